What follows belongs to an exercise in optimizing a design on an open flow for small area; a production flow would make more cautious choices.
RTL that was checked went through simulation tests only; none was proved equivalent to the original.
Order is by start time. A run may have started before the one above it ended, and the first run may already hold edits.
Some runs may be left out. An edit can pass the tests and still lose a function that they never use.
For runs 11 and 12, only the layout was checked, not whether the RTL still works.
The clock cells of runs 10 and 12 to 16 come from the design's own scripts or RTL, not from TritonCTS.
No driver is modelled on the clock port, so clock power and skew are understated where the tree is cut down; a real chip needs a root buffer or a tree.
Power is estimated from default activity; no workload was simulated.

**run.sh**
```bash
#!/bin/bash
# synth_recipe.tcl (not shown) runs the flow's synth.tcl, then flattens the netlist and writes it again
# the make line also repeats each setting of config.mk as NAME=value (left out here)
make -C /OpenROAD-flow-scripts/flow DESIGN_CONFIG=/design/flow/config.mk WORK_HOME=/design/flow/orfs CLKGATE_MAP_FILE= SYNTH_SCRIPT=/design/flow/synth_recipe.tcl finish
```
**config.mk**
```make
export PLATFORM = sky130hd
export DESIGN_NAME = lcd_driver
export DESIGN_NICKNAME = lcd_driver
export VERILOG_FILES = /design/flow/design.v
export SDC_FILE = /design/flow/constraint.sdc
export NUM_CORES = 4
export LEC_CHECK = 0
export CAP_MARGIN = 20
export CORE_MARGIN = 2
export CORE_UTILIZATION = 40
export SLEW_MARGIN = 20
```
**constraint.sdc**
```tcl
create_clock -name core_clock -period 10.0 [get_ports {clk}]
set_input_delay 2.0000 -clock core_clock [delete_from_list [all_inputs] [get_ports {clk}]]
set_output_delay 2.0000 -clock core_clock [all_outputs]
set_load 0.01 [all_outputs]
```
**design.v**
```verilog
`timescale 1ns / 1ps
module lcd_driver(line1, line2, clk, rst, lcd_rs, lcd_w, lcd_e, data);
		input [127:0]line1;
		input [127:0]line2;
		input clk;
		input rst;
		output lcd_rs, lcd_w, lcd_e;
		output [3:0]data;
		reg lcd_rs, lcd_w, lcd_e;
		reg [3:0]data;
		reg [7:0] db;
		reg [19:0]counter;
		reg [5:0] state;
		reg [2:0] s1;
		reg [6:0] idx;
		always @(posedge clk) begin
			if(rst) begin
				counter <= 20'b0;
				state <= 6'b0;
				s1 <= 3'b0;
				idx <= 7'b1111111;
				lcd_rs <= 0;
				lcd_w <= 0;
				lcd_e <= 0;
				data <= 4'b0;
			end
			else if(counter == 500) begin
				case(state)
					6'b000000: begin
									lcd_e <= 0;
									state <= state + 1;
								end
					6'b000001: begin
									lcd_rs <= 0;
									lcd_w <= 0;
									data <= 4'b0011;
									state <= state + 1;
								end
					6'b000010: begin
									lcd_e <= 1;
									state <= state + 1;
								end
					6'b000011: begin
									lcd_e <= 0;
									state <= state + 1;
								end
					6'b000100: begin
									lcd_rs <= 0;
									lcd_w <= 0;
									data <= 4'b0011;
									state <= state + 1;
								end
					6'b000101: begin
									lcd_e <= 1;
									state <= state + 1;
								end
					6'b000110: begin
									lcd_e <= 0;
									state <= state + 1;
								end
					6'b000111: begin
									lcd_rs <= 0;
									lcd_w <= 0;
									data <= 4'b0011;
									state <= state + 1;
								end
					6'b001000: begin
									lcd_e <= 1;
									state <= state + 1;
								end
					6'b001001: begin
									lcd_e <= 0;
									state <= state + 1;
								end
					6'b001010: begin
									lcd_rs <= 0;
									lcd_w <= 0;
									data <= 4'b0010;
									state <= state + 1;
								end
					6'b001011: begin
									lcd_e <= 1;
									state <= state + 1;
								end
					6'b001100: begin
									lcd_e <= 0;
									state <= state + 1;
								end
					6'b001101: begin
									lcd_rs <= 0;
									lcd_w <= 0;
									data <= 4'b0010;
									state <= state + 1;
								end
					6'b001110: begin
									lcd_e <= 1;
									state <= state + 1;
								end
					6'b001111: begin
									lcd_e <= 0;
									state <= state + 1;
								end
					6'b010000: begin
									lcd_rs <= 0;
									lcd_w <= 0;
									data <= 4'b1000;
									state <= state + 1;
								end
					6'b010001: begin
									lcd_e <= 1;
									state <= state + 1;
								end
					6'b010010: begin
									lcd_e <= 0;
									state <= state + 1;
								end
					6'b010011: begin
									lcd_rs <= 0;
									lcd_w <= 0;
									data <= 4'b0000;
									state <= state + 1;
								end
					6'b010100: begin
									lcd_e <= 1;
									state <= state + 1;
								end
					6'b010101: begin
									lcd_e <= 0;
									state <= state + 1;
								end
					6'b010110: begin
									lcd_rs <= 0;
									lcd_w <= 0;
									data <= 4'b0110;
									state <= state + 1;
								end
					6'b010111: begin
									lcd_e <= 1;
									state <= state + 1;
								end
					6'b011000: begin
									lcd_e <= 0;
									state <= state + 1;
								end
					6'b011001: begin
									lcd_rs <= 0;
									lcd_w <= 0;
									data <= 4'b0000;
									state <= state + 1;
								end
					6'b011010: begin
									lcd_e <= 1;
									state <= state + 1;
								end
					6'b011011: begin
									lcd_e <= 0;
									state <= state + 1;
								end
					6'b011100: begin
									lcd_rs <= 0;
									lcd_w <= 0;
									data <= 4'b1100;
									state <= state + 1;
								end
					6'b011101: begin
									lcd_e <= 1;
									state <= state + 1;
								end
					6'b011110: begin
									lcd_e <= 0;
									state <= state + 1;
								end
					6'b011111: begin
									lcd_rs <= 0;
									lcd_w <= 0;
									data <= 4'b0000;
									state <= state + 1;
								end
					6'b100000: begin
									lcd_e <= 1;
									state <= state + 1;
								end
					6'b100001: begin
									lcd_e <= 0;
									state <= state + 1;
								end
					6'b100010: begin
									lcd_rs <= 0;
									lcd_w <= 0;
									data <= 4'b0001;
									state <= state + 1;
								end
					6'b100011: begin
									lcd_e <= 1;
									state <= state + 1;
								end
					6'b100100: begin
									lcd_e <= 0;
									state <= state + 1;
								end
					6'b100101: begin
									lcd_rs <= 0;
									lcd_w <= 0;
									data <= 4'b1000;
									state <= state + 1;
								end
					6'b100110: begin
									lcd_e <= 1;
									state <= state + 1;
								end
					6'b100111: begin
									lcd_e <= 0;
									state <= state + 1;
								end
					6'b101000: begin
									lcd_rs <= 0;
									lcd_w <= 0;
									data <= 4'b0000;
									state <= state + 1;
								end
					6'b101001: begin
									lcd_e <= 1;
									state <= state + 1;
								end
					6'b101010:begin
									case(s1)
										3'b000: begin
													db= {line1[idx],line1[idx-1],line1[idx-2],line1[idx-3],line1[idx-4],line1[idx-5],line1[idx-6],line1[idx-7]};
													lcd_e <= 0;
													s1 <= s1 + 1;
												end
										3'b001: begin
													lcd_rs <= 1;
													lcd_w <= 0;
													data <= db[7:4];
													s1 <= s1 + 1;
												end
										3'b010: begin
													lcd_e <= 1;
													s1 <= s1 + 1;
												end
										3'b011: begin
													lcd_e <= 0;
													s1 <= s1 + 1;
												end
										3'b100: begin
													lcd_rs <= 1;
													lcd_w <= 0;
													data <= db[3:0];
													s1 <= s1 + 1;
												end
										3'b101: begin
													lcd_e <= 1;
													if(idx > 7'b0000111) begin
														idx <= idx - 8;
													end
													else begin
														state <= state + 1;
														idx <= 7'b1111111;
													end
													s1 <= 3'b000;
												end
									endcase
								end
					6'b101011: begin
									lcd_e <= 0;
									state <= state + 1;
								end
					6'b101100: begin
									lcd_rs <= 0;
									lcd_w <= 0;
									data <= 4'b1100;
									state <= state + 1;
								end
					6'b101101: begin
									lcd_e <= 1;
									state <= state + 1;
								end
					6'b101110: begin
									lcd_e <= 0;
									state <= state + 1;
								end
					6'b101111: begin
									lcd_rs <= 0;
									lcd_w <= 0;
									data <= 4'b0000;
									state <= state + 1;
								end
					6'b110000: begin
									lcd_e <= 1;
									state <= state + 1;
								end
					6'b110001:begin
									case(s1)
										3'b000: begin
													db= {line2[idx],line2[idx-1],line2[idx-2],line2[idx-3],line2[idx-4],line2[idx-5],line2[idx-6],line2[idx-7]};
													lcd_e <= 0;
													s1 <= s1 + 1;
												end
										3'b001: begin
													lcd_rs <= 1;
													lcd_w <= 0;
													data <= db[7:4];
													s1 <= s1 + 1;
												end
										3'b010: begin
													lcd_e <= 1;
													s1 <= s1 + 1;
												end
										3'b011: begin
													lcd_e <= 0;
													s1 <= s1 + 1;
												end
										3'b100: begin
													lcd_rs <= 1;
													lcd_w <= 0;
													data <= db[3:0];
													s1 <= s1 + 1;
												end
										3'b101: begin
													lcd_e <= 1;
													if(idx > 7'b0000111) begin
														idx <= idx - 8;
													end
													else begin
														state <= state + 1;
														idx <= 7'b1111111;
													end
													s1 <= 3'b000;
												end
									endcase
								end
					6'b110010: begin
									lcd_e <= 0;
								end
				endcase
				counter <= 20'b0;
			end
			else begin
				counter <= counter + 1;
			end
		end
endmodule
```
==> flow_metrics.env, run 1 <==
export IMPL_via_count=6865
export IMPL_number_of_nets_produced_by_synthesis=969
export IMPL_register_area_um2=1040
export IMPL_netSwitchingPower_uw=127
export IMPL_seq_power_share_pct=36.1
export IMPL_clock_fmax_mhz=230
export IMPL_viasPerCell=6.17
export IMPL_clock_tree_from_tritoncts="done"
export IMPL_ctsRootBufferMaster="sky130_fd_sc_hd__clkbuf_16"
export IMPL_yosys_mux_area_fraction_pct=32.2
export IMPL_hold_start="counter[0]"
export IMPL_vias_in_the_first_global_route=6736
export IMPL_timing_final_hold_violations=0
export IMPL_synth_xor_xnor_area_share_pct=4.54
export IMPL_power_frac_comb_pct=29.8
export IMPL_fin_crit_sh_pct=43.4
export IMPL_worst_ir_drop_vdd_mv=0.0797
export IMPL_timing_reg2reg_worst_path_depth=8
export IMPL_critical_path_startpoint="state[3]"
export IMPL_dpl_cell_count=1104
export IMPL_core_rowCount=45
export IMPL_post_dp_hpwl_mm=20.1
export IMPL_detailed_place_area_um2=8810
export IMPL_grt_antenna_before_repair=2
export IMPL_multi_input_comb_area_um2=4770
export IMPL_filler_cell_count=1358
export IMPL_global_route_congestion_overflow_total=0
export IMPL_die_w_um=128
export IMPL_synth_ff_type="sky130_fd_sc_hd__dfxtp_1"
export IMPL_postRouteAntennaNets=0
export IMPL_synth_top_family_by_area="multiplexers"
export IMPL_clockBufferDepth=2
export IMPL_critPathRequiredTime_ps=10030
export IMPL_crit_path_start_kind="register"
export IMPL_end_kind="register"
export IMPL_tritoncts_num_buffers=5
export IMPL_final_cell_area_um2=8990
export IMPL_drtPass1Iterations=8
export IMPL_p_leak_nw=3.04
export IMPL_end_of_flow_core_utilization_pct=59.3
export IMPL_drc=0
export IMPL_routed_wire_length_per_instance_um=22.1
export IMPL_tns_ps=0
export IMPL_die_area_um2=16500
export IMPL_clk_transition_reported_paths_ps=70
export IMPL_powerDensity_nw_per_um2=61.2
export IMPL_pwr_share_clk_pct=34.2
export IMPL_synth_simple_gate_area_share_pct=17.3
export IMPL_synth_seq_area_share_pct=16.8
export IMPL_synth_async_sr_flop_share_pct=0
export IMPL_post_cts_repair_setup_buffers=0
export IMPL_synthesis_area_um2=6180
export IMPL_ioPinCount=265
export IMPL_synth_seq_cells=48
export IMPL_syn_instance_count=698
export IMPL_timing_hold_worst_class="reg -> reg"
export IMPL_timing_max_cap_violations=0
export IMPL_postCtsHoldBufs=0
export IMPL_mostFrequentLayoutCells="sky130_fd_sc_hd__clkdlybuf4s50_1 (263), sky130_fd_sc_hd__mux2i_1 (83), sky130_fd_sc_hd__nor2_1 (70), sky130_fd_sc_hd__mux4_2 (49)"
export IMPL_final_cell_count_without_fillers=1113
export IMPL_signal_arrival_time_at_the_worst_endpoint_ps=4370
export IMPL_grt_setup_unrepaired="false"
export IMPL_synth_yosys_warnings=1
export IMPL_max_slew_margin_pct=34.9
export IMPL_post_route_cells_drive_above_1_share_pct=9.42
export IMPL_drt_first_iter_violations=763
export IMPL_grt_max_degree=59
export IMPL_synth_fa_ha_area_share_pct=2.63
export IMPL_netSwitchingFraction_pct=23.1
export IMPL_worstPathMaxFanout=58
export IMPL_synth_enable_flop_cells=8
export IMPL_clock_skew_final_ps=6.55
export IMPL_timing_setup_critical_path_class="reg -> reg"
export IMPL_initial_core_util_pct=40.8
export IMPL_hold_path_depth=1
export IMPL_first_pass_grt_wire_length_mm=36.9
export IMPL_design_final_nets=1194
export IMPL_htree_levels=2
export IMPL_core_area_um2=15100
export IMPL_final_critical_delay_including_setup_and_external_delays_ps=4340
export IMPL_placement_io_buffers=263
export IMPL_postSynthAreaPerCell_um2=8.85
export IMPL_yosys_cell_types_count=70
export IMPL_place_congestion=0.977
export IMPL_result_of_the_run="finished clean"
export IMPL_synth_compound_area_share_pct=20.3
export IMPL_clk_latency_ps=290
export IMPL_gr_usage_all_layers_pct=28.7
export IMPL_internal_power_uw=423
export IMPL_cts_resized_gates=0
export IMPL_die_height_um=128
export IMPL_setup_violations=0
export IMPL_syn_to_final_growth_pct=45.4
export IMPL_worstReg2RegStart="state[3]"
export IMPL_layout_commonest_cell="sky130_fd_sc_hd__clkdlybuf4s50_1"
export IMPL_worst_slew_pin_slew_ps=976
export IMPL_clkSinkCount=48
export IMPL_postRouteWirelength_mm=24.6
export IMPL_drv_slew=0
## power groups by stage
stage | logic (mW) | registers, mW | clock network, mW
after global routing | 0.172 | 0.198 | 0.198
after detailed placement | 0.162 | 0.203 | 0
after floorplan | 0.0426 | 0.202 | 0
after CTS | 0.163 | 0.198 | 0.191
final | 0.164 | 0.198 | 0.188
after global placement | 0.161 | 0.203 | 0
## metrics by stage
| stage | setup slack (ps) | total power, mW | hold slack [ps] |
|---|---|---|---|
| 2_1_floorplan | 6450 | 0.245 | 441 |
| 3_3_place_gp | 5810 | 0.363 | 457 |
| 3_5_place_dp | 5720 | 0.365 | 470 |
| 4_1_cts | 5690 | 0.552 | 486 |
| 5_1_grt | 5420 | 0.569 | 504 |
| 6_report | 5660 | 0.550 | 480 |
## worst max-delay path: stages (launching register included)
cell and delay [ps]:
sky130_fd_sc_hd__dfxtp_1 590, sky130_fd_sc_hd__or3b_1 600, sky130_fd_sc_hd__nor2_8 780, sky130_fd_sc_hd__buf_4 790, sky130_fd_sc_hd__mux4_2 420, sky130_fd_sc_hd__a22oi_1 280
sky130_fd_sc_hd__nor2_1 80, sky130_fd_sc_hd__o41ai_1 350, sky130_fd_sc_hd__nor3_1 120
## cell usage after synthesis, types with 10 or more instances
| cell | instances | area, µm² |
|---|---|---|
| sky130_fd_sc_hd__clkbuf_1 | 31 | 116 |
| sky130_fd_sc_hd__nand3_1 | 28 | 140 |
| sky130_fd_sc_hd__nor2_1 | 70 | 263 |
| sky130_fd_sc_hd__inv_1 | 15 | 56.3 |
| sky130_fd_sc_hd__nor3_1 | 10 | 50.1 |
| sky130_fd_sc_hd__xor2_1 | 16 | 140 |
| sky130_fd_sc_hd__ha_1 | 13 | 163 |
| sky130_fd_sc_hd__mux4_2 | 49 | 1100 |
| sky130_fd_sc_hd__nor2b_1 | 11 | 68.8 |
| sky130_fd_sc_hd__a221oi_1 | 10 | 87.6 |
| sky130_fd_sc_hd__mux2i_1 | 83 | 831 |
| sky130_fd_sc_hd__xnor2_1 | 16 | 140 |
| sky130_fd_sc_hd__a21oi_1 | 40 | 200 |
| sky130_fd_sc_hd__o22ai_1 | 17 | 106 |
| sky130_fd_sc_hd__dfxtp_1 | 40 | 801 |
| sky130_fd_sc_hd__nand2_1 | 38 | 143 |
| sky130_fd_sc_hd__o221ai_1 | 20 | 175 |
| sky130_fd_sc_hd__o21ai_0 | 33 | 165 |
## flip-flops by register name, summed over array words and instances (netlist names)
name,count
counter,20
db,8
state,6
idx,5
data,4
s1,3
lcd_e,1
lcd_rs,1
## kinds of logic (layout without fill, tap and decap cells)
kind of cell / Yosys count / in the layout
mux: 137 / 137
other cells: 1 / 2
fa+ha+maj: 13 / 13
buf+inv: 72 / 298
flops: 48 / 48
simple gates: 213 / 213
compound gates: 182 / 182
xor+xnor: 32 / 32
## per-layer routing
layer / wire length (µm) / vias to the layer above / part of all wire, % / track usage, %
met2: 12500 / 349 / 51 / 50.5
met5: 0 / - / 0 / 0
li1: - / 3167 / - / -
met1: 9930 / 3312 / 40 / 37.6
met4: 388 / 0 / 1.6 / 6.08
met3: 1770 / 37 / 7.2 / 3.71
## final timing paths
path	to	slack (ps)
min reg2reg	counter[0]	480
min	counter[0]	480
max	db[2]	5660
max reg2reg	db[2]	5660
## cell type report
type | count | share of cell area [%]
flip-flops and latches | 48 | 11.6
clock inverters | 2 | 0.167
diodes | 1 | 0.0278
clock buffers | 6 | 1.67
repair buffers | 273 | 30.1
well taps | 188 | 2.62
inverters | 17 | 0.710
multi-input cells | 578 | 53.1
==> run 2, diff against run 1 <==
==> design.v (replaced) <==
module lcd_driver(line1, line2, clk, rst, lcd_rs, lcd_w, lcd_e, data);
  input  [127:0] line1;
  input  [127:0] line2;
  input  clk;
  input  rst;
  output lcd_rs, lcd_w, lcd_e;
  output [3:0] data;
  reg [8:0] div;      
  reg [1:0] ph;       
  reg [1:0] sec;      
  reg [3:0] c;        
  reg       h;        
  reg [3:0] dreg;
  wire tick = (div == 9'd500);
  wire done = (sec == 2'd3) & (&c) & h;
  wire       h_n   = ~h;
  wire       cc    = h & ((&c) | (sec == 2'd2));
  wire [3:0] c_n   = (sec == 2'd2) ? 4'd0 : c + {3'b0, h};
  wire [1:0] sec_n = sec + {1'b0, cc};
  wire [127:0] ln  = sec_n[1] ? line2 : line1;
  wire [4:0]   k   = {c_n, h_n};
  wire [3:0]   lnib = ln[(5'd31 - k)*4 +: 4];
  reg  [3:0]   cnib;
  always @* begin
    case ({sec_n[1], c_n, h_n})
      6'b0_1001_0: cnib = 4'h3;
      6'b0_1001_1: cnib = 4'h3;
      6'b0_1010_0: cnib = 4'h3;
      6'b0_1010_1: cnib = 4'h2;
      6'b0_1011_0: cnib = 4'h2;
      6'b0_1011_1: cnib = 4'h8;
      6'b0_1100_0: cnib = 4'h0;
      6'b0_1100_1: cnib = 4'h6;
      6'b0_1101_0: cnib = 4'h0;
      6'b0_1101_1: cnib = 4'hC;
      6'b0_1110_0: cnib = 4'h0;
      6'b0_1110_1: cnib = 4'h1;
      6'b0_1111_0: cnib = 4'h8;
      6'b0_1111_1: cnib = 4'h0;
      6'b1_0000_0: cnib = 4'hC;
      6'b1_0000_1: cnib = 4'h0;
      default:     cnib = 4'hx;
    endcase
  end
  wire [3:0] nib = sec_n[0] ? lnib : cnib;
  always @(posedge clk) begin
    if (rst) begin
      div  <= 9'd0;
      ph   <= 2'd3;
      sec  <= 2'd0;
      c    <= 4'd8;
      h    <= 1'b1;
      dreg <= 4'd0;
    end else begin
      div <= tick ? 9'd0 : div + 9'd1;
      if (tick) begin
        case (ph)
          2'd3: ph <= 2'd2;
          2'd0: ph <= 2'd1;
          2'd1: ph <= 2'd2;
          2'd2: if (!done) begin
                  ph   <= 2'd0;
                  sec  <= sec_n;
                  c    <= c_n;
                  h    <= h_n;
                  dreg <= nib;
                end
        endcase
      end
    end
  end
  assign lcd_rs = sec[0];
  assign lcd_w  = 1'b0;
  assign lcd_e  = (ph == 2'd1);
  assign data   = dreg;
endmodule
==> flow_metrics.env, run 2 <==
export IMPL_place_congestion=0.973
export IMPL_critical_path_slowest_cell="sky130_fd_sc_hd__buf_4"
export IMPL_clockBufferDepth=2
export IMPL_synth_seq_cells=22
export IMPL_drc=0
export IMPL_ctsRootBufferMaster="sky130_fd_sc_hd__clkbuf_8"
export IMPL_drt_first_iter_violations=312
export IMPL_power_frac_comb_pct=43.7
export IMPL_worstSetupPathDepth=12
export IMPL_number_of_nets_produced_by_synthesis=761
export IMPL_post_route_cells_drive_above_1_share_pct=4.25
export IMPL_max_stage_delay_ps=840
export IMPL_mostFrequentLayoutCells="sky130_fd_sc_hd__clkdlybuf4s50_1 (263), sky130_fd_sc_hd__nand2_1 (108), sky130_fd_sc_hd__a21oi_1 (58), sky130_fd_sc_hd__mux2i_1 (53), sky130_fd_sc_hd__nor2_1 (25)"
export IMPL_grt_antenna_before_repair=1
export IMPL_clk_transition_reported_paths_ps=90
export IMPL_design_final_nets=994
export IMPL_seq_power_share_pct=28.9
export IMPL_final_cell_count_without_fillers=836
export IMPL_timing_hold_worst_class="reg -> reg"
export IMPL_worstReg2RegStart="sec[1]"
export IMPL_gr_usage_all_layers_pct=35.3
export IMPL_signal_arrival_time_at_the_worst_endpoint_ps=5040
export IMPL_post_dp_hpwl_mm=13.9
export IMPL_filler_cell_count=677
export IMPL_grt_setup_unrepaired="false"
export IMPL_synth_enable_flop_cells=0
export IMPL_post_layout_total_power_uw=310
export IMPL_clock_skew_final_ps=6.83
export IMPL_finalWorstSetupSlack_ps=5120
export IMPL_viasPerCell=5.94
export IMPL_result_of_the_run="finished clean"
export IMPL_ioPinCount=265
export IMPL_worst_slew_pin_slew_ps=978
export IMPL_yosys_cell_types_count=48
export IMPL_synth_seq_area_share_pct=12.7
export IMPL_tritoncts_num_buffers=3
export IMPL_first_pass_grt_wire_length_mm=26.8
export IMPL_die_height_um=97.1
export IMPL_hold_path_depth=1
export IMPL_post_cts_repair_setup_buffers=0
export IMPL_clock_tree_from_tritoncts="done"
export IMPL_postSynthAreaPerCell_um2=6.95
export IMPL_synth_ff_type="sky130_fd_sc_hd__dfxtp_1"
export IMPL_initial_core_util_pct=41.7
export IMPL_synth_commonest_cells="sky130_fd_sc_hd__nand2_1 (108), sky130_fd_sc_hd__a21oi_1 (58), sky130_fd_sc_hd__mux2i_1 (53), sky130_fd_sc_hd__nor2_1 (25), sky130_fd_sc_hd__o22ai_1 (24)"
export IMPL_routed_wire_length_per_instance_um=21.0
export IMPL_netSwitchingFraction_pct=21.1
export IMPL_timing_reg2reg_worst_path_depth=12
export IMPL_synth_area_leader_cell="sky130_fd_sc_hd__mux2i_1"
export IMPL_final_critical_delay_including_setup_and_external_delays_ps=4880
export IMPL_grt_max_degree=72
export IMPL_critical_path_startpoint="sec[1]"
export IMPL_clk_latency_ps=270
export IMPL_vias_in_the_first_global_route=4850
export IMPL_critPathRequiredTime_ps=10160
export IMPL_drv_slew=0
export IMPL_die_w_um=97.1
export IMPL_synthTopCellsByArea="sky130_fd_sc_hd__mux2i_1 (15%), sky130_fd_sc_hd__dfxtp_1 (13%), sky130_fd_sc_hd__nand2_1 (12%)"
export IMPL_netSwitchingPower_uw=65.3
export IMPL_most_frequent_cell_on_the_critical_path="sky130_fd_sc_hd__buf_4"
export IMPL_cts_resized_gates=0
export IMPL_timing_critical_path_max_delay_family="buffers and inverters"
export IMPL_crit_buf_inv=2
export IMPL_synthesis_area_um2=3460
export IMPL_timing_final_hold_violations=0
export IMPL_post_synth_top_area_fraction_pct=15.3
export IMPL_core_area_um2=8300
export IMPL_clock_fmax_mhz=205
export IMPL_postRouteWirelength_mm=17.6
export IMPL_syn_to_final_growth_pct=77.8
export IMPL_worst_hold_slack_ps=471
export IMPL_crit_path_start_kind="register"
export IMPL_die_area_um2=9420
export IMPL_core_rowCount=33
export IMPL_powerDensity_nw_per_um2=50.4
export IMPL_cp_cell_sequence="nand2b_1 > a21oi_1 > ha_1 > xnor2_4 > buf_4 > buf_4 > mux2i_1 > o22ai_1 > nor4_1 > a211oi_1 > a221oi_1 > nor3_1"
export IMPL_global_route_congestion_overflow_total=0
export IMPL_largest_register="div"
export IMPL_setup_violations=0
export IMPL_p_leak_nw=2.64
export IMPL_drtPass1Iterations=5
export IMPL_end_kind="register"
export IMPL_largest_register_ffs=9
export IMPL_hold_start="div[0]"
export IMPL_timing_max_cap_violations=0
export IMPL_layout_commonest_cell="sky130_fd_sc_hd__clkdlybuf4s50_1"
export IMPL_dpl_worst_slack_ps=5200
export IMPL_clkSinkCount=22
export IMPL_synth_async_sr_flop_share_pct=0
export IMPL_tns_ps=0
export IMPL_max_slew_margin_pct=34.8
export IMPL_pwr_share_clk_pct=27.5
export IMPL_htree_levels=1
export IMPL_worst_ir_drop_vdd_mv=0.0826
export IMPL_fin_crit_sh_pct=48.8
export IMPL_postRouteAntennaNets=0
export IMPL_internal_power_uw=245
export IMPL_placement_io_buffers=263
export IMPL_worstPathMaxFanout=71
export IMPL_synth_yosys_warnings=1
export IMPL_yosysMostFrequentCell="sky130_fd_sc_hd__nand2_1"
export IMPL_timing_setup_critical_path_class="reg -> reg"
export IMPL_postCtsHoldBufs=0
export IMPL_syn_instance_count=498
export IMPL_dpl_cell_count=831
export IMPL_via_count=4968
## run 2: cell count changes after synthesis, sizes merged, moves of 13 or more
cell    change
dfxtp      -18
mux4       -39
nand2      +70
nor2       -45
mux2i      -30
nand3      -14
o21ai      -13
a21oi      +18
o221ai     -15
## run 2: final cells by class
class,instances,area (µm²),share of cell area [%]
multi-input combinational,428,2810,45.6
antenna,1,2.50,0.0406
inverter,7,26.3,0.427
tap,105,131,2.13
sequential,22,440,7.15
clock inverter,1,30.0,0.488
timing repair buffer,269,2680,43.5
clock buffer,3,41.3,0.670
## run 2: metrics by stage
step	instance area [µm²]	util, %
2_1_floorplan	3460	-
3_3_place_gp	6080	73.3
3_5_place_dp	6080	73.3
4_1_cts	6160	74.2
5_1_grt	6160	74.2
6_report	6160	74.2
## run 2: worst reg2reg max path, delay by kind of cell, from the launching register on
| family | cells | cell delay, ps |
|---|---|---|
| and+or+nand+nor | 3 | 810 |
| buffers and inverters | 2 | 1290 |
| muxes | 1 | 330 |
| DFF | 1 | 800 |
| adders and majority gates | 1 | 620 |
| xor gates and xnor gates | 1 | 170 |
| AOI/OAI and AO/OA | 4 | 770 |
## run 2: cells by family (layout without fill, tap and decap cells)
kind of cell	after synthesis	in the layout	synth area share, %
compound gates	154	154	27.4
flops	22	22	12.7
fa+ha+maj	5	5	1.81
mux	69	69	23.8
other cells	1	2	0.108
xor+xnor	12	12	3.79
simple gates	187	187	23.9
buf+inv	48	280	6.50
## run 2: routing by layer
metal	track usage [%]	share of wire, %
met1	44.5	38
met2	62.1	49
met5	0	0
met3	7.77	10
met4	6.83	2.4
## run 2: power by group through the flow
| stage | clock, mW | sequential, mW | combinational (mW) |
|---|---|---|---|
| after global placement | 0 | 0.0915 | 0.133 |
| after floorplan | 0 | 0.0914 | 0.0251 |
| after global routing | 0.0893 | 0.0898 | 0.143 |
| after detailed placement | 0 | 0.0917 | 0.133 |
| final | 0.0852 | 0.0896 | 0.135 |
| after CTS | 0.0860 | 0.0896 | 0.135 |
## run 2: final timing paths
| kind | endpoint | slack [ps] |
|---|---|---|
| hold / removal | div[0] | 470 |
| setup reg to reg | dreg[0] | 5120 |
| setup / recovery | dreg[0] | 5120 |
| hold reg to reg | div[0] | 470 |
==> run 3, diff against run 2 <==
==> flow/run.sh (new file) <==
#!/bin/bash
# Standard ORFS layout, with the port buffers made from the smallest buffer cell.
set -euo pipefail
export BUFFER_PORTS_ARGS="-buffer_cell sky130_fd_sc_hd__buf_1"
bash standard.sh finish > orfs_make.log 2>&1
==> standard.sh (new file) <==
#!/bin/bash
# synth_recipe.tcl (not shown) runs the flow's synth.tcl, then flattens the netlist and writes it again
# the make line also repeats each setting of config.mk as NAME=value (left out here)
make -C /OpenROAD-flow-scripts/flow DESIGN_CONFIG=/design/flow/config.mk WORK_HOME=/design/flow/orfs CLKGATE_MAP_FILE= SYNTH_SCRIPT=/design/flow/synth_recipe.tcl "${@:-finish}"
removed: run.sh
==> flow_metrics.env, run 3 <==
export IMPL_synth_enable_flop_cells=0
export IMPL_postSynthAreaPerCell_um2=6.95
export IMPL_core_rowCount=33
export IMPL_netSwitchingPower_uw=67.3
export IMPL_layout_commonest_cell="sky130_fd_sc_hd__buf_1"
export IMPL_synth_simple_gate_area_share_pct=23.9
export IMPL_post_cts_repair_setup_buffers=0
export IMPL_filler_cell_count=916
export IMPL_synth_area_leader_cell="sky130_fd_sc_hd__mux2i_1"
export IMPL_placement_io_buffers=263
export IMPL_cp_cell_sequence="nand2b_1 > a21oi_1 > ha_1 > xnor2_4 > buf_4 > buf_4 > mux4_2 > nand2_1 > o221ai_1 > a221o_1 > a211oi_1 > nor3_1"
export IMPL_worst_hold_slack_ps=467
export IMPL_timing_hold_worst_class="reg -> reg"
export IMPL_timing_max_cap_violations=0
export IMPL_pwr_share_clk_pct=35.1
export IMPL_grt_antenna_before_repair=0
export IMPL_ioPinCount=265
export IMPL_syn_instance_count=498
export IMPL_post_route_cells_drive_above_1_share_pct=4.25
export IMPL_synthesis_area_um2=3460
export IMPL_post_synth_top_area_fraction_pct=15.3
export IMPL_clkSinkCount=22
export IMPL_ctsRootBufferMaster="sky130_fd_sc_hd__clkbuf_8"
export IMPL_die_height_um=97.1
export IMPL_grt_setup_unrepaired="false"
export IMPL_core_area_um2=8300
export IMPL_htree_levels=1
export IMPL_tritoncts_num_buffers=3
export IMPL_synth_xor_xnor_area_share_pct=3.79
export IMPL_cts_resized_gates=0
export IMPL_clock_tree_from_tritoncts="done"
export IMPL_max_slew_margin_pct=36.5
export IMPL_synth_commonest_cells="sky130_fd_sc_hd__nand2_1 (108), sky130_fd_sc_hd__a21oi_1 (58), sky130_fd_sc_hd__mux2i_1 (53), sky130_fd_sc_hd__nor2_1 (25), sky130_fd_sc_hd__o22ai_1 (24)"
export IMPL_clock_fmax_mhz=198
export IMPL_crit_path_start_kind="register"
export IMPL_routed_wire_length_per_instance_um=19.3
export IMPL_worstPathMaxFanout=60
export IMPL_yosys_mux_area_fraction_pct=23.8
export IMPL_viasPerCell=5.84
export IMPL_end_kind="register"
export IMPL_grt_max_degree=61
export IMPL_tns_ps=0
export IMPL_gr_usage_all_layers_pct=31.7
export IMPL_synth_compound_area_share_pct=27.4
export IMPL_worst_slew_pin_slew_ps=952
export IMPL_drtPass1Iterations=7
export IMPL_number_of_nets_produced_by_synthesis=761
export IMPL_clock_skew_final_ps=7.78
export IMPL_post_dp_hpwl_mm=12.7
export IMPL_largest_register_ffs=9
export IMPL_die_w_um=97.1
export IMPL_largest_register="div"
export IMPL_final_critical_delay_including_setup_and_external_delays_ps=5050
export IMPL_postRouteWirelength_mm=16.1
export IMPL_first_pass_grt_wire_length_mm=24.1
export IMPL_signal_arrival_time_at_the_worst_endpoint_ps=5220
export IMPL_insertedDiodeCount=0
export IMPL_fin_crit_sh_pct=50.5
export IMPL_timing_setup_critical_path_class="reg -> reg"
export IMPL_place_congestion=0.948
export IMPL_vias_in_the_first_global_route=4643
export IMPL_seq_power_share_pct=36.1
export IMPL_synth_seq_cells=22
export IMPL_most_frequent_cell_on_the_critical_path="sky130_fd_sc_hd__buf_4"
export IMPL_yosysMostFrequentCell="sky130_fd_sc_hd__nand2_1"
export IMPL_synth_fa_ha_area_share_pct=1.81
export IMPL_synth_seq_area_share_pct=12.7
export IMPL_setup_violations=0
export IMPL_syn_to_final_growth_pct=30.8
export IMPL_clk_latency_ps=280
export IMPL_synthTopCellsByArea="sky130_fd_sc_hd__mux2i_1 (15%), sky130_fd_sc_hd__dfxtp_1 (13%), sky130_fd_sc_hd__nand2_1 (12%)"
export IMPL_worst_ir_drop_vdd_mv=0.0564
export IMPL_result_of_the_run="finished clean"
export IMPL_timing_final_hold_violations=0
export IMPL_synth_top_family_by_area="compound AO/OA/AOI/OAI gates"
export IMPL_clockBufferDepth=2
export IMPL_global_route_congestion_overflow_total=0
export IMPL_critPathRequiredTime_ps=10170
export IMPL_netSwitchingFraction_pct=27.2
export IMPL_postRouteAntennaNets=0
export IMPL_internal_power_uw=180
export IMPL_power_frac_comb_pct=28.8
export IMPL_design_final_nets=994
export IMPL_drv_slew=0
export IMPL_p_leak_nw=1.93
export IMPL_mostFrequentLayoutCells="sky130_fd_sc_hd__buf_1 (263), sky130_fd_sc_hd__nand2_1 (108), sky130_fd_sc_hd__a21oi_1 (58), sky130_fd_sc_hd__mux2i_1 (53), sky130_fd_sc_hd__nor2_1 (25)"
export IMPL_initial_core_util_pct=41.7
export IMPL_synth_async_sr_flop_share_pct=0
export IMPL_critical_path_slowest_cell="sky130_fd_sc_hd__dfxtp_1"
export IMPL_powerDensity_nw_per_um2=54.7
export IMPL_max_stage_delay_ps=810
export IMPL_die_area_um2=9420
export IMPL_yosys_cell_types_count=48
export IMPL_synth_ff_type="sky130_fd_sc_hd__dfxtp_1"
export IMPL_via_count=4878
export IMPL_postCtsHoldBufs=0
export IMPL_synth_yosys_warnings=1
export IMPL_drc=0
export IMPL_clk_transition_reported_paths_ps=90
export IMPL_drt_first_iter_violations=351
-- run 3: cell count changes in the layout (fill, tap and decap cells not counted) --
cell,previous run,this run
sky130_fd_sc_hd__buf_16,0,1
sky130_fd_sc_hd__buf_4,6,5
sky130_fd_sc_hd__diode_2,1,0
sky130_fd_sc_hd__buf_1,0,263
sky130_fd_sc_hd__clkdlybuf4s50_1,263,0
-- run 3: power groups by stage --
stage                     clock (mW)  combinational [mW]  sequential, mW
after global routing          0.0913              0.0782          0.0897
after CTS                     0.0879              0.0706          0.0895
final                         0.0869              0.0712          0.0895
after global placement             0              0.0705          0.0915
after detailed placement           0              0.0700          0.0916
after floorplan                    0              0.0251          0.0914
-- run 3: layout make-up --
class	instances	area, µm²	share of cell area [%]
flip-flops and latches	22	440	9.72
clock inverters	1	30.0	0.663
multi-input cells	428	2810	62.0
clock buffers	3	41.3	0.911
well taps	105	131	2.90
repair buffers	269	1050	23.2
inverters	7	26.3	0.580
-- run 3: final timing paths --
| kind | cells after the start | from | slack, ps | end |
|---|---|---|---|---|
| max | 12 | sec[1] | 4950 | dreg[3] |
| min | 1 | div[0] | 470 | div[0] |
| max reg2reg | 12 | sec[1] | 4950 | dreg[3] |
| min reg2reg | 1 | div[0] | 470 | div[0] |
-- run 3: logic make-up after synthesis --
family	Yosys count
and+or+nand+nor	187
buffers and inverters	48
AOI/OAI and AO/OA	154
xor gates and xnor gates	12
adders and majority gates	5
muxes	69
DFF	22
other	1
-- run 3: worst max-delay path, delay by kind of cell, from the launching register on --
family	cells	cell delay [ps]
xor gates and xnor gates	1	170
DFF	1	810
AOI/OAI and AO/OA	4	950
buffers and inverters	2	1310
adders and majority gates	1	620
and+or+nand+nor	3	440
muxes	1	590
-- run 3: through the flow --
stage / area (µm²) / setup WS [ps] / utilization [%] / power (mW) / cells
final: 4530 / 4950 / 54.6 / 0.248 / 835
after global routing: 4530 / 4600 / 54.6 / 0.259 / 835
after CTS: 4500 / 5000 / 54.3 / 0.248 / 834
after detailed placement: 4430 / 5020 / 53.4 / 0.162 / 830
after global placement: 4430 / 5130 / 53.4 / 0.162 / 830
after floorplan: 3460 / 6640 / - / 0.116 / 498
-- run 3: per-layer routing --
metal  vias to the layer above  routed length [µm]  global-route usage, %  share of wire, %
met2                       245                7710                   53.6                48
met1                      2268                6640                   41.5                41
met4                         0                 430                   9.64               2.7
met5                         -                   0                      0                 0
met3                        30                1290                   5.11               8.0
li1                       2335                   -                      -                 -
==> run 4, diff against run 3 <==
==> design.v (replaced) <==
module lcd_driver(line1, line2, clk, rst, lcd_rs, lcd_w, lcd_e, data);
  input  [127:0] line1;
  input  [127:0] line2;
  input  clk;
  input  rst;
  output lcd_rs, lcd_w, lcd_e;
  output [3:0] data;
  reg [8:0] lfsr;
  reg [1:0] ph;       
  reg [1:0] sec;
  reg [3:0] c;
  reg       h;
  reg [3:0] dreg;
  wire tick = (lfsr == 9'h043);           
  wire done = (&sec) & (&c) & h;
  wire adv  = tick & (ph == 2'd2) & ~done;
  wire       c15   = &c;
  wire       inc_c = adv & h & ~(c15 & (sec == 2'd1));
  wire       inc_s = adv & h & c15;
  wire       h_d   = rst ? 1'b1    : h ^ adv;
  wire [3:0] c_d   = rst ? 4'd8    : c + {3'b0, inc_c};
  wire [1:0] sec_d = rst ? 2'd0    : sec + {1'b0, inc_s};
  wire [4:0] k   = {c_d, h_d};
  wire [7:0] row = 8'd1 << k[2:0];
  wire [7:0] col = sec_d[0] ? (8'd1 << {sec_d[1], k[4:3]}) : 8'd0;
  reg  [3:0] lnib;
  reg  [7:0] y;
  integer j, cl, r, kk;
  always @* begin
    for (j = 0; j < 4; j = j + 1) begin
      for (cl = 0; cl < 8; cl = cl + 1) begin
        y[cl] = 1'b0;
        for (r = 0; r < 8; r = r + 1) begin
          kk = (cl & 3) * 8 + r;
          y[cl] = y[cl] | (row[r] & (cl >= 4 ? line2[(31-kk)*4 + j] : line1[(31-kk)*4 + j]));
        end
      end
      lnib[j] = |(y & col);
    end
  end
  reg [3:0] cnib;
  always @* begin
    case ({sec_d[1], c_d, h_d})
      6'b0_1000_1: cnib = 4'h0;
      6'b0_1001_0: cnib = 4'h3;
      6'b0_1001_1: cnib = 4'h3;
      6'b0_1010_0: cnib = 4'h3;
      6'b0_1010_1: cnib = 4'h2;
      6'b0_1011_0: cnib = 4'h2;
      6'b0_1011_1: cnib = 4'h8;
      6'b0_1100_0: cnib = 4'h0;
      6'b0_1100_1: cnib = 4'h6;
      6'b0_1101_0: cnib = 4'h0;
      6'b0_1101_1: cnib = 4'hC;
      6'b0_1110_0: cnib = 4'h0;
      6'b0_1110_1: cnib = 4'h1;
      6'b0_1111_0: cnib = 4'h8;
      6'b0_1111_1: cnib = 4'h0;
      6'b1_1111_0: cnib = 4'hC;
      6'b1_1111_1: cnib = 4'h0;
      default:     cnib = 4'hx;
    endcase
  end
  wire [3:0] nib = lnib | (sec_d[0] ? 4'd0 : cnib);
  always @(posedge clk) begin
    if (rst | tick) lfsr <= 9'd0;
    else            lfsr <= {lfsr[7:0], ~(lfsr[8] ^ lfsr[4])};
    if (rst) ph <= 2'd3;
    else if (tick) begin
      case (ph)
        2'd3: ph <= 2'd2;
        2'd0: ph <= 2'd1;
        2'd1: ph <= 2'd2;
        2'd2: if (!done) ph <= 2'd0;
      endcase
    end
    h    <= h_d;
    c    <= c_d;
    sec  <= sec_d;
    dreg <= nib;
  end
  assign lcd_rs = sec[0];
  assign lcd_w  = 1'b0;
  assign lcd_e  = (ph == 2'd1);
  assign data   = dreg;
endmodule
==> flow/run.sh (replaced) <==
#!/bin/bash
# Standard ORFS layout (standard.sh), except:
#  - synthesis maps with an area-oriented ABC script (flow/synth.tcl);
#  - the port buffers use the smallest buffer cell, sky130_fd_sc_hd__buf_1.
set -euo pipefail
here=$(pwd)
export AREA_ABC_SCRIPT=$here/flow/abc_area.script
export BUFFER_PORTS_ARGS="-buffer_cell sky130_fd_sc_hd__buf_1"
bash standard.sh SYNTH_SCRIPT=$here/flow/synth.tcl finish > orfs_make.log 2>&1
==> flow/abc_area.script (new file) <==
strash
&get -n
&fraig -x
&put
scorr
dc2
dretime
strash
&get -n
&dch -f
&nf -a
&put
==> flow/synth.tcl (new file) <==
# synth_recipe.tcl (the standard synthesis), with ABC mapping for area:
# the abc call of ORFS's synth.tcl uses flow/abc_area.script instead of its
# own script, and no delay target.
proc synth {args} { yosys synth -nofsm -noshare {*}$args }
proc abc {args} {
  set i [lsearch $args -script]
  set args [lreplace $args $i [expr {$i+1}] -script $::env(AREA_ABC_SCRIPT)]
  set j [lsearch $args -D]
  if {$j >= 0} { set args [lreplace $args $j [expr {$j+1}]] }
  yosys abc {*}$args
}
source $::env(SCRIPTS_DIR)/synth.tcl
# left out here: clear keep_hierarchy, flatten, clean up, hide names made inside functions, write 1_2_yosys.v
==> flow_metrics.env, run 4 <==
export IMPL_ioPinCount=265
export IMPL_synth_top_family_by_area="compound AO/OA/AOI/OAI gates"
export IMPL_end_of_flow_core_utilization_pct=65.0
export IMPL_synth_yosys_warnings=1
export IMPL_power_frac_comb_pct=23.2
export IMPL_gr_usage_all_layers_pct=37.7
export IMPL_critPathCapture="dreg[2]"
export IMPL_layout_commonest_cell="sky130_fd_sc_hd__buf_1"
export IMPL_critPathRequiredTime_ps=10110
export IMPL_post_layout_total_power_uw=225
export IMPL_timing_max_cap_violations=0
export IMPL_syn_instance_count=271
export IMPL_netSwitchingFraction_pct=24.6
export IMPL_vias_in_the_first_global_route=3726
export IMPL_mostFrequentLayoutCells="sky130_fd_sc_hd__buf_1 (263), sky130_fd_sc_hd__a222oi_1 (41), sky130_fd_sc_hd__nand2_1 (23), sky130_fd_sc_hd__dfxtp_1 (22), sky130_fd_sc_hd__a22o_1 (21)"
export IMPL_register_area_um2=440
export IMPL_synthTopCellsByArea="sky130_fd_sc_hd__dfxtp_1 (20%), sky130_fd_sc_hd__a222oi_1 (18%), sky130_fd_sc_hd__a22o_1 (8.1%)"
export IMPL_post_dp_hpwl_mm=10.4
export IMPL_synth_seq_area_share_pct=19.5
export IMPL_synth_compound_area_share_pct=53.8
export IMPL_drv_slew=0
export IMPL_timing_final_hold_violations=0
export IMPL_crit_path_start_kind="register"
export IMPL_number_of_nets_produced_by_synthesis=533
export IMPL_worstPathMaxFanout=17
export IMPL_die_area_um2=6260
export IMPL_grt_antenna_before_repair=1
export IMPL_dpl_cell_count=614
export IMPL_tns_ps=0
export IMPL_routed_wire_length_per_instance_um=20.7
export IMPL_worst_slew_pin_slew_ps=973
export IMPL_core_rowCount=27
export IMPL_post_cts_repair_setup_buffers=0
export IMPL_synth_xor_xnor_area_share_pct=0.776
export IMPL_detailed_place_area_um2=3460
export IMPL_yosys_cell_types_count=42
export IMPL_synth_fa_ha_area_share_pct=2.22
export IMPL_synth_simple_gate_area_share_pct=22.9
export IMPL_postSynthAreaPerCell_um2=8.33
export IMPL_design_final_nets=810
export IMPL_powerDensity_nw_per_um2=63.4
export IMPL_synth_commonest_cells="sky130_fd_sc_hd__a222oi_1 (41), sky130_fd_sc_hd__nand2_1 (23), sky130_fd_sc_hd__dfxtp_1 (22), sky130_fd_sc_hd__a22o_1 (21)"
export IMPL_clock_fmax_mhz=229
export IMPL_timing_setup_critical_path_class="reg -> reg"
export IMPL_signal_arrival_time_at_the_worst_endpoint_ps=4480
export IMPL_post_synth_top_area_fraction_pct=19.5
export IMPL_seq_power_share_pct=39.5
export IMPL_result_of_the_run="finished clean"
export IMPL_clock_skew_final_ps=2.55
export IMPL_placement_io_buffers=263
export IMPL_die_w_um=79.1
export IMPL_critical_path_startpoint="lfsr[3]"
export IMPL_die_height_um=79.1
export IMPL_timing_hold_worst_class="reg -> reg"
export IMPL_synthesis_area_um2=2260
export IMPL_clk_transition_reported_paths_ps=80
export IMPL_p_leak_nw=1.09
export IMPL_synth_seq_cells=22
export IMPL_viasPerCell=6.62
export IMPL_yosys_mux_area_fraction_pct=0
export IMPL_via_count=4114
export IMPL_postRouteWirelength_mm=12.9
export IMPL_grt_max_degree=27
export IMPL_synth_area_leader_cell="sky130_fd_sc_hd__dfxtp_1"
export IMPL_ctsRootBufferMaster="sky130_fd_sc_hd__clkbuf_8"
export IMPL_reg2reg_setup_slack_ps=5630
export IMPL_initial_core_util_pct=41.3
export IMPL_syn_to_final_growth_pct=57.5
export IMPL_global_route_congestion_overflow_total=0
export IMPL_synth_ff_type="sky130_fd_sc_hd__dfxtp_1"
export IMPL_clk_latency_ps=270
export IMPL_cts_resized_gates=0
export IMPL_drc=0
export IMPL_multi_input_comb_area_um2=1880
export IMPL_max_slew_margin_pct=35.1
export IMPL_pwr_share_clk_pct=37.4
export IMPL_end_kind="register"
export IMPL_post_route_cells_drive_above_1_share_pct=3.66
export IMPL_fin_crit_sh_pct=43.7
export IMPL_synth_async_sr_flop_share_pct=0
export IMPL_dpl_worst_slack_ps=5510
export IMPL_worst_ir_drop_vdd_mv=0.0659
export IMPL_final_cell_count_without_fillers=621
export IMPL_timing_reg2reg_worst_path_depth=14
export IMPL_setup_violations=0
export IMPL_clkSinkCount=22
export IMPL_worstReg2RegStart="lfsr[3]"
export IMPL_clockBufferDepth=2
export IMPL_drt_first_iter_violations=705
export IMPL_synth_enable_flop_cells=0
export IMPL_first_pass_grt_wire_length_mm=18.6
export IMPL_grt_setup_unrepaired="false"
export IMPL_postRouteAntennaNets=0
export IMPL_htree_levels=1
export IMPL_r2r_end="dreg[2]"
export IMPL_largest_register="lfsr"
export IMPL_clock_tree_from_tritoncts="done"
export IMPL_worst_hold_slack_ps=464
export IMPL_filler_cell_count=530
export IMPL_tritoncts_num_buffers=3
export IMPL_final_critical_delay_including_setup_and_external_delays_ps=4370
export IMPL_netSwitchingPower_uw=55.3
export IMPL_finalWorstSetupSlack_ps=5630
export IMPL_drtPass1Iterations=8
export IMPL_largest_register_ffs=9
export IMPL_internal_power_uw=170
export IMPL_core_area_um2=5470
export IMPL_place_congestion=0.931
export IMPL_final_cell_area_um2=3560
export IMPL_postCtsHoldBufs=0
export IMPL_yosysMostFrequentCell="sky130_fd_sc_hd__a222oi_1"
run 4: cell types whose count changed after synthesis, sizes merged, moves of 19 or more:
cell,before,now
a221oi,1,20
o22ai,24,0
a222oi,0,41
nand2,108,23
a21oi,58,4
clkbuf,22,0
a22o,0,21
mux2i,53,0
run 4: worst min path at each step:
| stage | from | to | slack [ps] | cells past startpoint |
|---|---|---|---|---|
| floorplan | lfsr[6] | lfsr[7] | 420 | 1 |
| global placement | lfsr[6] | lfsr[7] | 430 | 1 |
| detailed placement | lfsr[3] | lfsr[4] | 450 | 1 |
| CTS | lfsr[3] | lfsr[4] | 470 | 1 |
| global route | lfsr[5] | lfsr[6] | 490 | 1 |
| finish | lfsr[3] | lfsr[4] | 460 | 1 |
run 4: kinds of logic after synthesis:
group / count (synthesis)
compound gates: 146
xor+xnor: 2
fa+ha+maj: 4
buf+inv: 3
flops: 22
other cells: 1
simple gates: 93
run 4: area by class of cell:
cell class / instances / share of cell area, %
diodes: 2 / 0.141
clock buffers: 3 / 1.16
clock inverters: 1 / 0.844
inverters: 2 / 0.211
multi-input cells: 246 / 52.7
flip-flops and latches: 22 / 12.4
well taps: 72 / 2.53
repair buffers: 273 / 30.0
run 4: per-layer routing:
layer  routed length (µm)  track usage, %  vias to the layer above  part of all wire (%)
li1                     -               -                     1823                     -
met1                 4850            51.2                     1873                    38
met5                    0               0                        -                     0
met2                 5920            60.0                      374                    46
met4                  380            10.2                        0                   3.0
met3                 1730            8.41                       44                    13
run 4: power groups by stage:
stage / combinational (mW) / clock (mW) / sequential [mW]
floorplan: 0.00801 / 0 / 0.0909
global placement: 0.0517 / 0 / 0.0910
detailed placement: 0.0505 / 0 / 0.0910
CTS: 0.0508 / 0.0831 / 0.0889
global route: 0.0561 / 0.0865 / 0.0891
finish: 0.0522 / 0.0842 / 0.0889
run 4: critical path: stages (launching register included):
cell,delay (ps)
sky130_fd_sc_hd__dfxtp_1,310
sky130_fd_sc_hd__nor4_1,320
sky130_fd_sc_hd__nand4_1,180
sky130_fd_sc_hd__nor4b_1,320
sky130_fd_sc_hd__ha_1,210
sky130_fd_sc_hd__clkinv_1,70
sky130_fd_sc_hd__nor2_1,130
sky130_fd_sc_hd__ha_1,220
sky130_fd_sc_hd__ha_1,440
sky130_fd_sc_hd__o21bai_1,160
sky130_fd_sc_hd__and2_1,410
sky130_fd_sc_hd__a222oi_1,430
sky130_fd_sc_hd__a31oi_1,160
sky130_fd_sc_hd__a2111oi_0,640
sky130_fd_sc_hd__nand4_1,190
==> run 5, diff against run 4 <==
--- a/design.v
+++ b/design.v
@@ -20,22 +20,35 @@
   wire       h_d   = rst ? 1'b1    : h ^ adv;
-  wire [3:0] c_d   = rst ? 4'd8    : c + {3'b0, inc_c};
-  wire [1:0] sec_d = rst ? 2'd0    : sec + {1'b0, inc_s};
-  wire [4:0] k   = {c_d, h_d};
-  wire [7:0] row = 8'd1 << k[2:0];
-  wire [7:0] col = sec_d[0] ? (8'd1 << {sec_d[1], k[4:3]}) : 8'd0;
-  reg  [3:0] lnib;
-  reg  [7:0] y;
-  integer j, cl, r, kk;
+  wire [3:0] c_inc = {c[3] ^ (inc_c & c[2] & c[1] & c[0]),
+                      c[2] ^ (inc_c & c[1] & c[0]),
+                      c[1] ^ (inc_c & c[0]),
+                      c[0] ^ inc_c};
+  wire [3:0] c_d   = rst ? 4'd8    : c_inc;
+  wire [1:0] sec_d = rst ? 2'd0    : {sec[1] ^ (inc_s & sec[0]), sec[0] ^ inc_s};
+  wire [4:0] k = {c_d, h_d};
+  reg  [7:0] rown, coln;
+  integer q;
   always @* begin
-    for (j = 0; j < 4; j = j + 1) begin
-      for (cl = 0; cl < 8; cl = cl + 1) begin
-        y[cl] = 1'b0;
-        for (r = 0; r < 8; r = r + 1) begin
-          kk = (cl & 3) * 8 + r;
-          y[cl] = y[cl] | (row[r] & (cl >= 4 ? line2[(31-kk)*4 + j] : line1[(31-kk)*4 + j]));
-        end
-      end
-      lnib[j] = |(y & col);
+    for (q = 0; q < 8; q = q + 1) begin
+      rown[q] = ~(k[2:0] == q);
+      coln[q] = ~(sec_d[0] & ({sec_d[1], k[4:3]} == q));
     end
   end
+  wire [3:0] lnib;
+  genvar gj, gc, gr;
+  generate
+    for (gj = 0; gj < 4; gj = gj + 1) begin : bit_g
+      wire [7:0] y;
+      for (gc = 0; gc < 8; gc = gc + 1) begin : col_g
+        wire [7:0] d;
+        for (gr = 0; gr < 8; gr = gr + 1) begin : row_g
+          if (gc >= 4)
+            assign d[gr] = line2[(31 - ((gc % 4) * 8 + gr)) * 4 + gj];
+          else
+            assign d[gr] = line1[(31 - ((gc % 4) * 8 + gr)) * 4 + gj];
+        end
+        lcd_and8 u_row (.sn(rown), .d(d), .y(y[gc]));
+      end
+      lcd_and8 u_col (.sn(coln), .d(y), .y(lnib[gj]));
+    end
+  endgenerate
   reg [3:0] cnib;
@@ -63,3 +76,3 @@
   end
-  wire [3:0] nib = lnib | (sec_d[0] ? 4'd0 : cnib);
+  wire [3:0] nib = lnib & (sec_d[0] ? 4'hf : cnib);
   always @(posedge clk) begin
@@ -86 +99,22 @@
 endmodule
+module lcd_and8(sn, d, y);
+  input  [7:0] sn;
+  input  [7:0] d;
+  output y;
+  wire [3:0] z;
+  lcd_oai22 u0 (.a0(d[0]), .s0(sn[0]), .a1(d[1]), .s1(sn[1]), .y(z[0]));
+  lcd_oai22 u1 (.a0(d[2]), .s0(sn[2]), .a1(d[3]), .s1(sn[3]), .y(z[1]));
+  lcd_oai22 u2 (.a0(d[4]), .s0(sn[4]), .a1(d[5]), .s1(sn[5]), .y(z[2]));
+  lcd_oai22 u3 (.a0(d[6]), .s0(sn[6]), .a1(d[7]), .s1(sn[7]), .y(z[3]));
+  lcd_nor4  u4 (.a(z), .y(y));
+endmodule
+module lcd_oai22(a0, s0, a1, s1, y);
+  input a0, s0, a1, s1;
+  output y;
+  assign y = ~((a0 | s0) & (a1 | s1));
+endmodule
+module lcd_nor4(a, y);
+  input [3:0] a;
+  output y;
+  assign y = ~|a;
+endmodule
==> flow/run.sh (replaced) <==
#!/bin/bash
# Standard ORFS layout (standard.sh), except:
#  - synthesis maps with an area-oriented ABC script (flow/synth.tcl);
#  - the port buffers use the smallest buffer cell, sky130_fd_sc_hd__buf_1;
#  - clock tree synthesis uses small clock buffers and no dummy loads.
set -euo pipefail
here=$(pwd)
export AREA_ABC_SCRIPT=$here/flow/abc_area.script
export BUFFER_PORTS_ARGS="-buffer_cell sky130_fd_sc_hd__buf_1"
export CTS_ARGS="-sink_clustering_enable -repair_clock_nets -dont_use_dummy_load -buf_list {sky130_fd_sc_hd__clkbuf_2 sky130_fd_sc_hd__clkbuf_4 sky130_fd_sc_hd__clkbuf_8}"
bash standard.sh SYNTH_SCRIPT=$here/flow/synth.tcl finish > orfs_make.log 2>&1
==> flow/abc_area.script (replaced) <==
strash
dc2
&get -n
&dch -f
&nf -a -p
&put
--- a/config.mk
+++ b/config.mk
@@ -11 +11,2 @@
 export SLEW_MARGIN = 20
+export SYNTH_HIERARCHICAL = 1
==> flow_metrics.env, run 5 <==
export IMPL_result_of_the_run="finished clean"
export IMPL_routed_wl_met3_mm=1.63
export IMPL_worst_ir_drop_vdd_mv=0.0434
export IMPL_synth_ff_type="sky130_fd_sc_hd__dfxtp_1"
export IMPL_clock_skew_final_ps=10.1
export IMPL_global_route_congestion_overflow_total=0
export IMPL_synth_seq_area_share_pct=21.0
export IMPL_synth_seq_cells=22
export IMPL_end_of_flow_core_utilization_pct=64.4
export IMPL_post_synth_top_area_fraction_pct=43.0
export IMPL_grt_antenna_before_repair=1
export IMPL_mostFrequentLayoutCells="sky130_fd_sc_hd__buf_1 (263), sky130_fd_sc_hd__o22ai_1 (144), sky130_fd_sc_hd__nor4_1 (37), sky130_fd_sc_hd__dfxtp_1 (22)"
export IMPL_post_cts_repair_setup_buffers=0
export IMPL_netSwitchingPower_uw=54.4
export IMPL_critPathRequiredTime_ps=10210
export IMPL_synth_async_sr_flop_share_pct=0
export IMPL_first_pass_grt_wire_length_mm=18.9
export IMPL_max_slew_margin_pct=49.5
export IMPL_post_layout_total_power_uw=200
export IMPL_seq_power_share_pct=44.5
export IMPL_core_rowCount=26
export IMPL_postSynthAreaPerCell_um2=7.18
export IMPL_postRouteWirelength_mm=12.6
export IMPL_ioPinCount=265
export IMPL_place_congestion=1.02
export IMPL_clk_latency_ps=270
export IMPL_drc=0
export IMPL_post_dp_hpwl_mm=10.2
export IMPL_tritoncts_num_buffers=3
export IMPL_timing_setup_critical_path_class="reg -> reg"
export IMPL_powerDensity_nw_per_um2=61.1
export IMPL_pwr_share_clk_pct=28.5
export IMPL_ctsRootBufferMaster="sky130_fd_sc_hd__clkbuf_8"
export IMPL_worst_hold_slack_ps=459
export IMPL_viasPerCell=6.24
export IMPL_tns_ps=0
export IMPL_wl_met1_mm=4.86
export IMPL_timing_hold_worst_class="reg -> reg"
export IMPL_syn_instance_count=292
export IMPL_clkSinkCount=22
export IMPL_final_cell_count_without_fillers=637
export IMPL_worstPathMaxFanout=17
export IMPL_die_height_um=76.4
export IMPL_cts_resized_gates=0
export IMPL_netSwitchingFraction_pct=27.3
export IMPL_clock_tree_from_tritoncts="done"
export IMPL_timing_max_cap_violations=0
export IMPL_core_area_um2=5070
export IMPL_crit_path_start_kind="register"
export IMPL_drtPass1Iterations=5
export IMPL_timing_final_hold_violations=0
export IMPL_number_of_nets_produced_by_synthesis=553
export IMPL_routed_wire_length_per_instance_um=19.7
export IMPL_post_route_cells_drive_above_1_share_pct=1.95
export IMPL_via_count=3977
export IMPL_fin_crit_sh_pct=51.7
export IMPL_postRouteAntennaNets=0
export IMPL_die_area_um2=5840
export IMPL_filler_cell_count=506
export IMPL_synthesis_area_um2=2100
export IMPL_design_final_nets=827
export IMPL_route_top_layer_used="met4"
export IMPL_end_kind="register"
export IMPL_initial_core_util_pct=41.3
export IMPL_gr_usage_all_layers_pct=40.6
export IMPL_layout_commonest_cell="sky130_fd_sc_hd__buf_1"
export IMPL_synthTopCellsByArea="sky130_fd_sc_hd__o22ai_1 (43%), sky130_fd_sc_hd__dfxtp_1 (21%), sky130_fd_sc_hd__nor4_1 (11%)"
export IMPL_power_frac_comb_pct=26.9
export IMPL_placement_io_buffers=263
export IMPL_clk_transition_reported_paths_ps=90
export IMPL_p_leak_nw=1.00
export IMPL_vias_in_the_first_global_route=3655
export IMPL_signal_arrival_time_at_the_worst_endpoint_ps=5380
export IMPL_setup_violations=0
export IMPL_synth_enable_flop_cells=0
export IMPL_syn_to_final_growth_pct=55.8
export IMPL_yosys_cell_types_count=29
export IMPL_final_critical_delay_including_setup_and_external_delays_ps=5170
export IMPL_worst_slew_pin_slew_ps=751
export IMPL_drt_first_iter_violations=398
export IMPL_synth_yosys_warnings=7
export IMPL_clockBufferDepth=2
export IMPL_synth_area_leader_cell="sky130_fd_sc_hd__o22ai_1"
export IMPL_dpl_cell_count=631
export IMPL_drv_slew=0
export IMPL_grt_setup_unrepaired="false"
export IMPL_postCtsHoldBufs=0
export IMPL_largest_register_ffs=9
export IMPL_die_w_um=76.4
export IMPL_largest_register="lfsr"
export IMPL_synth_commonest_cells="sky130_fd_sc_hd__o22ai_1 (144), sky130_fd_sc_hd__nor4_1 (37), sky130_fd_sc_hd__dfxtp_1 (22), sky130_fd_sc_hd__nand2_1 (11)"
export IMPL_internal_power_uw=145
export IMPL_grt_max_degree=34
export IMPL_wl_met2_mm=5.74
export IMPL_htree_levels=1
export IMPL_clock_fmax_mhz=193
export IMPL_yosysMostFrequentCell="sky130_fd_sc_hd__o22ai_1"
[run 5: logic make-up after synthesis]
family | after synthesis | share of synthesized area [%]
AOI/OAI and AO/OA | 161 | 48.0
xor gates and xnor gates | 5 | 2.09
adders and majority gates | 3 | 1.79
buffers and inverters | 4 | 0.895
DFF | 22 | 21.0
other | 1 | 0.179
and+or+nand+nor | 96 | 26.0
[run 5: path summary, 6_finish.rpt]
path,slack [ps],startpoint,depth (start not counted),to
hold reg to reg,460,lfsr[6],1,lfsr[7]
hold / removal,460,lfsr[6],1,lfsr[7]
setup reg to reg,4830,lfsr[4],16,dreg[1]
setup / recovery,4830,lfsr[4],16,dreg[1]
[run 5: modules after synthesis (local to each module, per instance), excerpt]
module	copies in the design	flip-flops and latches
lcd_nor4	36	0
lcd_oai22	144	0
lcd_driver	1	22
[run 5: metrics by stage]
step	cell area, µm²	setup WS (ps)
6_report	3270	4830
5_1_grt	3260	4540
4_1_cts	3260	4960
3_5_place_dp	3220	5030
3_3_place_gp	3220	5200
2_1_floorplan	2100	5600
[run 5: per-layer routing]
metal,track usage [%],up-vias
met5,0,-
met2,64.1,325
met4,13.6,0
met3,10.9,34
met1,53.4,1783
li1,-,1835
[run 5: power by group through the flow]
stage | sequential, mW | clock [mW] | combinational, mW
6_report | 0.0889 | 0.0569 | 0.0538
5_1_grt | 0.0890 | 0.0589 | 0.0582
4_1_cts | 0.0889 | 0.0550 | 0.0524
3_5_place_dp | 0.0909 | 0 | 0.0520
3_3_place_gp | 0.0909 | 0 | 0.0521
2_1_floorplan | 0.0908 | 0 | 0.0109
[run 5: cell type report]
type / instances / area (µm²) / area share, %
timing repair buffer: 270 / 1040 / 31.8
clock buffer: 3 / 41.3 / 1.26
tap: 70 / 87.6 / 2.68
multi-input combinational: 266 / 1640 / 50.2
inverter: 3 / 11.3 / 0.345
sequential: 22 / 440 / 13.5
antenna: 3 / 7.51 / 0.230
[run 5: worst max-delay path, cell delays in order, from the launching register on]
cell and delay [ps]:
sky130_fd_sc_hd__dfxtp_1 340, sky130_fd_sc_hd__or4b_1 510, sky130_fd_sc_hd__nor4_1 590, sky130_fd_sc_hd__o21ai_0 290
sky130_fd_sc_hd__nor3b_1 250, sky130_fd_sc_hd__ha_1 240, sky130_fd_sc_hd__o21a_1 140, sky130_fd_sc_hd__ha_1 200
sky130_fd_sc_hd__xnor2_1 180, sky130_fd_sc_hd__a21oi_1 240, sky130_fd_sc_hd__or2_1 550, sky130_fd_sc_hd__buf_4 360
sky130_fd_sc_hd__o22ai_1 120, sky130_fd_sc_hd__nor4_1 490, sky130_fd_sc_hd__o22ai_1 160, sky130_fd_sc_hd__nor4_1 300
sky130_fd_sc_hd__o21a_1 160
==> run 6, diff against run 5 <==
--- a/design.v
+++ b/design.v
@@ -7,4 +7,4 @@
   output [3:0] data;
-  reg [8:0] lfsr;
-  reg [1:0] ph;       
+  reg [8:0] tmr;
+  reg [1:0] ph;
   reg [1:0] sec;
@@ -13,9 +13,13 @@
   reg [3:0] dreg;
-  wire tick = (lfsr == 9'h043);           
+  wire tick = tmr[0] & ~tmr[1] & tmr[2] & ~tmr[3] & ~tmr[4] & ~tmr[5] &
+              ~tmr[6] & ~tmr[7] & tmr[8];
+  wire clr  = rst | tick;
   wire done = (&sec) & (&c) & h;
-  wire adv  = tick & (ph == 2'd2) & ~done;
+  wire adv  = tick & ~ph[1] & ~ph[0] & ~done;     
+  wire p1_n = ~ph[1] & ph[0];                      
+  wire p0_n = ~ph[1] & (ph[0] | ~done);            
   wire       c15   = &c;
-  wire       inc_c = adv & h & ~(c15 & (sec == 2'd1));
+  wire       inc_c = adv & h & ~(c15 & ~sec[1] & sec[0]);
   wire       inc_s = adv & h & c15;
-  wire       h_d   = rst ? 1'b1    : h ^ adv;
+  wire       h_d   = rst | (h ^ adv);
   wire [3:0] c_inc = {c[3] ^ (inc_c & c[2] & c[1] & c[0]),
@@ -24,4 +28,4 @@
                       c[0] ^ inc_c};
-  wire [3:0] c_d   = rst ? 4'd8    : c_inc;
-  wire [1:0] sec_d = rst ? 2'd0    : {sec[1] ^ (inc_s & sec[0]), sec[0] ^ inc_s};
+  wire [3:0] c_d   = rst ? 4'd8 : c_inc;
+  wire [1:0] sec_d = rst ? 2'd0 : {sec[1] ^ (inc_s & sec[0]), sec[0] ^ inc_s};
   wire [4:0] k = {c_d, h_d};
@@ -53,38 +57,18 @@
   endgenerate
-  reg [3:0] cnib;
-  always @* begin
-    case ({sec_d[1], c_d, h_d})
-      6'b0_1000_1: cnib = 4'h0;
-      6'b0_1001_0: cnib = 4'h3;
-      6'b0_1001_1: cnib = 4'h3;
-      6'b0_1010_0: cnib = 4'h3;
-      6'b0_1010_1: cnib = 4'h2;
-      6'b0_1011_0: cnib = 4'h2;
-      6'b0_1011_1: cnib = 4'h8;
-      6'b0_1100_0: cnib = 4'h0;
-      6'b0_1100_1: cnib = 4'h6;
-      6'b0_1101_0: cnib = 4'h0;
-      6'b0_1101_1: cnib = 4'hC;
-      6'b0_1110_0: cnib = 4'h0;
-      6'b0_1110_1: cnib = 4'h1;
-      6'b0_1111_0: cnib = 4'h8;
-      6'b0_1111_1: cnib = 4'h0;
-      6'b1_1111_0: cnib = 4'hC;
-      6'b1_1111_1: cnib = 4'h0;
-      default:     cnib = 4'hx;
-    endcase
-  end
-  wire [3:0] nib = lnib & (sec_d[0] ? 4'hf : cnib);
+  wire x = sec_d[1];
+  wire [2:0] cc = c_d[2:0];
+  wire hh = h_d;
+  wire [3:0] cnib;
+  assign cnib[0] = (~cc[2] & ~cc[0] & ~hh) | (~cc[2] & ~cc[1] & cc[0]) |
+                   (cc[2] & cc[1] & ~cc[0] & hh);
+  assign cnib[1] = (~cc[2] & ~hh) | (cc[2] & ~cc[1] & ~cc[0] & hh) |
+                   (~cc[2] & cc[1] & ~cc[0]) | (~cc[2] & ~cc[1] & cc[0]);
+  assign cnib[2] = (x & ~hh) | (cc[2] & ~cc[1] & hh);
+  assign cnib[3] = (cc[2] & ~cc[1] & cc[0] & hh) | (cc[2] & cc[1] & cc[0] & ~hh) |
+                   (~cc[2] & cc[1] & cc[0] & hh);
+  wire [3:0] nib = lnib & (cnib | {4{sec_d[0]}});
   always @(posedge clk) begin
-    if (rst | tick) lfsr <= 9'd0;
-    else            lfsr <= {lfsr[7:0], ~(lfsr[8] ^ lfsr[4])};
-    if (rst) ph <= 2'd3;
-    else if (tick) begin
-      case (ph)
-        2'd3: ph <= 2'd2;
-        2'd0: ph <= 2'd1;
-        2'd1: ph <= 2'd2;
-        2'd2: if (!done) ph <= 2'd0;
-      endcase
-    end
+    tmr  <= {~({8{clr}} | tmr[7:0]), ~clr & (tmr[3] ^ tmr[8])};
+    if (rst)       ph <= 2'b10;
+    else if (tick) ph <= {p1_n, p0_n};
     h    <= h_d;
@@ -96,3 +80,3 @@
   assign lcd_w  = 1'b0;
-  assign lcd_e  = (ph == 2'd1);
+  assign lcd_e  = ph[1] & ph[0];
   assign data   = dreg;
==> flow_metrics.env, run 6 <==
export IMPL_routed_wire_length_per_instance_um=18.9
export IMPL_worstPathMaxFanout=21
export IMPL_powerDensity_nw_per_um2=61.4
export IMPL_ioPinCount=265
export IMPL_ctsRootBufferMaster="sky130_fd_sc_hd__clkbuf_8"
export IMPL_worst_slew_pin_slew_ps=871
export IMPL_max_stage_delay_ps=670
export IMPL_seq_power_share_pct=45.9
export IMPL_final_critical_delay_including_setup_and_external_delays_ps=4830
export IMPL_timing_hold_worst_class="reg -> reg"
export IMPL_detailed_place_area_um2=3230
export IMPL_global_route_congestion_overflow_total=0
export IMPL_yosys_cell_types_count=30
export IMPL_drtPass1Iterations=7
export IMPL_gr_usage_all_layers_pct=39.2
export IMPL_die_area_um2=5760
export IMPL_post_dp_hpwl_mm=9.63
export IMPL_number_of_nets_produced_by_synthesis=555
export IMPL_first_pass_grt_wire_length_mm=18.2
export IMPL_synthesis_area_um2=2070
export IMPL_clkSinkCount=22
export IMPL_end_of_flow_core_utilization_pct=64.9
export IMPL_synth_commonest_cells="sky130_fd_sc_hd__o22ai_1 (144), sky130_fd_sc_hd__nor4_1 (36), sky130_fd_sc_hd__nor2_1 (24), sky130_fd_sc_hd__dfxtp_1 (22), sky130_fd_sc_hd__nand2_1 (11)"
export IMPL_placement_io_buffers=263
export IMPL_postRouteWirelength_mm=12.0
export IMPL_tns_ps=0
export IMPL_clock_tree_from_tritoncts="done"
export IMPL_filler_cell_count=510
export IMPL_post_synth_top_area_fraction_pct=43.6
export IMPL_initial_core_util_pct=41.0
export IMPL_fin_crit_sh_pct=48.3
export IMPL_postCtsHoldBufs=0
export IMPL_critPathRequiredTime_ps=10180
export IMPL_internal_power_uw=148
export IMPL_register_area_um2=440
export IMPL_clock_fmax_mhz=207
export IMPL_synth_ff_type="sky130_fd_sc_hd__dfxtp_1"
export IMPL_multi_input_comb_area_um2=1600
export IMPL_grt_setup_unrepaired="false"
export IMPL_yosysMostFrequentCell="sky130_fd_sc_hd__o22ai_1"
export IMPL_postSynthAreaPerCell_um2=7.03
export IMPL_worst_ir_drop_vdd_mv=0.0529
export IMPL_htree_levels=1
export IMPL_timing_setup_critical_path_class="reg -> reg"
export IMPL_crit_path_start_kind="register"
export IMPL_grt_antenna_before_repair=1
export IMPL_mostFrequentLayoutCells="sky130_fd_sc_hd__buf_1 (263), sky130_fd_sc_hd__o22ai_1 (144), sky130_fd_sc_hd__nor4_1 (36), sky130_fd_sc_hd__nor2_1 (24), sky130_fd_sc_hd__dfxtp_1 (22)"
export IMPL_layout_commonest_cell="sky130_fd_sc_hd__buf_1"
export IMPL_die_w_um=75.9
export IMPL_clockBufferDepth=2
export IMPL_synth_area_leader_cell="sky130_fd_sc_hd__o22ai_1"
export IMPL_netSwitchingFraction_pct=26.3
export IMPL_timing_final_hold_violations=0
export IMPL_timing_max_cap_violations=0
export IMPL_synthTopCellsByArea="sky130_fd_sc_hd__o22ai_1 (44%), sky130_fd_sc_hd__dfxtp_1 (21%), sky130_fd_sc_hd__nor4_1 (11%)"
export IMPL_via_count=3948
export IMPL_synth_async_sr_flop_share_pct=0
export IMPL_tritoncts_num_buffers=3
export IMPL_largest_register_ffs=9
export IMPL_syn_to_final_growth_pct=58.1
export IMPL_pwr_share_clk_pct=27.0
export IMPL_post_route_cells_drive_above_1_share_pct=2.12
export IMPL_die_height_um=75.9
export IMPL_power_frac_comb_pct=27.1
export IMPL_clock_skew_final_ps=14.1
export IMPL_synth_yosys_warnings=7
export IMPL_post_cts_repair_setup_buffers=0
export IMPL_clk_transition_reported_paths_ps=80
export IMPL_post_layout_total_power_uw=201
export IMPL_core_area_um2=5040
export IMPL_cts_resized_gates=0
export IMPL_synth_enable_flop_cells=0
export IMPL_postRouteAntennaNets=0
export IMPL_design_final_nets=830
export IMPL_result_of_the_run="finished clean"
export IMPL_core_rowCount=26
export IMPL_drt_first_iter_violations=358
export IMPL_end_kind="register"
export IMPL_cp_cell_sequence="nor4b_1 > nand4b_1 > nor2_1 > o21ai_0 > nor2_1 > ha_1 > clkinv_1 > nor2_1 > ha_1 > nor2b_1 > nor2_1 > nand2_1 > buf_4 > o22ai_1 > nor4_1 > o22ai_1 > nor4_1 > a21boi_0"
export IMPL_syn_instance_count=294
export IMPL_synth_seq_area_share_pct=21.3
export IMPL_p_leak_nw=1.01
export IMPL_critical_path_slowest_cell="sky130_fd_sc_hd__nand2_1"
export IMPL_final_cell_area_um2=3270
export IMPL_signal_arrival_time_at_the_worst_endpoint_ps=5010
export IMPL_place_congestion=0.916
export IMPL_viasPerCell=6.19
export IMPL_max_slew_margin_pct=41.8
export IMPL_drc=0
export IMPL_netSwitchingPower_uw=52.9
export IMPL_clk_latency_ps=260
export IMPL_vias_in_the_first_global_route=3689
export IMPL_setup_violations=0
export IMPL_worst_hold_slack_ps=409
export IMPL_synth_seq_cells=22
export IMPL_largest_register="tmr"
export IMPL_drv_slew=0
export IMPL_most_frequent_cell_on_the_critical_path="sky130_fd_sc_hd__nor2_1"
export IMPL_grt_max_degree=25
==> run 6: cell count changes after synthesis, sizes merged, moves of 2 or more <==
cell,before,now
xor2,3,1
nor2,8,24
nand3b,2,0
nor2b,10,3
clkinv,3,6
nand2b,5,1
and2,6,3
a31o,0,2
==> run 6: cells by family (layout without fill, tap and decap cells) <==
family	count (synthesis)	after routing	synth area share (%)
buffers and inverters	7	280	1.45
other	1	2	0.181
flip-flops	22	22	21.3
AND/OR/NAND/NOR	95	95	24.1
XOR/XNOR	4	4	1.69
adder cells (fa/ha/maj)	3	3	1.82
AO/OA/AOI/OAI	162	162	49.5
==> run 6: layout make-up <==
| type | instances | share of cell area (%) |
|---|---|---|
| multi-input cells | 265 | 49.0 |
| flip-flops and latches | 22 | 13.5 |
| diodes | 1 | 0.0765 |
| inverters | 6 | 0.689 |
| clock buffers | 3 | 1.26 |
| repair buffers | 271 | 32.9 |
| well taps | 70 | 2.68 |
==> run 6: worst max-delay path: cells and delay by family (launching register included) <==
family | cells | cell delay (ps)
buf+inv | 2 | 470
fa+ha+maj | 2 | 410
flops | 1 | 360
compound gates | 4 | 620
simple gates | 10 | 2870
==> run 6: through the flow <==
step	setup slack, ps	instances
floorplan	5160	294
global placement	5140	632
detailed placement	5200	634
CTS	5360	637
global route	4770	637
finish	5170	638
==> run 6: power groups by stage <==
stage	Combinational (mW)	Sequential (mW)	Clock, mW
global route	0.0596	0.0923	0.0576
global placement	0.0519	0.0939	0
finish	0.0543	0.0921	0.0543
detailed placement	0.0527	0.0940	0
floorplan	0.0127	0.0936	0
CTS	0.0531	0.0920	0.0536
==> run 6: layer usage <==
metal,part of all wire [%],GRT usage (%),vias to the layer above
met5,0,0,-
met2,46,62.2,299
met4,2.7,13.3,0
met3,11,7.14,30
li1,-,-,1851
met1,40,53.6,1768
==> run 6: worst paths after layout <==
check	from	end	slack (ps)	cells after the start
hold / removal	tmr[1]	tmr[2]	410	1
setup reg to reg	tmr[3]	dreg[2]	5170	18
setup / recovery	tmr[3]	dreg[2]	5170	18
hold reg to reg	tmr[1]	tmr[2]	410	1
==> run 6: Yosys stat by module, one instance, submodules excluded, excerpt <==
| module | cell area (µm²) | cells inside |
|---|---|---|
| lcd_driver | 942 | 114 |
| lcd_nor4 | 6.26 | 1 |
| lcd_oai22 | 6.26 | 1 |
==> run 7, diff against run 6 <==
--- a/design.v
+++ b/design.v
@@ -31,10 +31,12 @@
   wire [4:0] k = {c_d, h_d};
-  reg  [7:0] rown, coln;
+  wire [7:0] rown_a, rown_b, coln;
+  reg  [7:0] coln_r;
   integer q;
   always @* begin
-    for (q = 0; q < 8; q = q + 1) begin
-      rown[q] = ~(k[2:0] == q);
-      coln[q] = ~(sec_d[0] & ({sec_d[1], k[4:3]} == q));
-    end
+    for (q = 0; q < 8; q = q + 1)
+      coln_r[q] = ~(sec_d[0] & ({sec_d[1], k[4:3]} == q));
   end
+  assign coln = coln_r;
+  lcd_rowdec u_rowdec_a (.k(k[2:0]), .kn(~k[2:0]), .rown(rown_a));
+  lcd_rowdec u_rowdec_b (.k(k[2:0]), .kn(~k[2:0]), .rown(rown_b));
   wire [3:0] lnib;
@@ -52,3 +54,3 @@
         end
-        lcd_and8 u_row (.sn(rown), .d(d), .y(y[gc]));
+        lcd_and8 u_row (.sn(gj < 2 ? rown_a : rown_b), .d(d), .y(y[gc]));
       end
@@ -104 +106,12 @@
 endmodule
+module lcd_rowdec(k, kn, rown);
+  input  [2:0] k, kn;
+  output [7:0] rown;
+  genvar i;
+  generate
+    for (i = 0; i < 8; i = i + 1) begin : r_g
+      assign rown[i] = ~((i & 1 ? k[0] : kn[0]) & (i & 2 ? k[1] : kn[1]) &
+                         (i & 4 ? k[2] : kn[2]));
+    end
+  endgenerate
+endmodule
--- a/config.mk
+++ b/config.mk
@@ -10,2 +10,3 @@
 export CORE_UTILIZATION = 40
+export GPL_TIMING_DRIVEN = 0
 export SLEW_MARGIN = 20
==> flow_metrics.env, run 7 <==
export IMPL_final_cell_area_um2=3210
export IMPL_clock_skew_final_ps=10.2
export IMPL_detailed_place_area_um2=3170
export IMPL_critPathRequiredTime_ps=10180
export IMPL_synth_commonest_cells="sky130_fd_sc_hd__o22ai_1 (144), sky130_fd_sc_hd__nor4_1 (36), sky130_fd_sc_hd__dfxtp_1 (22), sky130_fd_sc_hd__nand3_1 (22), sky130_fd_sc_hd__nor2_1 (19)"
export IMPL_seq_power_share_pct=46.1
export IMPL_clk_latency_ps=260
export IMPL_netSwitchingPower_uw=51.5
export IMPL_placement_io_buffers=263
export IMPL_multi_input_comb_area_um2=1620
export IMPL_final_critical_delay_including_setup_and_external_delays_ps=5140
export IMPL_netSwitchingFraction_pct=25.8
export IMPL_postRouteAntennaNets=0
export IMPL_timing_setup_critical_path_class="in -> reg"
export IMPL_syn_to_final_growth_pct=53.4
export IMPL_postSynthAreaPerCell_um2=7.01
export IMPL_finalWorstSetupSlack_ps=4860
export IMPL_drc=0
export IMPL_power_frac_comb_pct=27.1
export IMPL_yosys_cell_types_count=28
export IMPL_end_kind="register"
export IMPL_worst_slew_pin_slew_ps=776
export IMPL_tns_ps=0
export IMPL_post_cts_repair_setup_buffers=0
export IMPL_post_dp_hpwl_mm=9.07
export IMPL_ctsRootBufferMaster="sky130_fd_sc_hd__clkbuf_8"
export IMPL_core_area_um2=5070
export IMPL_clockBufferDepth=2
export IMPL_worst_hold_slack_ps=408
export IMPL_routed_wire_length_per_instance_um=17.9
export IMPL_synth_async_sr_flop_share_pct=0
export IMPL_max_slew_margin_pct=48.1
export IMPL_grt_setup_unrepaired="false"
export IMPL_pwr_share_clk_pct=26.8
export IMPL_synth_ff_type="sky130_fd_sc_hd__dfxtp_1"
export IMPL_drt_first_iter_violations=420
export IMPL_result_of_the_run="finished clean"
export IMPL_synth_enable_flop_cells=0
export IMPL_post_synth_top_area_fraction_pct=43.0
export IMPL_die_area_um2=5830
export IMPL_syn_instance_count=299
export IMPL_timing_hold_worst_class="reg -> reg"
export IMPL_dpl_worst_slack_ps=4730
export IMPL_via_count=3968
export IMPL_htree_levels=1
export IMPL_grt_max_degree=17
export IMPL_largest_register="tmr"
export IMPL_reg2reg_setup_slack_ps=4950
export IMPL_drtPass1Iterations=5
export IMPL_drv_slew=0
export IMPL_synth_yosys_warnings=7
export IMPL_post_route_cells_drive_above_1_share_pct=0.708
export IMPL_hold_start="tmr[2]"
export IMPL_p_leak_nw=0.965
export IMPL_post_layout_total_power_uw=200
export IMPL_worst_ir_drop_vdd_mv=0.0402
export IMPL_yosysMostFrequentCell="sky130_fd_sc_hd__o22ai_1"
export IMPL_fin_crit_sh_pct=51.4
export IMPL_clock_fmax_mhz=195
export IMPL_mostFrequentLayoutCells="sky130_fd_sc_hd__buf_1 (263), sky130_fd_sc_hd__o22ai_1 (144), sky130_fd_sc_hd__nor4_1 (36), sky130_fd_sc_hd__nand3_1 (22), sky130_fd_sc_hd__dfxtp_1 (22)"
export IMPL_global_route_congestion_overflow_total=0
export IMPL_layout_commonest_cell="sky130_fd_sc_hd__buf_1"
export IMPL_viasPerCell=6.24
export IMPL_place_congestion=0.867
export IMPL_design_final_nets=828
export IMPL_timing_max_cap_violations=0
export IMPL_crit_path_start_kind="primary input"
export IMPL_gr_usage_all_layers_pct=35.6
export IMPL_r2r_end="dreg[0]"
export IMPL_postRouteWirelength_mm=11.4
export IMPL_postCtsHoldBufs=0
export IMPL_signal_arrival_time_at_the_worst_endpoint_ps=5320
export IMPL_register_area_um2=440
export IMPL_ioPinCount=265
export IMPL_synth_seq_cells=22
export IMPL_synth_area_leader_cell="sky130_fd_sc_hd__o22ai_1"
export IMPL_synthesis_area_um2=2090
export IMPL_hold_path_depth=1
export IMPL_worstReg2RegStart="tmr[3]"
export IMPL_tritoncts_num_buffers=3
export IMPL_die_height_um=76.4
export IMPL_clock_tree_from_tritoncts="done"
export IMPL_internal_power_uw=148
export IMPL_core_rowCount=26
export IMPL_die_w_um=76.4
export IMPL_powerDensity_nw_per_um2=62.1
export IMPL_worst_hold_path_endpoint="tmr[3]"
export IMPL_timing_final_hold_violations=0
export IMPL_clk_transition_reported_paths_ps=80
export IMPL_filler_cell_count=519
export IMPL_number_of_nets_produced_by_synthesis=560
export IMPL_synthTopCellsByArea="sky130_fd_sc_hd__o22ai_1 (43%), sky130_fd_sc_hd__dfxtp_1 (21%), sky130_fd_sc_hd__nor4_1 (11%)"
export IMPL_synth_seq_area_share_pct=21.0
export IMPL_largest_register_ffs=9
export IMPL_timing_reg2reg_worst_path_depth=19
export IMPL_setup_violations=0
export IMPL_first_pass_grt_wire_length_mm=17.0
export IMPL_grt_antenna_before_repair=0
export IMPL_worstPathMaxFanout=16
export IMPL_clkSinkCount=22
export IMPL_vias_in_the_first_global_route=3458
export IMPL_cts_resized_gates=0
export IMPL_initial_core_util_pct=41.3
[run 7: kinds of logic after synthesis]
logic type	count (synthesis)	share of synthesized area (%)
AO/OA/AOI/OAI	161	48.3
flip-flops	22	21.0
XOR/XNOR	3	1.25
adder cells (fa/ha/maj)	3	1.79
other	1	0.179
buffers and inverters	7	1.43
AND/OR/NAND/NOR	102	26.0
[run 7: cell type report]
class	count	area share [%]
multi-input cells	270	50.5
repair buffers	263	30.7
flip-flops and latches	22	13.7
well taps	70	2.73
clock buffers	3	1.29
inverters	6	0.701
plain buffers	1	0.234
diodes	1	0.0779
[run 7: stage by stage]
stage | utilization (%) | instances
after global placement | 62.5 | 632
after CTS | 63.3 | 635
after global routing | 63.3 | 635
after detailed placement | 62.5 | 632
final | 63.3 | 636
after floorplan | - | 299
[run 7: critical path, stage by stage]
cell	delay (ps)
sky130_fd_sc_hd__buf_1	220
sky130_fd_sc_hd__nor2_1	620
sky130_fd_sc_hd__clkinv_1	420
sky130_fd_sc_hd__nand3_1	660
sky130_fd_sc_hd__o22ai_1	200
sky130_fd_sc_hd__nor4_1	510
sky130_fd_sc_hd__o22ai_1	140
sky130_fd_sc_hd__nor4_1	290
sky130_fd_sc_hd__o21ai_0	120
sky130_fd_sc_hd__a21oi_1	140
[run 7: worst max path at each step]
stage	start	cells past startpoint	slack, ps	endpoint
6_report	rst	10	4860	dreg[0]
5_1_grt	tmr[3]	16	4540	dreg[0]
4_1_cts	rst	10	4980	dreg[0]
3_5_place_dp	rst	10	4730	dreg[0]
3_3_place_gp	rst	10	4730	dreg[0]
2_1_floorplan	rst	9	5820	dreg[0]
[run 7: modules after synthesis (local to each module, per instance), excerpt]
module | cells inside | area, µm²
lcd_nor4 | 1 | 6.26
lcd_driver | 103 | 888
lcd_oai22 | 1 | 6.26
lcd_rowdec | 8 | 40.0
[run 7: power groups by stage]
stage | registers (mW) | logic, mW | clock network, mW
6_report | 0.0920 | 0.0540 | 0.0535
5_1_grt | 0.0924 | 0.0589 | 0.0578
4_1_cts | 0.0920 | 0.0528 | 0.0540
3_5_place_dp | 0.0940 | 0.0525 | 0
3_3_place_gp | 0.0940 | 0.0514 | 0
2_1_floorplan | 0.0936 | 0.0124 | 0
[run 7: layer usage]
metal	part of all wire, %	up-vias	routed length [µm]	GRT usage, %
met5	0	-	0	0
met4	1.9	0	216	6.73
met3	11	34	1260	6.87
met2	45	315	5120	56.6
met1	42	1762	4790	50.4
li1	-	1857	-	-
==> run 8, diff against run 7 <==
--- a/config.mk
+++ b/config.mk
@@ -10,3 +10,2 @@
 export CORE_UTILIZATION = 40
-export GPL_TIMING_DRIVEN = 0
 export SLEW_MARGIN = 20
==> flow_metrics.env, run 8 <==
export IMPL_postRouteAntennaNets=0
export IMPL_max_slew_margin_pct=47.4
export IMPL_drt_first_iter_violations=437
export IMPL_clk_transition_reported_paths_ps=80
export IMPL_tns_ps=0
export IMPL_place_congestion=1.01
export IMPL_finalWorstSetupSlack_ps=4970
export IMPL_first_pass_grt_wire_length_mm=18.1
export IMPL_post_dp_hpwl_mm=9.45
export IMPL_drc=0
export IMPL_tritoncts_num_buffers=3
export IMPL_synth_ff_type="sky130_fd_sc_hd__dfxtp_1"
export IMPL_clock_skew_final_ps=4.42
export IMPL_synth_xor_xnor_area_share_pct=1.25
export IMPL_post_route_cells_drive_above_1_share_pct=0.532
export IMPL_design_final_nets=827
export IMPL_ctsRootBufferMaster="sky130_fd_sc_hd__clkbuf_8"
export IMPL_insertedDiodeCount=0
export IMPL_global_route_congestion_overflow_total=0
export IMPL_yosys_cell_types_count=28
export IMPL_cts_resized_gates=0
export IMPL_synth_seq_area_share_pct=21.0
export IMPL_grt_antenna_before_repair=0
export IMPL_synth_fa_ha_area_share_pct=1.79
export IMPL_synth_enable_flop_cells=0
export IMPL_gr_usage_all_layers_pct=38.1
export IMPL_syn_instance_count=299
export IMPL_grt_max_degree=17
export IMPL_end_kind="register"
export IMPL_viasPerCell=6.28
export IMPL_timing_hold_worst_class="reg -> reg"
export IMPL_worst_slew_pin_slew_ps=787
export IMPL_synthesis_area_um2=2090
export IMPL_syn_to_final_growth_pct=52.9
export IMPL_timing_final_hold_violations=0
export IMPL_die_w_um=76.4
export IMPL_core_rowCount=26
export IMPL_yosysMostFrequentCell="sky130_fd_sc_hd__o22ai_1"
export IMPL_postSynthAreaPerCell_um2=7.01
export IMPL_ioPinCount=265
export IMPL_clock_tree_from_tritoncts="done"
export IMPL_synth_seq_cells=22
export IMPL_grt_setup_unrepaired="false"
export IMPL_cp_cell_sequence="buf_1 > nor2_1 > clkinv_1 > nand3_1 > o22ai_1 > nor4_1 > o22ai_1 > nor4_1 > a21boi_0"
export IMPL_powerDensity_nw_per_um2=63.8
export IMPL_die_height_um=76.4
export IMPL_timing_setup_critical_path_class="in -> reg"
export IMPL_max_stage_delay_ps=660
export IMPL_die_area_um2=5830
export IMPL_vias_in_the_first_global_route=3679
export IMPL_post_cts_repair_setup_buffers=0
export IMPL_largest_register="tmr"
export IMPL_via_count=3980
export IMPL_dpl_worst_slack_ps=4830
export IMPL_layout_commonest_cell="sky130_fd_sc_hd__buf_1"
export IMPL_core_area_um2=5070
export IMPL_drv_slew=0
export IMPL_signal_arrival_time_at_the_worst_endpoint_ps=5210
export IMPL_final_cell_count_without_fillers=634
export IMPL_clock_fmax_mhz=199
export IMPL_fin_crit_sh_pct=50.3
export IMPL_dpl_cell_count=631
export IMPL_critPathRequiredTime_ps=10180
export IMPL_htree_levels=1
export IMPL_synth_yosys_warnings=7
export IMPL_synth_async_sr_flop_share_pct=0
export IMPL_clockBufferDepth=2
export IMPL_routed_wire_length_per_instance_um=18.7
export IMPL_filler_cell_count=508
export IMPL_largest_register_ffs=9
export IMPL_post_synth_top_area_fraction_pct=43.0
export IMPL_p_leak_nw=0.960
export IMPL_timing_max_cap_violations=0
export IMPL_synth_top_family_by_area="compound AO/OA/AOI/OAI gates"
export IMPL_hold_path_depth=1
export IMPL_result_of_the_run="finished clean"
export IMPL_postRouteWirelength_mm=11.9
export IMPL_post_layout_total_power_uw=204
export IMPL_number_of_nets_produced_by_synthesis=560
export IMPL_critical_path_slowest_cell="sky130_fd_sc_hd__nand3_1"
export IMPL_initial_core_util_pct=41.3
export IMPL_setup_violations=0
export IMPL_postCtsHoldBufs=0
export IMPL_synth_compound_area_share_pct=48.3
export IMPL_yosys_mux_area_fraction_pct=0
export IMPL_worst_ir_drop_vdd_mv=0.0483
export IMPL_clkSinkCount=22
export IMPL_synth_area_leader_cell="sky130_fd_sc_hd__o22ai_1"
export IMPL_drtPass1Iterations=8
export IMPL_crit_path_start_kind="primary input"
export IMPL_synth_simple_gate_area_share_pct=26.0
export IMPL_reg2reg_setup_slack_ps=5070
export IMPL_placement_io_buffers=263
export IMPL_mostFrequentLayoutCells="sky130_fd_sc_hd__buf_1 (263), sky130_fd_sc_hd__o22ai_1 (144), sky130_fd_sc_hd__nor4_1 (36), sky130_fd_sc_hd__nand3_1 (22), sky130_fd_sc_hd__dfxtp_1 (22)"
export IMPL_synthTopCellsByArea="sky130_fd_sc_hd__o22ai_1 (43%), sky130_fd_sc_hd__dfxtp_1 (21%), sky130_fd_sc_hd__nor4_1 (11%)"
export IMPL_timing_reg2reg_worst_path_depth=17
export IMPL_final_critical_delay_including_setup_and_external_delays_ps=5030
export IMPL_worstPathMaxFanout=16
export IMPL_synth_commonest_cells="sky130_fd_sc_hd__o22ai_1 (144), sky130_fd_sc_hd__nor4_1 (36), sky130_fd_sc_hd__dfxtp_1 (22), sky130_fd_sc_hd__nand3_1 (22), sky130_fd_sc_hd__nor2_1 (19)"
export IMPL_clk_latency_ps=270
[run 8: cell counts after synthesis]
No cell type changed its count.
[run 8: cells by family (layout without fill, tap and decap cells)]
group,after synthesis,count (layout)
buffers and inverters,7,272
adders and majority gates,3,3
other,1,1
DFF,22,22
and+or+nand+nor,102,102
AOI/OAI and AO/OA,161,161
xor gates and xnor gates,3,3
[run 8: worst paths after layout]
path,startpoint,endpoint
worst max-delay path,rst,dreg[3]
worst min-delay path,tmr[2],tmr[3]
worst max register to register,tmr[1],dreg[3]
worst min register to register,tmr[2],tmr[3]
[run 8: through the flow]
stage / area [µm²] / util (%) / hold WS (ps)
floorplan: 2090 / - / 383
global route: 3200 / 63.1 / 433
detailed placement: 3160 / 62.3 / 401
CTS: 3200 / 63.1 / 414
global placement: 3160 / 62.3 / 400
finish: 3200 / 63.1 / 415
[run 8: modules after synthesis, one instance, submodules excluded, a selection]
module	cells inside	cell area (µm²)	times used
lcd_nor4	1	6.26	36
lcd_rowdec	8	40.0	2
lcd_oai22	1	6.26	144
lcd_driver	103	888	1
[run 8: report_power, final]
group | leakage (nW) | internal, mW | switching (mW)
Combinational | 0.758 | 0.0305 | 0.0244
Sequential | 0.180 | 0.0904 | 0.00172
Clock | 0.0216 | 0.0270 | 0.0303
[run 8: cell type report]
type | instances | area [µm²] | share of cell area [%]
sequential | 22 | 440 | 13.7
inverter | 6 | 22.5 | 0.703
multi-input combinational | 270 | 1620 | 50.7
timing repair buffer | 263 | 987 | 30.8
tap | 70 | 87.6 | 2.73
clock buffer | 3 | 41.3 | 1.29
[run 8: worst max-delay path, delay by kind of cell]
family                 cells  cell delay, ps
and+or+nand+nor            4            1970
buffers and inverters      2             640
AOI/OAI and AO/OA          3             580
[run 8: per-layer routing]
metal | track usage [%] | wire [µm] | up-vias
li1 | - | - | 1844
met1 | 54.0 | 4890 | 1789
met2 | 59.7 | 5380 | 319
met3 | 7.11 | 1410 | 28
met4 | 9.27 | 166 | 0
met5 | 0 | 0 | -
==> run 9, diff against run 8 <==
--- a/design.v
+++ b/design.v
@@ -41,3 +41,3 @@
   lcd_rowdec u_rowdec_b (.k(k[2:0]), .kn(~k[2:0]), .rown(rown_b));
-  wire [3:0] lnib;
+  wire [3:0] nib, cmask;
   genvar gj, gc, gr;
@@ -56,3 +56,3 @@
       end
-      lcd_and8 u_col (.sn(coln), .d(y), .y(lnib[gj]));
+      lcd_and8g u_col (.sn(coln), .d(y), .g(cmask[gj]), .y(nib[gj]));
     end
@@ -70,3 +70,3 @@
                    (~cc[2] & cc[1] & cc[0] & hh);
-  wire [3:0] nib = lnib & (cnib | {4{sec_d[0]}});
+  assign cmask = cnib | {4{sec_d[0]}};
   always @(posedge clk) begin
@@ -96,2 +96,19 @@
 endmodule
+module lcd_and8g(sn, d, g, y);
+  input  [7:0] sn;
+  input  [7:0] d;
+  input  g;
+  output y;
+  wire [3:0] z;
+  lcd_oai22  u0 (.a0(d[0]), .s0(sn[0]), .a1(d[1]), .s1(sn[1]), .y(z[0]));
+  lcd_oai22  u1 (.a0(d[2]), .s0(sn[2]), .a1(d[3]), .s1(sn[3]), .y(z[1]));
+  lcd_oai22  u2 (.a0(d[4]), .s0(sn[4]), .a1(d[5]), .s1(sn[5]), .y(z[2]));
+  lcd_oai221 u3 (.a0(d[6]), .s0(sn[6]), .a1(d[7]), .s1(sn[7]), .g(g), .y(z[3]));
+  lcd_nor4   u4 (.a(z), .y(y));
+endmodule
+module lcd_oai221(a0, s0, a1, s1, g, y);
+  input a0, s0, a1, s1, g;
+  output y;
+  assign y = ~((a0 | s0) & (a1 | s1) & g);
+endmodule
 module lcd_oai22(a0, s0, a1, s1, y);
--- a/flow/run.sh
+++ b/flow/run.sh
@@ -2,8 +2,11 @@
 # Standard ORFS layout (standard.sh), except:
-#  - synthesis maps with an area-oriented ABC script (flow/synth.tcl);
+#  - synthesis maps with several area-oriented ABC scripts and keeps the
+#    smallest result (flow/synth.tcl, flow/abc_*.script);
 #  - the port buffers use the smallest buffer cell, sky130_fd_sc_hd__buf_1;
-#  - clock tree synthesis uses small clock buffers and no dummy loads.
+#  - clock tree synthesis inserts no dummy loads.
 set -euo pipefail
 here=$(pwd)
-export AREA_ABC_SCRIPT=$here/flow/abc_area.script
+AREA_ABC_SCRIPTS=""
+for s in $here/flow/abc_*.script; do AREA_ABC_SCRIPTS="$AREA_ABC_SCRIPTS $s"; done
+export AREA_ABC_SCRIPTS
 export BUFFER_PORTS_ARGS="-buffer_cell sky130_fd_sc_hd__buf_1"
==> flow/abc_P1.script (new file) <==
strash
&get -n
&dch -f
&nf -a -p
&put
==> flow/abc_P2.script (new file) <==
strash
dc2
&get -n
&dch -f
&nf -a -p -F 10 -A 10
&put
==> flow/abc_P3.script (new file) <==
strash
&get -n
&fraig -x
&put
dc2
strash
&get -n
&dch -f
&nf -a
&put
==> flow/abc_P4.script (new file) <==
strash
dch -f
map -a
topo
==> flow/abc_P5.script (new file) <==
strash
dc2
dch -f
amap
topo
==> flow/abc_P6.script (new file) <==
strash
balance
dc2
balance
dc2
&get -n
&dch -f
&nf -a -p
&put
==> flow/abc_P7.script (new file) <==
strash
&get -n
&st
&synch2
&dch -f
&nf -a -p
&put
==> flow/abc_P8.script (new file) <==
strash
rewrite -l
refactor -l
balance
dc2
&get -n
&dch -f
&nf -a -p
&put
==> flow/synth.tcl (replaced) <==
# synth_recipe.tcl (the standard synthesis), with area-oriented ABC mapping:
# the abc call of ORFS synth.tcl is replaced by the proc below.
proc synth {args} { yosys synth -nofsm -noshare {*}$args }
# Technology mapping: run ABC with each script in AREA_ABC_SCRIPTS and keep
# the mapping with the smallest total cell area.
proc abc {args} {
  set j [lsearch $args -D]
  if {$j >= 0} { set args [lreplace $args $j [expr {$j+1}]] }
  set i [lsearch $args -script]
  yosys design -save pre_abc
  set best -1
  set best_area 1e30
  set k 0
  foreach script $::env(AREA_ABC_SCRIPTS) {
    yosys design -load pre_abc
    yosys abc {*}[lreplace $args $i [expr {$i+1}] -script $script]
    set s [tee -q -s result.string stat {*}$::lib_args]
    set area 1e30
    regexp {Chip area for top module '[^']*': ([0-9.]+)} $s -> area
    if {$area == 1e30} { regexp {Chip area for module '[^']*': ([0-9.]+)} $s -> area }
    puts "ABC script $script: area $area"
    if {$area < $best_area} {
      set best_area $area
      set best $k
      yosys design -save best_abc
    }
    incr k
  }
  puts "ABC: kept script [lindex $::env(AREA_ABC_SCRIPTS) $best], area $best_area"
  yosys design -load best_abc
}
source $::env(SCRIPTS_DIR)/synth.tcl
# left out here: clear keep_hierarchy, flatten, clean up, hide names made inside functions, write 1_2_yosys.v
removed: flow/abc_area.script
==> flow_metrics.env, run 9 <==
export IMPL_result_of_the_run="finished clean"
export IMPL_worst_slew_pin_slew_ps=1050
export IMPL_synthesis_area_um2=2090
export IMPL_first_pass_grt_wire_length_mm=17.9
export IMPL_yosys_cell_types_count=26
export IMPL_initial_core_util_pct=41.2
export IMPL_clk_latency_ps=270
export IMPL_number_of_nets_produced_by_synthesis=560
export IMPL_final_cell_count_without_fillers=634
export IMPL_most_frequent_cell_on_the_critical_path="sky130_fd_sc_hd__nor4_1"
export IMPL_post_synth_top_area_fraction_pct=41.9
export IMPL_mostFrequentLayoutCells="sky130_fd_sc_hd__buf_1 (263), sky130_fd_sc_hd__o22ai_1 (140), sky130_fd_sc_hd__nor4_1 (38), sky130_fd_sc_hd__dfxtp_1 (22), sky130_fd_sc_hd__nor2_1 (19)"
export IMPL_vias_in_the_first_global_route=3624
export IMPL_cts_resized_gates=0
export IMPL_layout_commonest_cell="sky130_fd_sc_hd__buf_1"
export IMPL_crit_path_start_kind="register"
export IMPL_routed_wire_length_per_instance_um=18.9
export IMPL_clkSinkCount=22
export IMPL_postSynthAreaPerCell_um2=6.99
export IMPL_post_route_cells_drive_above_1_share_pct=0.532
export IMPL_synthTopCellsByArea="sky130_fd_sc_hd__o22ai_1 (42%), sky130_fd_sc_hd__dfxtp_1 (21%), sky130_fd_sc_hd__nor4_1 (11%)"
export IMPL_internal_power_uw=149
export IMPL_finalWorstSetupSlack_ps=4480
export IMPL_grt_antenna_before_repair=0
export IMPL_postCtsHoldBufs=0
export IMPL_final_critical_delay_including_setup_and_external_delays_ps=5520
export IMPL_post_cts_repair_setup_buffers=0
export IMPL_grt_setup_unrepaired="false"
export IMPL_global_route_congestion_overflow_total=0
export IMPL_synth_commonest_cells="sky130_fd_sc_hd__o22ai_1 (140), sky130_fd_sc_hd__nor4_1 (38), sky130_fd_sc_hd__dfxtp_1 (22), sky130_fd_sc_hd__nor2_1 (19), sky130_fd_sc_hd__nand3_1 (17)"
export IMPL_clockBufferDepth=2
export IMPL_synth_seq_area_share_pct=21.1
export IMPL_cp_cell_sequence="nor4_1 > nand4b_1 > nor3b_1 > nand2_1 > a41oi_1 > nor2b_1 > ha_1 > clkinv_1 > a31oi_1 > ha_1 > o21ai_0 > a21oi_1 > clkinv_1 > nand3_1 > o22ai_1 > nor4_1 > o221ai_1 > nor4_1"
export IMPL_netSwitchingPower_uw=54.5
export IMPL_detailed_place_area_um2=3160
export IMPL_design_final_nets=827
export IMPL_timing_critical_path_max_delay_family="simple AND/OR/NAND/NOR gates"
export IMPL_timing_max_cap_violations=0
export IMPL_worst_hold_slack_ps=403
export IMPL_synth_seq_cells=22
export IMPL_crit_buf_inv=2
export IMPL_final_cell_area_um2=3200
export IMPL_netSwitchingFraction_pct=26.8
export IMPL_timing_setup_critical_path_class="reg -> reg"
export IMPL_drt_first_iter_violations=391
export IMPL_tns_ps=0
export IMPL_critical_path_slowest_cell="sky130_fd_sc_hd__nand3_1"
export IMPL_die_w_um=76.3
export IMPL_worstPathMaxFanout=16
export IMPL_timing_hold_worst_class="reg -> reg"
export IMPL_setup_violations=0
export IMPL_dpl_worst_slack_ps=4640
export IMPL_synth_async_sr_flop_share_pct=0
export IMPL_end_of_flow_core_utilization_pct=63.0
export IMPL_yosysMostFrequentCell="sky130_fd_sc_hd__o22ai_1"
export IMPL_synth_ff_type="sky130_fd_sc_hd__dfxtp_1"
export IMPL_tritoncts_num_buffers=3
export IMPL_core_rowCount=26
export IMPL_grt_max_degree=17
export IMPL_viasPerCell=6.35
export IMPL_clock_skew_final_ps=7.90
export IMPL_max_stage_delay_ps=670
export IMPL_drv_slew=0
export IMPL_largest_register_ffs=9
export IMPL_post_dp_hpwl_mm=9.69
export IMPL_signal_arrival_time_at_the_worst_endpoint_ps=5690
export IMPL_clk_transition_reported_paths_ps=80
export IMPL_post_layout_total_power_uw=204
export IMPL_synth_enable_flop_cells=0
export IMPL_place_congestion=1.10
export IMPL_core_area_um2=5070
export IMPL_register_area_um2=440
export IMPL_end_kind="register"
export IMPL_critPathRequiredTime_ps=10180
export IMPL_p_leak_nw=0.949
export IMPL_drc=0
export IMPL_gr_usage_all_layers_pct=38.2
export IMPL_ioPinCount=265
export IMPL_syn_to_final_growth_pct=53.1
export IMPL_htree_levels=1
export IMPL_max_slew_margin_pct=29.5
export IMPL_die_height_um=76.3
export IMPL_powerDensity_nw_per_um2=63.7
export IMPL_postRouteAntennaNets=0
export IMPL_postRouteWirelength_mm=12.0
export IMPL_ctsRootBufferMaster="sky130_fd_sc_hd__clkbuf_8"
export IMPL_drtPass1Iterations=5
export IMPL_synth_area_leader_cell="sky130_fd_sc_hd__o22ai_1"
export IMPL_filler_cell_count=515
export IMPL_placement_io_buffers=263
export IMPL_seq_power_share_pct=45.2
export IMPL_synth_yosys_warnings=7
export IMPL_worst_ir_drop_vdd_mv=0.0759
export IMPL_via_count=4025
export IMPL_insertedDiodeCount=0
export IMPL_largest_register="tmr"
export IMPL_power_frac_comb_pct=27.7
export IMPL_clock_fmax_mhz=181
export IMPL_clock_tree_from_tritoncts="done"
export IMPL_pwr_share_clk_pct=27.1
export IMPL_fin_crit_sh_pct=55.2
export IMPL_timing_final_hold_violations=0
export IMPL_syn_instance_count=299
export IMPL_dpl_cell_count=631
export IMPL_die_area_um2=5820
export IMPL_multi_input_comb_area_um2=1590
==> run 9: cell types whose count changed in the layout (fill, tap and decap cells not counted), moves of 2 or more <==
cell	previous run	this run
sky130_fd_sc_hd__xnor2_1	3	0
sky130_fd_sc_hd__nand2b_1	5	0
sky130_fd_sc_hd__nor4_1	36	38
sky130_fd_sc_hd__o221ai_1	0	5
sky130_fd_sc_hd__o22ai_1	144	140
sky130_fd_sc_hd__clkinv_1	6	13
sky130_fd_sc_hd__and2_0	4	0
sky130_fd_sc_hd__a21boi_0	2	0
sky130_fd_sc_hd__a211oi_1	0	3
sky130_fd_sc_hd__nand3_1	22	17
sky130_fd_sc_hd__o21bai_1	0	2
sky130_fd_sc_hd__or3_1	2	8
==> run 9: final timing paths <==
check	from	to	slack, ps	cells after the start
hold / removal	tmr[6]	tmr[7]	400	1
hold reg to reg	tmr[6]	tmr[7]	400	1
setup / recovery	tmr[4]	dreg[1]	4480	18
setup reg to reg	tmr[4]	dreg[1]	4480	18
==> run 9: cells by family after synthesis <==
group	after synthesis	synth area share, %
compound gates	163	49.6
simple gates	96	24.7
flops	22	21.1
buf+inv	14	2.69
fa+ha+maj	3	1.80
other cells	1	0.179
==> run 9: power groups by stage <==
| stage | clock [mW] | combinational [mW] | sequential [mW] |
|---|---|---|---|
| floorplan | 0 | 0.0138 | 0.0935 |
| global placement | 0 | 0.0550 | 0.0939 |
| detailed placement | 0 | 0.0547 | 0.0940 |
| CTS | 0.0558 | 0.0551 | 0.0919 |
| global route | 0.0598 | 0.0609 | 0.0921 |
| finish | 0.0552 | 0.0564 | 0.0919 |
==> run 9: Yosys stat by module (local to each module, per instance), a selection <==
module | flops+latches | times used
lcd_oai22 | 0 | 140
lcd_rowdec | 0 | 2
lcd_oai221 | 0 | 4
lcd_driver | 22 | 1
lcd_nor4 | 0 | 36
==> run 9: cell type report <==
class / instances / area share [%]
Tap cell: 70 / 2.74
Sequential cell: 22 / 13.8
Clock buffer: 3 / 1.29
Multi-Input combinational cell: 263 / 49.8
Timing Repair Buffer: 263 / 30.9
Inverter: 13 / 1.53
==> run 9: per-layer routing <==
metal  wire length, µm  GRT usage (%)  vias up
met5                 0              0        -
li1                  -              -     1859
met3              1330           7.35       31
met1              4820           50.5     1809
met4               246           11.6        0
met2              5590           62.7      326
==> run 10, diff against run 9 <==
--- a/flow/run.sh
+++ b/flow/run.sh
@@ -5,3 +5,5 @@
 #  - the port buffers use the smallest buffer cell, sky130_fd_sc_hd__buf_1;
-#  - clock tree synthesis inserts no dummy loads.
+#  - the clock tree is one sky130_fd_sc_hd__buf_12 driving every register
+#    clock pin (flow/cts.tcl, run by ORFS's cts step in place of its
+#    clock_tree_synthesis).
 set -euo pipefail
@@ -12,3 +14,4 @@
 export BUFFER_PORTS_ARGS="-buffer_cell sky130_fd_sc_hd__buf_1"
-export CTS_ARGS="-sink_clustering_enable -repair_clock_nets -dont_use_dummy_load -buf_list {sky130_fd_sc_hd__clkbuf_2 sky130_fd_sc_hd__clkbuf_4 sky130_fd_sc_hd__clkbuf_8}"
+export PRE_CTS_TCL=$here/flow/cts.tcl
+export FLOW_CLOCK_PORT=clk FLOW_CLOCK_BUF=sky130_fd_sc_hd__buf_12 FLOW_CLOCK_NBUF=1
 bash standard.sh SYNTH_SCRIPT=$here/flow/synth.tcl finish > orfs_make.log 2>&1
==> flow/cts.tcl (new file) <==
# Clock tree for a small design: FLOW_CLOCK_NBUF clock buffers driven by the
# clock port, each driving the clock pins of one group of registers (grouped
# by x position) from the centre of its group.
proc clock_tree_synthesis {args} {
  set block [ord::get_db_block]
  set db [ord::get_db]
  set clk_net [[$block findBTerm $::env(FLOW_CLOCK_PORT)] getNet]
  set master [$db findMaster $::env(FLOW_CLOCK_BUF)]
  set nbuf $::env(FLOW_CLOCK_NBUF)
  set sinks {}
  foreach it [$clk_net getITerms] {
    set bb [[$it getInst] getBBox]
    lappend sinks [list [expr {([$bb xMin] + [$bb xMax]) / 2}] [expr {([$bb yMin] + [$bb yMax]) / 2}] $it]
  }
  set sinks [lsort -integer -index 0 $sinks]
  set n [llength $sinks]
  for {set b 0} {$b < $nbuf} {incr b} {
    set lo [expr {$b * $n / $nbuf}]
    set hi [expr {($b + 1) * $n / $nbuf - 1}]
    set inst [odb::dbInst_create $block $master clkbuf_${b}_clk]
    set net [odb::dbNet_create $block clknet_${b}_clk]
    $net setSigType CLOCK
    set sx 0; set sy 0; set m 0
    foreach s [lrange $sinks $lo $hi] {
      lassign $s x y it
      set sx [expr {$sx + $x}]; set sy [expr {$sy + $y}]; incr m
      $it disconnect
      $it connect $net
    }
    [$inst findITerm A] connect $clk_net
    [$inst findITerm X] connect $net
    $inst setLocation [expr {$sx / $m}] [expr {$sy / $m}]
    $inst setPlacementStatus PLACED
    puts "clock buffer [$master getName] drives $m clock pins"
  }
  global_connect
  set_propagated_clock [all_clocks]
}
==> flow_metrics.env, run 10 <==
export IMPL_result_of_the_run="finished clean"
export IMPL_ioPinCount=265
export IMPL_grt_setup_unrepaired="false"
export IMPL_worstReg2RegStart="tmr[4]"
export IMPL_synth_enable_flop_cells=0
export IMPL_largest_register_ffs=9
export IMPL_synth_seq_cells=22
export IMPL_insertedDiodeCount=0
export IMPL_timing_hold_worst_class="reg -> reg"
export IMPL_clk_latency_ps=130
export IMPL_synth_ff_type="sky130_fd_sc_hd__dfxtp_1"
export IMPL_place_congestion=1.10
export IMPL_post_route_cells_drive_above_1_share_pct=0.178
export IMPL_initial_core_util_pct=41.2
export IMPL_drt_first_iter_violations=429
export IMPL_mostFrequentLayoutCells="sky130_fd_sc_hd__buf_1 (263), sky130_fd_sc_hd__o22ai_1 (140), sky130_fd_sc_hd__nor4_1 (38), sky130_fd_sc_hd__dfxtp_1 (22), sky130_fd_sc_hd__nor2_1 (19)"
export IMPL_postRouteAntennaNets=0
export IMPL_core_rowCount=26
export IMPL_end_kind="register"
export IMPL_syn_to_final_growth_pct=52.0
export IMPL_cts_resized_gates=0
export IMPL_yosysMostFrequentCell="sky130_fd_sc_hd__o22ai_1"
export IMPL_most_frequent_cell_on_the_critical_path="sky130_fd_sc_hd__nor4_1"
export IMPL_postRouteWirelength_mm=11.9
export IMPL_powerDensity_nw_per_um2=59.6
export IMPL_p_leak_nw=0.937
export IMPL_post_synth_top_area_fraction_pct=41.9
export IMPL_drtPass1Iterations=8
export IMPL_timing_final_hold_violations=0
export IMPL_via_count=3974
export IMPL_post_layout_total_power_uw=189
export IMPL_synth_async_sr_flop_share_pct=0
export IMPL_die_height_um=76.3
export IMPL_routed_wire_length_per_instance_um=18.9
export IMPL_timing_setup_critical_path_class="reg -> reg"
export IMPL_max_stage_delay_ps=670
export IMPL_critPathRequiredTime_ps=10040
export IMPL_clock_fmax_mhz=179
export IMPL_grt_antenna_before_repair=0
export IMPL_drv_slew=0
export IMPL_clk_transition_reported_paths_ps=100
export IMPL_viasPerCell=6.29
export IMPL_vias_in_the_first_global_route=3599
export IMPL_number_of_nets_produced_by_synthesis=560
export IMPL_synth_area_leader_cell="sky130_fd_sc_hd__o22ai_1"
export IMPL_worst_ir_drop_vdd_mv=0.0896
export IMPL_postCtsHoldBufs=0
export IMPL_final_critical_delay_including_setup_and_external_delays_ps=5570
export IMPL_synth_seq_area_share_pct=21.1
export IMPL_drc=0
export IMPL_syn_instance_count=299
export IMPL_layout_commonest_cell="sky130_fd_sc_hd__buf_1"
export IMPL_hold_start="tmr[6]"
export IMPL_max_slew_margin_pct=28.4
export IMPL_worst_slew_pin_slew_ps=1070
export IMPL_synthesis_area_um2=2090
export IMPL_die_w_um=76.3
export IMPL_clock_skew_final_ps=7.16
export IMPL_crit_path_start_kind="register"
export IMPL_synth_commonest_cells="sky130_fd_sc_hd__o22ai_1 (140), sky130_fd_sc_hd__nor4_1 (38), sky130_fd_sc_hd__dfxtp_1 (22), sky130_fd_sc_hd__nor2_1 (19), sky130_fd_sc_hd__nand3_1 (17)"
export IMPL_critical_path_startpoint="tmr[4]"
export IMPL_grt_max_degree=23
export IMPL_synth_yosys_warnings=7
export IMPL_worstPathMaxFanout=16
export IMPL_gr_usage_all_layers_pct=37.1
export IMPL_yosys_cell_types_count=26
export IMPL_end_of_flow_core_utilization_pct=62.6
export IMPL_critical_path_slowest_cell="sky130_fd_sc_hd__a21oi_1"
export IMPL_post_dp_hpwl_mm=9.69
export IMPL_core_area_um2=5070
export IMPL_global_route_congestion_overflow_total=0
export IMPL_tns_ps=0
export IMPL_synthTopCellsByArea="sky130_fd_sc_hd__o22ai_1 (42%), sky130_fd_sc_hd__dfxtp_1 (21%), sky130_fd_sc_hd__nor4_1 (11%)"
export IMPL_post_cts_repair_setup_buffers=0
export IMPL_signal_arrival_time_at_the_worst_endpoint_ps=5620
export IMPL_fin_crit_sh_pct=55.7
export IMPL_design_final_nets=825
export IMPL_die_area_um2=5820
export IMPL_cp_cell_sequence="nor4_1 > nand4b_1 > nor3b_1 > nand2_1 > a41oi_1 > nor2b_1 > ha_1 > clkinv_1 > a31oi_1 > ha_1 > o21ai_0 > a21oi_1 > clkinv_1 > nand3_1 > o22ai_1 > nor4_1 > o221ai_1 > nor4_1"
export IMPL_largest_register="tmr"
export IMPL_placement_io_buffers=263
export IMPL_first_pass_grt_wire_length_mm=17.8
export IMPL_timing_max_cap_violations=0
export IMPL_setup_violations=0
export IMPL_postSynthAreaPerCell_um2=6.99
-- run 10: cell counts after synthesis --
Identical to the previous run, type by type.
-- run 10: modules after synthesis, one instance, submodules excluded, excerpt --
module	flip-flops and latches	copies in the design	cells inside	cell area, µm²
lcd_oai221	0	4	1	8.76
lcd_driver	22	1	103	873
lcd_nor4	0	36	1	6.26
lcd_rowdec	0	2	8	40.0
lcd_oai22	0	140	1	6.26
-- run 10: cells by family (layout without fill, tap and decap cells) --
logic type,after synthesis,count (layout),synth area share (%)
flip-flops,22,22,21.1
AND/OR/NAND/NOR,96,96,24.7
adder cells (fa/ha/maj),3,3,1.80
AO/OA/AOI/OAI,163,163,49.6
buffers and inverters,14,277,2.69
other,1,1,0.179
-- run 10: layer usage --
layer / track usage (%) / wire length [µm] / vias up
li1: - / - / 1847
met1: 49.7 / 4930 / 1809
met2: 62.8 / 5530 / 284
met3: 6.40 / 1210 / 34
met4: 7.27 / 246 / 0
met5: 0 / 0 / -
-- run 10: layout make-up --
class                           instances  area [µm²]
Multi-Input combinational cell        263        1590
Timing Repair Buffer                  263         987
Buffer                                  1        20.0
Inverter                               13        48.8
Sequential cell                        22         440
Tap cell                               70        87.6
Fill cell                             518        1900
-- run 10: per-stage QoR --
stage / worst slack [ps] / instance area, µm² / instances / hold WS [ps]
final: 4430 / 3180 / 632 / 413
after floorplan: 5690 / 2090 / 299 / 383
after global routing: 4040 / 3180 / 632 / 425
after global placement: 4830 / 3160 / 631 / 394
after CTS: 4580 / 3180 / 632 / 410
after detailed placement: 4640 / 3160 / 631 / 397
-- run 10: power by group --
group | switching [mW] | leakage [nW] | internal [mW]
combinational | 0.0249 | 0.747 | 0.0318
clock | 0.0245 | 0.00940 | 0.0163
sequential | 0.00160 | 0.180 | 0.0903
total | 0.0509 | 0.937 | 0.138
-- run 10: critical path, delay by kind of cell (launching register included) --
family,cells,cell delay (ps)
flip-flops,1,330
AO/OA/AOI/OAI,6,1620
AND/OR/NAND/NOR,8,2580
buffers and inverters,2,570
adder cells (fa/ha/maj),2,380
-- run 10: final timing paths --
kind	slack (ps)	endpoint	cells after the start
setup / recovery	4430	dreg[1]	18
hold / removal	410	tmr[7]	1
setup reg to reg	4430	dreg[1]	18
hold reg to reg	410	tmr[7]	1
==> run 11, diff against run 10 <==
--- a/design.v
+++ b/design.v
@@ -31,3 +31,3 @@
   wire [4:0] k = {c_d, h_d};
-  wire [7:0] rown_a, rown_b, coln;
+  wire [7:0] rown_a, coln;
   reg  [7:0] coln_r;
@@ -40,3 +40,2 @@
   lcd_rowdec u_rowdec_a (.k(k[2:0]), .kn(~k[2:0]), .rown(rown_a));
-  lcd_rowdec u_rowdec_b (.k(k[2:0]), .kn(~k[2:0]), .rown(rown_b));
   wire [3:0] nib, cmask;
@@ -54,3 +53,3 @@
         end
-        lcd_and8 u_row (.sn(gj < 2 ? rown_a : rown_b), .d(d), .y(y[gc]));
+        lcd_and8 u_row (.sn(rown_a), .d(d), .y(y[gc]));
       end
==> flow/abc_Q1.script (new file) <==
strash
dch -f
amap
topo
==> flow/abc_Q5.script (new file) <==
strash
&get -n
&dc2
&put
dch -f
amap
topo
==> flow/abc_Q7.script (new file) <==
strash
dc2
dch -f
amap -F 5 -A 5
topo
--- a/config.mk
+++ b/config.mk
@@ -7,6 +7,7 @@
 export LEC_CHECK = 0
-export CAP_MARGIN = 20
+export CAP_MARGIN = 0
 export CORE_MARGIN = 2
 export CORE_UTILIZATION = 40
-export SLEW_MARGIN = 20
+export GPL_TIMING_DRIVEN = 0
+export SLEW_MARGIN = 0
 export SYNTH_HIERARCHICAL = 1
==> flow_metrics.env, run 11 <==
export IMPL_die_height_um=75.4
export IMPL_synth_enable_flop_cells=0
export IMPL_stop_stage="I/O pin placement (3_2_place_iop)"
export IMPL_number_of_nets_produced_by_synthesis=553
export IMPL_postSynthAreaPerCell_um2=6.98
export IMPL_synth_area_leader_cell="sky130_fd_sc_hd__o22ai_1"
export IMPL_syn_instance_count=292
export IMPL_die_w_um=75.4
export IMPL_yosysMostFrequentCell="sky130_fd_sc_hd__o22ai_1"
export IMPL_core_rowCount=25
export IMPL_result_of_the_run="stopped before the end"
export IMPL_synth_seq_cells=22
export IMPL_initial_core_util_pct=42.3
export IMPL_synth_ff_type="sky130_fd_sc_hd__dfxtp_1"
export IMPL_post_synth_top_area_fraction_pct=43.0
export IMPL_synthesis_area_um2=2040
export IMPL_yosys_cell_types_count=23
export IMPL_synth_seq_area_share_pct=21.6
export IMPL_synth_async_sr_flop_share_pct=0
export IMPL_synth_yosys_warnings=7
export IMPL_first_error="[ERROR PPL-0024] Number of IO pins (265) exceeds maximum number of available positions (264). Increase the die perimeter from 301.52um to 360.40um."
export IMPL_synth_commonest_cells="sky130_fd_sc_hd__o22ai_1 (140), sky130_fd_sc_hd__nor4_1 (37), sky130_fd_sc_hd__dfxtp_1 (22), sky130_fd_sc_hd__nor2_1 (21), sky130_fd_sc_hd__clkinv_1 (15)"
export IMPL_synthTopCellsByArea="sky130_fd_sc_hd__o22ai_1 (43%), sky130_fd_sc_hd__dfxtp_1 (22%), sky130_fd_sc_hd__nor4_1 (11%)"
## run 11: cells by family after synthesis
| logic type | count (synthesis) | synth area share [%] |
|---|---|---|
| AO/OA/AOI/OAI | 163 | 50.6 |
| adder cells (fa/ha/maj) | 3 | 1.84 |
| buffers and inverters | 16 | 3.13 |
| flip-flops | 22 | 21.6 |
| other | 1 | 0.184 |
| AND/OR/NAND/NOR | 87 | 22.7 |
## run 11: Yosys stat by module (local to each module, per instance), a selection
module,flops+latches,cells,copies in the design
lcd_driver,22,104,1
lcd_rowdec,0,8,1
lcd_oai221,0,1,4
lcd_nor4,0,1,36
lcd_oai22,0,1,140
==> run 12, diff against run 11 <==
--- a/config.mk
+++ b/config.mk
@@ -9,3 +9,3 @@
 export CORE_MARGIN = 2
-export CORE_UTILIZATION = 40
+export CORE_UTILIZATION = 30
 export GPL_TIMING_DRIVEN = 0
==> flow_metrics.env, run 12 <==
export IMPL_yosys_cell_types_count=23
export IMPL_end_kind="register"
export IMPL_die_w_um=86.4
export IMPL_initial_core_util_pct=30.5
export IMPL_number_of_nets_produced_by_synthesis=553
export IMPL_die_area_um2=7470
export IMPL_dpl_worst_slack_ps=4510
export IMPL_timing_setup_critical_path_class="in -> reg"
export IMPL_postCtsHoldBufs=0
export IMPL_synth_async_sr_flop_share_pct=0
export IMPL_drtPass1Iterations=5
export IMPL_drt_first_iter_violations=332
export IMPL_postRouteAntennaNets=0
export IMPL_first_pass_grt_wire_length_mm=18.4
export IMPL_timing_final_hold_violations=0
export IMPL_grt_setup_unrepaired="false"
export IMPL_cts_resized_gates=0
export IMPL_fin_crit_sh_pct=52.8
export IMPL_crit_path_start_kind="primary input"
export IMPL_synth_commonest_cells="sky130_fd_sc_hd__o22ai_1 (140), sky130_fd_sc_hd__nor4_1 (37), sky130_fd_sc_hd__dfxtp_1 (22), sky130_fd_sc_hd__nor2_1 (21), sky130_fd_sc_hd__clkinv_1 (15)"
export IMPL_critPathRequiredTime_ps=10040
export IMPL_global_route_congestion_overflow_total=0
export IMPL_max_slew_margin_pct=42.8
export IMPL_synthesis_area_um2=2040
export IMPL_postRouteWirelength_mm=12.7
export IMPL_cp_cell_sequence="buf_1 > clkinv_1 > o21ai_0 > a21oi_1 > clkinv_1 > nand3_2 > o22ai_1 > nor4_1 > o221ai_1 > nor4_1"
export IMPL_layout_commonest_cell="sky130_fd_sc_hd__buf_1"
export IMPL_post_route_cells_drive_above_1_share_pct=1.80
export IMPL_clk_transition_reported_paths_ps=90
export IMPL_clock_skew_final_ps=4.06
export IMPL_yosysMostFrequentCell="sky130_fd_sc_hd__o22ai_1"
export IMPL_signal_arrival_time_at_the_worst_endpoint_ps=5320
export IMPL_mostFrequentLayoutCells="sky130_fd_sc_hd__buf_1 (263), sky130_fd_sc_hd__o22ai_1 (140), sky130_fd_sc_hd__nor4_1 (37), sky130_fd_sc_hd__dfxtp_1 (22), sky130_fd_sc_hd__nor2_1 (21)"
export IMPL_setup_violations=0
export IMPL_core_area_um2=6680
export IMPL_placement_io_buffers=263
export IMPL_clock_fmax_mhz=190
export IMPL_design_final_nets=819
export IMPL_drc=0
export IMPL_finalWorstSetupSlack_ps=4720
export IMPL_critical_path_slowest_cell="sky130_fd_sc_hd__nand3_2"
export IMPL_worstPathMaxFanout=32
export IMPL_powerDensity_nw_per_um2=59.1
export IMPL_tns_ps=0
export IMPL_filler_cell_count=737
export IMPL_synth_area_leader_cell="sky130_fd_sc_hd__o22ai_1"
export IMPL_gr_usage_all_layers_pct=30.9
export IMPL_synthTopCellsByArea="sky130_fd_sc_hd__o22ai_1 (43%), sky130_fd_sc_hd__dfxtp_1 (22%), sky130_fd_sc_hd__nor4_1 (11%)"
export IMPL_clk_latency_ps=130
export IMPL_via_count=3884
export IMPL_synth_yosys_warnings=7
export IMPL_die_height_um=86.4
export IMPL_syn_to_final_growth_pct=56.4
export IMPL_worst_ir_drop_vdd_mv=0.0547
export IMPL_core_rowCount=30
export IMPL_grt_max_degree=33
export IMPL_drv_slew=0
export IMPL_result_of_the_run="finished clean"
export IMPL_postSynthAreaPerCell_um2=6.98
export IMPL_viasPerCell=6.10
export IMPL_largest_register="tmr"
export IMPL_ioPinCount=265
export IMPL_synth_enable_flop_cells=0
export IMPL_place_congestion=0.856
export IMPL_post_dp_hpwl_mm=9.67
export IMPL_vias_in_the_first_global_route=3582
export IMPL_p_leak_nw=0.945
export IMPL_worst_slew_pin_slew_ps=853
export IMPL_syn_instance_count=292
export IMPL_timing_max_cap_violations=0
export IMPL_routed_wire_length_per_instance_um=19.9
export IMPL_post_synth_top_area_fraction_pct=43.0
export IMPL_max_stage_delay_ps=650
export IMPL_timing_hold_worst_class="reg -> reg"
export IMPL_post_cts_repair_setup_buffers=0
export IMPL_synth_seq_area_share_pct=21.6
export IMPL_final_critical_delay_including_setup_and_external_delays_ps=5280
export IMPL_synth_seq_cells=22
export IMPL_largest_register_ffs=9
export IMPL_grt_antenna_before_repair=1
export IMPL_synth_ff_type="sky130_fd_sc_hd__dfxtp_1"
[run 12: cell counts after synthesis]
Identical to the previous run, type by type.
[run 12: path summary, 6_finish.rpt]
| kind | start | endpoint | slack [ps] | cells past startpoint |
|---|---|---|---|---|
| hold reg to reg | tmr[7] | tmr[8] | 410 | 1 |
| setup reg to reg | tmr[4] | dreg[2] | 4970 | 18 |
| setup / recovery | rst | dreg[2] | 4720 | 10 |
| hold / removal | tmr[7] | tmr[8] | 410 | 1 |
[run 12: kinds of logic (layout without fill, tap and decap cells)]
kind of cell	Yosys count	after routing	share of synthesized area, %
AOI/OAI and AO/OA	163	163	50.6
and+or+nand+nor	87	87	22.7
DFF	22	22	21.6
buffers and inverters	16	280	3.13
adders and majority gates	3	3	1.84
other	1	2	0.184
[run 12: stage by stage]
| step | total power, mW | instances | util [%] | hold WS, ps | cell area, µm² |
|---|---|---|---|---|---|
| after detailed placement | 0.149 | 635 | 46.8 | 403 | 3130 |
| after floorplan | 0.107 | 292 | - | 383 | 2040 |
| final | 0.188 | 637 | 47.7 | 411 | 3190 |
| after global placement | 0.148 | 635 | 46.8 | 392 | 3130 |
| after CTS | 0.189 | 636 | 47.1 | 416 | 3150 |
| after global routing | 0.197 | 637 | 47.7 | 442 | 3190 |
[run 12: area by class of cell]
class                           instances  area [µm²]  share of cell area, %
Tap cell                               80         100                   3.14
Sequential cell                        22         440                   13.8
Antenna cell                            1        2.50                 0.0785
Multi-Input combinational cell        254        1570                   49.4
Timing Repair Buffer                  263         987                   31.0
Inverter                               15        56.3                   1.77
Buffer                                  2        27.5                  0.863
[run 12: report_power, final]
group | switching [mW] | internal [mW] | total, mW | leakage, nW
Sequential | 0.00169 | 0.0904 | 0.0921 | 0.180
Combinational | 0.0245 | 0.0320 | 0.0565 | 0.755
Clock | 0.0234 | 0.0163 | 0.0397 | 0.00940
[run 12: routing by layer]
layer / part of all wire, % / global-route usage, % / wire length (µm)
met1: 42 / 42.5 / 5330
met2: 46 / 50.4 / 5880
met3: 9.5 / 5.24 / 1210
met4: 2.3 / 7.67 / 293
met5: 0 / 0 / 0
[run 12: worst max-delay path, delay by kind of cell]
family                 cells  cell delay, ps
buffers and inverters      3             780
AOI/OAI and AO/OA          4            1040
and+or+nand+nor            3            1470
[run 12: modules after synthesis (local to each module, per instance), a selection]
module      area (µm²)  copies in the design  flip-flops and latches
lcd_driver         862                     1                      22
lcd_oai221        8.76                     4                       0
lcd_oai22         6.26                   140                       0
lcd_rowdec        40.0                     1                       0
lcd_nor4          6.26                    36                       0
==> run 13, diff against run 12 <==
--- a/design.v
+++ b/design.v
@@ -19,3 +19,3 @@
   wire p1_n = ~ph[1] & ph[0];                      
-  wire p0_n = ~ph[1] & (ph[0] | ~done);            
+  wire p0_n = ~ph[1] & ~ph[0] & ~done;             
   wire       c15   = &c;
@@ -24,10 +24,7 @@
   wire       h_d   = rst | (h ^ adv);
-  wire [3:0] c_inc = {c[3] ^ (inc_c & c[2] & c[1] & c[0]),
-                      c[2] ^ (inc_c & c[1] & c[0]),
-                      c[1] ^ (inc_c & c[0]),
-                      c[0] ^ inc_c};
+  wire [3:0] c_inc = c + {3'b0, inc_c};
   wire [3:0] c_d   = rst ? 4'd8 : c_inc;
-  wire [1:0] sec_d = rst ? 2'd0 : {sec[1] ^ (inc_s & sec[0]), sec[0] ^ inc_s};
+  wire [1:0] sec_d = rst ? 2'd0 : sec + {1'b0, inc_s};
   wire [4:0] k = {c_d, h_d};
-  wire [7:0] rown_a, coln;
+  wire [7:0] rown_a, rown_b, coln;
   reg  [7:0] coln_r;
@@ -40,2 +37,3 @@
   lcd_rowdec u_rowdec_a (.k(k[2:0]), .kn(~k[2:0]), .rown(rown_a));
+  lcd_rowdec u_rowdec_b (.k(k[2:0]), .kn(~k[2:0]), .rown(rown_b));
   wire [3:0] nib, cmask;
@@ -53,3 +51,3 @@
         end
-        lcd_and8 u_row (.sn(rown_a), .d(d), .y(y[gc]));
+        lcd_and8 u_row (.sn(gj < 2 ? rown_a : rown_b), .d(d), .y(y[gc]));
       end
@@ -72,3 +70,3 @@
     tmr  <= {~({8{clr}} | tmr[7:0]), ~clr & (tmr[3] ^ tmr[8])};
-    if (rst)       ph <= 2'b10;
+    if (rst)       ph <= 2'b11;
     else if (tick) ph <= {p1_n, p0_n};
@@ -81,3 +79,3 @@
   assign lcd_w  = 1'b0;
-  assign lcd_e  = ph[1] & ph[0];
+  assign lcd_e  = ph[1] & ~ph[0];
   assign data   = dreg;
--- a/config.mk
+++ b/config.mk
@@ -7,3 +7,3 @@
 export LEC_CHECK = 0
-export CAP_MARGIN = 0
+export CAP_MARGIN = 20
 export CORE_MARGIN = 2
@@ -11,3 +11,3 @@
 export GPL_TIMING_DRIVEN = 0
-export SLEW_MARGIN = 0
+export SLEW_MARGIN = 20
 export SYNTH_HIERARCHICAL = 1
==> flow_metrics.env, run 13 <==
export IMPL_clock_fmax_mhz=189
export IMPL_die_w_um=86.8
export IMPL_ioPinCount=265
export IMPL_timing_setup_critical_path_class="in -> reg"
export IMPL_postSynthAreaPerCell_um2=7.12
export IMPL_grt_max_degree=23
export IMPL_design_final_nets=817
export IMPL_layout_commonest_cell="sky130_fd_sc_hd__buf_1"
export IMPL_powerDensity_nw_per_um2=58.2
export IMPL_clk_transition_reported_paths_ps=80
export IMPL_synthesis_area_um2=2060
export IMPL_synth_ff_type="sky130_fd_sc_hd__dfxtp_1"
export IMPL_fin_crit_sh_pct=53.0
export IMPL_number_of_nets_produced_by_synthesis=551
export IMPL_drt_first_iter_violations=313
export IMPL_critical_path_slowest_cell="sky130_fd_sc_hd__nand3_1"
export IMPL_grt_setup_unrepaired="false"
export IMPL_first_pass_grt_wire_length_mm=17.2
export IMPL_mostFrequentLayoutCells="sky130_fd_sc_hd__buf_1 (263), sky130_fd_sc_hd__o22ai_1 (140), sky130_fd_sc_hd__nor4_1 (36), sky130_fd_sc_hd__dfxtp_1 (22), sky130_fd_sc_hd__nand3_1 (19)"
export IMPL_timing_max_cap_violations=0
export IMPL_drv_slew=0
export IMPL_yosysMostFrequentCell="sky130_fd_sc_hd__o22ai_1"
export IMPL_pwr_share_clk_pct=20.2
export IMPL_setup_violations=0
export IMPL_multi_input_comb_area_um2=1570
export IMPL_place_congestion=0.876
export IMPL_register_area_um2=440
export IMPL_end_kind="register"
export IMPL_max_stage_delay_ps=710
export IMPL_synth_area_leader_cell="sky130_fd_sc_hd__o22ai_1"
export IMPL_clk_latency_ps=120
export IMPL_synth_commonest_cells="sky130_fd_sc_hd__o22ai_1 (140), sky130_fd_sc_hd__nor4_1 (36), sky130_fd_sc_hd__dfxtp_1 (22), sky130_fd_sc_hd__nand3_1 (19), sky130_fd_sc_hd__nor2_1 (17)"
export IMPL_p_leak_nw=0.946
export IMPL_yosys_cell_types_count=28
export IMPL_vias_in_the_first_global_route=3451
export IMPL_viasPerCell=6.06
export IMPL_timing_critical_path_max_delay_family="simple AND/OR/NAND/NOR gates"
export IMPL_post_synth_top_area_fraction_pct=42.6
export IMPL_result_of_the_run="finished clean"
export IMPL_end_of_flow_core_utilization_pct=47.1
export IMPL_post_route_cells_drive_above_1_share_pct=0.362
export IMPL_most_frequent_cell_on_the_critical_path="sky130_fd_sc_hd__nor4_1"
export IMPL_worst_ir_drop_vdd_mv=0.0602
export IMPL_insertedDiodeCount=0
export IMPL_final_cell_area_um2=3170
export IMPL_largest_register_ffs=9
export IMPL_post_layout_total_power_uw=184
export IMPL_postRouteWirelength_mm=12.0
export IMPL_die_area_um2=7540
export IMPL_syn_instance_count=289
export IMPL_synth_seq_cells=22
export IMPL_worst_slew_pin_slew_ps=977
export IMPL_global_route_congestion_overflow_total=0
export IMPL_syn_to_final_growth_pct=53.8
export IMPL_timing_hold_worst_class="reg -> reg"
export IMPL_postRouteAntennaNets=0
export IMPL_placement_io_buffers=263
export IMPL_netSwitchingPower_uw=45.4
export IMPL_drtPass1Iterations=5
export IMPL_timing_final_hold_violations=0
export IMPL_synth_yosys_warnings=7
export IMPL_synthTopCellsByArea="sky130_fd_sc_hd__o22ai_1 (43%), sky130_fd_sc_hd__dfxtp_1 (21%), sky130_fd_sc_hd__nor4_1 (11%)"
export IMPL_cts_resized_gates=0
export IMPL_final_critical_delay_including_setup_and_external_delays_ps=5300
export IMPL_netSwitchingFraction_pct=24.6
export IMPL_crit_buf_inv=2
export IMPL_via_count=3836
export IMPL_core_rowCount=30
export IMPL_largest_register="tmr"
export IMPL_die_height_um=86.8
export IMPL_synth_async_sr_flop_share_pct=0
export IMPL_initial_core_util_pct=30.6
export IMPL_routed_wire_length_per_instance_um=18.9
export IMPL_postCtsHoldBufs=0
export IMPL_gr_usage_all_layers_pct=28.5
export IMPL_synth_seq_area_share_pct=21.4
export IMPL_power_frac_comb_pct=29.9
export IMPL_core_area_um2=6720
export IMPL_cp_cell_sequence="buf_1 > nor2_1 > clkinv_1 > nand3_1 > o22ai_1 > nor4_1 > o221ai_1 > nor4_1"
export IMPL_seq_power_share_pct=49.9
export IMPL_critPathRequiredTime_ps=10000
export IMPL_max_slew_margin_pct=34.2
export IMPL_synth_enable_flop_cells=0
export IMPL_grt_antenna_before_repair=0
export IMPL_post_cts_repair_setup_buffers=0
export IMPL_post_dp_hpwl_mm=9.65
export IMPL_filler_cell_count=742
export IMPL_internal_power_uw=139
export IMPL_crit_path_start_kind="primary input"
export IMPL_clock_skew_final_ps=3.80
export IMPL_worstPathMaxFanout=16
export IMPL_drc=0
export IMPL_tns_ps=0
export IMPL_signal_arrival_time_at_the_worst_endpoint_ps=5290
export IMPL_detailed_place_area_um2=3150
## run 13: changes by cell type in the layout (fill, tap and decap cells not counted), moves of 4 or more
cell / before / now
sky130_fd_sc_hd__clkinv_1: 15 / 10
sky130_fd_sc_hd__nand3_2: 8 / 0
sky130_fd_sc_hd__nand3_1: 1 / 19
sky130_fd_sc_hd__or3_1: 8 / 0
sky130_fd_sc_hd__nand4_1: 1 / 9
sky130_fd_sc_hd__nand2_1: 8 / 2
sky130_fd_sc_hd__nor2_1: 21 / 17
## run 13: metal layers
layer / track usage, % / vias up / routed length (µm)
li1: - / 1832 / -
met1: 41.2 / 1748 / 5100
met2: 44.3 / 236 / 5610
met3: 3.90 / 20 / 1010
met4: 7.39 / 0 / 273
met5: 0 / - / 0
## run 13: path summary, 6_finish.rpt
| check | startpoint | to | slack [ps] | cells after the start |
|---|---|---|---|---|
| hold reg to reg | tmr[1] | tmr[2] | 400 | 1 |
| hold / removal | tmr[1] | tmr[2] | 400 | 1 |
| setup / recovery | rst | dreg[2] | 4700 | 8 |
| setup reg to reg | tmr[1] | dreg[2] | 4710 | 12 |
## run 13: through the flow
step | hold slack, ps | setup slack, ps | std cells
CTS | 405 | 4790 | 633
global placement | 389 | 4740 | 632
finish | 403 | 4700 | 633
global route | 424 | 4260 | 633
floorplan | 383 | 5910 | 289
detailed placement | 393 | 4720 | 632
## run 13: power by group through the flow
stage	registers, mW	logic (mW)	clock network, mW
floorplan	0.0935	0.0138	0
global placement	0.0938	0.0531	0
detailed placement	0.0939	0.0540	0
CTS	0.0919	0.0543	0.0381
global route	0.0923	0.0606	0.0414
finish	0.0920	0.0551	0.0372
## run 13: logic make-up after synthesis
group	count (synthesis)	share of synthesized area, %
buffers and inverters	11	2.19
AO/OA/AOI/OAI	162	50.0
other	1	0.182
flip-flops	22	21.4
adder cells (fa/ha/maj)	4	2.43
AND/OR/NAND/NOR	89	23.8
## run 13: modules after synthesis, one instance, submodules excluded, excerpt
| module | cells inside | times used |
|---|---|---|
| lcd_driver | 93 | 1 |
| lcd_nor4 | 1 | 36 |
| lcd_oai22 | 1 | 140 |
| lcd_oai221 | 1 | 4 |
| lcd_rowdec | 8 | 2 |
## run 13: worst register-to-register path, cell delays in order (launching register included)
cell	delay [ps]
sky130_fd_sc_hd__dfxtp_1	310
sky130_fd_sc_hd__nand3b_1	140
sky130_fd_sc_hd__or4_1	490
sky130_fd_sc_hd__nor4b_1	600
sky130_fd_sc_hd__o2111a_1	310
sky130_fd_sc_hd__ha_1	250
sky130_fd_sc_hd__nor2_1	620
sky130_fd_sc_hd__clkinv_1	490
sky130_fd_sc_hd__nand3_1	710
sky130_fd_sc_hd__o22ai_1	190
sky130_fd_sc_hd__nor4_1	440
sky130_fd_sc_hd__o221ai_1	190
sky130_fd_sc_hd__nor4_1	410
## run 13: area by class of cell
class / instances / share of cell area [%]
Inverter: 10 / 1.19
Buffer: 2 / 0.870
Sequential cell: 22 / 13.9
Multi-Input combinational cell: 256 / 49.7
Tap cell: 80 / 3.16
Timing Repair Buffer: 263 / 31.2
==> run 14, diff against run 13 <==
--- a/design.v
+++ b/design.v
@@ -19,3 +19,3 @@
   wire p1_n = ~ph[1] & ph[0];                      
-  wire p0_n = ~ph[1] & ~ph[0] & ~done;             
+  wire p0_n = ~ph[1] & (ph[0] | ~done);            
   wire       c15   = &c;
@@ -70,3 +70,3 @@
     tmr  <= {~({8{clr}} | tmr[7:0]), ~clr & (tmr[3] ^ tmr[8])};
-    if (rst)       ph <= 2'b11;
+    if (rst)       ph <= 2'b10;
     else if (tick) ph <= {p1_n, p0_n};
@@ -79,3 +79,3 @@
   assign lcd_w  = 1'b0;
-  assign lcd_e  = ph[1] & ~ph[0];
+  assign lcd_e  = ph[1] & ph[0];
   assign data   = dreg;
==> flow_metrics.env, run 14 <==
export IMPL_result_of_the_run="finished clean"
export IMPL_synth_enable_flop_cells=0
export IMPL_timing_final_hold_violations=0
export IMPL_vias_in_the_first_global_route=3581
export IMPL_largest_register="tmr"
export IMPL_crit_path_start_kind="primary input"
export IMPL_syn_to_final_growth_pct=53.9
export IMPL_end_kind="register"
export IMPL_yosys_cell_types_count=24
export IMPL_synth_seq_area_share_pct=21.3
export IMPL_signal_arrival_time_at_the_worst_endpoint_ps=5170
export IMPL_ioPinCount=265
export IMPL_grt_antenna_before_repair=1
export IMPL_design_final_nets=824
export IMPL_post_layout_total_power_uw=186
export IMPL_layout_commonest_cell="sky130_fd_sc_hd__buf_1"
export IMPL_first_pass_grt_wire_length_mm=18.1
export IMPL_powerDensity_nw_per_um2=58.5
export IMPL_drc=0
export IMPL_tns_ps=0
export IMPL_die_w_um=87.0
export IMPL_routed_wire_length_per_instance_um=19.2
export IMPL_core_area_um2=6720
export IMPL_synthesis_area_um2=2070
export IMPL_synth_compound_area_share_pct=49.2
export IMPL_drt_first_iter_violations=420
export IMPL_reg2reg_setup_slack_ps=5010
export IMPL_dpl_cell_count=639
export IMPL_worstPathMaxFanout=16
export IMPL_final_critical_delay_including_setup_and_external_delays_ps=5170
export IMPL_critPathRequiredTime_ps=10000
export IMPL_synth_top_family_by_area="compound AO/OA/AOI/OAI gates"
export IMPL_clock_fmax_mhz=193
export IMPL_place_congestion=0.826
export IMPL_global_route_congestion_overflow_total=0
export IMPL_postCtsHoldBufs=0
export IMPL_largest_register_ffs=9
export IMPL_dpl_worst_slack_ps=4790
export IMPL_critPathCapture="dreg[0]"
export IMPL_drv_slew=0
export IMPL_critical_path_slowest_cell="sky130_fd_sc_hd__nand3_1"
export IMPL_filler_cell_count=733
export IMPL_finalWorstSetupSlack_ps=4830
export IMPL_synth_xor_xnor_area_share_pct=0
export IMPL_clock_skew_final_ps=1.76
export IMPL_grt_max_degree=23
export IMPL_drtPass1Iterations=7
export IMPL_p_leak_nw=0.966
export IMPL_postRouteWirelength_mm=12.4
export IMPL_fin_crit_sh_pct=51.7
export IMPL_max_slew_margin_pct=48.5
export IMPL_most_frequent_cell_on_the_critical_path="sky130_fd_sc_hd__nor4_1"
export IMPL_crit_buf_inv=2
export IMPL_r2r_end="dreg[0]"
export IMPL_postRouteAntennaNets=0
export IMPL_worstSetupPathDepth=8
export IMPL_cts_resized_gates=0
export IMPL_final_cell_count_without_fillers=643
export IMPL_critical_path_startpoint="rst"
export IMPL_setup_violations=0
export IMPL_mostFrequentLayoutCells="sky130_fd_sc_hd__buf_1 (263), sky130_fd_sc_hd__o22ai_1 (140), sky130_fd_sc_hd__nor4_1 (37), sky130_fd_sc_hd__dfxtp_1 (22), sky130_fd_sc_hd__nor2_1 (21)"
export IMPL_synth_fa_ha_area_share_pct=2.42
export IMPL_die_height_um=87.0
export IMPL_die_area_um2=7570
export IMPL_post_cts_repair_setup_buffers=0
export IMPL_core_rowCount=30
export IMPL_worst_ir_drop_vdd_mv=0.0675
export IMPL_synth_simple_gate_area_share_pct=24.4
export IMPL_worst_slew_pin_slew_ps=770
export IMPL_register_area_um2=440
export IMPL_synth_yosys_warnings=7
export IMPL_worstReg2RegStart="tmr[1]"
export IMPL_cp_cell_sequence="buf_1 > nor2_1 > clkinv_1 > nand3_1 > o22ai_1 > nor4_1 > o221ai_1 > nor4_1"
export IMPL_clk_transition_reported_paths_ps=90
export IMPL_post_dp_hpwl_mm=9.95
export IMPL_gr_usage_all_layers_pct=29.9
export IMPL_synth_async_sr_flop_share_pct=0
export IMPL_post_route_cells_drive_above_1_share_pct=0.357
export IMPL_number_of_nets_produced_by_synthesis=558
export IMPL_grt_setup_unrepaired="false"
export IMPL_timing_setup_critical_path_class="in -> reg"
export IMPL_yosysMostFrequentCell="sky130_fd_sc_hd__o22ai_1"
export IMPL_synth_seq_cells=22
export IMPL_clk_latency_ps=120
export IMPL_post_synth_top_area_fraction_pct=42.4
export IMPL_synth_commonest_cells="sky130_fd_sc_hd__o22ai_1 (140), sky130_fd_sc_hd__nor4_1 (37), sky130_fd_sc_hd__dfxtp_1 (22), sky130_fd_sc_hd__nor2_1 (21), sky130_fd_sc_hd__nand3_1 (18)"
export IMPL_placement_io_buffers=263
export IMPL_timing_reg2reg_worst_path_depth=18
export IMPL_timing_critical_path_max_delay_family="simple AND/OR/NAND/NOR gates"
export IMPL_postSynthAreaPerCell_um2=6.98
export IMPL_synth_ff_type="sky130_fd_sc_hd__dfxtp_1"
export IMPL_via_count=3855
export IMPL_timing_max_cap_violations=0
export IMPL_syn_instance_count=296
export IMPL_yosys_mux_area_fraction_pct=0
export IMPL_multi_input_comb_area_um2=1570
export IMPL_timing_hold_worst_class="reg -> reg"
export IMPL_synth_area_leader_cell="sky130_fd_sc_hd__o22ai_1"
export IMPL_initial_core_util_pct=30.8
export IMPL_synthTopCellsByArea="sky130_fd_sc_hd__o22ai_1 (42%), sky130_fd_sc_hd__dfxtp_1 (21%), sky130_fd_sc_hd__nor4_1 (11%)"
export IMPL_viasPerCell=6.00
export IMPL_max_stage_delay_ps=660
## run 14: cell count changes after synthesis
cell and delta:
sky130_fd_sc_hd__a211o_1 -1, sky130_fd_sc_hd__a21oi_1 +1, sky130_fd_sc_hd__a41oi_1 +1, sky130_fd_sc_hd__clkinv_1 +2
sky130_fd_sc_hd__nand2_1 +4, sky130_fd_sc_hd__nand3_1 -1, sky130_fd_sc_hd__nor2_1 +4, sky130_fd_sc_hd__nor4_1 +1
sky130_fd_sc_hd__nor4b_1 -1, sky130_fd_sc_hd__o2111a_1 -1, sky130_fd_sc_hd__o21bai_1 -1, sky130_fd_sc_hd__or4_1 -1
## run 14: cell families after synthesis
| kind of cell | Yosys count |
|---|---|
| adder cells (fa/ha/maj) | 4 |
| other | 1 |
| flip-flops | 22 |
| AO/OA/AOI/OAI | 161 |
| AND/OR/NAND/NOR | 95 |
| buffers and inverters | 13 |
## run 14: per-module statistics from Yosys, one instance, submodules excluded, excerpt
module / times used / area, µm² / flip-flops and latches
lcd_oai221: 4 / 8.76 / 0
lcd_oai22: 140 / 6.26 / 0
lcd_driver: 1 / 851 / 22
lcd_nor4: 36 / 6.26 / 0
lcd_rowdec: 2 / 40.0 / 0
## run 14: per-layer routing
layer | routed length [µm] | GRT usage (%) | vias to the layer above | part of all wire, %
met5 | 0 | 0 | - | 0
met1 | 5330 | 44.3 | 1753 | 43
li1 | - | - | 1859 | -
met2 | 5840 | 45.7 | 219 | 47
met4 | 282 | 8.81 | 0 | 2.3
met3 | 911 | 2.37 | 24 | 7.4
## run 14: report_power, final
part	leakage (nW)	internal, mW	switching (mW)
clock network	0.00942	0.0163	0.0225
registers	0.180	0.0904	0.00149
logic	0.777	0.0320	0.0234
total	0.966	0.139	0.0474
## run 14: worst min-delay path by stage
stage	cells past startpoint	to	start	slack [ps]
floorplan	1	tmr[2]	tmr[1]	380
global placement	1	tmr[2]	tmr[1]	390
detailed placement	1	tmr[2]	tmr[1]	400
CTS	1	tmr[2]	tmr[1]	410
global route	1	tmr[2]	tmr[1]	430
finish	1	tmr[2]	tmr[1]	410
## run 14: final cells by class
cell class,count,area share (%)
repair buffers,263,31.0
diodes,3,0.236
multi-input cells,261,49.5
inverters,12,1.42
plain buffers,2,0.865
flip-flops and latches,22,13.8
well taps,80,3.15
## run 14: metrics by stage
step	instance area, µm²	utilization (%)	hold WS (ps)
2_1_floorplan	2070	-	383
3_3_place_gp	3150	46.9	390
3_5_place_dp	3150	46.9	395
4_1_cts	3170	47.2	408
5_1_grt	3180	47.3	427
6_report	3180	47.4	409
## run 14: worst register-to-register path: stages, from the launching register on
cell,delay (ps)
sky130_fd_sc_hd__dfxtp_1,320
sky130_fd_sc_hd__nand3b_1,150
sky130_fd_sc_hd__nor4_1,270
sky130_fd_sc_hd__nand3_1,170
sky130_fd_sc_hd__or2_0,260
sky130_fd_sc_hd__a41oi_1,220
sky130_fd_sc_hd__nor2b_1,180
sky130_fd_sc_hd__ha_1,160
sky130_fd_sc_hd__clkinv_1,70
sky130_fd_sc_hd__a21oi_1,150
sky130_fd_sc_hd__ha_1,190
sky130_fd_sc_hd__ha_1,230
sky130_fd_sc_hd__nand2_1,310
sky130_fd_sc_hd__clkinv_1,340
sky130_fd_sc_hd__nand3_1,610
sky130_fd_sc_hd__o22ai_1,190
sky130_fd_sc_hd__nor4_1,440
sky130_fd_sc_hd__o221ai_1,190
sky130_fd_sc_hd__nor4_1,410
==> run 15, diff against run 14 <==
--- a/flow/run.sh
+++ b/flow/run.sh
@@ -4,3 +4,4 @@
 #    smallest result (flow/synth.tcl, flow/abc_*.script);
-#  - the port buffers use the smallest buffer cell, sky130_fd_sc_hd__buf_1;
+#  - the port buffers, and synthesis's buffers on nets that drive an output
+#    port, use the smallest buffer cell, sky130_fd_sc_hd__buf_1;
 #  - the clock tree is one sky130_fd_sc_hd__buf_12 driving every register
@@ -16,2 +17,2 @@
 export FLOW_CLOCK_PORT=clk FLOW_CLOCK_BUF=sky130_fd_sc_hd__buf_12 FLOW_CLOCK_NBUF=1
-bash standard.sh SYNTH_SCRIPT=$here/flow/synth.tcl finish > orfs_make.log 2>&1
+bash standard.sh SYNTH_SCRIPT=$here/flow/synth.tcl "MIN_BUF_CELL_AND_PORTS=sky130_fd_sc_hd__buf_1 A X" finish > orfs_make.log 2>&1
--- a/config.mk
+++ b/config.mk
@@ -10,3 +10,2 @@
 export CORE_UTILIZATION = 30
-export GPL_TIMING_DRIVEN = 0
 export SLEW_MARGIN = 20
==> flow_metrics.env, run 15 <==
export IMPL_worstPathMaxFanout=16
export IMPL_routed_wire_length_per_instance_um=20.0
export IMPL_synth_async_sr_flop_share_pct=0
export IMPL_post_synth_top_area_fraction_pct=42.4
export IMPL_seq_power_share_pct=48.8
export IMPL_synth_yosys_warnings=7
export IMPL_number_of_nets_produced_by_synthesis=558
export IMPL_postRouteWirelength_mm=12.8
export IMPL_synth_commonest_cells="sky130_fd_sc_hd__o22ai_1 (140), sky130_fd_sc_hd__nor4_1 (37), sky130_fd_sc_hd__dfxtp_1 (22), sky130_fd_sc_hd__nor2_1 (21), sky130_fd_sc_hd__nand3_1 (18)"
export IMPL_drt_first_iter_violations=311
export IMPL_synth_enable_flop_cells=0
export IMPL_drv_slew=0
export IMPL_grt_antenna_before_repair=0
export IMPL_place_congestion=0.955
export IMPL_timing_setup_critical_path_class="in -> reg"
export IMPL_postRouteAntennaNets=0
export IMPL_clock_skew_final_ps=2.76
export IMPL_insertedDiodeCount=0
export IMPL_timing_final_hold_violations=0
export IMPL_multi_input_comb_area_um2=1570
export IMPL_vias_in_the_first_global_route=3592
export IMPL_netSwitchingFraction_pct=26.6
export IMPL_syn_to_final_growth_pct=53.5
export IMPL_max_slew_margin_pct=50.6
export IMPL_result_of_the_run="finished clean"
export IMPL_synth_seq_cells=22
export IMPL_clock_fmax_mhz=204
export IMPL_die_height_um=86.9
export IMPL_power_frac_comb_pct=30.1
export IMPL_placement_io_buffers=263
export IMPL_end_of_flow_core_utilization_pct=47.1
export IMPL_worstReg2RegStart="tmr[1]"
export IMPL_post_route_cells_drive_above_1_share_pct=0.179
export IMPL_gr_usage_all_layers_pct=30.7
export IMPL_filler_cell_count=729
export IMPL_internal_power_uw=138
export IMPL_post_dp_hpwl_mm=10.5
export IMPL_synth_seq_area_share_pct=21.3
export IMPL_drc=0
export IMPL_clk_latency_ps=130
export IMPL_setup_violations=0
export IMPL_synthesis_area_um2=2060
export IMPL_pwr_share_clk_pct=21.1
export IMPL_core_rowCount=30
export IMPL_drtPass1Iterations=5
export IMPL_layout_commonest_cell="sky130_fd_sc_hd__buf_1"
export IMPL_design_final_nets=823
export IMPL_synth_ff_type="sky130_fd_sc_hd__dfxtp_1"
export IMPL_postSynthAreaPerCell_um2=6.97
export IMPL_tns_ps=0
export IMPL_critical_path_startpoint="rst"
export IMPL_viasPerCell=6.18
export IMPL_critPathRequiredTime_ps=10020
export IMPL_grt_max_degree=23
export IMPL_register_area_um2=440
export IMPL_first_pass_grt_wire_length_mm=18.4
export IMPL_die_area_um2=7560
export IMPL_timing_hold_worst_class="reg -> reg"
export IMPL_p_leak_nw=0.961
export IMPL_via_count=3949
export IMPL_yosysMostFrequentCell="sky130_fd_sc_hd__o22ai_1"
export IMPL_final_critical_delay_including_setup_and_external_delays_ps=4890
export IMPL_ioPinCount=265
export IMPL_global_route_congestion_overflow_total=0
export IMPL_worst_ir_drop_vdd_mv=0.0568
export IMPL_crit_path_start_kind="primary input"
export IMPL_syn_instance_count=296
export IMPL_hold_start="tmr[1]"
export IMPL_largest_register="tmr"
export IMPL_timing_max_cap_violations=0
export IMPL_mostFrequentLayoutCells="sky130_fd_sc_hd__buf_1 (263), sky130_fd_sc_hd__o22ai_1 (140), sky130_fd_sc_hd__nor4_1 (37), sky130_fd_sc_hd__dfxtp_1 (22), sky130_fd_sc_hd__nor2_1 (21)"
export IMPL_worst_hold_slack_ps=415
export IMPL_synth_area_leader_cell="sky130_fd_sc_hd__o22ai_1"
export IMPL_largest_register_ffs=9
export IMPL_postCtsHoldBufs=0
export IMPL_signal_arrival_time_at_the_worst_endpoint_ps=4920
export IMPL_die_w_um=86.9
export IMPL_core_area_um2=6720
export IMPL_initial_core_util_pct=30.7
export IMPL_end_kind="register"
export IMPL_clk_transition_reported_paths_ps=90
export IMPL_yosys_cell_types_count=24
export IMPL_post_cts_repair_setup_buffers=0
export IMPL_fin_crit_sh_pct=48.9
export IMPL_powerDensity_nw_per_um2=59.5
export IMPL_worst_slew_pin_slew_ps=738
export IMPL_netSwitchingPower_uw=50.1
export IMPL_grt_setup_unrepaired="false"
export IMPL_cts_resized_gates=0
export IMPL_post_layout_total_power_uw=188
export IMPL_synthTopCellsByArea="sky130_fd_sc_hd__o22ai_1 (42%), sky130_fd_sc_hd__dfxtp_1 (21%), sky130_fd_sc_hd__nor4_1 (11%)"
## run 15: final timing paths
kind | to | slack, ps | cells after the start
min | tmr[2] | 410 | 1
max reg2reg | dreg[1] | 5270 | 18
max | dreg[1] | 5110 | 8
min reg2reg | tmr[2] | 410 | 1
## run 15: worst max-delay path: stages
cell and delay (ps):
sky130_fd_sc_hd__buf_1 130, sky130_fd_sc_hd__nor2_1 600, sky130_fd_sc_hd__clkinv_1 460, sky130_fd_sc_hd__nand3_1 630, sky130_fd_sc_hd__o22ai_1 180, sky130_fd_sc_hd__nor4_1 420
sky130_fd_sc_hd__o221ai_1 160, sky130_fd_sc_hd__nor4_1 330
## run 15: area by class of cell
class / count / area share (%)
plain buffers: 1 / 0.632
inverters: 12 / 1.42
multi-input cells: 261 / 49.7
flip-flops and latches: 22 / 13.9
well taps: 80 / 3.16
repair buffers: 263 / 31.2
## run 15: power groups by stage
stage,sequential [mW],clock (mW),combinational [mW]
after floorplan,0.0936,0,0.0136
after global placement,0.0940,0,0.0552
after detailed placement,0.0940,0,0.0553
after CTS,0.0920,0.0399,0.0556
after global routing,0.0924,0.0440,0.0614
final,0.0920,0.0398,0.0567
## run 15: cell families (layout without fill, tap and decap cells)
group / count (synthesis) / in the layout / share of synthesized area [%]
and+or+nand+nor: 95 / 95 / 24.4
AOI/OAI and AO/OA: 161 / 161 / 49.2
adders and majority gates: 4 / 4 / 2.43
DFF: 22 / 22 / 21.3
buffers and inverters: 13 / 276 / 2.36
other: 1 / 1 / 0.182
## run 15: per-stage QoR
| step | setup WS [ps] | instances | cell area (µm²) |
|---|---|---|---|
| floorplan | 5910 | 296 | 2060 |
| detailed placement | 5030 | 638 | 3150 |
| global placement | 5230 | 638 | 3150 |
| global route | 4690 | 639 | 3170 |
| CTS | 5160 | 639 | 3170 |
| finish | 5110 | 639 | 3170 |
## run 15: routing by layer
metal	share of wire, %	up-vias	GRT usage, %
li1	-	1847	-
met1	41	1812	44.4
met2	46	251	47.8
met3	9.1	39	3.98
met4	3.2	0	7.67
met5	0	-	0
## run 15: modules after synthesis (local to each module, per instance), excerpt
module | times used | area, µm²
lcd_oai221 | 4 | 8.76
lcd_nor4 | 36 | 6.26
lcd_rowdec | 2 | 40.0
lcd_driver | 1 | 847
lcd_oai22 | 140 | 6.26
==> run 16, diff against run 15 <==
--- a/flow/run.sh
+++ b/flow/run.sh
@@ -6,3 +6,3 @@
 #    port, use the smallest buffer cell, sky130_fd_sc_hd__buf_1;
-#  - the clock tree is one sky130_fd_sc_hd__buf_12 driving every register
+#  - the clock tree is one sky130_fd_sc_hd__buf_8 driving every register
 #    clock pin (flow/cts.tcl, run by ORFS's cts step in place of its
@@ -16,3 +16,3 @@
 export PRE_CTS_TCL=$here/flow/cts.tcl
-export FLOW_CLOCK_PORT=clk FLOW_CLOCK_BUF=sky130_fd_sc_hd__buf_12 FLOW_CLOCK_NBUF=1
+export FLOW_CLOCK_PORT=clk FLOW_CLOCK_BUF=sky130_fd_sc_hd__buf_8 FLOW_CLOCK_NBUF=1
 bash standard.sh SYNTH_SCRIPT=$here/flow/synth.tcl "MIN_BUF_CELL_AND_PORTS=sky130_fd_sc_hd__buf_1 A X" finish > orfs_make.log 2>&1
==> flow_metrics.env, run 16 <==
export IMPL_global_route_congestion_overflow_total=0
export IMPL_multi_input_comb_area_um2=1570
export IMPL_post_cts_repair_setup_buffers=0
export IMPL_synth_async_sr_flop_share_pct=0
export IMPL_place_congestion=0.955
export IMPL_core_area_um2=6720
export IMPL_synth_yosys_warnings=7
export IMPL_worst_ir_drop_vdd_mv=0.0502
export IMPL_timing_hold_worst_class="reg -> reg"
export IMPL_largest_register_ffs=9
export IMPL_drt_first_iter_violations=315
export IMPL_clk_latency_ps=150
export IMPL_critPathRequiredTime_ps=10050
export IMPL_grt_setup_unrepaired="false"
export IMPL_synth_area_leader_cell="sky130_fd_sc_hd__o22ai_1"
export IMPL_viasPerCell=6.17
export IMPL_end_of_flow_core_utilization_pct=47.1
export IMPL_postSynthAreaPerCell_um2=6.97
export IMPL_synth_commonest_cells="sky130_fd_sc_hd__o22ai_1 (140), sky130_fd_sc_hd__nor4_1 (37), sky130_fd_sc_hd__dfxtp_1 (22), sky130_fd_sc_hd__nor2_1 (21), sky130_fd_sc_hd__nand3_1 (18)"
export IMPL_yosysMostFrequentCell="sky130_fd_sc_hd__o22ai_1"
export IMPL_postRouteWirelength_mm=12.8
export IMPL_powerDensity_nw_per_um2=58.1
export IMPL_drv_slew=0
export IMPL_placement_io_buffers=263
export IMPL_syn_to_final_growth_pct=53.2
export IMPL_largest_register="tmr"
export IMPL_layout_commonest_cell="sky130_fd_sc_hd__buf_1"
export IMPL_synth_seq_area_share_pct=21.3
export IMPL_cts_resized_gates=0
export IMPL_postRouteAntennaNets=0
export IMPL_filler_cell_count=730
export IMPL_setup_violations=0
export IMPL_ioPinCount=265
export IMPL_post_layout_total_power_uw=184
export IMPL_grt_max_degree=23
export IMPL_register_area_um2=440
export IMPL_die_w_um=86.9
export IMPL_mostFrequentLayoutCells="sky130_fd_sc_hd__buf_1 (263), sky130_fd_sc_hd__o22ai_1 (140), sky130_fd_sc_hd__nor4_1 (37), sky130_fd_sc_hd__dfxtp_1 (22), sky130_fd_sc_hd__nor2_1 (21)"
export IMPL_synthesis_area_um2=2060
export IMPL_yosys_cell_types_count=24
export IMPL_tns_ps=0
export IMPL_routed_wire_length_per_instance_um=20.0
export IMPL_post_synth_top_area_fraction_pct=42.4
export IMPL_dpl_cell_count=638
export IMPL_syn_instance_count=296
export IMPL_drc=0
export IMPL_clock_fmax_mhz=205
export IMPL_timing_max_cap_violations=0
export IMPL_worst_hold_slack_ps=419
export IMPL_via_count=3944
export IMPL_die_area_um2=7560
export IMPL_grt_antenna_before_repair=0
export IMPL_clk_transition_reported_paths_ps=120
export IMPL_first_pass_grt_wire_length_mm=18.4
export IMPL_p_leak_nw=0.959
export IMPL_post_route_cells_drive_above_1_share_pct=0.179
export IMPL_synth_enable_flop_cells=0
export IMPL_clock_skew_final_ps=2.71
export IMPL_initial_core_util_pct=30.7
export IMPL_result_of_the_run="finished clean"
export IMPL_timing_final_hold_violations=0
export IMPL_worstPathMaxFanout=16
export IMPL_number_of_nets_produced_by_synthesis=558
export IMPL_insertedDiodeCount=0
export IMPL_finalWorstSetupSlack_ps=5130
export IMPL_gr_usage_all_layers_pct=30.7
export IMPL_max_slew_margin_pct=50.5
export IMPL_dpl_worst_slack_ps=5030
export IMPL_synth_seq_cells=22
export IMPL_die_height_um=86.9
export IMPL_fin_crit_sh_pct=48.7
export IMPL_reg2reg_setup_slack_ps=5250
export IMPL_timing_setup_critical_path_class="in -> reg"
export IMPL_synthTopCellsByArea="sky130_fd_sc_hd__o22ai_1 (42%), sky130_fd_sc_hd__dfxtp_1 (21%), sky130_fd_sc_hd__nor4_1 (11%)"
export IMPL_vias_in_the_first_global_route=3592
export IMPL_postCtsHoldBufs=0
export IMPL_post_dp_hpwl_mm=10.5
export IMPL_drtPass1Iterations=5
export IMPL_worst_slew_pin_slew_ps=739
export IMPL_final_cell_area_um2=3160
export IMPL_signal_arrival_time_at_the_worst_endpoint_ps=4920
export IMPL_core_rowCount=30
export IMPL_synth_ff_type="sky130_fd_sc_hd__dfxtp_1"
export IMPL_end_kind="register"
export IMPL_final_critical_delay_including_setup_and_external_delays_ps=4870
export IMPL_design_final_nets=823
export IMPL_final_cell_count_without_fillers=639
export IMPL_crit_path_start_kind="primary input"
export IMPL_detailed_place_area_um2=3150
## run 16: worst paths after layout
kind,to,depth (start not counted),startpoint
hold reg to reg,tmr[2],1,tmr[1]
hold / removal,tmr[2],1,tmr[1]
setup reg to reg,dreg[1],18,tmr[1]
setup / recovery,dreg[1],8,rst
## run 16: logic make-up after synthesis
group	synth area share [%]
buffers and inverters	2.36
and+or+nand+nor	24.4
DFF	21.3
AOI/OAI and AO/OA	49.2
other	0.182
adders and majority gates	2.43
## run 16: critical path: stages
cell	delay, ps
sky130_fd_sc_hd__buf_1	130
sky130_fd_sc_hd__nor2_1	600
sky130_fd_sc_hd__clkinv_1	460
sky130_fd_sc_hd__nand3_1	630
sky130_fd_sc_hd__o22ai_1	180
sky130_fd_sc_hd__nor4_1	420
sky130_fd_sc_hd__o221ai_1	160
sky130_fd_sc_hd__nor4_1	320
## run 16: layout make-up
| type | instances | area share [%] |
|---|---|---|
| buffer | 1 | 0.475 |
| inverter | 12 | 1.42 |
| multi-input combinational | 261 | 49.8 |
| sequential | 22 | 13.9 |
| tap | 80 | 3.17 |
| timing repair buffer | 263 | 31.2 |
## run 16: per-layer routing
layer,part of all wire (%),track usage (%),vias up
met5,0,0,-
met4,3.2,7.67,0
met3,8.3,3.98,34
met2,46,47.8,229
met1,42,44.4,1831
li1,-,-,1850
## run 16: per-module statistics from Yosys (local to each module, per instance), a selection
module	cells inside	area (µm²)
lcd_oai22	1	6.26
lcd_driver	100	847
lcd_rowdec	8	40.0
lcd_nor4	1	6.26
lcd_oai221	1	8.76
## run 16: power breakdown
group          switching, mW  internal [mW]  total [mW]
sequential           0.00164         0.0904      0.0920
clock                 0.0236         0.0115      0.0351
combinational         0.0249         0.0317      0.0566
total                 0.0501          0.134       0.184

-- port drivers added, routing unchanged --
How much do the figures lean on ideal ports? The routed layouts below were timed once more, with nothing changed but the port constraints. Step 1 sets driving cells, clkbuf_16 on the clock port and buf_2 on the other inputs (assumed; they add their load-dependent delay and slew). Step 2 also shifts input and output timing later by t, the mid clock arrival at the registers, as if the neighbouring blocks saw the same clock. Slacks: ideal ports / drivers / drivers and shift; pairs: ideal ports / drivers.
| run | t, ns | setup slack, ns | worst hold slack (ns) | worst data-port slew with drivers (ns) |
|---|---|---|---|---|
| run 1 | 0.327 | 5.657 / 5.657 / 5.657 | 0.480 / 0.480 / 0.480 | 0.08 |
| run 2 | 0.289 | 5.117 / 5.117 / 5.117 | 0.471 / 0.471 / 0.471 | 0.11 |
| run 3 | 0.300 | 4.951 / 4.951 / 4.951 | 0.467 / 0.467 / 0.467 | 0.07 |
| run 4 | 0.295 | 5.635 / 5.635 / 5.439 | 0.464 / 0.464 / 0.464 | 0.11 |
| run 5 | 0.294 | 4.828 / 4.828 / 4.828 | 0.459 / 0.459 / 0.459 | 0.09 |
| run 6 | 0.288 | 5.170 / 5.170 / 5.069 | 0.409 / 0.409 / 0.409 | 0.09 |
| run 7 | 0.285 | 4.860 / 4.864 / 4.579 | 0.408 / 0.408 / 0.408 | 0.09 |
| run 8 | 0.294 | 4.965 / 4.967 / 4.673 | 0.415 / 0.415 / 0.415 | 0.08 |
| run 9 | 0.293 | 4.484 / 4.484 / 4.481 | 0.403 / 0.403 / 0.403 | 0.06 |
| run 10 | 0.163 | 4.428 / 4.428 / 4.428 | 0.413 / 0.413 / 0.413 | 0.06 |
| run 12 | 0.157 | 4.723 / 4.733 / 4.576 | 0.411 / 0.411 / 0.411 | 0.09 |
| run 13 | 0.148 | 4.703 / 4.710 / 4.562 | 0.403 / 0.403 / 0.403 | 0.09 |
| run 14 | 0.153 | 4.826 / 4.834 / 4.681 | 0.409 / 0.409 / 0.409 | 0.09 |
| run 15 | 0.158 | 5.106 / 5.109 / 4.951 | 0.415 / 0.415 / 0.415 | 0.08 |
| run 16 | 0.172 | 5.128 / 5.128 / 4.956 | 0.419 / 0.419 / 0.419 | 0.08 |
After both steps every run listed still meets setup and hold. The setup slack of run 8, which loses most, moves by +0.002 ns with the drivers and by -0.292 ns with both steps.
